This is an optimization exercise on Yosys and OpenROAD, whose aim is small area, not a production implementation.
At most, simulation tests tie the RTL to the original design; equivalence was not proved.
Runs are listed by start time; runs that overlapped did not see each other's results, and the first one shown may already differ from the original design.
Not every run is shown, and edits may drop behaviour that the tests do not exercise.
For runs 9, 10, 13 to 15 and 17, only the layout was checked, not whether the RTL still works.
The clock port is modelled as an ideal driver; clocking choices that lean on that would not hold on a real chip.
No activity file was given, so power comes from the tool's default toggle rates.

--- config.mk ---
export PLATFORM = sky130hd
export DESIGN_NAME = uart_fifo
export DESIGN_NICKNAME = uart_fifo
export VERILOG_FILES = /design/flow/design.v
export SDC_FILE = /design/flow/constraint.sdc
export NUM_CORES = 4
export LEC_CHECK = 0
export CAP_MARGIN = 20
export CORE_MARGIN = 2
export CORE_UTILIZATION = 40
export SLEW_MARGIN = 20
--- design.v ---
`timescale 1ns / 1ps
module fifo #(parameter WIDTH=8, DEPTH=16)(   
    input clk,
    input reset,
    input wr_en,  
    input rd_en,   
    input [WIDTH-1:0] din, 
    output reg [WIDTH-1:0] dout,
    output empty,
    output full  
);
    reg [WIDTH-1:0] mem [0:DEPTH-1];  
    reg [3:0] wr_ptr;  
    reg [3:0] rd_ptr;  
    reg [4:0] count;  
    always @(posedge clk or posedge reset) begin
        if(reset) begin
            wr_ptr <= 0;
            rd_ptr <= 0;
            count <= 0;
            dout <= 0;
        end else begin
            if(wr_en && !full) begin
                mem[wr_ptr] <= din;  
                wr_ptr <= wr_ptr + 1;  
                count <= count + 1;  
            end
            if(rd_en && !empty) begin
                dout <= mem[rd_ptr];
                rd_ptr <= rd_ptr + 1;
                count <= count - 1;
            end
        end
    end
    assign empty = (count == 0);
    assign full = (count == DEPTH);
endmodule
module uart #(parameter CLK_FREQ=50000000, BAUD=115200)(
    input clk,
    input reset,
    input rx, 
    output reg tx,
    input [7:0] tx_data,
    input tx_start,
    output reg tx_busy,
    output reg [7:0] rx_data,
    output reg rx_ready
);
    localparam CLOCKS_PER_BIT = CLK_FREQ / BAUD;
    reg [15:0] tx_counter;
    reg [3:0] tx_bit_count;
    reg [9:0] tx_shift;
    reg [15:0] rx_counter;
    reg [3:0] rx_bit_count;
    reg [9:0] rx_shift;
    reg rx_active;
    always @(posedge clk or posedge reset) begin
        if(reset) begin
            tx <= 1;   
            tx_busy <= 0;
            tx_counter <= 0;
            tx_bit_count <= 0;
        end else begin
            if(tx_start && !tx_busy) begin
                tx_shift <= {1'b1, tx_data, 1'b0};  
                tx_busy <= 1;
                tx_bit_count <= 0;
                tx_counter <= 0;
            end
            if(tx_busy) begin
                if(tx_counter == CLOCKS_PER_BIT-1) begin   
                    tx_counter <= 0;   
                    tx <= tx_shift[0];  
                    tx_shift <= tx_shift >> 1;  
                    tx_bit_count <= tx_bit_count + 1;
                    if(tx_bit_count == 9) begin   
                        tx_busy <= 0;
                    end
                end else begin
                    tx_counter <= tx_counter + 1;
                end
            end
        end
    end
    always @(posedge clk or posedge reset) begin
        if(reset) begin
            rx_data <= 0;
            rx_ready <= 0;
            rx_active <= 0;
            rx_counter <= 0;
            rx_bit_count <= 0;
        end else begin
            rx_ready <= 0;
            if(!rx_active) begin   
                if(rx == 1'b0) begin
                    rx_active <= 1;
                    rx_counter <= 0;
                    rx_bit_count <= 0;
                end
            end else begin
                if(rx_counter == CLOCKS_PER_BIT-1) begin
                    rx_counter <= 0;
                    rx_shift <= {rx, rx_shift[9:1]};  
                    rx_bit_count <= rx_bit_count + 1;
                    if(rx_bit_count == 9) begin
                        rx_data <= rx_shift[8:1];
                        rx_ready <= 1;  
                        rx_active <= 0;
                    end
                end else begin
                    rx_counter <= rx_counter + 1;
                end
            end
        end
    end
endmodule
module uart_fifo(
    input clk,
    input reset,
    input uart_rx,
    output uart_tx,
    output [7:0] led
);
    wire [7:0] fifo_out;
    wire fifo_empty;
    wire fifo_full;
    wire fifo_rd;
    wire [7:0] uart_rx_data;
    wire uart_rx_ready;
    wire uart_tx_busy;
    reg fifo_wr;
    reg [7:0] uart_tx_data;
    reg uart_tx_start;
    fifo fifo_inst (
        .clk(clk),
        .reset(reset),
        .wr_en(fifo_wr),
        .rd_en(fifo_rd),
        .din(uart_rx_data),
        .dout(fifo_out),
        .empty(fifo_empty),
        .full(fifo_full)
    );
    uart #(.CLK_FREQ(50000000), .BAUD(3125000)) uart_inst (
        .clk(clk),
        .reset(reset),
        .rx(uart_rx),
        .tx(uart_tx),
        .tx_data(uart_tx_data),
        .tx_start(uart_tx_start),
        .tx_busy(uart_tx_busy),
        .rx_data(uart_rx_data),
        .rx_ready(uart_rx_ready)
    );
    assign led = fifo_out;
    assign fifo_rd = !fifo_empty && !uart_tx_busy;
    always @(posedge clk or posedge reset) begin
        if(reset) begin
            fifo_wr <= 0;
            uart_tx_start <= 0;
            uart_tx_data <= 0;
        end else begin
            fifo_wr <= uart_rx_ready;  
            if(uart_rx_ready) begin
                uart_tx_data <= uart_rx_data;
            end
            if(fifo_rd) begin
                uart_tx_start <= 1;
            end else begin
                uart_tx_start <= 0;
            end
        end
    end
endmodule
--- run.sh ---
#!/bin/bash
# synth_recipe.tcl (not shown) runs the flow's synth.tcl, then flattens the netlist and writes it again
# the make line also repeats each setting of config.mk as NAME=value (left out here)
make -C /OpenROAD-flow-scripts/flow DESIGN_CONFIG=/design/flow/config.mk WORK_HOME=/design/flow/orfs CLKGATE_MAP_FILE= SYNTH_SCRIPT=/design/flow/synth_recipe.tcl finish
--- constraint.sdc ---
create_clock -name core_clock -period 10.0 [get_ports {clk}]
set_input_delay 2.0000 -clock core_clock [delete_from_list [all_inputs] [get_ports {clk}]]
set_output_delay 2.0000 -clock core_clock [all_outputs]
set_load 0.01 [all_outputs]
==> flow_metrics.env, run 1 <==
export IMPL_status="timing/DRC/antenna clean"
export IMPL_leakagePower_nw=3.78
export IMPL_seq_power_share=0.425
export IMPL_crit_path_cell_trace="clkdlybuf4s50_1 -> inv_4 -> and2_1 -> nand2_1 -> nor3_1"
export IMPL_drt_iter0_drc=745
export IMPL_post_synth_num_cell_types=59
export IMPL_synth_seq_cells=230
export IMPL_synth_top_family_by_area="compound AO/OA/AOI/OAI gates"
export IMPL_grt_util_all_layers=0.174
export IMPL_synth_compound_area_share=0.122
export IMPL_total_power_divided_by_cell_area_nw_per_um2=251
export IMPL_postRouteWirelength_um=22300
export IMPL_cp_slowest_cell="sky130_fd_sc_hd__nor3_1"
export IMPL_clock_insertion_delay_worst_skew_ps=520
export IMPL_cts_buffer_count=24
export IMPL_cp_buffers_inverters=2
export IMPL_synth_area_in_adders=0.0204
export IMPL_final_layout_size_suffix_gt1_frac=0.108
export IMPL_pin_count_of_the_biggest_net_entering_global_routing=60
export IMPL_htreeDepth=1
export IMPL_worstRegToRegCells=7
export IMPL_clk_path_buf_depth=3
export IMPL_synthesis_area_per_instance_um2=12.9
export IMPL_synth_edff_count=147
export IMPL_yosysSeqAreaShare=0.662
export IMPL_min_path_cells=0
export IMPL_vias_after_detailed_routing=6217
export IMPL_timing_clock_skew_ps=15.5
export IMPL_ys_flop_type="sky130_fd_sc_hd__edfxtp_1"
export IMPL_synth_cells=761
export IMPL_cap_violations=0
export IMPL_number_of_search_and_repair_iterations_in_the_first_detailed_routing_pass=5
export IMPL_timing_critical_path_arrival_ps=4110
export IMPL_grt_first_pass_wirelength_um=35000
export IMPL_area_growth_pct=12.3
export IMPL_gpl_final_weighted_congestion=0.822
export IMPL_holdBufCountCts=0
export IMPL_synthTopCellsByArea="sky130_fd_sc_hd__edfxtp_1 45%, sky130_fd_sc_hd__dfrtp_1 21%, sky130_fd_sc_hd__o21ai_0 2.8%"
export IMPL_maxSlewHeadroom=0.287
export IMPL_max_vdd_ir_drop_mv=0.140
export IMPL_die_height_um=161
export IMPL_finish_utilization=0.456
export IMPL_mostFrequentLayoutCells="147 x sky130_fd_sc_hd__edfxtp_1, 82 x sky130_fd_sc_hd__dfrtp_1, 64 x sky130_fd_sc_hd__nand2_1, 55 x sky130_fd_sc_hd__o21ai_0, 43 x sky130_fd_sc_hd__nor2_1"
export IMPL_report_final_hold_viol_count=0
export IMPL_worst_path_maximum_fanout=36
export IMPL_cp_required_ps=10130
export IMPL_die_width_um=161
export IMPL_clk_root_buffer_cell="sky130_fd_sc_hd__clkbuf_16"
export IMPL_synth_top_area_cell="sky130_fd_sc_hd__edfxtp_1"
export IMPL_n_fill_cell=2156
export IMPL_post_cts_repair_setup_buffers=0
export IMPL_fin_setup_tns_ps=0
export IMPL_port_buffer_count=11
export IMPL_cts_sink_count=230
export IMPL_worstSetupPathType="primary input to flop"
export IMPL_rsz_0062_raised_after_global_routing="no"
export IMPL_min_period_over_period=0.398
export IMPL_number_of_failing_setup_endpoints_in_the_final_timing_report=0
export IMPL_share_clk_of_total_power=0.307
export IMPL_switching_share=0.322
export IMPL_layout_nets=789
export IMPL_final_common_cell="sky130_fd_sc_hd__edfxtp_1"
export IMPL_num_io_pins=12
export IMPL_core_region_area_um2=24200
export IMPL_post_route_min_period_ps=3980
export IMPL_cp_slowest_stage_delay_ps=850
export IMPL_cts_tree="built"
export IMPL_critical_path_top_delay_family="simple AND/OR/NAND/NOR gates"
export IMPL_clock_pin_transition_on_the_worst_setup_and_hold_timing_paths_ps=60
export IMPL_num_rows=57
export IMPL_hpwlAfterDp_um=13700
export IMPL_synth_fp_nets=780
export IMPL_synth_area_mux_share=0.0468
export IMPL_p_int_mw=1.87
export IMPL_synthXorXnorAreaFrac=0.0161
export IMPL_initial_core_util=0.406
export IMPL_worst_hold_path_type="flop to flop"
export IMPL_antenna_violations_before_repair=1
export IMPL_viasPerCell=5.59
export IMPL_max_freq_ghz=0.251
export IMPL_number_of_cells_upsized_or_downsized_after_cts=0
export IMPL_worst_setup_path_start_kind="primary input"
export IMPL_endpoint_kind="flop"
export IMPL_routed_wire_length_per_instance_um=20.0
export IMPL_power_switching_uw=891
export IMPL_ant_nets=0
export IMPL_fp_dieArea_um2=25800
export IMPL_netlist_area_leader_share=0.450
export IMPL_power_combinational_fraction=0.268
export IMPL_ys_warnings_count=4
export IMPL_ys_async_sr_fraction=0.361
export IMPL_drcViolationCount=0
export IMPL_yosys_area_share_simple=0.109
export IMPL_final_max_slew_violation_count=0
export IMPL_cp_num_cells=5
export IMPL_tightest_slew_ps=1060
export IMPL_synth_cell_area_um2=9810
export IMPL_overflow=0
export IMPL_vias_in_the_first_global_route=5927
-- metrics by stage --
| step | power, mW | area (um2) | cells | hold slack, ps | worst slack, ps |
|---|---|---|---|---|---|
| global route | 2.91 | 11000 | 1112 | 440 | 5870 |
| detailed placement | 1.93 | 10200 | 1066 | 412 | 5390 |
| global placement | 1.93 | 10200 | 1066 | 406 | 5430 |
| finish | 2.76 | 11000 | 1113 | 424 | 6020 |
| floorplan | 1.70 | 9810 | 761 | 352 | 4590 |
| CTS | 2.78 | 11000 | 1110 | 426 | 5910 |
-- cell type report --
| cell class | count | area, um2 | share of cell area |
|---|---|---|---|
| inverter | 18 | 70.1 | 0.00636 |
| clock buffer | 29 | 641 | 0.0582 |
| multi-input combinational | 471 | 3090 | 0.280 |
| timing repair buffer | 25 | 210 | 0.0191 |
| tap | 324 | 405 | 0.0368 |
| sequential | 230 | 6490 | 0.589 |
| clock inverter | 15 | 104 | 0.00943 |
| antenna | 1 | 2.50 | 0.000227 |
-- power by group through the flow --
| stage | registers, mW | clock network, mW | logic (mW) |
|---|---|---|---|
| floorplan | 1.18 | 0 | 0.521 |
| global placement | 1.19 | 0 | 0.734 |
| detailed placement | 1.19 | 0 | 0.739 |
| CTS | 1.18 | 0.866 | 0.740 |
| global route | 1.19 | 0.900 | 0.815 |
| finish | 1.18 | 0.847 | 0.741 |
-- routing by layer --
| layer | global-route usage | vias to the layer above | part of all wire |
|---|---|---|---|
| li1 | - | 2906 | - |
| met1 | 0.264 | 3074 | 0.47 |
| met2 | 0.259 | 197 | 0.44 |
| met3 | 0.0263 | 40 | 0.057 |
| met4 | 0.0541 | 0 | 0.026 |
| met5 | 0 | - | 0 |
-- registers in the layout (all words and copies together), names as in the netlist, 5 cells and up --
register              flops
fifo_inst.count           5
fifo_inst.dout            8
uart_inst.tx_shift       10
uart_inst.rx_counter     16
fifo_inst.mem           128
uart_inst.rx_shift        9
uart_inst.tx_counter     16
uart_inst.rx_data         8
uart_tx_data              8
-- cell families (layout without fill, tap and decap cells) --
logic type | Yosys count | after routing
adders and majority gates | 16 | 16
buffers and inverters | 60 | 87
xor gates and xnor gates | 18 | 18
and+or+nand+nor | 214 | 214
muxes | 40 | 40
other | 0 | 1
AOI/OAI and AO/OA | 183 | 183
DFF | 230 | 230
-- final timing paths --
kind / start / end / slack, ps
worst max-delay path: reset / fifo_inst.mem[3][1]$_DFFE_PP_ / 6020
worst min-delay path: uart_inst.rx_shift[9]$_DFFE_PP_ / uart_inst.rx_shift[8]$_DFFE_PP_ / 420
worst max register to register: fifo_inst.count[1]$_DFFE_PP0P_ / fifo_inst.count[4]$_DFFE_PP0P_ / 6910
worst min register to register: uart_inst.rx_shift[9]$_DFFE_PP_ / uart_inst.rx_shift[8]$_DFFE_PP_ / 420
max in group asynchronous: reset / fifo_inst.dout[2]$_DFFE_PP0P_ / 7010
min in group asynchronous: reset / uart_inst.rx_bit_count[1]$_DFFE_PP0P_ / 1870
-- cells in the mapped netlist (15+ instances only) --
| master | number |
|---|---|
| sky130_fd_sc_hd__a21oi_1 | 33 |
| sky130_fd_sc_hd__a22oi_1 | 18 |
| sky130_fd_sc_hd__inv_1 | 18 |
| sky130_fd_sc_hd__nand2_1 | 64 |
| sky130_fd_sc_hd__edfxtp_1 | 147 |
| sky130_fd_sc_hd__mux2i_1 | 17 |
| sky130_fd_sc_hd__mux2_2 | 15 |
| sky130_fd_sc_hd__ha_1 | 16 |
| sky130_fd_sc_hd__o21ai_0 | 55 |
| sky130_fd_sc_hd__clkbuf_1 | 35 |
| sky130_fd_sc_hd__nor2_1 | 44 |
| sky130_fd_sc_hd__nand3_1 | 30 |
| sky130_fd_sc_hd__dfrtp_1 | 82 |
==> run 2, diff against run 1 <==
==> design.v (replaced) <==
`timescale 1ns / 1ps
module uart_fifo(
    input clk,
    input reset,
    input uart_rx,
    output uart_tx,
    output [7:0] led
);
    reg [3:0] rph;
    reg [3:0] rb;
    reg [7:0] rsh;
    reg rrdy, fwr;
    wire ract = rb[3] | ~rb[1];
    wire rsmp = ract & (rph == 4'd15);
    always @(posedge clk or posedge reset) begin
        if (reset) begin
            rb <= 4'd2;
            rrdy <= 1'b0;
            fwr <= 1'b0;
        end else begin
            rrdy <= rsmp & (rb == 4'd1);
            fwr <= rrdy;
            if (!ract) begin
                if (!uart_rx) rb <= 4'd8;
            end else if (rsmp) begin
                rb <= rb + 4'd1;
            end
        end
    end
    always @(posedge clk) begin
        rph <= (!ract) ? 4'd0 : rph + 4'd1;
        if (rsmp & rb[3]) rsh <= {uart_rx, rsh[7:1]};
    end
    reg [7:0] mem [0:15];
    reg cnt;
    reg [3:0] s;
    reg [7:0] dout;
    reg [8:0] t;
    wire busy = t[8];
    wire rd = cnt & ~busy;
    integer i;
    always @(posedge clk) begin
        if (fwr) begin
            mem[0] <= rsh;
            for (i = 1; i < 16; i = i + 1) mem[i] <= mem[i-1];
        end
    end
    always @(posedge clk or posedge reset) begin
        if (reset) begin
            cnt <= 1'b0;
            s <= 4'd0;
            dout <= 8'd0;
        end else begin
            cnt <= ~rd & (cnt | fwr);
            if (rd & fwr) s <= s + 4'd1;
            if (rd) dout <= mem[s];
        end
    end
    reg flag;
    always @(posedge clk or posedge reset) begin
        if (reset) begin
            t <= 9'd0;
        end else begin
            if (rd) t <= 9'd351;
            else if (busy) t <= t + 9'd1;
        end
    end
    always @(posedge clk) begin
        if (t == 9'd351) flag <= 1'b0;
        else if (fwr) flag <= 1'b1;
    end
    wire [7:0] txb = flag ? mem[1] : mem[0];
    assign uart_tx = (busy & t[7]) ? txb[t[6:4]] : ~(busy & (t[7:4] == 4'd7));
    assign led = dout;
endmodule
--- a/config.mk
+++ b/config.mk
@@ -5,7 +5,8 @@
 export SDC_FILE = /design/flow/constraint.sdc
 export NUM_CORES = 4
 export LEC_CHECK = 0
+export ABC_AREA = 1
 export CAP_MARGIN = 20
 export CORE_MARGIN = 2
-export CORE_UTILIZATION = 40
+export CORE_UTILIZATION = 70
 export SLEW_MARGIN = 20
==> run 2 against run 1 <==
Against the previous run:
- still clean
- clock skew fell by 7.9 ps
- clock-buffer cell count is 2 lower
- synthesized cell count is 10% lower
- wire length fell by 31%
- worst setup slack worse by 330 ps
- core utilization rose by 35 points
- combinational power shrank 76%
- critical path type is now flop to primary output
- critical endpoint is now uart_tx
==> flow_metrics.env, run 2 <==
export IMPL_cp_slowest_stage_delay_ps=550
export IMPL_die_width_um=105
export IMPL_cts_buffer_count=17
export IMPL_drcViolationCount=0
export IMPL_grt_first_pass_wirelength_um=24500
export IMPL_synth_top_area_cell="sky130_fd_sc_hd__edfxtp_1"
export IMPL_min_period_over_period=0.431
export IMPL_vias_after_detailed_routing=4970
export IMPL_cpMostUsedCell="sky130_fd_sc_hd__nand2_1"
export IMPL_number_of_search_and_repair_iterations_in_the_first_detailed_routing_pass=6
export IMPL_antenna_cells=0
export IMPL_fin_setup_tns_ps=0
export IMPL_total_power_divided_by_cell_area_nw_per_um2=211
export IMPL_synth_cells=685
export IMPL_status="timing/DRC/antenna clean"
export IMPL_cp_buffers_inverters=1
export IMPL_cp_required_ps=8000
export IMPL_timing_critical_path_arrival_ps=2310
export IMPL_core_region_area_um2=9860
export IMPL_viasPerCell=5.92
export IMPL_clock_pin_transition_on_the_worst_setup_and_hold_timing_paths_ps=60
export IMPL_r2r_start="s[1]$_DFFE_PP0P_"
export IMPL_post_cts_repair_setup_buffers=0
export IMPL_critical_path_top_delay_family="simple AND/OR/NAND/NOR gates"
export IMPL_num_rows=36
export IMPL_postRouteWirelength_um=15400
export IMPL_pin_count_of_the_biggest_net_entering_global_routing=80
export IMPL_cp_num_cells=9
export IMPL_worst_hold_path_type="flop to flop"
export IMPL_max_vdd_ir_drop_mv=0.204
export IMPL_worst_setup_path_start_kind="flop"
export IMPL_ys_flop_type="sky130_fd_sc_hd__edfxtp_1"
export IMPL_number_of_cells_upsized_or_downsized_after_cts=0
export IMPL_timing_rr_end="dout[6]$_DFFE_PP0P_"
export IMPL_report_final_hold_viol_count=0
export IMPL_ys_async_sr_fraction=0.166
export IMPL_antenna_violations_before_repair=0
export IMPL_synth_fp_nets=696
export IMPL_final_max_slew_violation_count=0
export IMPL_port_buffer_count=11
export IMPL_synth_top_cells_by_count="143 x sky130_fd_sc_hd__nand2_1, 136 x sky130_fd_sc_hd__edfxtp_1, 109 x sky130_fd_sc_hd__nor2_1, 81 x sky130_fd_sc_hd__inv_1, 69 x sky130_fd_sc_hd__nand3_1"
export IMPL_grt_util_all_layers=0.296
export IMPL_number_of_flip_flops_in_the_largest_register=128
export IMPL_synthesis_area_per_instance_um2=10.5
export IMPL_yosysMostFrequentCell="sky130_fd_sc_hd__nand2_1"
export IMPL_crit_end="uart_tx"
export IMPL_tightest_slew_ps=991
export IMPL_final_layout_size_suffix_gt1_frac=0.0608
export IMPL_overflow=0
export IMPL_place_ws_ps=6290
export IMPL_htreeDepth=4
export IMPL_cap_violations=0
export IMPL_clk_root_buffer_cell="sky130_fd_sc_hd__clkbuf_8"
export IMPL_leakagePower_nw=3.33
export IMPL_area_growth_pct=11.1
export IMPL_num_io_pins=12
export IMPL_reg2reg_setup_slack_ps=7030
export IMPL_mostFrequentLayoutCells="143 x sky130_fd_sc_hd__nand2_1, 136 x sky130_fd_sc_hd__edfxtp_1, 109 x sky130_fd_sc_hd__nor2_1, 80 x sky130_fd_sc_hd__inv_1, 69 x sky130_fd_sc_hd__nand3_1"
export IMPL_worstSetupPathType="flop to primary output"
export IMPL_synth_edff_count=136
export IMPL_final_common_cell="sky130_fd_sc_hd__nand2_1"
export IMPL_clk_path_buf_depth=2
export IMPL_synth_cell_area_um2=7180
export IMPL_maxSlewHeadroom=0.340
export IMPL_layout_nets=705
export IMPL_post_route_min_period_ps=4310
export IMPL_setup_ws_ps=5690
export IMPL_vias_in_the_first_global_route=4767
export IMPL_hpwlAfterDp_um=9020
export IMPL_endpoint_kind="primary output"
export IMPL_registers_top_by_ff_count="mem"
export IMPL_post_synth_num_cell_types=28
export IMPL_clock_insertion_delay_worst_skew_ps=550
export IMPL_fp_dieArea_um2=11100
export IMPL_largestRegisters="mem (128), t (9)"
export IMPL_ys_warnings_count=2
export IMPL_number_of_failing_setup_endpoints_in_the_final_timing_report=0
export IMPL_crit_path_cell_trace="nor2_1 -> nor2_1 -> o21ai_0 -> nand3_1 -> nand3_1 -> nand2_1 -> nand2_1 -> nand2_1 -> clkdlybuf4s50_1"
export IMPL_rsz_0062_raised_after_global_routing="no"
export IMPL_drt_iter0_drc=525
export IMPL_holdBufCountCts=0
export IMPL_cp_slowest_cell="sky130_fd_sc_hd__dfxtp_1"
export IMPL_crit_start="flag$_SDFFE_PN0P_"
export IMPL_routed_wire_length_per_instance_um=18.3
export IMPL_max_freq_ghz=0.232
export IMPL_ant_nets=0
export IMPL_gpl_final_weighted_congestion=0.872
export IMPL_worst_path_maximum_fanout=13
export IMPL_synthTopCellsByArea="sky130_fd_sc_hd__edfxtp_1 57%, sky130_fd_sc_hd__dfrtp_1 9.4%, sky130_fd_sc_hd__nand2_1 7.5%"
export IMPL_cts_sink_count=169
export IMPL_netlist_area_leader_share=0.569
export IMPL_die_height_um=105
export IMPL_synth_seq_cells=169
export IMPL_post_layout_total_power_mw=1.68
export IMPL_cts_tree="built"
export IMPL_timing_clock_skew_ps=7.60
export IMPL_yosysSeqAreaShare=0.681
export IMPL_initial_core_util=0.728
export IMPL_worstRegToRegCells=9
-- run 2: cell types whose count changed after synthesis, moves of 16 or more --
| cell | delta |
|---|---|
| sky130_fd_sc_hd__nand2_1 | +79 |
| sky130_fd_sc_hd__nor2_1 | +65 |
| sky130_fd_sc_hd__inv_1 | +63 |
| sky130_fd_sc_hd__dfrtp_1 | -55 |
| sky130_fd_sc_hd__o21ai_0 | -44 |
| sky130_fd_sc_hd__nand3_1 | +39 |
| sky130_fd_sc_hd__clkbuf_1 | -25 |
| sky130_fd_sc_hd__nand4_1 | +23 |
| sky130_fd_sc_hd__a21oi_1 | -20 |
| sky130_fd_sc_hd__a22oi_1 | -18 |
| sky130_fd_sc_hd__mux2i_1 | -16 |
-- run 2: logic make-up (layout without fill, tap and decap cells) --
group	Yosys count	count (layout)	synth area share
adder cells (fa/ha/maj)	8	8	0.0139
buffers and inverters	111	133	0.0610
XOR/XNOR	5	5	0.00610
multiplexers	1	1	0.00139
AO/OA/AOI/OAI	29	29	0.0216
flip-flops	169	169	0.681
AND/OR/NAND/NOR	362	362	0.215
-- run 2: worst reg2reg max path, stage by stage, from the launching register on --
cell,delay [ps]
sky130_fd_sc_hd__dfrtp_1,410
sky130_fd_sc_hd__inv_1,140
sky130_fd_sc_hd__ha_1,760
sky130_fd_sc_hd__nand3_1,670
sky130_fd_sc_hd__nand2_1,290
sky130_fd_sc_hd__nor2_2,190
sky130_fd_sc_hd__nor2_1,130
sky130_fd_sc_hd__nand2_1,80
sky130_fd_sc_hd__nand2_1,100
sky130_fd_sc_hd__nand2_1,70
-- run 2: per-layer routing --
metal / up-vias / track usage / wire (um)
met3: 35 / 0.0742 / 1370
met2: 238 / 0.464 / 7440
li1: 2306 / - / -
met4: 0 / 0.114 / 352
met5: - / 0 / 0
met1: 2391 / 0.405 / 6220
-- run 2: per-stage QoR --
stage / utilization / std cells / cell area [um2] / hold WS, ps
4_1_cts: 0.809 / 840 / 7980 / 355
3_5_place_dp: 0.749 / 808 / 7380 / 340
2_1_floorplan: - / 685 / 7180 / 331
3_3_place_gp: 0.749 / 808 / 7380 / 336
5_1_grt: 0.809 / 840 / 7980 / 356
6_report: 0.809 / 840 / 7980 / 352
-- run 2: area by class of cell --
cell class	count	area (um2)
Clock buffer	27	567
Clock inverter	5	25.0
Fill cell	560	1890
Inverter	83	312
Multi-Input combinational cell	405	1850
Sequential cell	169	4890
Tap cell	133	166
Timing Repair Buffer	18	163
-- run 2: power by group --
part | switching (mW) | internal, mW
clock network | 0.259 | 0.384
logic | 0.0955 | 0.0795
registers | 0.0495 | 0.813
-- run 2: worst min-delay path by stage --
stage / startpoint / to / slack, ps / cells after the start
2_1_floorplan: rrdy$_DFF_PP0_ / fwr$_DFF_PP0_ / 330 / 0
3_3_place_gp: rrdy$_DFF_PP0_ / fwr$_DFF_PP0_ / 340 / 0
3_5_place_dp: rrdy$_DFF_PP0_ / fwr$_DFF_PP0_ / 340 / 0
4_1_cts: rrdy$_DFF_PP0_ / fwr$_DFF_PP0_ / 360 / 0
5_1_grt: rrdy$_DFF_PP0_ / fwr$_DFF_PP0_ / 360 / 0
6_report: rrdy$_DFF_PP0_ / fwr$_DFF_PP0_ / 350 / 0
==> run 3, diff against run 2 <==
--- a/config.mk
+++ b/config.mk
@@ -5,8 +5,7 @@
 export SDC_FILE = /design/flow/constraint.sdc
 export NUM_CORES = 4
 export LEC_CHECK = 0
-export ABC_AREA = 1
 export CAP_MARGIN = 20
 export CORE_MARGIN = 2
-export CORE_UTILIZATION = 70
+export CORE_UTILIZATION = 40
 export SLEW_MARGIN = 20
==> run 3 against run 2 <==
Against the previous run:
- sequential cell count is the same
- global-route usage shrank 14 points
- sequential share of layout area grew 3.6 points
- largest power group unchanged
- wire length shrank 12%
- via count shrank 22%
- synthesized cell count shrank 36%
- combinational power shrank 41%
- first-iteration DRC count shrank 19%
==> flow_metrics.env, run 3 <==
export IMPL_htreeDepth=4
export IMPL_num_io_pins=12
export IMPL_routed_wire_length_per_instance_um=19.8
export IMPL_ys_warnings_count=2
export IMPL_use_met3=0.0452
export IMPL_ant_nets=0
export IMPL_cts_buffer_count=17
export IMPL_synth_cells=435
export IMPL_final_common_cell="sky130_fd_sc_hd__edfxtp_1"
export IMPL_reg2reg_setup_slack_ps=7480
export IMPL_cap_violations=0
export IMPL_max_vdd_ir_drop_mv=0.126
export IMPL_mostFrequentLayoutCells="136 x sky130_fd_sc_hd__edfxtp_1, 26 x sky130_fd_sc_hd__nor2_1, 26 x sky130_fd_sc_hd__dfrtp_1, 22 x sky130_fd_sc_hd__a21oi_1, 21 x sky130_fd_sc_hd__nand2_1"
export IMPL_fin_setup_tns_ps=0
export IMPL_core_region_area_um2=16400
export IMPL_post_synth_num_cell_types=47
export IMPL_yosysMostFrequentCell="sky130_fd_sc_hd__edfxtp_1"
export IMPL_area_growth_pct=13.4
export IMPL_vias_after_detailed_routing=3864
export IMPL_synth_top_cells_by_count="136 x sky130_fd_sc_hd__edfxtp_1, 27 x sky130_fd_sc_hd__dfrtp_1, 26 x sky130_fd_sc_hd__nor2_1, 22 x sky130_fd_sc_hd__a21oi_1, 21 x sky130_fd_sc_hd__nand2_1"
export IMPL_yosysSeqAreaShare=0.735
export IMPL_pin_count_of_the_biggest_net_entering_global_routing=71
export IMPL_final_instance_count_excl_fill=685
export IMPL_clock_insertion_delay_worst_skew_ps=430
export IMPL_min_period_over_period=0.475
export IMPL_dpl_cell_count=653
export IMPL_clk_path_buf_depth=2
export IMPL_synth_fp_nets=446
export IMPL_ys_async_sr_fraction=0.166
export IMPL_post_route_min_period_ps=4750
export IMPL_num_rows=47
export IMPL_setup_ws_ps=5250
export IMPL_leakagePower_nw=2.51
export IMPL_post_layout_total_power_mw=1.54
export IMPL_post_route_design_area_um2=7540
export IMPL_number_of_search_and_repair_iterations_in_the_first_detailed_routing_pass=6
export IMPL_final_layout_size_suffix_gt1_frac=0.0989
export IMPL_endpoint_kind="primary output"
export IMPL_cts_sink_count=169
export IMPL_number_of_cells_upsized_or_downsized_after_cts=0
export IMPL_antenna_cells=0
export IMPL_placed_cell_area_um2=7010
export IMPL_status="timing/DRC/antenna clean"
export IMPL_registers_top_by_ff_count="mem"
export IMPL_vias_in_the_first_global_route=3791
export IMPL_fp_dieArea_um2=17700
export IMPL_hpwlAfterDp_um=7790
export IMPL_synth_top_area_cell="sky130_fd_sc_hd__edfxtp_1"
export IMPL_synth_edff_count=136
export IMPL_number_of_flip_flops_in_the_largest_register=128
export IMPL_cts_tree="built"
export IMPL_synth_seq_cells=169
export IMPL_holdBufCountCts=0
export IMPL_number_of_failing_setup_endpoints_in_the_final_timing_report=0
export IMPL_worst_setup_path_start_kind="flop"
export IMPL_timing_clock_skew_ps=13.0
export IMPL_drcViolationCount=0
export IMPL_grt_first_pass_wirelength_um=21500
export IMPL_worst_path_maximum_fanout=12
export IMPL_overflow=0
export IMPL_timing_critical_path_arrival_ps=2750
export IMPL_cp_required_ps=8000
export IMPL_worst_hold_path_type="flop to flop"
export IMPL_initial_core_util=0.405
export IMPL_synth_cell_area_um2=6650
export IMPL_clk_root_buffer_cell="sky130_fd_sc_hd__clkbuf_16"
export IMPL_largestRegisters="mem (128), t (9)"
export IMPL_post_cts_repair_setup_buffers=0
export IMPL_die_width_um=133
export IMPL_gpl_final_weighted_congestion=0.818
export IMPL_die_height_um=133
export IMPL_worstSetupPathType="flop to primary output"
export IMPL_layout_nets=463
export IMPL_max_freq_ghz=0.210
export IMPL_grt_util_all_layers=0.160
export IMPL_clock_pin_transition_on_the_worst_setup_and_hold_timing_paths_ps=60
export IMPL_viasPerCell=5.64
export IMPL_tightest_slew_ps=872
export IMPL_netlist_area_leader_share=0.614
export IMPL_antenna_violations_before_repair=0
export IMPL_hold_worst_slack_ps=348
export IMPL_gr_max_usage_layer="met2"
export IMPL_ys_flop_type="sky130_fd_sc_hd__edfxtp_1"
export IMPL_total_power_divided_by_cell_area_nw_per_um2=205
export IMPL_synthesis_area_per_instance_um2=15.3
export IMPL_synthTopCellsByArea="sky130_fd_sc_hd__edfxtp_1 61%, sky130_fd_sc_hd__dfrtp_1 10%, sky130_fd_sc_hd__mux2i_1 1.8%"
export IMPL_n_fill_cell=1421
export IMPL_final_max_slew_violation_count=0
export IMPL_use_met2=0.233
export IMPL_finish_utilization=0.459
export IMPL_drt_iter0_drc=425
export IMPL_port_buffer_count=11
export IMPL_postRouteWirelength_um=13600
export IMPL_report_final_hold_viol_count=0
export IMPL_place_ws_ps=5710
export IMPL_grt_util_met1=0.229
export IMPL_rsz_0062_raised_after_global_routing="no"
export IMPL_maxSlewHeadroom=0.419
[run 3: metal layers]
layer,vias to the layer above,wire length (um)
met5,-,0
met4,0,268
met3,21,812
met2,141,6250
met1,1950,6250
li1,1752,-
[run 3: cell families after synthesis]
| kind of cell | synth area share |
|---|---|
| adders and majority gates | 0.0151 |
| buffers and inverters | 0.0179 |
| xor gates and xnor gates | 0.00922 |
| muxes | 0.0412 |
| AOI/OAI and AO/OA | 0.113 |
| DFF | 0.735 |
| and+or+nand+nor | 0.0693 |
[run 3: final timing paths]
kind | cells past startpoint | start | to
worst max register to register | 3 | fwr$_DFF_PP0_ | s[1]$_DFFE_PP0P_
worst max-delay path | 5 | t[5]$_DFFE_PP0P_ | uart_tx
worst min register to register | 0 | rrdy$_DFF_PP0_ | fwr$_DFF_PP0_
max in group asynchronous | 3 | reset | fwr$_DFF_PP0_
min in group asynchronous | 3 | reset | dout[1]$_DFFE_PP0P_
worst min-delay path | 0 | rrdy$_DFF_PP0_ | fwr$_DFF_PP0_
[run 3: final cells by class]
type / count / area (um2) / area share
clock buffers: 25 / 485 / 0.0644
clock inverters: 7 / 46.3 / 0.00614
inverters: 5 / 18.8 / 0.00249
multi-input cells: 239 / 1640 / 0.218
flip-flops and latches: 169 / 4890 / 0.649
well taps: 220 / 275 / 0.0365
repair buffers: 20 / 178 / 0.0236
[run 3: power by group]
group	internal, mW	switching [mW]
registers	0.798	0.0458
logic	0.0556	0.0486
clock network	0.336	0.258
total	1.19	0.352
[run 3: critical path, stage by stage (launching register included)]
cell	delay, ps
sky130_fd_sc_hd__dfrtp_1	620
sky130_fd_sc_hd__mux4_1	620
sky130_fd_sc_hd__mux2_2	290
sky130_fd_sc_hd__a211oi_2	210
sky130_fd_sc_hd__a21oi_1	90
sky130_fd_sc_hd__clkdlybuf4s50_1	500
==> run 4, diff against run 3 <==
--- a/design.v
+++ b/design.v
@@ -31,32 +31,45 @@
         rph <= (!ract) ? 4'd0 : rph + 4'd1;
         if (rsmp & rb[3]) rsh <= {uart_rx, rsh[7:1]};
     end
-    reg [7:0] mem [0:15];
     reg cnt;
-    reg [3:0] s;
-    reg [7:0] dout;
-    reg [8:0] t;
+    reg [3:0] pw, pr;
+    reg [8:0] t;             
     wire busy = t[8];
     wire rd = cnt & ~busy;
+    reg [7:0] ring [0:15];
+    wire [7:0] tap = ring[15];
+    wire wphys = ract & (rb == 4'd0) & (pw == 4'd15);
     integer i;
     always @(posedge clk) begin
-        if (fwr) begin
-            mem[0] <= rsh;
-            for (i = 1; i < 16; i = i + 1) mem[i] <= mem[i-1];
-        end
+        ring[0] <= wphys ? rsh : tap;
+        for (i = 1; i < 16; i = i + 1) ring[i] <= ring[i-1];
     end
     always @(posedge clk or posedge reset) begin
         if (reset) begin
             cnt <= 1'b0;
-            s <= 4'd0;
-            dout <= 8'd0;
+            pw <= 4'd0;
+            pr <= 4'd0;
         end else begin
             cnt <= ~rd & (cnt | fwr);
-            if (rd & fwr) s <= s + 4'd1;
-            if (rd) dout <= mem[s];
+            pw <= pw + 4'd1 + {3'd0, fwr};
+            pr <= pr + 4'd1 + {3'd0, rd};
         end
     end
-    reg flag;
+    reg [7:0] nxt;
+    wire fix = fwr & ~rd & (pw == pr);
+    wire fetch = busy & (t[7:4] == 4'd6) & (pr == 4'd15);
+    always @(posedge clk) begin
+        if (fix) nxt <= rsh;
+        else if (fetch) nxt <= tap;
+    end
+    reg [7:0] dout;
+    always @(posedge clk or posedge reset) begin
+        if (reset) dout <= 8'd0;
+        else if (rd) dout <= nxt;
+    end
+    reg flag;                
+    reg pre;                 
+    reg tx;
     always @(posedge clk or posedge reset) begin
         if (reset) begin
             t <= 9'd0;
@@ -65,11 +78,18 @@
             else if (busy) t <= t + 9'd1;
         end
     end
+    wire [2:0] lane = t[6:4] + 3'd1;
+    wire nb = (pw == {3'd0, flag}) ? tap[lane] : pre;
     always @(posedge clk) begin
         if (t == 9'd351) flag <= 1'b0;
         else if (fwr) flag <= 1'b1;
+        pre <= nb;
     end
-    wire [7:0] txb = flag ? mem[1] : mem[0];
-    assign uart_tx = (busy & t[7]) ? txb[t[6:4]] : ~(busy & (t[7:4] == 4'd7));
+    always @(posedge clk or posedge reset) begin
+        if (reset) tx <= 1'b1;
+        else if (busy & (t[3:0] == 4'd15) & (t[7] | t[5]))
+            tx <= (t[7:4] == 4'd6) ? 1'b0 : (t[7:4] == 4'd15) ? 1'b1 : nb;
+    end
+    assign uart_tx = tx;
     assign led = dout;
 endmodule
==> run 4 against run 3 <==
Against the previous run:
- combinational power grew 62%
- total power grew 11%
- highest routed layer unchanged
- sequential power grew 5.3%
- non-clock buffer count shrank 8
- area after synthesis shrank 23%
- critical endpoint unchanged
==> flow_metrics.env, run 4 <==
export IMPL_status="timing/DRC/antenna clean"
export IMPL_number_of_flip_flops_in_the_largest_register=128
export IMPL_worst_hold_path_type="flop to flop"
export IMPL_place_ws_ps=6930
export IMPL_cts_sink_count=183
export IMPL_clk_root_buffer_cell="sky130_fd_sc_hd__clkbuf_16"
export IMPL_endpoint_kind="primary output"
export IMPL_post_cts_repair_setup_buffers=0
export IMPL_ant_nets=0
export IMPL_num_rows=41
export IMPL_post_route_min_period_ps=3500
export IMPL_final_instance_count_excl_fill=553
export IMPL_synthTopCellsByArea="sky130_fd_sc_hd__dfxtp_1 53%, sky130_fd_sc_hd__dfrtp_1 15%, sky130_fd_sc_hd__edfxtp_1 9.4%"
export IMPL_ys_async_sr_fraction=0.180
export IMPL_setup_ws_ps=6500
export IMPL_yosysMostFrequentCell="sky130_fd_sc_hd__dfxtp_1"
export IMPL_worst_setup_path_start_kind="flop"
export IMPL_worstSetupPathType="flop to primary output"
export IMPL_post_synth_num_cell_types=37
export IMPL_final_layout_size_suffix_gt1_frac=0.144
export IMPL_clock_insertion_delay_worst_skew_ps=420
export IMPL_antenna_cells=0
export IMPL_synth_cell_area_um2=5090
export IMPL_cap_violations=0
export IMPL_synth_fp_nets=357
export IMPL_switching_share=0.250
export IMPL_n_fill_cell=1099
export IMPL_timing_critical_path_arrival_ps=1500
export IMPL_final_max_slew_violation_count=0
export IMPL_cp_buffers_inverters=1
export IMPL_netlist_area_leader_share=0.527
export IMPL_ys_warnings_count=2
export IMPL_cts_tree="built"
export IMPL_htreeDepth=4
export IMPL_registers_top_by_ff_count="ring"
export IMPL_hpwlAfterDp_um=4220
export IMPL_worst_path_maximum_fanout=4
export IMPL_initial_core_util=0.407
export IMPL_timing_clock_skew_ps=10.5
export IMPL_tightest_slew_ps=884
export IMPL_seq_power_share=0.519
export IMPL_leakagePower_nw=2.52
export IMPL_min_period_over_period=0.350
export IMPL_vias_after_detailed_routing=2401
export IMPL_max_freq_ghz=0.286
export IMPL_cp_required_ps=8000
export IMPL_pin_count_of_the_biggest_net_entering_global_routing=34
export IMPL_total_power_divided_by_cell_area_nw_per_um2=285
export IMPL_placed_cell_area_um2=5410
export IMPL_critical_path_top_delay_family="flip-flops"
export IMPL_holdBufCountCts=0
export IMPL_grt_util_all_layers=0.111
export IMPL_layout_nets=383
export IMPL_dpl_cell_count=521
export IMPL_post_route_design_area_um2=6000
export IMPL_synth_seq_cells=183
export IMPL_cts_buffer_count=17
export IMPL_seq_area_um2=3990
export IMPL_port_buffer_count=11
export IMPL_vias_in_the_first_global_route=2326
export IMPL_p_int_mw=1.28
export IMPL_cp_slowest_stage_delay_ps=560
export IMPL_rsz_0062_raised_after_global_routing="no"
export IMPL_crit_end="uart_tx"
export IMPL_clk_path_buf_depth=2
export IMPL_overflow=0
export IMPL_r2r_start="t[8]$_DFF_PP0_"
export IMPL_synthesis_area_per_instance_um2=14.9
export IMPL_drt_iter0_drc=128
export IMPL_number_of_cells_upsized_or_downsized_after_cts=0
export IMPL_multi_input_comb_area_um2=1030
export IMPL_fp_dieArea_um2=13700
export IMPL_area_growth_pct=17.8
export IMPL_crit_path_cell_trace="clkdlybuf4s50_1"
export IMPL_die_height_um=117
export IMPL_postRouteWirelength_um=6750
export IMPL_final_common_cell="sky130_fd_sc_hd__dfxtp_1"
export IMPL_viasPerCell=4.34
export IMPL_num_io_pins=12
export IMPL_largestRegisters="ring (128), t (9)"
export IMPL_die_width_um=117
export IMPL_reg2reg_setup_slack_ps=7530
export IMPL_crit_start="tx$_DFFE_PP1P_"
export IMPL_power_combinational_fraction=0.098
export IMPL_grt_first_pass_wirelength_um=11200
export IMPL_synth_edff_count=16
export IMPL_share_clk_of_total_power=0.383
export IMPL_number_of_failing_setup_endpoints_in_the_final_timing_report=0
export IMPL_hold_worst_slack_ps=324
export IMPL_number_of_search_and_repair_iterations_in_the_first_detailed_routing_pass=7
export IMPL_ys_flop_type="sky130_fd_sc_hd__dfxtp_1"
export IMPL_synth_top_area_cell="sky130_fd_sc_hd__dfxtp_1"
export IMPL_routed_wire_length_per_instance_um=12.2
export IMPL_antenna_violations_before_repair=0
export IMPL_gpl_final_weighted_congestion=0.705
export IMPL_core_region_area_um2=12500
export IMPL_power_switching_uw=428
export IMPL_synth_cells=342
export IMPL_timing_rr_end="pr[3]$_DFF_PP0_"
export IMPL_drcViolationCount=0
export IMPL_fin_setup_tns_ps=0
export IMPL_synth_top_cells_by_count="134 x sky130_fd_sc_hd__dfxtp_1, 31 x sky130_fd_sc_hd__dfrtp_1, 30 x sky130_fd_sc_hd__nand2_1, 17 x sky130_fd_sc_hd__mux2_2, 16 x sky130_fd_sc_hd__edfxtp_1"
export IMPL_cp_num_cells=1
export IMPL_max_vdd_ir_drop_mv=0.147
export IMPL_worstRegToRegCells=6
export IMPL_clock_pin_transition_on_the_worst_setup_and_hold_timing_paths_ps=70
export IMPL_maxSlewHeadroom=0.410
export IMPL_yosysSeqAreaShare=0.783
export IMPL_cp_slowest_cell="sky130_fd_sc_hd__dfstp_2"
export IMPL_mostFrequentLayoutCells="134 x sky130_fd_sc_hd__dfxtp_1, 31 x sky130_fd_sc_hd__dfrtp_1, 30 x sky130_fd_sc_hd__nand2_1, 18 x sky130_fd_sc_hd__clkbuf_16, 17 x sky130_fd_sc_hd__mux2_2"
export IMPL_report_final_hold_viol_count=0
[run 4: cell count changes after synthesis, sizes merged, moves of 14 or more]
cell	change
a21oi	-18
dfxtp	+129
buf	-14
edfxtp	-120
nand3	-15
[run 4: cell type report]
cell class	count	area share
inverters	15	0.00938
multi-input cells	139	0.171
flip-flops and latches	183	0.665
well taps	172	0.0359
repair buffers	12	0.0196
clock inverters	12	0.0211
clock buffers	20	0.0780
[run 4: kinds of logic (layout without fill, tap and decap cells)]
kind of cell | after synthesis | in the layout | synth area share
adder cells (fa/ha/maj) | 12 | 12 | 0.0295
XOR/XNOR | 14 | 14 | 0.0241
multiplexers | 22 | 22 | 0.0540
AND/OR/NAND/NOR | 69 | 69 | 0.0661
flip-flops | 183 | 183 | 0.783
buffers and inverters | 20 | 59 | 0.0150
AO/OA/AOI/OAI | 22 | 22 | 0.0280
[run 4: worst min path at each step]
stage,startpoint,end,slack [ps],cells past startpoint
finish,ring[12][1]$_DFF_P_,ring[13][1]$_DFF_P_,320,0
global route,ring[6][4]$_DFF_P_,ring[7][4]$_DFF_P_,330,0
CTS,ring[12][1]$_DFF_P_,ring[13][1]$_DFF_P_,320,0
detailed placement,ring[7][7]$_DFF_P_,ring[8][7]$_DFF_P_,310,0
global placement,ring[14][4]$_DFF_P_,ring[15][4]$_DFF_P_,310,0
floorplan,ring[9][0]$_DFF_P_,ring[10][0]$_DFF_P_,310,0
[run 4: power groups by stage]
stage | clock [mW] | sequential [mW] | combinational (mW)
after floorplan | 0 | 0.888 | 0.122
after global placement | 0 | 0.901 | 0.163
after detailed placement | 0 | 0.905 | 0.170
after CTS | 0.670 | 0.890 | 0.172
after global routing | 0.703 | 0.901 | 0.191
final | 0.656 | 0.889 | 0.168
[run 4: layer usage]
layer  vias up  GRT usage  share of wire
met1      1164      0.142           0.51
met4         0     0.0682          0.018
met3         9     0.0433          0.037
met2        34      0.159           0.43
li1       1194          -              -
met5         -          0              0
[run 4: metrics by stage]
stage | util | power [mW]
detailed placement | 0.432 | 1.07
global route | 0.480 | 1.79
floorplan | - | 1.01
CTS | 0.480 | 1.73
global placement | 0.432 | 1.06
finish | 0.480 | 1.71
==> run 5, diff against run 4 <==
--- a/config.mk
+++ b/config.mk
@@ -7,5 +7,7 @@
 export LEC_CHECK = 0
 export CAP_MARGIN = 20
 export CORE_MARGIN = 2
-export CORE_UTILIZATION = 40
+export CORE_UTILIZATION = 60
+export CTS_BUF_LIST = sky130_fd_sc_hd__clkbuf_8
+export CTS_CLUSTER_SIZE = 30
 export SLEW_MARGIN = 20
==> run 5 against run 4 <==
Against the previous run:
- synthesized cell count stayed put
- first-iteration DRC count fell by 34%
- die area shrank 32%
- largest cell class unchanged
- core utilization increased by 22 points
- critical path type unchanged
- highest routed layer unchanged
- final area shrank 3.6%
==> flow_metrics.env, run 5 <==
export IMPL_synth_top_cells_by_count="134 x sky130_fd_sc_hd__dfxtp_1, 31 x sky130_fd_sc_hd__dfrtp_1, 30 x sky130_fd_sc_hd__nand2_1, 17 x sky130_fd_sc_hd__mux2_2, 16 x sky130_fd_sc_hd__edfxtp_1"
export IMPL_overflow=0
export IMPL_worst_setup_path_start_kind="flop"
export IMPL_synthTopCellsByArea="sky130_fd_sc_hd__dfxtp_1 53%, sky130_fd_sc_hd__dfrtp_1 15%, sky130_fd_sc_hd__edfxtp_1 9.4%"
export IMPL_drcViolationCount=0
export IMPL_synth_fp_nets=357
export IMPL_met2_wirelength_um=2830
export IMPL_drt_iter0_drc=85
export IMPL_n_fill_cell=548
export IMPL_hold_worst_slack_ps=326
export IMPL_num_io_pins=12
export IMPL_grt_util_all_layers=0.164
export IMPL_total_power_divided_by_cell_area_nw_per_um2=273
export IMPL_number_of_cells_upsized_or_downsized_after_cts=0
export IMPL_clock_pin_transition_on_the_worst_setup_and_hold_timing_paths_ps=110
export IMPL_number_of_flip_flops_in_the_largest_register=128
export IMPL_dpl_cell_count=455
export IMPL_antenna_violations_before_repair=0
export IMPL_endpoint_kind="primary output"
export IMPL_synth_cell_area_um2=5090
export IMPL_min_period_over_period=0.354
export IMPL_clock_insertion_delay_worst_skew_ps=450
export IMPL_die_width_um=96.2
export IMPL_cts_sink_count=183
export IMPL_vias_after_detailed_routing=2373
export IMPL_cp_slowest_stage_delay_ps=560
export IMPL_cts_tree="built"
export IMPL_final_layout_size_suffix_gt1_frac=0.149
export IMPL_post_route_design_area_um2=5790
export IMPL_fp_dieArea_um2=9240
export IMPL_synth_cells=342
export IMPL_initial_core_util=0.620
export IMPL_ys_flop_type="sky130_fd_sc_hd__dfxtp_1"
export IMPL_max_freq_ghz=0.282
export IMPL_yosysMostFrequentCell="sky130_fd_sc_hd__dfxtp_1"
export IMPL_reg2reg_setup_slack_ps=7660
export IMPL_placed_cell_area_um2=5330
export IMPL_grt_first_pass_wirelength_um=10900
export IMPL_netlist_area_leader_share=0.527
export IMPL_num_rows=33
export IMPL_cp_num_cells=1
export IMPL_ant_nets=0
export IMPL_core_region_area_um2=8220
export IMPL_seq_area_um2=3990
export IMPL_post_synth_num_cell_types=37
export IMPL_tightest_slew_ps=665
export IMPL_cts_buffer_count=17
export IMPL_postRouteWirelength_um=6560
export IMPL_max_vdd_ir_drop_mv=0.165
export IMPL_synthesis_area_per_instance_um2=14.9
export IMPL_critical_path_top_delay_family="flip-flops"
export IMPL_die_height_um=96.2
export IMPL_hold_path_startpoint="ring[5][4]$_DFF_P_"
export IMPL_cp_slowest_cell="sky130_fd_sc_hd__dfstp_2"
export IMPL_area_growth_pct=13.6
export IMPL_r2r_start="t[4]$_DFFE_PP0P_"
export IMPL_number_of_search_and_repair_iterations_in_the_first_detailed_routing_pass=4
export IMPL_clk_root_buffer_cell="sky130_fd_sc_hd__clkbuf_8"
export IMPL_cp_buffers_inverters=1
export IMPL_synth_top_area_cell="sky130_fd_sc_hd__dfxtp_1"
export IMPL_post_route_min_period_ps=3540
export IMPL_synth_edff_count=16
export IMPL_synth_seq_cells=183
export IMPL_hpwlAfterDp_um=4120
export IMPL_fin_setup_tns_ps=0
export IMPL_layout_nets=384
export IMPL_routed_wl_met3_um=208
export IMPL_worst_path_maximum_fanout=4
export IMPL_timing_critical_path_arrival_ps=1540
export IMPL_worstSetupPathType="flop to primary output"
export IMPL_final_max_slew_violation_count=0
export IMPL_routed_wire_length_per_instance_um=13.5
export IMPL_highest_signal_layer="met4"
export IMPL_largestRegisters="ring (128), t (9)"
export IMPL_setup_ws_ps=6460
export IMPL_viasPerCell=4.87
export IMPL_pin_count_of_the_biggest_net_entering_global_routing=34
export IMPL_maxSlewHeadroom=0.556
export IMPL_gpl_final_weighted_congestion=0.736
export IMPL_timing_clock_skew_ps=14.4
export IMPL_met1Wirelength_um=3410
export IMPL_worst_hold_path_type="flop to flop"
export IMPL_cap_violations=0
export IMPL_cp_required_ps=8000
export IMPL_final_common_cell="sky130_fd_sc_hd__dfxtp_1"
export IMPL_final_instance_count_excl_fill=487
export IMPL_vias_in_the_first_global_route=2274
export IMPL_multi_input_comb_area_um2=1030
export IMPL_crit_start="tx$_DFFE_PP1P_"
export IMPL_min_path_cells=0
export IMPL_yosysSeqAreaShare=0.783
export IMPL_holdBufCountCts=0
export IMPL_ys_warnings_count=2
export IMPL_htreeDepth=4
export IMPL_crit_path_cell_trace="clkdlybuf4s50_1"
export IMPL_post_layout_total_power_mw=1.58
export IMPL_port_buffer_count=11
export IMPL_rsz_0062_raised_after_global_routing="no"
export IMPL_report_final_hold_viol_count=0
export IMPL_finish_utilization=0.704
export IMPL_registers_top_by_ff_count="ring"
export IMPL_mostFrequentLayoutCells="134 x sky130_fd_sc_hd__dfxtp_1, 31 x sky130_fd_sc_hd__dfrtp_1, 30 x sky130_fd_sc_hd__nand2_1, 17 x sky130_fd_sc_hd__mux2_2, 17 x sky130_fd_sc_hd__clkbuf_8"
export IMPL_place_ws_ps=6940
export IMPL_antenna_cells=0
export IMPL_number_of_failing_setup_endpoints_in_the_final_timing_report=0
export IMPL_ys_async_sr_fraction=0.180
export IMPL_status="timing/DRC/antenna clean"
export IMPL_post_cts_repair_setup_buffers=0
export IMPL_leakagePower_nw=2.46
export IMPL_worstRegToRegCells=6
export IMPL_clk_path_buf_depth=2
[run 5: final cells by class]
class                   instances  area share
clock buffers                  17      0.0404
clock inverters                15      0.0385
inverters                      15     0.00973
multi-input cells             139       0.177
flip-flops and latches        183       0.690
well taps                     105      0.0227
repair buffers                 13      0.0216
[run 5: per-layer routing]
metal | track usage | vias to the layer above
li1 | - | 1204
met1 | 0.227 | 1124
met2 | 0.229 | 35
met3 | 0.0517 | 10
met4 | 0.0893 | 0
met5 | 0 | -
[run 5: kinds of logic after synthesis]
kind of cell               after synthesis  share of synthesized area
xor gates and xnor gates                14                     0.0241
muxes                                   22                     0.0540
and+or+nand+nor                         69                     0.0661
DFF                                    183                      0.783
adders and majority gates               12                     0.0295
buffers and inverters                   20                     0.0150
AOI/OAI and AO/OA                       22                     0.0280
[run 5: power by group]
group	internal, mW	switching [mW]
registers	0.822	0.0668
logic	0.0891	0.0792
clock network	0.224	0.297
[run 5: final timing paths]
check / end
max: uart_tx
min: ring[6][4]$_DFF_P_
max reg2reg: tx$_DFFE_PP1P_
min reg2reg: ring[6][4]$_DFF_P_
max in group asynchronous: rb[1]$_DFFE_PP1P_
min in group asynchronous: t[0]$_DFFE_PP0P_
==> run 6, diff against run 5 <==
--- a/config.mk
+++ b/config.mk
@@ -8,6 +8,7 @@
 export CAP_MARGIN = 20
 export CORE_MARGIN = 2
 export CORE_UTILIZATION = 60
-export CTS_BUF_LIST = sky130_fd_sc_hd__clkbuf_8
-export CTS_CLUSTER_SIZE = 30
+export CTS_BUF_LIST = sky130_fd_sc_hd__clkbuf_4 sky130_fd_sc_hd__clkbuf_8
+export CTS_CLUSTER_DIAMETER = 40
+export CTS_CLUSTER_SIZE = 12
 export SLEW_MARGIN = 20
==> run 6 against run 5 <==
Against the previous run:
- still clean
- worst setup slack unchanged
- critical path type unchanged
- total power unchanged
- core utilization unchanged
- highest routed layer unchanged
==> flow_metrics.env, run 6 <==
export IMPL_htreeDepth=4
export IMPL_worstSetupPathType="flop to primary output"
export IMPL_report_final_hold_viol_count=0
export IMPL_synth_edff_count=16
export IMPL_grt_util_all_layers=0.164
export IMPL_final_max_slew_violation_count=0
export IMPL_grt_first_pass_wirelength_um=10900
export IMPL_holdBufCountCts=0
export IMPL_netlist_area_leader_share=0.527
export IMPL_layout_nets=384
export IMPL_ant_nets=0
export IMPL_timing_clock_skew_ps=14.4
export IMPL_worstRegToRegCells=6
export IMPL_num_rows=33
export IMPL_worst_setup_path_start_kind="flop"
export IMPL_initial_core_util=0.620
export IMPL_clock_pin_transition_on_the_worst_setup_and_hold_timing_paths_ps=110
export IMPL_post_route_min_period_ps=3540
export IMPL_registers_top_by_ff_count="ring"
export IMPL_status="timing/DRC/antenna clean"
export IMPL_cp_slowest_stage_delay_ps=560
export IMPL_cts_buffer_count=17
export IMPL_antenna_cells=0
export IMPL_timing_critical_path_arrival_ps=1540
export IMPL_pin_count_of_the_biggest_net_entering_global_routing=34
export IMPL_worst_hold_path_type="flop to flop"
export IMPL_postRouteWirelength_um=6560
export IMPL_die_width_um=96.2
export IMPL_min_delay_worst_endpoint="ring[6][4]$_DFF_P_"
export IMPL_synth_cell_area_um2=5090
export IMPL_leakagePower_nw=2.46
export IMPL_synthTopCellsByArea="sky130_fd_sc_hd__dfxtp_1 53%, sky130_fd_sc_hd__dfrtp_1 15%, sky130_fd_sc_hd__edfxtp_1 9.4%"
export IMPL_synth_fp_nets=357
export IMPL_largestRegisters="ring (128), t (9)"
export IMPL_finish_utilization=0.704
export IMPL_cp_slowest_cell="sky130_fd_sc_hd__dfstp_2"
export IMPL_drt_iter0_drc=85
export IMPL_synth_top_cells_by_count="134 x sky130_fd_sc_hd__dfxtp_1, 31 x sky130_fd_sc_hd__dfrtp_1, 30 x sky130_fd_sc_hd__nand2_1, 17 x sky130_fd_sc_hd__mux2_2, 16 x sky130_fd_sc_hd__edfxtp_1"
export IMPL_routed_wire_length_per_instance_um=13.5
export IMPL_ys_warnings_count=2
export IMPL_ys_flop_type="sky130_fd_sc_hd__dfxtp_1"
export IMPL_tightest_slew_ps=665
export IMPL_clk_path_buf_depth=2
export IMPL_drcViolationCount=0
export IMPL_seq_area_um2=3990
export IMPL_dpl_cell_count=455
export IMPL_vias_in_the_first_global_route=2274
export IMPL_core_region_area_um2=8220
export IMPL_fin_setup_tns_ps=0
export IMPL_cp_buffers_inverters=1
export IMPL_total_power_divided_by_cell_area_nw_per_um2=273
export IMPL_viasPerCell=4.87
export IMPL_final_layout_size_suffix_gt1_frac=0.149
export IMPL_multi_input_comb_area_um2=1030
export IMPL_overflow=0
export IMPL_number_of_search_and_repair_iterations_in_the_first_detailed_routing_pass=4
export IMPL_yosysMostFrequentCell="sky130_fd_sc_hd__dfxtp_1"
export IMPL_num_io_pins=12
export IMPL_min_period_over_period=0.354
export IMPL_ys_async_sr_fraction=0.180
export IMPL_fp_dieArea_um2=9240
export IMPL_port_buffer_count=11
export IMPL_critical_path_top_delay_family="flip-flops"
export IMPL_post_cts_repair_setup_buffers=0
export IMPL_reg2reg_setup_slack_ps=7660
export IMPL_vias_after_detailed_routing=2373
export IMPL_synth_top_area_cell="sky130_fd_sc_hd__dfxtp_1"
export IMPL_cp_required_ps=8000
export IMPL_cts_tree="built"
export IMPL_setup_ws_ps=6460
export IMPL_endpoint_kind="primary output"
export IMPL_synthesis_area_per_instance_um2=14.9
export IMPL_timing_rr_end="tx$_DFFE_PP1P_"
export IMPL_n_fill_cell=548
export IMPL_clock_insertion_delay_worst_skew_ps=450
export IMPL_antenna_violations_before_repair=0
export IMPL_number_of_failing_setup_endpoints_in_the_final_timing_report=0
export IMPL_mostFrequentLayoutCells="134 x sky130_fd_sc_hd__dfxtp_1, 31 x sky130_fd_sc_hd__dfrtp_1, 30 x sky130_fd_sc_hd__nand2_1, 17 x sky130_fd_sc_hd__mux2_2, 17 x sky130_fd_sc_hd__clkbuf_8"
export IMPL_worst_path_maximum_fanout=4
export IMPL_maxSlewHeadroom=0.556
export IMPL_yosysSeqAreaShare=0.783
export IMPL_synth_cells=342
export IMPL_rsz_0062_raised_after_global_routing="no"
export IMPL_place_ws_ps=6940
export IMPL_post_synth_num_cell_types=37
export IMPL_clk_root_buffer_cell="sky130_fd_sc_hd__clkbuf_8"
export IMPL_cts_sink_count=183
export IMPL_die_height_um=96.2
export IMPL_hold_path_startpoint="ring[5][4]$_DFF_P_"
export IMPL_gpl_final_weighted_congestion=0.736
export IMPL_crit_path_cell_trace="clkdlybuf4s50_1"
export IMPL_number_of_flip_flops_in_the_largest_register=128
export IMPL_max_vdd_ir_drop_mv=0.165
export IMPL_r2r_start="t[4]$_DFFE_PP0P_"
export IMPL_final_common_cell="sky130_fd_sc_hd__dfxtp_1"
export IMPL_max_freq_ghz=0.282
export IMPL_min_path_cells=0
export IMPL_area_growth_pct=13.6
export IMPL_cap_violations=0
export IMPL_final_instance_count_excl_fill=487
export IMPL_hpwlAfterDp_um=4120
export IMPL_number_of_cells_upsized_or_downsized_after_cts=0
export IMPL_synth_seq_cells=183
==> run 6: cell counts in the layout (fill, tap and decap cells not counted) <==
No cell type changed its count.
==> run 6: layout make-up <==
cell class / count / area share
timing repair buffer: 13 / 0.0216
inverter: 15 / 0.00973
sequential: 183 / 0.690
multi-input combinational: 139 / 0.177
clock inverter: 15 / 0.0385
tap: 105 / 0.0227
clock buffer: 17 / 0.0404
==> run 6: worst max-delay path by stage <==
stage	startpoint	end	depth (start not counted)
2_1_floorplan	reset	cnt$_DFF_PP0_	1
6_report	tx$_DFFE_PP1P_	uart_tx	1
3_3_place_gp	tx$_DFFE_PP1P_	uart_tx	1
5_1_grt	tx$_DFFE_PP1P_	uart_tx	1
4_1_cts	tx$_DFFE_PP1P_	uart_tx	1
3_5_place_dp	tx$_DFFE_PP1P_	uart_tx	1
==> run 6: cells by family after synthesis <==
group | count (synthesis) | synth area share
flops | 183 | 0.783
simple gates | 69 | 0.0661
compound gates | 22 | 0.0280
mux | 22 | 0.0540
buf+inv | 20 | 0.0150
xor+xnor | 14 | 0.0241
fa+ha+maj | 12 | 0.0295
==> run 6: through the flow <==
stage / hold slack, ps / total power [mW] / instance area (um2)
floorplan: 310 / 1.01 / 5090
global placement: 310 / 1.06 / 5330
detailed placement: 312 / 1.07 / 5330
CTS: 330 / 1.59 / 5790
global route: 335 / 1.66 / 5790
finish: 326 / 1.58 / 5790
==> run 6: metal layers <==
metal  GRT usage  part of all wire  up-vias
met5           0                 0        -
met2       0.229              0.43       35
met1       0.227              0.52     1124
met3      0.0517             0.032       10
met4      0.0893             0.016        0
li1            -                 -     1204
==> run 6: power breakdown <==
part | leakage [nW] | internal, mW | switching (mW)
clock network | 0.223 | 0.224 | 0.297
registers | 1.65 | 0.822 | 0.0668
logic | 0.580 | 0.0891 | 0.0792
==> run 7, diff against run 6 <==
==> design.v (replaced) <==
`timescale 1ns / 1ps
module uart_fifo(
    input clk,
    input reset,
    input uart_rx,
    output uart_tx,
    output [7:0] led
);
    reg ract;
    reg [3:0] rph;
    reg [3:0] rb;
    reg sb;                  
    reg rrdy, fwr;
    wire rsmp = ract & (rph == 4'd15);
    always @(posedge clk or posedge reset) begin
        if (reset) begin
            ract <= 1'b0;
            rrdy <= 1'b0;
            fwr <= 1'b0;
        end else begin
            rrdy <= rsmp & (rb == 4'd0);
            fwr <= rrdy;
            if (!ract) ract <= ~uart_rx;
            else if (rsmp & (rb == 4'd0)) ract <= 1'b0;
        end
    end
    always @(posedge clk) begin
        rph <= (!ract) ? 4'd0 : rph + 4'd1;
        if (!ract) rb <= 4'd7;
        else if (rsmp) rb <= rb + 4'd1;
        if (rsmp) sb <= uart_rx;
    end
    reg cnt;
    reg [3:0] pw, pr;
    reg busy;                
    reg [7:0] tl;
    wire rd = cnt & ~busy;
    reg [7:0] ring [0:15];
    wire [7:0] tap = ring[15];
    wire wbit = ract & rb[3] & (pw == 4'd15);    
    wire [7:0] wl = wbit ? (8'd1 << rb[2:0]) : 8'd0;
    integer i;
    always @(posedge clk) begin
        ring[0] <= (tap & ~wl) | ({8{sb}} & wl);
        for (i = 1; i < 16; i = i + 1) ring[i] <= ring[i-1];
    end
    always @(posedge clk or posedge reset) begin
        if (reset) begin
            cnt <= 1'b0;
            pw <= 4'd0;
            pr <= 4'd0;
        end else begin
            cnt <= ~rd & (cnt | fwr);
            pw <= pw + 4'd1 + {3'd0, fwr};
            pr <= pr + 4'd1 + {3'd0, rd};
        end
    end
    reg [7:0] nxt;
    wire [7:0] cl = (~cnt & (pw == pr)) ? wl : 8'd0;
    wire fetch = busy & (tl[7:4] == 4'd6) & (pr == 4'd15);
    always @(posedge clk) begin
        if (fetch) nxt <= (tap & ~cl) | ({8{sb}} & cl);
        else nxt <= (nxt & ~cl) | ({8{sb}} & cl);
    end
    reg [7:0] dout;
    always @(posedge clk or posedge reset) begin
        if (reset) dout <= 8'd0;
        else if (rd) dout <= nxt;
    end
    reg flag;                
    reg pre;                 
    reg tx;
    always @(posedge clk or posedge reset) begin
        if (reset) busy <= 1'b0;
        else busy <= rd | (busy & ~(tl == 8'hff));
    end
    always @(posedge clk) tl <= rd ? 8'h5f : tl + 8'd1;
    wire [2:0] lane = tl[6:4] + 3'd1;
    wire nb = (pw == {3'd0, flag}) ? tap[lane] : pre;
    always @(posedge clk) begin
        if (busy & (tl == 8'h5f)) flag <= 1'b0;
        else if (fwr) flag <= 1'b1;
        pre <= nb;
    end
    always @(posedge clk or posedge reset) begin
        if (reset) tx <= 1'b1;
        else if (busy & (tl[3:0] == 4'd15) & (tl[7] | tl[5]))
            tx <= (tl[7:4] == 4'd6) ? 1'b0 : (tl[7:4] == 4'd15) ? 1'b1 : nb;
    end
    assign uart_tx = tx;
    assign led = dout;
endmodule
--- a/config.mk
+++ b/config.mk
@@ -8,7 +8,5 @@
 export CAP_MARGIN = 20
 export CORE_MARGIN = 2
 export CORE_UTILIZATION = 60
-export CTS_BUF_LIST = sky130_fd_sc_hd__clkbuf_4 sky130_fd_sc_hd__clkbuf_8
-export CTS_CLUSTER_DIAMETER = 40
-export CTS_CLUSTER_SIZE = 12
+export CTS_BUF_LIST = sky130_fd_sc_hd__clkbuf_8
 export SLEW_MARGIN = 20
==> run 7 against run 6 <==
Against the previous run:
- still clean
- core utilization decreased by 0.65 points
- first-iteration DRC count increased by 47%
- fmax increased by 1.2%
- critical path type unchanged
- highest routed layer unchanged
==> flow_metrics.env, run 7 <==
export IMPL_routed_wire_length_per_instance_um=13.8
export IMPL_max_freq_ghz=0.286
export IMPL_final_common_cell="sky130_fd_sc_hd__dfxtp_1"
export IMPL_hold_path_startpoint="ring[6][3]$_DFF_P_"
export IMPL_postRouteWirelength_um=7130
export IMPL_worst_path_maximum_fanout=2
export IMPL_leakagePower_nw=2.50
export IMPL_synthesis_area_per_instance_um2=13.5
export IMPL_critical_path_top_delay_family="flip-flops"
export IMPL_clock_pin_transition_on_the_worst_setup_and_hold_timing_paths_ps=100
export IMPL_timing_critical_path_arrival_ps=1500
export IMPL_netlist_area_leader_share=0.581
export IMPL_clock_insertion_delay_worst_skew_ps=430
export IMPL_overflow=0
export IMPL_fin_setup_tns_ps=0
export IMPL_synth_edff_count=9
export IMPL_number_of_search_and_repair_iterations_in_the_first_detailed_routing_pass=4
export IMPL_die_width_um=95.6
export IMPL_max_vdd_ir_drop_mv=0.157
export IMPL_vias_in_the_first_global_route=2485
export IMPL_cap_violations=0
export IMPL_rsz_0062_raised_after_global_routing="no"
export IMPL_number_of_failing_setup_endpoints_in_the_final_timing_report=0
export IMPL_timing_clock_skew_ps=11.2
export IMPL_yosysMostFrequentCell="sky130_fd_sc_hd__dfxtp_1"
export IMPL_post_synth_num_cell_types=39
export IMPL_n_fill_cell=596
export IMPL_worstRegToRegCells=6
export IMPL_initial_core_util=0.616
export IMPL_worstSetupPathType="flop to primary output"
export IMPL_min_delay_worst_endpoint="ring[7][3]$_DFF_P_"
export IMPL_pin_count_of_the_biggest_net_entering_global_routing=23
export IMPL_tightest_slew_ps=871
export IMPL_cts_buffer_count=17
export IMPL_drcViolationCount=0
export IMPL_clk_root_buffer_cell="sky130_fd_sc_hd__clkbuf_8"
export IMPL_gpl_final_weighted_congestion=0.765
export IMPL_post_route_design_area_um2=5710
export IMPL_synth_top_area_cell="sky130_fd_sc_hd__dfxtp_1"
export IMPL_endpoint_kind="primary output"
export IMPL_htreeDepth=4
export IMPL_synth_top_cells_by_count="146 x sky130_fd_sc_hd__dfxtp_1, 61 x sky130_fd_sc_hd__nand2_1, 21 x sky130_fd_sc_hd__dfrtp_1, 17 x sky130_fd_sc_hd__inv_1, 15 x sky130_fd_sc_hd__ha_1"
export IMPL_maxSlewHeadroom=0.418
export IMPL_synth_seq_cells=177
export IMPL_cts_tree="built"
export IMPL_r2r_start="busy$_DFF_PP0_"
export IMPL_clk_path_buf_depth=2
export IMPL_ys_async_sr_fraction=0.124
export IMPL_cp_required_ps=8000
export IMPL_vias_after_detailed_routing=2556
export IMPL_antenna_violations_before_repair=0
export IMPL_antenna_cells=0
export IMPL_port_buffer_count=11
export IMPL_core_region_area_um2=8180
export IMPL_post_cts_repair_setup_buffers=0
export IMPL_number_of_cells_upsized_or_downsized_after_cts=0
export IMPL_status="timing/DRC/antenna clean"
export IMPL_number_of_flip_flops_in_the_largest_register=128
export IMPL_synthTopCellsByArea="sky130_fd_sc_hd__dfxtp_1 58%, sky130_fd_sc_hd__dfrtp_1 10%, sky130_fd_sc_hd__edfxtp_1 5.4%"
export IMPL_grt_first_pass_wirelength_um=11900
export IMPL_synth_fp_nets=390
export IMPL_final_max_slew_violation_count=0
export IMPL_viasPerCell=4.95
export IMPL_timing_rr_end="pr[2]$_DFF_PP0_"
export IMPL_holdBufCountCts=0
export IMPL_post_route_min_period_ps=3500
export IMPL_report_final_hold_viol_count=0
export IMPL_synth_cells=372
export IMPL_worst_hold_path_type="flop to flop"
export IMPL_area_growth_pct=13.3
export IMPL_cp_buffers_inverters=1
export IMPL_cp_slowest_stage_delay_ps=540
export IMPL_min_path_cells=0
export IMPL_yosysSeqAreaShare=0.744
export IMPL_final_layout_size_suffix_gt1_frac=0.127
export IMPL_grt_util_all_layers=0.178
export IMPL_min_period_over_period=0.350
export IMPL_registers_top_by_ff_count="ring"
export IMPL_ant_nets=0
export IMPL_mostFrequentLayoutCells="146 x sky130_fd_sc_hd__dfxtp_1, 61 x sky130_fd_sc_hd__nand2_1, 21 x sky130_fd_sc_hd__dfrtp_1, 17 x sky130_fd_sc_hd__inv_1, 17 x sky130_fd_sc_hd__clkbuf_8"
export IMPL_num_rows=33
export IMPL_layout_nets=416
export IMPL_crit_path_cell_trace="clkdlybuf4s50_1"
export IMPL_cp_slowest_cell="sky130_fd_sc_hd__dfstp_2"
export IMPL_cts_sink_count=177
export IMPL_reg2reg_setup_slack_ps=7810
export IMPL_ys_warnings_count=2
export IMPL_ys_flop_type="sky130_fd_sc_hd__dfxtp_1"
export IMPL_largestRegisters="ring (128), dout (8), tl (8)"
export IMPL_die_height_um=95.6
export IMPL_total_power_divided_by_cell_area_nw_per_um2=247
export IMPL_synth_cell_area_um2=5030
export IMPL_drt_iter0_drc=125
export IMPL_fp_dieArea_um2=9140
export IMPL_num_io_pins=12
export IMPL_worst_setup_path_start_kind="flop"
export IMPL_placed_cell_area_um2=5260
export IMPL_hpwlAfterDp_um=4730
## run 7: changes by cell type after synthesis, sizes merged, moves of 4 or more
cell	before	now
dfrtp	31	21
dfxtp	134	146
edfxtp	16	9
mux2	18	9
mux2i	2	9
nand2	30	62
nand4	4	11
o21ai	7	2
xnor2	4	8
## run 7: worst register-to-register path: stages (launching register included)
cell                      delay (ps)
sky130_fd_sc_hd__dfrtp_1         460
sky130_fd_sc_hd__nor2b_1         580
sky130_fd_sc_hd__inv_1           440
sky130_fd_sc_hd__ha_1            330
sky130_fd_sc_hd__inv_1            60
sky130_fd_sc_hd__ha_1            140
sky130_fd_sc_hd__xor2_1          130
## run 7: per-layer routing
layer,vias up,GRT usage,routed length (um)
met5,-,0,0
met4,0,0.0786,139
met3,15,0.0617,199
met2,44,0.279,3300
met1,1218,0.225,3490
li1,1279,-,-
## run 7: area by class of cell
class,instances,area [um2],area share
repair buffers,11,110,0.0193
multi-input cells,174,1210,0.212
clock inverters,15,211,0.0371
inverters,17,63.8,0.0112
well taps,105,131,0.0230
clock buffers,17,234,0.0410
flip-flops and latches,177,3740,0.656
## run 7: power by group
group / total (mW) / internal, mW / switching, mW / leakage (nW)
Sequential: 0.779 / 0.742 / 0.0368 / 1.50
Clock: 0.520 / 0.242 / 0.279 / 0.222
Combinational: 0.112 / 0.0448 / 0.0674 / 0.773
## run 7: cells by family after synthesis
group / after synthesis / share of synthesized area
flip-flops: 177 / 0.744
AND/OR/NAND/NOR: 109 / 0.108
buffers and inverters: 21 / 0.0159
XOR/XNOR: 20 / 0.0348
multiplexers: 20 / 0.0470
adder cells (fa/ha/maj): 15 / 0.0373
AO/OA/AOI/OAI: 10 / 0.0134
## run 7: how the worst max path moves through the flow
stage / startpoint / depth (start not counted) / to / slack [ps]
after floorplan: tx$_DFFE_PP1P_ / 0 / uart_tx / 7470
after global placement: reset / 2 / dout[6]$_DFFE_PP0P_ / 6930
after detailed placement: reset / 2 / dout[6]$_DFFE_PP0P_ / 6900
after CTS: tx$_DFFE_PP1P_ / 1 / uart_tx / 6470
after global routing: tx$_DFFE_PP1P_ / 1 / uart_tx / 6440
final: tx$_DFFE_PP1P_ / 1 / uart_tx / 6500
## run 7: through the flow
step	hold WS (ps)	setup WS (ps)	power (mW)	cells	util
after floorplan	310	7470	0.873	372	-
after global placement	311	6930	0.902	484	0.643
after detailed placement	312	6900	0.906	484	0.643
after CTS	328	6470	1.42	516	0.698
after global routing	331	6440	1.47	516	0.698
final	326	6500	1.41	516	0.698
==> run 8, diff against run 7 <==
==> flow/run.sh (new file) <==
#!/bin/bash
# Standard layout, with the clock tree built without dummy loads and from
# clkbuf_8 cells, and ports buffered with buf_1.
set -o pipefail
export CTS_ARGS="-sink_clustering_enable -repair_clock_nets -dont_use_dummy_load -buf_list sky130_fd_sc_hd__clkbuf_8"
export BUFFER_PORTS_ARGS="-buffer_cell sky130_fd_sc_hd__buf_1"
bash standard.sh > standard.log 2>&1
==> standard.sh (new file) <==
#!/bin/bash
# synth_recipe.tcl (not shown) runs the flow's synth.tcl, then flattens the netlist and writes it again
# the make line also repeats each setting of config.mk as NAME=value (left out here)
make -C /OpenROAD-flow-scripts/flow DESIGN_CONFIG=/design/flow/config.mk WORK_HOME=/design/flow/orfs CLKGATE_MAP_FILE= SYNTH_SCRIPT=/design/flow/synth_recipe.tcl "${@:-finish}"
--- a/config.mk
+++ b/config.mk
@@ -8,5 +8,4 @@
 export CAP_MARGIN = 20
 export CORE_MARGIN = 2
 export CORE_UTILIZATION = 60
-export CTS_BUF_LIST = sky130_fd_sc_hd__clkbuf_8
 export SLEW_MARGIN = 20
removed: run.sh
==> run 8 against run 7 <==
Against the previous run:
- global-route usage is 0.25 points lower
- fmax up 13%
- cell count down 2.9%
- via count down 4.3%
- clock skew grew 41 ps
- highest routed layer unchanged
- final area shrank 4.9%
- first-iteration DRC count is 26% lower
- wire length is 1.8% lower
- die area unchanged
- still clean
==> flow_metrics.env, run 8 <==
export IMPL_routed_wire_length_per_instance_um=14.0
export IMPL_crit_path_cell_trace="buf_1"
export IMPL_cp_buffers_inverters=1
export IMPL_worst_setup_path_start_kind="flop"
export IMPL_ys_warnings_count=2
export IMPL_min_period_over_period=0.308
export IMPL_die_height_um=95.6
export IMPL_num_rows=33
export IMPL_drt_iter0_drc=93
export IMPL_layout_nets=416
export IMPL_met1Wirelength_um=3450
export IMPL_finish_utilization=0.664
export IMPL_post_cts_repair_setup_buffers=0
export IMPL_hold_worst_slack_ps=299
export IMPL_fp_dieArea_um2=9140
export IMPL_synth_area_mux_share=0.0470
export IMPL_htreeDepth=4
export IMPL_cap_violations=0
export IMPL_timing_rr_end="pr[2]$_DFF_PP0_"
export IMPL_initial_core_util=0.616
export IMPL_cp_required_ps=8000
export IMPL_met2_wirelength_um=3200
export IMPL_yosys_area_share_simple=0.108
export IMPL_antenna_violations_before_repair=0
export IMPL_ys_async_sr_fraction=0.124
export IMPL_endpoint_kind="primary output"
export IMPL_n_fill_cell=634
export IMPL_max_freq_ghz=0.325
export IMPL_synth_seq_cells=177
export IMPL_synth_area_in_adders=0.0373
export IMPL_grt_util_all_layers=0.176
export IMPL_gpl_final_weighted_congestion=0.786
export IMPL_synthXorXnorAreaFrac=0.0348
export IMPL_timing_critical_path_arrival_ps=1080
export IMPL_drcViolationCount=0
export IMPL_worstSetupPathType="flop to primary output"
export IMPL_status="timing/DRC/antenna clean"
export IMPL_worstRegToRegCells=6
export IMPL_number_of_search_and_repair_iterations_in_the_first_detailed_routing_pass=4
export IMPL_yosysMostFrequentCell="sky130_fd_sc_hd__dfxtp_1"
export IMPL_final_layout_size_suffix_gt1_frac=0.0934
export IMPL_min_path_cells=0
export IMPL_holdBufCountCts=0
export IMPL_grt_first_pass_wirelength_um=11800
export IMPL_hold_path_startpoint="ring[5][1]$_DFF_P_"
export IMPL_antenna_cells=0
export IMPL_hpwlAfterDp_um=4680
export IMPL_timing_clock_skew_ps=52.5
export IMPL_total_power_divided_by_cell_area_nw_per_um2=229
export IMPL_vias_after_detailed_routing=2447
export IMPL_worst_hold_path_type="flop to flop"
export IMPL_highest_signal_layer="met4"
export IMPL_min_delay_worst_endpoint="ring[6][1]$_DFF_P_"
export IMPL_synth_top_cells_by_count="146 x sky130_fd_sc_hd__dfxtp_1, 61 x sky130_fd_sc_hd__nand2_1, 21 x sky130_fd_sc_hd__dfrtp_1, 17 x sky130_fd_sc_hd__inv_1, 15 x sky130_fd_sc_hd__ha_1"
export IMPL_cts_sink_count=177
export IMPL_cts_tree="built"
export IMPL_area_growth_pct=7.75
export IMPL_registers_top_by_ff_count="ring"
export IMPL_final_instance_count_excl_fill=501
export IMPL_clock_pin_transition_on_the_worst_setup_and_hold_timing_paths_ps=90
export IMPL_report_final_hold_viol_count=0
export IMPL_dpl_cell_count=484
export IMPL_synth_top_area_cell="sky130_fd_sc_hd__dfxtp_1"
export IMPL_worst_path_maximum_fanout=2
export IMPL_number_of_cells_upsized_or_downsized_after_cts=0
export IMPL_ant_nets=0
export IMPL_number_of_failing_setup_endpoints_in_the_final_timing_report=0
export IMPL_r2r_start="busy$_DFF_PP0_"
export IMPL_final_common_cell="sky130_fd_sc_hd__dfxtp_1"
export IMPL_postRouteWirelength_um=7000
export IMPL_ys_flop_type="sky130_fd_sc_hd__dfxtp_1"
export IMPL_critical_path_top_delay_family="flip-flops"
export IMPL_leakagePower_nw=2.37
export IMPL_final_max_slew_violation_count=0
export IMPL_rsz_0062_raised_after_global_routing="no"
export IMPL_fin_setup_tns_ps=0
export IMPL_synth_top_family_by_area="simple AND/OR/NAND/NOR gates"
export IMPL_post_route_min_period_ps=3080
export IMPL_synth_edff_count=9
export IMPL_reg2reg_setup_slack_ps=7860
export IMPL_netlist_area_leader_share=0.581
export IMPL_number_of_flip_flops_in_the_largest_register=128
export IMPL_cp_slowest_cell="sky130_fd_sc_hd__dfstp_2"
export IMPL_clk_path_buf_depth=2
export IMPL_routed_wl_met3_um=256
export IMPL_clk_root_buffer_cell="sky130_fd_sc_hd__clkbuf_8"
export IMPL_overflow=0
export IMPL_max_vdd_ir_drop_mv=0.198
export IMPL_synth_compound_area_share=0.0134
export IMPL_synth_fp_nets=390
export IMPL_synth_cells=372
export IMPL_tightest_slew_ps=861
export IMPL_clock_insertion_delay_worst_skew_ps=450
export IMPL_mostFrequentLayoutCells="146 x sky130_fd_sc_hd__dfxtp_1, 61 x sky130_fd_sc_hd__nand2_1, 21 x sky130_fd_sc_hd__dfrtp_1, 17 x sky130_fd_sc_hd__inv_1, 17 x sky130_fd_sc_hd__clkbuf_8"
export IMPL_synth_cell_area_um2=5030
export IMPL_synthTopCellsByArea="sky130_fd_sc_hd__dfxtp_1 58%, sky130_fd_sc_hd__dfrtp_1 10%, sky130_fd_sc_hd__edfxtp_1 5.4%"
export IMPL_yosysSeqAreaShare=0.744
export IMPL_core_region_area_um2=8180
export IMPL_cts_buffer_count=17
export IMPL_num_io_pins=12
export IMPL_die_width_um=95.6
export IMPL_vias_in_the_first_global_route=2444
export IMPL_cp_slowest_stage_delay_ps=530
export IMPL_port_buffer_count=11
export IMPL_largestRegisters="ring (128), dout (8), tl (8)"
export IMPL_synthesis_area_per_instance_um2=13.5
export IMPL_pin_count_of_the_biggest_net_entering_global_routing=23
export IMPL_post_synth_num_cell_types=39
export IMPL_maxSlewHeadroom=0.426
export IMPL_viasPerCell=4.88
[run 8: changes by cell type in the layout (fill, tap and decap cells not counted)]
| cell | delta |
|---|---|
| sky130_fd_sc_hd__inv_6 | -1 |
| sky130_fd_sc_hd__clkinv_8 | -2 |
| sky130_fd_sc_hd__bufinv_16 | -2 |
| sky130_fd_sc_hd__inv_8 | -5 |
| sky130_fd_sc_hd__inv_12 | -2 |
| sky130_fd_sc_hd__clkinv_4 | -1 |
| sky130_fd_sc_hd__clkdlybuf4s50_1 | -11 |
| sky130_fd_sc_hd__buf_1 | +11 |
| sky130_fd_sc_hd__clkinvlp_4 | -1 |
| sky130_fd_sc_hd__clkinv_2 | -1 |
[run 8: worst max-delay path by stage]
stage / depth (start not counted) / endpoint / slack (ps) / startpoint
floorplan: 0 / uart_tx / 7470 / tx$_DFFE_PP1P_
global placement: 2 / dout[6]$_DFFE_PP0P_ / 7270 / reset
detailed placement: 2 / dout[5]$_DFFE_PP0P_ / 7230 / reset
CTS: 1 / uart_tx / 6900 / tx$_DFFE_PP1P_
global route: 1 / uart_tx / 6880 / tx$_DFFE_PP1P_
finish: 1 / uart_tx / 6920 / tx$_DFFE_PP1P_
[run 8: layer usage]
| layer | GRT usage | vias up |
|---|---|---|
| met2 | 0.273 | 43 |
| met3 | 0.0474 | 9 |
| li1 | - | 1255 |
| met4 | 0.0786 | 0 |
| met1 | 0.232 | 1140 |
| met5 | 0 | - |
[run 8: logic make-up after synthesis]
logic type,Yosys count
buf+inv,21
mux,20
fa+ha+maj,15
xor+xnor,20
compound gates,10
simple gates,109
flops,177
[run 8: through the flow]
| stage | setup WS (ps) | power [mW] | instance area, um2 |
|---|---|---|---|
| 6_report | 6920 | 1.24 | 5430 |
| 5_1_grt | 6880 | 1.29 | 5430 |
| 4_1_cts | 6900 | 1.25 | 5430 |
| 3_5_place_dp | 7230 | 0.907 | 5190 |
| 3_3_place_gp | 7270 | 0.901 | 5190 |
| 2_1_floorplan | 7470 | 0.873 | 5030 |
[run 8: report_power, final]
part	internal (mW)	switching, mW
logic	0.0444	0.0668
clock network	0.150	0.200
registers	0.742	0.0375
[run 8: area by class of cell]
type | count | area [um2] | area share
Clock buffer | 17 | 234 | 0.0431
Inverter | 17 | 63.8 | 0.0118
Multi-Input combinational cell | 174 | 1210 | 0.223
Sequential cell | 177 | 3740 | 0.690
Tap cell | 105 | 131 | 0.0242
Timing Repair Buffer | 11 | 41.3 | 0.00761
==> run 9, diff against run 8 <==
--- a/design.v
+++ b/design.v
@@ -37,11 +37,11 @@
     wire rd = cnt & ~busy;
     reg [7:0] ring [0:15];
     wire [7:0] tap = ring[15];
-    wire wbit = ract & rb[3] & (pw == 4'd15);    
-    wire [7:0] wl = wbit ? (8'd1 << rb[2:0]) : 8'd0;
+    wire wbit = ract & rb[3] & (pw == 4'd15);
+    wire [7:0] rin = wbit ? {sb, tap[7:1]} : tap;
     integer i;
     always @(posedge clk) begin
-        ring[0] <= (tap & ~wl) | ({8{sb}} & wl);
+        ring[0] <= rin;
         for (i = 1; i < 16; i = i + 1) ring[i] <= ring[i-1];
     end
     always @(posedge clk or posedge reset) begin
@@ -56,11 +56,11 @@
         end
     end
     reg [7:0] nxt;
-    wire [7:0] cl = (~cnt & (pw == pr)) ? wl : 8'd0;
-    wire fetch = busy & (tl[7:4] == 4'd6) & (pr == 4'd15);
+    wire fwin = busy & ~tl[7] & ~(tl[5] & tl[4]) & ~(tl[5] & (tl[3:0] == 4'd15));
+    wire fetch = fwin & (pr == 4'd15);
+    wire cap = wbit & ~cnt & (pw == pr);
     always @(posedge clk) begin
-        if (fetch) nxt <= (tap & ~cl) | ({8{sb}} & cl);
-        else nxt <= (nxt & ~cl) | ({8{sb}} & cl);
+        if (fetch | cap) nxt <= rin;
     end
     reg [7:0] dout;
     always @(posedge clk or posedge reset) begin
@@ -70,22 +70,23 @@
     reg flag;                
     reg pre;                 
     reg tx;
+    wire [8:0] tl1 = {1'b0, tl} + 9'd1;
     always @(posedge clk or posedge reset) begin
         if (reset) busy <= 1'b0;
-        else busy <= rd | (busy & ~(tl == 8'hff));
+        else busy <= rd | (busy & ~tl1[8]);
     end
-    always @(posedge clk) tl <= rd ? 8'h5f : tl + 8'd1;
+    always @(posedge clk) tl <= rd ? 8'h5f : tl1[7:0];
     wire [2:0] lane = tl[6:4] + 3'd1;
     wire nb = (pw == {3'd0, flag}) ? tap[lane] : pre;
     always @(posedge clk) begin
-        if (busy & (tl == 8'h5f)) flag <= 1'b0;
+        if (busy & ~tl[7] & ~tl[5]) flag <= 1'b0;
         else if (fwr) flag <= 1'b1;
         pre <= nb;
     end
     always @(posedge clk or posedge reset) begin
         if (reset) tx <= 1'b1;
         else if (busy & (tl[3:0] == 4'd15) & (tl[7] | tl[5]))
-            tx <= (tl[7:4] == 4'd6) ? 1'b0 : (tl[7:4] == 4'd15) ? 1'b1 : nb;
+            tx <= (~tl[7] & ~tl[4]) ? 1'b0 : (tl[7:4] == 4'd15) ? 1'b1 : nb;
     end
     assign uart_tx = tx;
     assign led = dout;
==> flow/run.sh (replaced) <==
#!/bin/bash
# Standard layout, except:
# - the clock tree is built by flow/clock_tree.tcl before CTS (a root buffer
#   and one clkbuf_16 per region of registers); CTS then skips its nets;
# - ports are buffered with buf_1.
set -o pipefail
export PRE_CTS_TCL="$PWD/flow/clock_tree.tcl"
export BUFFER_PORTS_ARGS="-buffer_cell sky130_fd_sc_hd__buf_1"
bash standard.sh > standard.log 2>&1
==> flow/clock_tree.tcl (new file) <==
# A two-level clock tree, built before CTS: the clock port drives one root
# buffer, which drives NLEAF leaf buffers, each driving the registers of one
# region of the placement (found by recursive bisection at the median, along
# the longer side). CTS is then told to skip these nets.
set nleaf 5
set leafcell sky130_fd_sc_hd__clkbuf_16
set rootcell sky130_fd_sc_hd__clkbuf_4
set block [ord::get_db_block]
set db [ord::get_db]
set clknet [$block findNet clk]
set sinks {}
foreach it [$clknet getITerms] {
  set loc [[$it getInst] getLocation]
  lappend sinks [list $it [lindex $loc 0] [lindex $loc 1]]
}
proc bisect {items n} {
  if {$n <= 1 || [llength $items] <= 1} { return [list $items] }
  set xs [lsort -integer [lmap i $items {lindex $i 1}]]
  set ys [lsort -integer [lmap i $items {lindex $i 2}]]
  set dx [expr {[lindex $xs end] - [lindex $xs 0]}]
  set dy [expr {[lindex $ys end] - [lindex $ys 0]}]
  set key [expr {$dx >= $dy ? 1 : 2}]
  set s [lsort -integer -index $key $items]
  set n1 [expr {$n / 2}]
  set k [expr {([llength $s] * $n1) / $n}]
  return [concat [bisect [lrange $s 0 [expr {$k-1}]] $n1] [bisect [lrange $s $k end] [expr {$n - $n1}]]]
}
set groups [bisect $sinks $nleaf]
set rootnet [odb::dbNet_create $block "clkroot_net"]
$rootnet setSigType CLOCK
set skip [list clk clkroot_net]
set gi 0; set rx 0; set ry 0
foreach g $groups {
  set sx 0; set sy 0
  foreach i $g { incr sx [lindex $i 1]; incr sy [lindex $i 2] }
  set cx [expr {$sx / [llength $g]}]; set cy [expr {$sy / [llength $g]}]
  set buf [odb::dbInst_create $block [$db findMaster $leafcell] "clkleaf_$gi"]
  set net [odb::dbNet_create $block "clkleaf_net_$gi"]
  $net setSigType CLOCK
  foreach i $g {
    set it [lindex $i 0]
    $it disconnect
    $it connect $net
  }
  [$buf findITerm A] connect $rootnet
  [$buf findITerm X] connect $net
  $buf setLocation $cx $cy
  $buf setPlacementStatus PLACED
  lappend skip "clkleaf_net_$gi"
  puts "clkleaf_$gi: [llength $g] sinks at $cx $cy"
  incr rx $cx; incr ry $cy
  incr gi
}
set root [odb::dbInst_create $block [$db findMaster $rootcell] "clkroot"]
[$root findITerm A] connect $clknet
[$root findITerm X] connect $rootnet
$root setLocation [expr {$rx / $gi}] [expr {$ry / $gi}]
$root setPlacementStatus PLACED
set_cts_config -skip_nets $skip
==> run 9 against run 8 <==
Against the previous run:
- first-iteration DRC count shrank 24%
- final area shrank 8.7%
- sequential share of layout area grew 6.6 points
- fmax shrank 2.5%
- total power shrank 12%
- register-to-register slack gained 220 ps
- combinational power shrank 52%
- via count shrank 17%
==> flow_metrics.env, run 9 <==
export IMPL_leakagePower_nw=2.07
export IMPL_synthesis_area_per_instance_um2=14.7
export IMPL_setup_ws_ps=6840
export IMPL_place_ws_ps=7180
export IMPL_drt_iter0_drc=71
export IMPL_postRouteWirelength_um=5800
export IMPL_number_of_cells_upsized_or_downsized_after_cts=0
export IMPL_die_width_um=92.1
export IMPL_synth_cells=316
export IMPL_crit_path_cell_trace="buf_1"
export IMPL_number_of_failing_setup_endpoints_in_the_final_timing_report=0
export IMPL_grt_first_pass_wirelength_um=9770
export IMPL_fp_dieArea_um2=8470
export IMPL_worstSetupPathType="flop to primary output"
export IMPL_cp_buffers_inverters=1
export IMPL_die_height_um=92.1
export IMPL_number_of_search_and_repair_iterations_in_the_first_detailed_routing_pass=4
export IMPL_num_rows=32
export IMPL_min_period_over_period=0.316
export IMPL_timing_clock_skew_ps=14.6
export IMPL_cp_slowest_stage_delay_ps=550
export IMPL_final_max_slew_violation_count=0
export IMPL_timing_critical_path_arrival_ps=1160
export IMPL_status="timing/DRC/antenna clean"
export IMPL_synth_fp_nets=328
export IMPL_tightest_slew_ps=881
export IMPL_ys_warnings_count=2
export IMPL_total_power_divided_by_cell_area_nw_per_um2=220
export IMPL_worst_path_maximum_fanout=2
export IMPL_synth_cell_area_um2=4650
export IMPL_cp_slowest_cell="sky130_fd_sc_hd__dfstp_2"
export IMPL_post_cts_repair_setup_buffers=0
export IMPL_vias_after_detailed_routing=2043
export IMPL_ys_async_sr_fraction=0.124
export IMPL_critical_path_top_delay_family="flip-flops"
export IMPL_synth_seq_cells=177
export IMPL_mostFrequentLayoutCells="146 x sky130_fd_sc_hd__dfxtp_1, 39 x sky130_fd_sc_hd__nand2_1, 21 x sky130_fd_sc_hd__dfrtp_1, 12 x sky130_fd_sc_hd__inv_1, 11 x sky130_fd_sc_hd__buf_1"
export IMPL_max_freq_ghz=0.316
export IMPL_final_common_cell="sky130_fd_sc_hd__dfxtp_1"
export IMPL_post_synth_num_cell_types=34
export IMPL_fin_setup_tns_ps=0
export IMPL_number_of_flip_flops_in_the_largest_register=128
export IMPL_synthTopCellsByArea="sky130_fd_sc_hd__dfxtp_1 63%, sky130_fd_sc_hd__dfrtp_1 11%, sky130_fd_sc_hd__edfxtp_1 5.8%"
export IMPL_antenna_violations_before_repair=0
export IMPL_holdBufCountCts=0
export IMPL_routed_wire_length_per_instance_um=13.4
export IMPL_clock_pin_transition_on_the_worst_setup_and_hold_timing_paths_ps=120
export IMPL_final_instance_count_excl_fill=433
export IMPL_viasPerCell=4.72
export IMPL_antenna_cells=0
export IMPL_grt_util_all_layers=0.142
export IMPL_vias_in_the_first_global_route=2010
export IMPL_clock_insertion_delay_worst_skew_ps=470
export IMPL_pin_count_of_the_biggest_net_entering_global_routing=37
export IMPL_layout_nets=345
export IMPL_post_route_min_period_ps=3160
export IMPL_ys_flop_type="sky130_fd_sc_hd__dfxtp_1"
export IMPL_worst_setup_path_start_kind="flop"
export IMPL_dpl_cell_count=427
export IMPL_hpwlAfterDp_um=3660
export IMPL_maxSlewHeadroom=0.412
export IMPL_yosysSeqAreaShare=0.805
export IMPL_endpoint_kind="primary output"
export IMPL_report_final_hold_viol_count=0
export IMPL_area_growth_pct=6.48
export IMPL_max_vdd_ir_drop_mv=0.241
export IMPL_port_buffer_count=11
export IMPL_synth_top_area_cell="sky130_fd_sc_hd__dfxtp_1"
export IMPL_yosysMostFrequentCell="sky130_fd_sc_hd__dfxtp_1"
export IMPL_core_region_area_um2=7610
export IMPL_drcViolationCount=0
export IMPL_rsz_0062_raised_after_global_routing="no"
export IMPL_gpl_final_weighted_congestion=0.770
export IMPL_netlist_area_leader_share=0.628
export IMPL_overflow=0
export IMPL_synth_edff_count=9
export IMPL_worst_hold_path_type="flop to flop"
export IMPL_registers_top_by_ff_count="ring"
export IMPL_num_io_pins=12
export IMPL_final_layout_size_suffix_gt1_frac=0.0634
export IMPL_synth_top_cells_by_count="146 x sky130_fd_sc_hd__dfxtp_1, 39 x sky130_fd_sc_hd__nand2_1, 21 x sky130_fd_sc_hd__dfrtp_1, 12 x sky130_fd_sc_hd__inv_1, 10 x sky130_fd_sc_hd__xor2_1"
export IMPL_ant_nets=0
export IMPL_initial_core_util=0.612
export IMPL_cap_violations=0
export IMPL_cp_required_ps=8000
run 9: changes by cell type in the layout (fill, tap and decap cells not counted), moves of 3 or more:
cell                        before  now
sky130_fd_sc_hd__clkbuf_8       17    0
sky130_fd_sc_hd__clkbuf_16       0    5
sky130_fd_sc_hd__nand2_1        61   39
sky130_fd_sc_hd__inv_1          17   12
sky130_fd_sc_hd__nand4_1        10    5
sky130_fd_sc_hd__mux2i_1         9    1
sky130_fd_sc_hd__ha_1           15    9
sky130_fd_sc_hd__nor2_1         14    7
sky130_fd_sc_hd__nor3_4          3    0
run 9: worst paths after layout:
kind                       slack [ps]  cells after the start                 from             endpoint
max                              6840                      1       tx$_DFFE_PP1P_              uart_tx
min                               330                      0  ring[11][7]$_DFF_P_  ring[12][7]$_DFF_P_
max reg2reg                      8080                      5       ract$_DFF_PP0_     nxt[4]$_DFFE_PP_
min reg2reg                       330                      0  ring[11][7]$_DFF_P_  ring[12][7]$_DFF_P_
max in group asynchronous        7790                      2                reset  dout[6]$_DFFE_PP0P_
min in group asynchronous        1660                      2                reset       rrdy$_DFF_PP0_
run 9: cell type report:
cell class	instances	area, um2
Sequential cell	177	3740
Fill cell	577	2650
Multi-Input combinational cell	123	847
Buffer	6	133
Tap cell	102	128
Timing Repair Buffer	13	56.3
Inverter	12	45.0
run 9: power by group:
group          switching (mW)  internal, mW  leakage [nW]
logic                  0.0256        0.0277         0.512
clock network           0.179        0.0954        0.0662
registers              0.0250         0.738          1.49
total                   0.229         0.861          2.07
run 9: cell families (layout without fill, tap and decap cells):
group	count (synthesis)	in the layout	share of synthesized area
AO/OA/AOI/OAI	13	13	0.0183
XOR/XNOR	19	19	0.0358
adder cells (fa/ha/maj)	9	9	0.0242
buffers and inverters	16	31	0.0129
flip-flops	177	177	0.805
multiplexers	12	12	0.0352
AND/OR/NAND/NOR	70	70	0.0686
run 9: per-layer routing:
layer  global-route usage  routed length (um)  vias to the layer above
li1                     -                   -                     1049
met1                0.216                3070                      975
met2                0.232                2520                       14
met3               0.0148                 151                        5
met4               0.0162                  63                        0
met5                    0                   0                        -
run 9: metrics by stage:
| stage | hold WS, ps | util | instance area [um2] | power (mW) |
|---|---|---|---|---|
| after floorplan | 310 | - | 4650 | 0.818 |
| after CTS | 312 | 0.651 | 4950 | 1.05 |
| after global routing | 339 | 0.651 | 4950 | 1.14 |
| after global placement | 310 | 0.634 | 4820 | 0.830 |
| after detailed placement | 312 | 0.634 | 4820 | 0.833 |
| final | 332 | 0.651 | 4950 | 1.09 |
==> run 10, diff against run 9 <==
--- a/flow/clock_tree.tcl
+++ b/flow/clock_tree.tcl
@@ -2,7 +2,7 @@
 # buffer, which drives NLEAF leaf buffers, each driving the registers of one
 # region of the placement (found by recursive bisection at the median, along
 # the longer side). CTS is then told to skip these nets.
-set nleaf 5
+set nleaf 6
 set leafcell sky130_fd_sc_hd__clkbuf_16
 set rootcell sky130_fd_sc_hd__clkbuf_4
 set block [ord::get_db_block]
==> run 10 against run 9 <==
Against the previous run:
- still clean on timing, DRC and antenna
- wire length is 3.0% higher
- area after synthesis is the same
- final area is 0.51% higher
- clock skew grew 5.6 ps
- worst setup slack got worse by 12 ps
- total power up 1.7%
- die area is the same
- sequential share of layout area decreased by 0.38 points
- combinational power barely moved
- register-to-register slack is essentially flat
==> flow_metrics.env, run 10 <==
export IMPL_synth_fp_nets=328
export IMPL_hpwlAfterDp_um=3660
export IMPL_max_vdd_ir_drop_mv=0.205
export IMPL_netlist_area_leader_share=0.628
export IMPL_synth_edff_count=9
export IMPL_total_power_divided_by_cell_area_nw_per_um2=223
export IMPL_min_period_over_period=0.317
export IMPL_drt_iter0_drc=83
export IMPL_synth_cell_area_um2=4650
export IMPL_cp_required_ps=8000
export IMPL_tightest_slew_ps=882
export IMPL_synth_top_area_cell="sky130_fd_sc_hd__dfxtp_1"
export IMPL_use_met2=0.247
export IMPL_grt_util_met1=0.220
export IMPL_max_freq_ghz=0.315
export IMPL_synth_top_cells_by_count="146 x sky130_fd_sc_hd__dfxtp_1, 39 x sky130_fd_sc_hd__nand2_1, 21 x sky130_fd_sc_hd__dfrtp_1, 12 x sky130_fd_sc_hd__inv_1, 10 x sky130_fd_sc_hd__xor2_1"
export IMPL_synth_seq_cells=177
export IMPL_report_final_hold_viol_count=0
export IMPL_critical_path_top_delay_family="flip-flops"
export IMPL_num_io_pins=12
export IMPL_drcViolationCount=0
export IMPL_ys_warnings_count=2
export IMPL_post_cts_repair_setup_buffers=0
export IMPL_status="timing/DRC/antenna clean"
export IMPL_post_synth_num_cell_types=34
export IMPL_postRouteWirelength_um=5980
export IMPL_vias_in_the_first_global_route=2081
export IMPL_cp_buffers_inverters=1
export IMPL_grt_util_all_layers=0.148
export IMPL_holdBufCountCts=0
export IMPL_routed_wire_length_per_instance_um=13.8
export IMPL_gpl_final_weighted_congestion=0.770
export IMPL_area_growth_pct=7.02
export IMPL_port_buffer_count=11
export IMPL_synthTopCellsByArea="sky130_fd_sc_hd__dfxtp_1 63%, sky130_fd_sc_hd__dfrtp_1 11%, sky130_fd_sc_hd__edfxtp_1 5.8%"
export IMPL_cp_slowest_stage_delay_ps=550
export IMPL_initial_core_util=0.612
export IMPL_synth_cells=316
export IMPL_final_max_slew_violation_count=0
export IMPL_synthesis_area_per_instance_um2=14.7
export IMPL_yosysSeqAreaShare=0.805
export IMPL_antenna_cells=0
export IMPL_grt_first_pass_wirelength_um=10100
export IMPL_core_region_area_um2=7610
export IMPL_pin_count_of_the_biggest_net_entering_global_routing=31
export IMPL_crit_path_cell_trace="buf_1"
export IMPL_registers_top_by_ff_count="ring"
export IMPL_worst_hold_path_type="flop to flop"
export IMPL_number_of_flip_flops_in_the_largest_register=128
export IMPL_timing_critical_path_arrival_ps=1170
export IMPL_worst_setup_path_start_kind="flop"
export IMPL_num_rows=32
export IMPL_use_met3=0.0140
export IMPL_overflow=0
export IMPL_worst_path_maximum_fanout=2
export IMPL_worstSetupPathType="flop to primary output"
export IMPL_ant_nets=0
export IMPL_ys_async_sr_fraction=0.124
export IMPL_fin_setup_tns_ps=0
export IMPL_number_of_failing_setup_endpoints_in_the_final_timing_report=0
export IMPL_ys_flop_type="sky130_fd_sc_hd__dfxtp_1"
export IMPL_clock_pin_transition_on_the_worst_setup_and_hold_timing_paths_ps=110
export IMPL_rsz_0062_raised_after_global_routing="no"
export IMPL_vias_after_detailed_routing=2088
export IMPL_number_of_cells_upsized_or_downsized_after_cts=0
export IMPL_post_route_min_period_ps=3170
export IMPL_gr_max_usage_layer="met2"
export IMPL_maxSlewHeadroom=0.411
export IMPL_final_common_cell="sky130_fd_sc_hd__dfxtp_1"
export IMPL_antenna_violations_before_repair=0
export IMPL_endpoint_kind="primary output"
export IMPL_cap_violations=0
export IMPL_final_layout_size_suffix_gt1_frac=0.0663
export IMPL_fp_dieArea_um2=8470
export IMPL_layout_nets=346
export IMPL_clock_insertion_delay_worst_skew_ps=480
export IMPL_yosysMostFrequentCell="sky130_fd_sc_hd__dfxtp_1"
export IMPL_cp_slowest_cell="sky130_fd_sc_hd__dfstp_2"
export IMPL_mostFrequentLayoutCells="146 x sky130_fd_sc_hd__dfxtp_1, 39 x sky130_fd_sc_hd__nand2_1, 21 x sky130_fd_sc_hd__dfrtp_1, 12 x sky130_fd_sc_hd__inv_1, 11 x sky130_fd_sc_hd__buf_1"
export IMPL_viasPerCell=4.81
export IMPL_die_width_um=92.1
export IMPL_post_layout_total_power_mw=1.11
export IMPL_number_of_search_and_repair_iterations_in_the_first_detailed_routing_pass=4
export IMPL_leakagePower_nw=2.08
export IMPL_n_fill_cell=573
export IMPL_timing_clock_skew_ps=20.3
export IMPL_die_height_um=92.1
==> run 10: through the flow <==
stage | setup slack, ps | area [um2] | hold slack, ps | instances | util
floorplan | 7470 | 4650 | 310 | 316 | -
global placement | 7260 | 4820 | 310 | 427 | 0.634
detailed placement | 7180 | 4820 | 312 | 427 | 0.634
CTS | 7170 | 4980 | 312 | 434 | 0.654
global route | 6780 | 4980 | 331 | 434 | 0.654
finish | 6830 | 4980 | 321 | 434 | 0.654
==> run 10: area by class of cell <==
class,instances,area [um2],area share
inverter,12,45.0,0.00905
multi-input combinational,123,847,0.170
sequential,177,3740,0.752
buffer,7,158,0.0317
tap,102,128,0.0256
timing repair buffer,13,56.3,0.0113
==> run 10: path summary, 6_finish.rpt <==
kind                       slack [ps]  cells past startpoint                 from             endpoint
max                              6830                      1       tx$_DFFE_PP1P_              uart_tx
min                               320                      0  ring[13][5]$_DFF_P_  ring[14][5]$_DFF_P_
max reg2reg                      8080                      7        cnt$_DFF_PP0_      pr[2]$_DFF_PP0_
min reg2reg                       320                      0  ring[13][5]$_DFF_P_  ring[14][5]$_DFF_P_
max in group asynchronous        7780                      2                reset  dout[6]$_DFFE_PP0P_
min in group asynchronous        1650                      2                reset       rrdy$_DFF_PP0_
==> run 10: cells by family after synthesis <==
logic type / share of synthesized area
adders and majority gates: 0.0242
DFF: 0.805
AOI/OAI and AO/OA: 0.0183
xor gates and xnor gates: 0.0358
muxes: 0.0352
and+or+nand+nor: 0.0686
buffers and inverters: 0.0129
==> run 10: routing by layer <==
layer | up-vias | share of wire | wire (um)
met1 | 1008 | 0.51 | 3030
met3 | 4 | 0.030 | 180
met5 | - | 0 | 0
met2 | 22 | 0.45 | 2710
li1 | 1054 | - | -
met4 | 0 | 0.0094 | 56
==> run 10: report_power, final <==
part / switching (mW) / internal, mW / leakage [nW] / total, mW
Combinational: 0.0253 / 0.0276 / 0.512 / 0.0530
Sequential: 0.0250 / 0.738 / 1.49 / 0.763
Clock: 0.181 / 0.112 / 0.0785 / 0.293
==> run 11, diff against run 10 <==
--- a/design.v
+++ b/design.v
@@ -7,27 +7,25 @@
     output [7:0] led
 );
     reg ract;
-    reg [3:0] rph;
-    reg [3:0] rb;
+    reg [7:0] u;
     reg sb;                  
     reg rrdy, fwr;
-    wire rsmp = ract & (rph == 4'd15);
+    wire rsmp = ract & (u[3:0] == 4'd15);
+    wire rend = ract & (u == 8'h0f);
     always @(posedge clk or posedge reset) begin
         if (reset) begin
             ract <= 1'b0;
             rrdy <= 1'b0;
             fwr <= 1'b0;
         end else begin
-            rrdy <= rsmp & (rb == 4'd0);
+            rrdy <= rend;
             fwr <= rrdy;
             if (!ract) ract <= ~uart_rx;
-            else if (rsmp & (rb == 4'd0)) ract <= 1'b0;
+            else if (rend) ract <= 1'b0;
         end
     end
     always @(posedge clk) begin
-        rph <= (!ract) ? 4'd0 : rph + 4'd1;
-        if (!ract) rb <= 4'd7;
-        else if (rsmp) rb <= rb + 4'd1;
+        u <= ract ? u + 8'd1 : 8'h70;
         if (rsmp) sb <= uart_rx;
     end
     reg cnt;
@@ -37,8 +35,9 @@
     wire rd = cnt & ~busy;
     reg [7:0] ring [0:15];
     wire [7:0] tap = ring[15];
-    wire wbit = ract & rb[3] & (pw == 4'd15);
-    wire [7:0] rin = wbit ? {sb, tap[7:1]} : tap;
+    wire wbit = ract & u[7] & (pw == 4'd15);
+    wire trot;
+    wire [7:0] rin = (wbit | trot) ? {wbit ? sb : tap[0], tap[7:1]} : tap;
     integer i;
     always @(posedge clk) begin
         ring[0] <= rin;
@@ -76,8 +75,9 @@
         else busy <= rd | (busy & ~tl1[8]);
     end
     always @(posedge clk) tl <= rd ? 8'h5f : tl1[7:0];
-    wire [2:0] lane = tl[6:4] + 3'd1;
-    wire nb = (pw == {3'd0, flag}) ? tap[lane] : pre;
+    wire tslot = (pw == {3'd0, flag});
+    assign trot = tslot & busy & ((tl[7] & ~(tl[6] & tl[5] & tl[4])) | (tl[7:4] == 4'd7));
+    wire nb = tslot ? tap[0] : pre;
     always @(posedge clk) begin
         if (busy & ~tl[7] & ~tl[5]) flag <= 1'b0;
         else if (fwr) flag <= 1'b1;
==> flow/run.sh (replaced) <==
#!/bin/bash
# Standard layout, except:
# - the clock tree is built by flow/clock_tree.tcl before CTS (a root buffer
#   and one clkbuf_16 per region of registers); CTS then skips its nets;
# - ports are buffered with buf_1;
# - after global routing, gates off the critical paths are downsized
#   (ORFS's power recovery, on all paths).
set -o pipefail
export PRE_CTS_TCL="$PWD/flow/clock_tree.tcl"
export BUFFER_PORTS_ARGS="-buffer_cell sky130_fd_sc_hd__buf_1"
export RECOVER_POWER=100
bash standard.sh > standard.log 2>&1
--- a/flow/clock_tree.tcl
+++ b/flow/clock_tree.tcl
@@ -2,7 +2,7 @@
 # buffer, which drives NLEAF leaf buffers, each driving the registers of one
 # region of the placement (found by recursive bisection at the median, along
 # the longer side). CTS is then told to skip these nets.
-set nleaf 6
+set nleaf 5
 set leafcell sky130_fd_sc_hd__clkbuf_16
 set rootcell sky130_fd_sc_hd__clkbuf_4
 set block [ord::get_db_block]
--- a/config.mk
+++ b/config.mk
@@ -7,5 +7,5 @@
 export LEC_CHECK = 0
 export CAP_MARGIN = 20
 export CORE_MARGIN = 2
-export CORE_UTILIZATION = 60
+export CORE_UTILIZATION = 75
 export SLEW_MARGIN = 20
==> run 11 against run 10 <==
Against the previous run:
- still clean on timing, DRC and antenna
- total power grew 0.64%
- sequential power hardly changed
- fmax grew 0.30%
- clock power down 5%
- via count grew 4.1%
- critical path depth unchanged
- clock skew fell by 11 ps
- cell count is 5.8% lower
- sequential cell count is the same
- global-route usage rose by 7.5 points
- area after synthesis decreased by 0.24%
- core utilization increased by 16 points
- critical path type unchanged
- largest cell class unchanged
==> flow_metrics.env, run 11 <==
export IMPL_status="timing/DRC/antenna clean"
export IMPL_cp_slowest_cell="sky130_fd_sc_hd__dfstp_1"
export IMPL_post_route_design_area_um2=4850
export IMPL_worstRegToRegCells=6
export IMPL_initial_core_util=0.779
export IMPL_cp_required_ps=8000
export IMPL_die_width_um=82.7
export IMPL_worstSetupPathType="flop to primary output"
export IMPL_synth_fp_nets=332
export IMPL_synth_cells=323
export IMPL_final_common_cell="sky130_fd_sc_hd__dfxtp_1"
export IMPL_ys_warnings_count=2
export IMPL_worst_path_maximum_fanout=2
export IMPL_synth_top_area_cell="sky130_fd_sc_hd__dfxtp_1"
export IMPL_gpl_final_weighted_congestion=0.767
export IMPL_hpwlAfterDp_um=4610
export IMPL_drcViolationCount=0
export IMPL_maxSlewHeadroom=0.457
export IMPL_cp_slowest_stage_delay_ps=550
export IMPL_grt_first_pass_wirelength_um=11300
export IMPL_report_final_hold_viol_count=0
export IMPL_ys_async_sr_fraction=0.124
export IMPL_holdBufCountCts=0
export IMPL_viasPerCell=5.32
export IMPL_synth_top_cells_by_count="146 x sky130_fd_sc_hd__dfxtp_1, 43 x sky130_fd_sc_hd__nand2_1, 21 x sky130_fd_sc_hd__dfrtp_1, 11 x sky130_fd_sc_hd__inv_1, 11 x sky130_fd_sc_hd__nor2_1"
export IMPL_layout_nets=345
export IMPL_overflow=0
export IMPL_synth_cell_area_um2=4640
export IMPL_crit_path_cell_trace="buf_1"
export IMPL_met2_wirelength_um=3740
export IMPL_met1Wirelength_um=3110
export IMPL_cap_violations=0
export IMPL_cp_buffers_inverters=1
export IMPL_number_of_cells_upsized_or_downsized_after_cts=0
export IMPL_rsz_0062_raised_after_global_routing="no"
export IMPL_num_rows=28
export IMPL_vias_in_the_first_global_route=2186
export IMPL_final_layout_size_suffix_gt1_frac=0.0240
export IMPL_synthesis_area_per_instance_um2=14.4
export IMPL_final_instance_count_excl_fill=409
export IMPL_dpl_cell_count=403
export IMPL_area_growth_pct=4.42
export IMPL_num_io_pins=12
export IMPL_worst_setup_path_start_kind="flop"
export IMPL_max_vdd_ir_drop_mv=0.218
export IMPL_ys_flop_type="sky130_fd_sc_hd__dfxtp_1"
export IMPL_fin_setup_tns_ps=0
export IMPL_timing_clock_skew_ps=9.50
export IMPL_core_region_area_um2=5960
export IMPL_antenna_cells=0
export IMPL_post_cts_repair_setup_buffers=0
export IMPL_post_route_min_period_ps=3160
export IMPL_placed_cell_area_um2=4740
export IMPL_vias_after_detailed_routing=2174
export IMPL_postRouteWirelength_um=7200
export IMPL_timing_critical_path_arrival_ps=1160
export IMPL_r2r_start="busy$_DFF_PP0_"
export IMPL_endpoint_kind="primary output"
export IMPL_netlist_area_leader_share=0.630
export IMPL_number_of_flip_flops_in_the_largest_register=128
export IMPL_hold_path_startpoint="ring[11][7]$_DFF_P_"
export IMPL_leakagePower_nw=2.02
export IMPL_clock_insertion_delay_worst_skew_ps=470
export IMPL_pin_count_of_the_biggest_net_entering_global_routing=37
export IMPL_registers_top_by_ff_count="ring"
export IMPL_setup_ws_ps=6840
export IMPL_reg2reg_setup_slack_ps=7790
export IMPL_total_power_divided_by_cell_area_nw_per_um2=230
export IMPL_fp_dieArea_um2=6830
export IMPL_yosysSeqAreaShare=0.807
export IMPL_grt_util_all_layers=0.223
export IMPL_min_path_cells=0
export IMPL_critical_path_top_delay_family="flip-flops"
export IMPL_timing_rr_end="pr[2]$_DFF_PP0_"
export IMPL_number_of_search_and_repair_iterations_in_the_first_detailed_routing_pass=4
export IMPL_tightest_slew_ps=814
export IMPL_routed_wire_length_per_instance_um=17.6
export IMPL_clock_pin_transition_on_the_worst_setup_and_hold_timing_paths_ps=120
export IMPL_final_max_slew_violation_count=0
export IMPL_worst_hold_path_type="flop to flop"
export IMPL_mostFrequentLayoutCells="146 x sky130_fd_sc_hd__dfxtp_1, 43 x sky130_fd_sc_hd__nand2_1, 21 x sky130_fd_sc_hd__dfrtp_1"
export IMPL_ant_nets=0
export IMPL_finish_utilization=0.814
export IMPL_number_of_failing_setup_endpoints_in_the_final_timing_report=0
export IMPL_post_synth_num_cell_types=32
export IMPL_synthTopCellsByArea="sky130_fd_sc_hd__dfxtp_1 63%, sky130_fd_sc_hd__dfrtp_1 11%, sky130_fd_sc_hd__edfxtp_1 5.8%"
export IMPL_min_period_over_period=0.316
export IMPL_highest_signal_layer="met4"
export IMPL_die_height_um=82.7
export IMPL_min_delay_worst_endpoint="ring[12][7]$_DFF_P_"
export IMPL_synth_edff_count=9
export IMPL_max_freq_ghz=0.316
export IMPL_place_ws_ps=7290
export IMPL_synth_seq_cells=177
export IMPL_port_buffer_count=11
export IMPL_antenna_violations_before_repair=0
export IMPL_routed_wl_met3_um=203
export IMPL_drt_iter0_drc=178
export IMPL_yosysMostFrequentCell="sky130_fd_sc_hd__dfxtp_1"
==> run 11: cell types whose count changed after synthesis, moves of 3 or more <==
cell | before | now
sky130_fd_sc_hd__nand2_1 | 39 | 43
sky130_fd_sc_hd__nand3_1 | 2 | 7
sky130_fd_sc_hd__mux2_4 | 0 | 8
sky130_fd_sc_hd__ha_1 | 9 | 6
sky130_fd_sc_hd__o21ai_0 | 3 | 7
sky130_fd_sc_hd__mux2_2 | 9 | 1
sky130_fd_sc_hd__nor2_1 | 7 | 11
==> run 11: through the flow <==
stage	hold WS (ps)	total power [mW]
final	335	1.12
after detailed placement	313	0.851
after CTS	312	1.07
after global routing	339	1.15
after global placement	312	0.836
after floorplan	310	0.829
==> run 11: cell families (layout without fill, tap and decap cells) <==
logic type,after synthesis,count (layout),synth area share
AND/OR/NAND/NOR,80,80,0.0763
adder cells (fa/ha/maj),6,6,0.0162
XOR/XNOR,20,20,0.0377
AO/OA/AOI/OAI,14,14,0.0186
multiplexers,9,9,0.0283
buffers and inverters,17,28,0.0159
flip-flops,177,177,0.807
==> run 11: area by class of cell <==
type / count / area, um2
sequential: 177 / 3740
multi-input combinational: 129 / 792
inverter: 11 / 41.3
buffer: 6 / 133
fill: 316 / 1110
tap: 75 / 93.8
timing repair buffer: 11 / 41.3
==> run 11: worst max path at each step <==
stage / cells past startpoint / start / slack, ps / end
finish: 1 / tx$_DFFE_PP1P_ / 6840 / uart_tx
detailed placement: 2 / reset / 7290 / dout[1]$_DFFE_PP0P_
global placement: 2 / reset / 7340 / dout[0]$_DFFE_PP0P_
floorplan: 0 / tx$_DFFE_PP1P_ / 7470 / uart_tx
global route: 1 / tx$_DFFE_PP1P_ / 6740 / uart_tx
CTS: 2 / reset / 7310 / dout[1]$_DFFE_PP0P_
==> run 11: power by group <==
group / switching, mW / internal, mW / leakage (nW) / total [mW]
sequential: 0.0281 / 0.737 / 1.49 / 0.765
combinational: 0.0410 / 0.0308 / 0.456 / 0.0718
clock: 0.184 / 0.0957 / 0.0662 / 0.279
==> run 11: metal layers <==
layer / track usage / up-vias
li1: - / 1053
met1: 0.292 / 1066
met2: 0.413 / 45
met3: 0.0141 / 10
met4: 0.0410 / 0
met5: 0 / -
==> run 12, diff against run 11 <==
--- a/config.mk
+++ b/config.mk
@@ -7,5 +7,5 @@
 export LEC_CHECK = 0
 export CAP_MARGIN = 20
 export CORE_MARGIN = 2
-export CORE_UTILIZATION = 75
+export CORE_UTILIZATION = 60
 export SLEW_MARGIN = 20
==> run 12 against run 11 <==
Against the previous run:
- still clean
- worst hold slack got worse by 3.1 ps
- wire length shrank 22%
- fmax increased by 0.36%
- critical path depth unchanged
- first-iteration DRC count is 61% lower
- combinational power decreased by 17%
- sequential cell count is the same
- total power down 2.1%
- cell count up 6.6%
- sequential share of layout area decreased by 0.53 points
- core utilization shrank 17 points
==> flow_metrics.env, run 12 <==
export IMPL_max_vdd_ir_drop_mv=0.209
export IMPL_die_width_um=91.9
export IMPL_grt_first_pass_wirelength_um=9210
export IMPL_number_of_flip_flops_in_the_largest_register=128
export IMPL_multi_input_comb_area_um2=792
export IMPL_hold_worst_slack_ps=332
export IMPL_cp_slowest_cell="sky130_fd_sc_hd__dfstp_2"
export IMPL_report_final_hold_viol_count=0
export IMPL_final_layout_size_suffix_gt1_frac=0.0269
export IMPL_number_of_search_and_repair_iterations_in_the_first_detailed_routing_pass=5
export IMPL_rsz_0062_raised_after_global_routing="no"
export IMPL_synth_top_area_cell="sky130_fd_sc_hd__dfxtp_1"
export IMPL_fin_setup_tns_ps=0
export IMPL_n_fill_cell=595
export IMPL_netlist_area_leader_share=0.630
export IMPL_hpwlAfterDp_um=3780
export IMPL_routed_wl_met3_um=173
export IMPL_vias_in_the_first_global_route=1969
export IMPL_leakagePower_nw=2.02
export IMPL_cap_violations=0
export IMPL_clock_pin_transition_on_the_worst_setup_and_hold_timing_paths_ps=120
export IMPL_number_of_cells_upsized_or_downsized_after_cts=0
export IMPL_registers_top_by_ff_count="ring"
export IMPL_final_common_cell="sky130_fd_sc_hd__dfxtp_1"
export IMPL_synth_cells=323
export IMPL_min_period_over_period=0.315
export IMPL_met1Wirelength_um=2870
export IMPL_total_power_divided_by_cell_area_nw_per_um2=224
export IMPL_drt_iter0_drc=69
export IMPL_die_height_um=91.9
export IMPL_cp_slowest_stage_delay_ps=540
export IMPL_post_cts_repair_setup_buffers=0
export IMPL_grt_util_all_layers=0.134
export IMPL_worst_hold_path_type="flop to flop"
export IMPL_post_route_min_period_ps=3150
export IMPL_synth_edff_count=9
export IMPL_layout_nets=345
export IMPL_ant_nets=0
export IMPL_drcViolationCount=0
export IMPL_port_buffer_count=11
export IMPL_mostFrequentLayoutCells="146 x sky130_fd_sc_hd__dfxtp_1, 43 x sky130_fd_sc_hd__nand2_1, 21 x sky130_fd_sc_hd__dfrtp_1"
export IMPL_vias_after_detailed_routing=2056
export IMPL_fp_dieArea_um2=8450
export IMPL_post_synth_num_cell_types=32
export IMPL_synth_cell_area_um2=4640
export IMPL_max_freq_ghz=0.317
export IMPL_yosysMostFrequentCell="sky130_fd_sc_hd__dfxtp_1"
export IMPL_reg2reg_setup_slack_ps=7770
export IMPL_routed_wire_length_per_instance_um=12.9
export IMPL_postRouteWirelength_um=5610
export IMPL_clock_insertion_delay_worst_skew_ps=470
export IMPL_synthTopCellsByArea="sky130_fd_sc_hd__dfxtp_1 63%, sky130_fd_sc_hd__dfrtp_1 11%, sky130_fd_sc_hd__edfxtp_1 5.8%"
export IMPL_post_route_design_area_um2=4880
export IMPL_synth_seq_cells=177
export IMPL_ys_flop_type="sky130_fd_sc_hd__dfxtp_1"
export IMPL_synth_top_cells_by_count="146 x sky130_fd_sc_hd__dfxtp_1, 43 x sky130_fd_sc_hd__nand2_1, 21 x sky130_fd_sc_hd__dfrtp_1, 11 x sky130_fd_sc_hd__inv_1, 11 x sky130_fd_sc_hd__nor2_1"
export IMPL_timing_clock_skew_ps=13.3
export IMPL_area_growth_pct=5.15
export IMPL_num_rows=32
export IMPL_seq_area_um2=3740
export IMPL_cp_required_ps=8000
export IMPL_crit_path_cell_trace="buf_1"
export IMPL_dpl_cell_count=430
export IMPL_critical_path_top_delay_family="flip-flops"
export IMPL_placed_cell_area_um2=4780
export IMPL_pin_count_of_the_biggest_net_entering_global_routing=37
export IMPL_gpl_final_weighted_congestion=0.798
export IMPL_worst_setup_path_start_kind="flop"
export IMPL_maxSlewHeadroom=0.436
export IMPL_holdBufCountCts=0
export IMPL_antenna_violations_before_repair=0
export IMPL_final_max_slew_violation_count=0
export IMPL_highest_signal_layer="met4"
export IMPL_timing_critical_path_arrival_ps=1150
export IMPL_core_region_area_um2=7610
export IMPL_ys_warnings_count=2
export IMPL_cp_buffers_inverters=1
export IMPL_worstSetupPathType="flop to primary output"
export IMPL_viasPerCell=4.72
export IMPL_yosysSeqAreaShare=0.807
export IMPL_synthesis_area_per_instance_um2=14.4
export IMPL_ys_async_sr_fraction=0.124
export IMPL_final_instance_count_excl_fill=436
export IMPL_met2_wirelength_um=2430
export IMPL_antenna_cells=0
export IMPL_initial_core_util=0.610
export IMPL_overflow=0
export IMPL_tightest_slew_ps=845
export IMPL_worst_path_maximum_fanout=2
export IMPL_synth_fp_nets=332
export IMPL_endpoint_kind="primary output"
export IMPL_finish_utilization=0.641
export IMPL_status="timing/DRC/antenna clean"
export IMPL_num_io_pins=12
export IMPL_number_of_failing_setup_endpoints_in_the_final_timing_report=0
## run 12: stage by stage
| stage | total power, mW | setup slack [ps] |
|---|---|---|
| after floorplan | 0.829 | 7470 |
| after global placement | 0.839 | 7260 |
| after detailed placement | 0.841 | 7220 |
| after CTS | 1.06 | 7230 |
| after global routing | 1.14 | 6780 |
| final | 1.09 | 6850 |
## run 12: area by class of cell
| cell class | instances | area share |
|---|---|---|
| well taps | 102 | 0.0262 |
| flip-flops and latches | 177 | 0.767 |
| multi-input cells | 129 | 0.162 |
| plain buffers | 6 | 0.0272 |
| repair buffers | 11 | 0.00846 |
| inverters | 11 | 0.00846 |
## run 12: power breakdown
part	internal (mW)	switching, mW
Clock	0.0953	0.177
Sequential	0.737	0.0244
Combinational	0.0302	0.0292
## run 12: kinds of logic after synthesis
kind of cell / synth area share
AND/OR/NAND/NOR: 0.0763
XOR/XNOR: 0.0377
adder cells (fa/ha/maj): 0.0162
multiplexers: 0.0283
buffers and inverters: 0.0159
AO/OA/AOI/OAI: 0.0186
flip-flops: 0.807
## run 12: path summary, 6_finish.rpt
path / startpoint / end / cells past startpoint
worst max-delay path: tx$_DFFE_PP1P_ / uart_tx / 1
worst min-delay path: ring[7][4]$_DFF_P_ / ring[8][4]$_DFF_P_ / 0
worst max register to register: busy$_DFF_PP0_ / pr[2]$_DFF_PP0_ / 6
worst min register to register: ring[7][4]$_DFF_P_ / ring[8][4]$_DFF_P_ / 0
max in group asynchronous: reset / dout[6]$_DFFE_PP0P_ / 2
min in group asynchronous: reset / rrdy$_DFF_PP0_ / 2
## run 12: per-layer routing
layer / track usage / up-vias
li1: - / 1051
met1: 0.198 / 962
met2: 0.219 / 30
met3: 0.0123 / 13
met4: 0.0286 / 0
met5: 0 / -
==> run 13, diff against run 12 <==
--- a/design.v
+++ b/design.v
@@ -6,12 +6,16 @@
     output uart_tx,
     output [7:0] led
 );
+    function [3:0] db;
+        input [3:0] q;
+        db = {q[2:0], q[3] ^ q[2] ^ (q[2:0] == 3'd0)};
+    endfunction
     reg ract;
-    reg [7:0] u;
+    reg [3:0] ul, uh;
     reg sb;                  
     reg rrdy, fwr;
-    wire rsmp = ract & (u[3:0] == 4'd15);
-    wire rend = ract & (u == 8'h0f);
+    wire rsmp = ract & (ul == 4'd8);
+    wire rend = rsmp & (uh == 4'd0);
     always @(posedge clk or posedge reset) begin
         if (reset) begin
             ract <= 1'b0;
@@ -25,17 +29,18 @@
         end
     end
     always @(posedge clk) begin
-        u <= ract ? u + 8'd1 : 8'h70;
+        ul <= ract ? db(ul) : 4'd0;
+        uh <= ract ? uh + {3'd0, ul == 4'd8} : 4'd7;
         if (rsmp) sb <= uart_rx;
     end
     reg cnt;
     reg [3:0] pw, pr;
     reg busy;                
-    reg [7:0] tl;
+    reg [3:0] tlo, th;       
     wire rd = cnt & ~busy;
     reg [7:0] ring [0:15];
     wire [7:0] tap = ring[15];
-    wire wbit = ract & u[7] & (pw == 4'd15);
+    wire wbit = ract & uh[3] & (pw == 4'd15);
     wire trot;
     wire [7:0] rin = (wbit | trot) ? {wbit ? sb : tap[0], tap[7:1]} : tap;
     integer i;
@@ -55,7 +60,7 @@
         end
     end
     reg [7:0] nxt;
-    wire fwin = busy & ~tl[7] & ~(tl[5] & tl[4]) & ~(tl[5] & (tl[3:0] == 4'd15));
+    wire fwin = busy & ~th[3] & ~(th[1] & th[0]) & ~(th[1] & (tlo == 4'd8));
     wire fetch = fwin & (pr == 4'd15);
     wire cap = wbit & ~cnt & (pw == pr);
     always @(posedge clk) begin
@@ -69,24 +74,26 @@
     reg flag;                
     reg pre;                 
     reg tx;
-    wire [8:0] tl1 = {1'b0, tl} + 9'd1;
     always @(posedge clk or posedge reset) begin
         if (reset) busy <= 1'b0;
-        else busy <= rd | (busy & ~tl1[8]);
+        else busy <= rd | (busy & ~((th == 4'd15) & (tlo == 4'd8)));
     end
-    always @(posedge clk) tl <= rd ? 8'h5f : tl1[7:0];
+    always @(posedge clk) begin
+        tlo <= rd ? 4'd8 : db(tlo);
+        th <= rd ? 4'd5 : th + {3'd0, tlo == 4'd8};
+    end
     wire tslot = (pw == {3'd0, flag});
-    assign trot = tslot & busy & ((tl[7] & ~(tl[6] & tl[5] & tl[4])) | (tl[7:4] == 4'd7));
+    assign trot = tslot & busy & ((th[3] & ~(th[2] & th[1] & th[0])) | (th == 4'd7));
     wire nb = tslot ? tap[0] : pre;
     always @(posedge clk) begin
-        if (busy & ~tl[7] & ~tl[5]) flag <= 1'b0;
+        if (busy & ~th[3] & ~th[1]) flag <= 1'b0;
         else if (fwr) flag <= 1'b1;
         pre <= nb;
     end
     always @(posedge clk or posedge reset) begin
         if (reset) tx <= 1'b1;
-        else if (busy & (tl[3:0] == 4'd15) & (tl[7] | tl[5]))
-            tx <= (~tl[7] & ~tl[4]) ? 1'b0 : (tl[7:4] == 4'd15) ? 1'b1 : nb;
+        else if (busy & (tlo == 4'd8) & (th[3] | th[1]))
+            tx <= (~th[3] & ~th[0]) ? 1'b0 : (th == 4'd15) ? 1'b1 : nb;
     end
     assign uart_tx = tx;
     assign led = dout;
--- a/flow/clock_tree.tcl
+++ b/flow/clock_tree.tcl
@@ -4,7 +4,7 @@
 # the longer side). CTS is then told to skip these nets.
 set nleaf 5
 set leafcell sky130_fd_sc_hd__clkbuf_16
-set rootcell sky130_fd_sc_hd__clkbuf_4
+set rootcell sky130_fd_sc_hd__clkbuf_1
 set block [ord::get_db_block]
 set db [ord::get_db]
 set clknet [$block findNet clk]
==> run 13 against run 12 <==
Against the previous run:
- die area is essentially flat
- critical path depth is the same
- synthesized cell count shrank 4.0%
- highest routed layer unchanged
- still clean on timing, DRC and antenna
- final area grew 0.15%
- critical endpoint unchanged
- wire length grew 0.68%
- sequential cell count is the same
==> flow_metrics.env, run 13 <==
export IMPL_die_height_um=91.9
export IMPL_vias_after_detailed_routing=2030
export IMPL_port_buffer_count=11
export IMPL_post_route_min_period_ps=3560
export IMPL_finish_utilization=0.642
export IMPL_holdBufCountCts=0
export IMPL_num_rows=32
export IMPL_synth_cells=310
export IMPL_mostFrequentLayoutCells="146 x sky130_fd_sc_hd__dfxtp_1, 30 x sky130_fd_sc_hd__nand2_1, 21 x sky130_fd_sc_hd__dfrtp_1, 13 x sky130_fd_sc_hd__inv_1"
export IMPL_cp_required_ps=8000
export IMPL_report_final_hold_viol_count=0
export IMPL_post_cts_repair_setup_buffers=0
export IMPL_tightest_slew_ps=827
export IMPL_clock_insertion_delay_worst_skew_ps=870
export IMPL_ys_flop_type="sky130_fd_sc_hd__dfxtp_1"
export IMPL_cp_buffers_inverters=1
export IMPL_endpoint_kind="primary output"
export IMPL_postRouteWirelength_um=5650
export IMPL_num_io_pins=12
export IMPL_ys_async_sr_fraction=0.124
export IMPL_die_width_um=91.9
export IMPL_gpl_final_weighted_congestion=0.776
export IMPL_synth_edff_count=9
export IMPL_grt_util_all_layers=0.140
export IMPL_drcViolationCount=0
export IMPL_yosysMostFrequentCell="sky130_fd_sc_hd__dfxtp_1"
export IMPL_largestRegisters="ring (128), dout (8), nxt (8)"
export IMPL_dpl_cell_count=421
export IMPL_antenna_cells=0
export IMPL_vias_in_the_first_global_route=1959
export IMPL_netlist_area_leader_share=0.630
export IMPL_maxSlewHeadroom=0.448
export IMPL_min_period_over_period=0.356
export IMPL_number_of_failing_setup_endpoints_in_the_final_timing_report=0
export IMPL_area_growth_pct=5.34
export IMPL_synthTopCellsByArea="sky130_fd_sc_hd__dfxtp_1 63%, sky130_fd_sc_hd__dfrtp_1 11%, sky130_fd_sc_hd__edfxtp_1 5.8%"
export IMPL_clock_pin_transition_on_the_worst_setup_and_hold_timing_paths_ps=130
export IMPL_number_of_cells_upsized_or_downsized_after_cts=0
export IMPL_cp_slowest_cell="sky130_fd_sc_hd__dfstp_2"
export IMPL_worst_hold_path_type="flop to flop"
export IMPL_worstSetupPathType="flop to primary output"
export IMPL_post_route_design_area_um2=4890
export IMPL_final_max_slew_violation_count=0
export IMPL_overflow=0
export IMPL_core_region_area_um2=7610
export IMPL_number_of_flip_flops_in_the_largest_register=128
export IMPL_timing_critical_path_arrival_ps=1560
export IMPL_synthesis_area_per_instance_um2=15.0
export IMPL_synth_top_cells_by_count="146 x sky130_fd_sc_hd__dfxtp_1, 30 x sky130_fd_sc_hd__nand2_1, 21 x sky130_fd_sc_hd__dfrtp_1, 13 x sky130_fd_sc_hd__inv_1, 11 x sky130_fd_sc_hd__nor2_1"
export IMPL_synth_seq_cells=177
export IMPL_synth_top_area_cell="sky130_fd_sc_hd__dfxtp_1"
export IMPL_fin_setup_tns_ps=0
export IMPL_final_instance_count_excl_fill=427
export IMPL_fp_dieArea_um2=8450
export IMPL_synth_cell_area_um2=4640
export IMPL_routed_wire_length_per_instance_um=13.2
export IMPL_rsz_0062_raised_after_global_routing="no"
export IMPL_grt_first_pass_wirelength_um=9650
export IMPL_yosysSeqAreaShare=0.807
export IMPL_viasPerCell=4.75
export IMPL_registers_top_by_ff_count="ring"
export IMPL_final_common_cell="sky130_fd_sc_hd__dfxtp_1"
export IMPL_reg2reg_setup_slack_ps=7670
export IMPL_hpwlAfterDp_um=3710
export IMPL_cap_violations=0
export IMPL_post_synth_num_cell_types=36
export IMPL_layout_nets=340
export IMPL_drt_iter0_drc=61
export IMPL_initial_core_util=0.610
export IMPL_pin_count_of_the_biggest_net_entering_global_routing=37
export IMPL_worst_setup_path_start_kind="flop"
export IMPL_worst_path_maximum_fanout=2
export IMPL_ys_warnings_count=2
export IMPL_max_freq_ghz=0.281
export IMPL_placed_cell_area_um2=4800
export IMPL_synth_fp_nets=323
export IMPL_status="timing/DRC/antenna clean"
export IMPL_cp_slowest_stage_delay_ps=550
export IMPL_ant_nets=0
export IMPL_timing_clock_skew_ps=16.0
export IMPL_number_of_search_and_repair_iterations_in_the_first_detailed_routing_pass=4
export IMPL_final_layout_size_suffix_gt1_frac=0.0338
export IMPL_antenna_violations_before_repair=0
export IMPL_crit_path_cell_trace="buf_1"
export IMPL_critical_path_top_delay_family="flip-flops"
[run 13: path summary, 6_finish.rpt]
kind / startpoint / endpoint / cells past startpoint
hold reg to reg: ring[10][3]$_DFF_P_ / ring[11][3]$_DFF_P_ / 0
max in group asynchronous: reset / dout[3]$_DFFE_PP0P_ / 2
min in group asynchronous: reset / dout[7]$_DFFE_PP0P_ / 2
setup / recovery: tx$_DFFE_PP1P_ / uart_tx / 1
hold / removal: ring[10][3]$_DFF_P_ / ring[11][3]$_DFF_P_ / 0
setup reg to reg: busy$_DFF_PP0_ / pr[2]$_DFF_PP0_ / 6
[run 13: kinds of logic (layout without fill, tap and decap cells)]
| family | Yosys count | after routing | share of synthesized area |
|---|---|---|---|
| AO/OA/AOI/OAI | 12 | 12 | 0.0186 |
| XOR/XNOR | 16 | 16 | 0.0302 |
| multiplexers | 9 | 9 | 0.0283 |
| adder cells (fa/ha/maj) | 10 | 10 | 0.0270 |
| AND/OR/NAND/NOR | 70 | 70 | 0.0742 |
| flip-flops | 177 | 177 | 0.807 |
| buffers and inverters | 16 | 31 | 0.0146 |
[run 13: final cells by class]
type                    instances  area (um2)
flip-flops and latches        177        3740
fillers                       578        2720
multi-input cells             117         792
plain buffers                   6         129
well taps                     102         128
inverters                      13        48.8
repair buffers                 12        45.0
[run 13: through the flow]
step	setup WS, ps	hold WS, ps
after global routing	6320	332
after detailed placement	7240	312
final	6440	328
after floorplan	7470	310
after CTS	7240	312
after global placement	7240	310
[run 13: metal layers]
metal,up-vias,share of wire,track usage
met5,-,0,0
met4,0,0.019,0.0224
met3,9,0.024,0.0123
met2,15,0.43,0.222
met1,981,0.53,0.216
li1,1025,-,-
Power of run 13 is not shown: the default activity estimate is doubtful for this run.
==> run 14, diff against run 13 <==
--- a/flow/clock_tree.tcl
+++ b/flow/clock_tree.tcl
@@ -4,7 +4,7 @@
 # the longer side). CTS is then told to skip these nets.
 set nleaf 5
 set leafcell sky130_fd_sc_hd__clkbuf_16
-set rootcell sky130_fd_sc_hd__clkbuf_1
+set rootcell sky130_fd_sc_hd__clkbuf_4
 set block [ord::get_db_block]
 set db [ord::get_db]
 set clknet [$block findNet clk]
==> run 14 against run 13 <==
Against the previous run:
- wire length barely moved
- clock skew down 0.67 ps
- first-iteration DRC count is 1.6% higher
- still clean on timing, DRC and antenna
- sequential cell count did not move
- worst setup slack better by 410 ps
- final area hardly changed
- die area unchanged
- area after synthesis is the same
- fmax increased by 13%
- critical path type unchanged
- register-to-register slack is essentially flat
==> flow_metrics.env, run 14 <==
export IMPL_n_fill_cell=578
export IMPL_cp_slowest_stage_delay_ps=550
export IMPL_gpl_final_weighted_congestion=0.776
export IMPL_endpoint_kind="primary output"
export IMPL_critical_path_top_delay_family="flip-flops"
export IMPL_vias_after_detailed_routing=2031
export IMPL_mostFrequentLayoutCells="146 x sky130_fd_sc_hd__dfxtp_1, 30 x sky130_fd_sc_hd__nand2_1, 21 x sky130_fd_sc_hd__dfrtp_1, 13 x sky130_fd_sc_hd__inv_1"
export IMPL_post_cts_repair_setup_buffers=0
export IMPL_reg2reg_setup_slack_ps=7670
export IMPL_die_height_um=91.9
export IMPL_overflow=0
export IMPL_port_buffer_count=11
export IMPL_worstRegToRegCells=6
export IMPL_report_final_hold_viol_count=0
export IMPL_synth_edff_count=9
export IMPL_num_io_pins=12
export IMPL_crit_start="tx$_DFFE_PP1P_"
export IMPL_clock_insertion_delay_worst_skew_ps=460
export IMPL_core_region_area_um2=7610
export IMPL_largestRegisters="ring (128), dout (8), nxt (8)"
export IMPL_die_width_um=91.9
export IMPL_pin_count_of_the_biggest_net_entering_global_routing=37
export IMPL_cp_num_cells=1
export IMPL_number_of_cells_upsized_or_downsized_after_cts=0
export IMPL_holdBufCountCts=0
export IMPL_synth_cell_area_um2=4640
export IMPL_max_freq_ghz=0.317
export IMPL_worst_path_maximum_fanout=2
export IMPL_num_rows=32
export IMPL_viasPerCell=4.76
export IMPL_synthesis_area_per_instance_um2=15.0
export IMPL_r2r_start="busy$_DFF_PP0_"
export IMPL_synth_fp_nets=323
export IMPL_synth_seq_cells=177
export IMPL_number_of_flip_flops_in_the_largest_register=128
export IMPL_grt_first_pass_wirelength_um=9650
export IMPL_hpwlAfterDp_um=3710
export IMPL_postRouteWirelength_um=5650
export IMPL_synthTopCellsByArea="sky130_fd_sc_hd__dfxtp_1 63%, sky130_fd_sc_hd__dfrtp_1 11%, sky130_fd_sc_hd__edfxtp_1 5.8%"
export IMPL_post_synth_num_cell_types=36
export IMPL_status="timing/DRC/antenna clean"
export IMPL_ys_async_sr_fraction=0.124
export IMPL_worstSetupPathType="flop to primary output"
export IMPL_maxSlewHeadroom=0.448
export IMPL_netlist_area_leader_share=0.630
export IMPL_worst_setup_path_start_kind="flop"
export IMPL_ant_nets=0
export IMPL_antenna_cells=0
export IMPL_registers_top_by_ff_count="ring"
export IMPL_rsz_0062_raised_after_global_routing="no"
export IMPL_min_period_over_period=0.315
export IMPL_final_layout_size_suffix_gt1_frac=0.0369
export IMPL_synth_top_area_cell="sky130_fd_sc_hd__dfxtp_1"
export IMPL_cp_slowest_cell="sky130_fd_sc_hd__dfstp_2"
export IMPL_final_max_slew_violation_count=0
export IMPL_grt_util_all_layers=0.140
export IMPL_initial_core_util=0.610
export IMPL_crit_path_cell_trace="buf_1"
export IMPL_fin_setup_tns_ps=0
export IMPL_post_route_min_period_ps=3150
export IMPL_yosysSeqAreaShare=0.807
export IMPL_synth_cells=310
export IMPL_layout_nets=340
export IMPL_cp_required_ps=8000
export IMPL_drcViolationCount=0
export IMPL_fp_dieArea_um2=8450
export IMPL_tightest_slew_ps=827
export IMPL_yosysMostFrequentCell="sky130_fd_sc_hd__dfxtp_1"
export IMPL_timing_rr_end="pr[2]$_DFF_PP0_"
export IMPL_ys_warnings_count=2
export IMPL_synth_top_cells_by_count="146 x sky130_fd_sc_hd__dfxtp_1, 30 x sky130_fd_sc_hd__nand2_1, 21 x sky130_fd_sc_hd__dfrtp_1, 13 x sky130_fd_sc_hd__inv_1, 11 x sky130_fd_sc_hd__nor2_1"
export IMPL_timing_clock_skew_ps=15.3
export IMPL_final_common_cell="sky130_fd_sc_hd__dfxtp_1"
export IMPL_timing_critical_path_arrival_ps=1150
export IMPL_worst_hold_path_type="flop to flop"
export IMPL_area_growth_pct=5.42
export IMPL_crit_end="uart_tx"
export IMPL_cap_violations=0
export IMPL_routed_wire_length_per_instance_um=13.2
export IMPL_drt_iter0_drc=62
export IMPL_ys_flop_type="sky130_fd_sc_hd__dfxtp_1"
export IMPL_antenna_violations_before_repair=0
export IMPL_cp_buffers_inverters=1
export IMPL_clock_pin_transition_on_the_worst_setup_and_hold_timing_paths_ps=120
export IMPL_vias_in_the_first_global_route=1964
export IMPL_number_of_failing_setup_endpoints_in_the_final_timing_report=0
export IMPL_number_of_search_and_repair_iterations_in_the_first_detailed_routing_pass=4
-- run 14: how the worst min path moves through the flow --
stage	cells after the start	slack, ps	startpoint	end
2_1_floorplan	0	310	ring[9][0]$_DFF_P_	ring[10][0]$_DFF_P_
3_3_place_gp	0	310	ring[6][1]$_DFF_P_	ring[7][1]$_DFF_P_
3_5_place_dp	0	310	ring[3][1]$_DFF_P_	ring[4][1]$_DFF_P_
4_1_cts	0	310	ring[9][6]$_DFF_P_	ring[10][6]$_DFF_P_
5_1_grt	0	330	ring[14][1]$_DFF_P_	ring[15][1]$_DFF_P_
6_report	0	330	ring[10][3]$_DFF_P_	ring[11][3]$_DFF_P_
-- run 14: cells by family after synthesis --
group,count (synthesis),share of synthesized area
AOI/OAI and AO/OA,12,0.0186
xor gates and xnor gates,16,0.0302
adders and majority gates,10,0.0270
buffers and inverters,16,0.0146
DFF,177,0.807
muxes,9,0.0283
and+or+nand+nor,70,0.0742
-- run 14: layer usage --
layer | track usage | part of all wire | up-vias | wire length (um)
met3 | 0.0123 | 0.024 | 9 | 133
li1 | - | - | 1025 | -
met4 | 0.0224 | 0.018 | 0 | 104
met1 | 0.216 | 0.53 | 981 | 2990
met5 | 0 | 0 | - | 0
met2 | 0.222 | 0.43 | 16 | 2420
-- run 14: layout make-up --
cell class                      count  area, um2  share of cell area
Multi-Input combinational cell    117        792               0.162
Sequential cell                   177       3740               0.766
Timing Repair Buffer               12       45.0             0.00921
Inverter                           13       48.8             0.00998
Buffer                              6        133              0.0271
Tap cell                          102        128              0.0261
-- run 14: metrics by stage --
step,util,std cells,setup WS (ps),hold slack (ps),area [um2]
final,0.643,427,6850,327,4890
after detailed placement,0.631,421,7240,312,4800
after global routing,0.643,427,6780,331,4890
after global placement,0.631,421,7240,310,4800
after CTS,0.648,427,7240,312,4930
after floorplan,-,310,7470,310,4640
Power of run 14 is not shown: the default activity estimate is doubtful for this run.
==> run 15, diff against run 14 <==
==> design.v (replaced) <==
`timescale 1ns / 1ps
module uart_fifo(
    input clk,
    input reset,
    input uart_rx,
    output uart_tx,
    output [7:0] led
);
    reg ract;
    reg [7:0] u;
    reg sb;
    reg fwr;
    wire rsmp = ract & (u[3:0] == 4'd15);
    wire rend = ract & (u == 8'h0f);
    wire rrdy = sb & ~ract;
    always @(posedge clk or posedge reset) begin
        if (reset) begin
            ract <= 1'b0;
            sb <= 1'b0;
            fwr <= 1'b0;
        end else begin
            fwr <= rrdy;
            if (!ract) ract <= ~uart_rx;
            else if (rend) ract <= 1'b0;
            if (rsmp) sb <= uart_rx | rend;
            else if (!ract) sb <= 1'b0;
        end
    end
    always @(posedge clk) begin
        u <= ract ? u + 8'd1 : 8'h70;
    end
    reg cnt;
    reg [3:0] pw, pr;
    reg busy;                
    reg [7:0] tl;
    wire rd = cnt & ~busy;
    reg [7:0] ring [0:15];
    wire [7:0] tap = ring[15];
    wire wbit = ract & u[7] & (pw == 4'd15);
    wire trot;
    wire [7:0] rin = (wbit | trot) ? {wbit ? sb : tap[0], tap[7:1]} : tap;
    integer i;
    always @(posedge clk) begin
        ring[0] <= rin;
        for (i = 1; i < 16; i = i + 1) ring[i] <= ring[i-1];
    end
    always @(posedge clk or posedge reset) begin
        if (reset) begin
            cnt <= 1'b0;
            pw <= 4'd0;
            pr <= 4'd0;
        end else begin
            cnt <= ~rd & (cnt | fwr);
            pw <= pw + 4'd1 + {3'd0, fwr};
            pr <= pr + 4'd1 + {3'd0, rd};
        end
    end
    reg [7:0] nxt;
    wire fwin = busy & ~tl[7] & ~(tl[5] & tl[4]) & ~(tl[5] & (tl[3:0] == 4'd15));
    wire fetch = fwin & (pr == 4'd15);
    wire cap = wbit & ~cnt & (pw == pr);
    always @(posedge clk) begin
        if (fetch | cap) nxt <= rin;
    end
    reg [7:0] dout;
    always @(posedge clk or posedge reset) begin
        if (reset) dout <= 8'd0;
        else if (rd) dout <= nxt;
    end
    reg flag;                
    reg pre;                 
    reg tx;
    wire [8:0] tl1 = {1'b0, tl} + 9'd1;
    always @(posedge clk or posedge reset) begin
        if (reset) busy <= 1'b0;
        else busy <= rd | (busy & ~tl1[8]);
    end
    always @(posedge clk) tl <= rd ? 8'h5f : tl1[7:0];
    wire tslot = (pw == {3'd0, flag});
    assign trot = tslot & busy & ((tl[7] & ~(tl[6] & tl[5] & tl[4])) | (tl[7:4] == 4'd7));
    wire nb = tslot ? tap[0] : pre;
    always @(posedge clk) begin
        if (busy & ~tl[7] & ~tl[5]) flag <= 1'b0;
        else if (fwr) flag <= 1'b1;
        pre <= nb;
    end
    always @(posedge clk or posedge reset) begin
        if (reset) tx <= 1'b1;
        else if (busy & (tl[3:0] == 4'd15) & (tl[7] | tl[5]))
            tx <= (~tl[7] & ~tl[4]) ? 1'b0 : (tl[7:4] == 4'd15) ? 1'b1 : nb;
    end
    assign uart_tx = tx;
    assign led = dout;
endmodule
==> run 15 against run 14 <==
Against the previous run:
- still clean on timing, DRC and antenna
- register-to-register slack improved by 90 ps
- worst setup slack worse by 3.8 ps
- worst hold slack worse by 2.7 ps
- core utilization fell by 0.12 points
- cell count increased by 0.94%
- via count increased by 0.15%
- critical path type unchanged
- wire length up 0.53%
==> flow_metrics.env, run 15 <==
export IMPL_r2r_start="busy$_DFF_PP0_"
export IMPL_cp_slowest_cell="sky130_fd_sc_hd__dfstp_1"
export IMPL_yosysSeqAreaShare=0.801
export IMPL_share_clk_of_total_power=0.216
export IMPL_power_switching_uw=314
export IMPL_number_of_search_and_repair_iterations_in_the_first_detailed_routing_pass=4
export IMPL_multi_input_comb_area_um2=825
export IMPL_drt_iter0_drc=28
export IMPL_endpoint_kind="primary output"
export IMPL_post_synth_num_cell_types=37
export IMPL_synth_edff_count=8
export IMPL_power_combinational_fraction=0.122
export IMPL_clock_insertion_delay_worst_skew_ps=460
export IMPL_reg2reg_setup_slack_ps=7760
export IMPL_total_power_divided_by_cell_area_nw_per_um2=258
export IMPL_post_route_min_period_ps=3160
export IMPL_port_buffer_count=11
export IMPL_seq_power_share=0.662
export IMPL_cp_buffers_inverters=1
export IMPL_finish_utilization=0.642
export IMPL_synth_seq_cells=176
export IMPL_die_width_um=91.9
export IMPL_ys_async_sr_fraction=0.125
export IMPL_tightest_slew_ps=842
export IMPL_antenna_violations_before_repair=0
export IMPL_pin_count_of_the_biggest_net_entering_global_routing=37
export IMPL_clock_pin_transition_on_the_worst_setup_and_hold_timing_paths_ps=120
export IMPL_final_layout_size_suffix_gt1_frac=0.0304
export IMPL_hold_worst_slack_ps=324
export IMPL_switching_share=0.249
export IMPL_worst_setup_path_start_kind="flop"
export IMPL_synth_cell_area_um2=4640
export IMPL_number_of_flip_flops_in_the_largest_register=128
export IMPL_layout_nets=340
export IMPL_post_cts_repair_setup_buffers=0
export IMPL_min_period_over_period=0.316
export IMPL_number_of_failing_setup_endpoints_in_the_final_timing_report=0
export IMPL_setup_ws_ps=6840
export IMPL_holdBufCountCts=0
export IMPL_leakagePower_nw=2.03
export IMPL_mostFrequentLayoutCells="146 x sky130_fd_sc_hd__dfxtp_1, 36 x sky130_fd_sc_hd__nand2_1, 21 x sky130_fd_sc_hd__dfrtp_1, 11 x sky130_fd_sc_hd__xor2_1, 11 x sky130_fd_sc_hd__buf_1"
export IMPL_cap_violations=0
export IMPL_ys_warnings_count=2
export IMPL_synthTopCellsByArea="sky130_fd_sc_hd__dfxtp_1 63%, sky130_fd_sc_hd__dfrtp_1 11%, sky130_fd_sc_hd__edfxtp_1 5.2%"
export IMPL_max_vdd_ir_drop_mv=0.265
export IMPL_num_io_pins=12
export IMPL_initial_core_util=0.610
export IMPL_grt_util_all_layers=0.136
export IMPL_final_max_slew_violation_count=0
export IMPL_ys_flop_type="sky130_fd_sc_hd__dfxtp_1"
export IMPL_yosysMostFrequentCell="sky130_fd_sc_hd__dfxtp_1"
export IMPL_viasPerCell=4.72
export IMPL_synth_top_cells_by_count="146 x sky130_fd_sc_hd__dfxtp_1, 36 x sky130_fd_sc_hd__nand2_1, 21 x sky130_fd_sc_hd__dfrtp_1, 11 x sky130_fd_sc_hd__xor2_1"
export IMPL_grt_first_pass_wirelength_um=9440
export IMPL_worstSetupPathType="flop to primary output"
export IMPL_crit_path_cell_trace="buf_1"
export IMPL_routed_wire_length_per_instance_um=13.2
export IMPL_status="timing/DRC/antenna clean"
export IMPL_p_int_uw=946
export IMPL_critical_path_top_delay_family="flip-flops"
export IMPL_final_instance_count_excl_fill=431
export IMPL_netlist_area_leader_share=0.630
export IMPL_synth_fp_nets=326
export IMPL_crit_start="tx$_DFFE_PP1P_"
export IMPL_vias_after_detailed_routing=2034
export IMPL_vias_in_the_first_global_route=1937
export IMPL_registers_top_by_ff_count="ring"
export IMPL_area_growth_pct=5.26
export IMPL_cp_slowest_stage_delay_ps=550
export IMPL_max_freq_ghz=0.317
export IMPL_num_rows=32
export IMPL_rsz_0062_raised_after_global_routing="no"
export IMPL_core_region_area_um2=7610
export IMPL_final_common_cell="sky130_fd_sc_hd__dfxtp_1"
export IMPL_cp_required_ps=8000
export IMPL_place_ws_ps=7240
export IMPL_timing_clock_skew_ps=15.1
export IMPL_ant_nets=0
export IMPL_maxSlewHeadroom=0.438
export IMPL_antenna_cells=0
export IMPL_overflow=0
export IMPL_synth_top_area_cell="sky130_fd_sc_hd__dfxtp_1"
export IMPL_synth_cells=317
export IMPL_hpwlAfterDp_um=3800
export IMPL_worst_path_maximum_fanout=2
export IMPL_synthesis_area_per_instance_um2=14.6
export IMPL_postRouteWirelength_um=5680
export IMPL_report_final_hold_viol_count=0
export IMPL_worst_hold_path_type="flop to flop"
export IMPL_hold_path_startpoint="ring[10][1]$_DFF_P_"
export IMPL_fp_dieArea_um2=8450
export IMPL_seq_area_um2=3710
export IMPL_dpl_cell_count=425
export IMPL_die_height_um=91.9
export IMPL_number_of_cells_upsized_or_downsized_after_cts=0
export IMPL_n_fill_cell=592
export IMPL_gpl_final_weighted_congestion=0.781
export IMPL_drcViolationCount=0
export IMPL_fin_setup_tns_ps=0
export IMPL_timing_critical_path_arrival_ps=1160
[run 15: cell types whose count changed after synthesis, sizes merged, moves of 2 or more]
cell   previous run  this run
nand2            30        36
and2              6         2
ha               10         6
inv              13        10
nand3             2         5
nor2b             2         5
nor3              3         0
xnor2             7        10
and3              3         5
buf               1         3
xor2              9        11
[run 15: final timing paths]
kind                                        to  depth (start not counted)
min reg2reg                ring[11][1]$_DFF_P_                          0
max                                    uart_tx                          1
max in group asynchronous  dout[3]$_DFFE_PP0P_                          2
min                        ring[11][1]$_DFF_P_                          0
min in group asynchronous       ract$_DFF_PP0_                          2
max reg2reg                    pr[2]$_DFF_PP0_                          6
[run 15: cells by family (layout without fill, tap and decap cells)]
group / count (synthesis) / in the layout / synth area share
flip-flops: 176 / 176 / 0.801
adder cells (fa/ha/maj): 6 / 6 / 0.0162
multiplexers: 10 / 10 / 0.0305
XOR/XNOR: 21 / 21 / 0.0397
AO/OA/AOI/OAI: 16 / 16 / 0.0248
buffers and inverters: 16 / 28 / 0.0148
AND/OR/NAND/NOR: 72 / 72 / 0.0731
[run 15: layer usage]
metal  track usage  routed length (um)  up-vias
li1              -                   -     1040
met5             0                   0        -
met2         0.214                2470       17
met3        0.0140                 153        5
met1         0.213                3000      972
met4        0.0149                  63        0
[run 15: power by group through the flow]
stage	Sequential [mW]	Combinational [mW]	Clock, mW
global placement	0.848	0.152	0
detailed placement	0.850	0.158	0
finish	0.834	0.153	0.273
global route	0.843	0.176	0.305
floorplan	0.834	0.132	0
CTS	0.850	0.159	0.216
[run 15: area by class of cell]
| class | instances | area share |
|---|---|---|
| buffer | 6 | 0.0272 |
| inverter | 10 | 0.00769 |
| multi-input combinational | 125 | 0.169 |
| sequential | 176 | 0.761 |
| tap | 102 | 0.0261 |
| timing repair buffer | 12 | 0.00923 |
[run 15: worst reg2reg max path, stage by stage (launching register included)]
cell	delay (ps)
sky130_fd_sc_hd__dfrtp_1	470
sky130_fd_sc_hd__nor2b_1	590
sky130_fd_sc_hd__inv_1	440
sky130_fd_sc_hd__ha_1	330
sky130_fd_sc_hd__inv_1	60
sky130_fd_sc_hd__ha_1	150
sky130_fd_sc_hd__xor2_1	140
[run 15: metrics by stage]
step                      instance area, um2  power (mW)
final                                   4880        1.26
after floorplan                         4640       0.966
after global routing                    4880        1.32
after global placement                  4780       0.999
after CTS                               4920        1.22
after detailed placement                4780        1.01
==> run 16, diff against run 15 <==
--- a/design.v
+++ b/design.v
@@ -6,12 +6,16 @@
     output uart_tx,
     output [7:0] led
 );
+    function [3:0] db;
+        input [3:0] q;
+        db = {q[2:0], q[3] ^ q[2] ^ (q[2:0] == 3'd0)};
+    endfunction
     reg ract;
-    reg [7:0] u;
+    reg [3:0] ul, uh;
     reg sb;
     reg fwr;
-    wire rsmp = ract & (u[3:0] == 4'd15);
-    wire rend = ract & (u == 8'h0f);
+    wire rsmp = ract & (ul == 4'd8);
+    wire rend = rsmp & (uh == 4'd0);
     wire rrdy = sb & ~ract;
     always @(posedge clk or posedge reset) begin
         if (reset) begin
@@ -27,16 +31,17 @@
         end
     end
     always @(posedge clk) begin
-        u <= ract ? u + 8'd1 : 8'h70;
+        ul <= ract ? db(ul) : 4'd0;
+        uh <= ract ? uh + {3'd0, ul == 4'd8} : 4'd7;
     end
     reg cnt;
     reg [3:0] pw, pr;
     reg busy;                
-    reg [7:0] tl;
+    reg [3:0] tlo, th;       
     wire rd = cnt & ~busy;
     reg [7:0] ring [0:15];
     wire [7:0] tap = ring[15];
-    wire wbit = ract & u[7] & (pw == 4'd15);
+    wire wbit = ract & uh[3] & (pw == 4'd15);
     wire trot;
     wire [7:0] rin = (wbit | trot) ? {wbit ? sb : tap[0], tap[7:1]} : tap;
     integer i;
@@ -56,7 +61,7 @@
         end
     end
     reg [7:0] nxt;
-    wire fwin = busy & ~tl[7] & ~(tl[5] & tl[4]) & ~(tl[5] & (tl[3:0] == 4'd15));
+    wire fwin = busy & ~th[3] & ~(th[1] & th[0]) & ~(th[1] & (tlo == 4'd8));
     wire fetch = fwin & (pr == 4'd15);
     wire cap = wbit & ~cnt & (pw == pr);
     always @(posedge clk) begin
@@ -70,24 +75,26 @@
     reg flag;                
     reg pre;                 
     reg tx;
-    wire [8:0] tl1 = {1'b0, tl} + 9'd1;
     always @(posedge clk or posedge reset) begin
         if (reset) busy <= 1'b0;
-        else busy <= rd | (busy & ~tl1[8]);
+        else busy <= rd | (busy & ~((th == 4'd15) & (tlo == 4'd8)));
     end
-    always @(posedge clk) tl <= rd ? 8'h5f : tl1[7:0];
+    always @(posedge clk) begin
+        tlo <= rd ? 4'd8 : db(tlo);
+        th <= rd ? 4'd5 : th + {3'd0, tlo == 4'd8};
+    end
     wire tslot = (pw == {3'd0, flag});
-    assign trot = tslot & busy & ((tl[7] & ~(tl[6] & tl[5] & tl[4])) | (tl[7:4] == 4'd7));
+    assign trot = tslot & busy & ((th[3] & ~(th[2] & th[1] & th[0])) | (th == 4'd7));
     wire nb = tslot ? tap[0] : pre;
     always @(posedge clk) begin
-        if (busy & ~tl[7] & ~tl[5]) flag <= 1'b0;
+        if (busy & ~th[3] & ~th[1]) flag <= 1'b0;
         else if (fwr) flag <= 1'b1;
         pre <= nb;
     end
     always @(posedge clk or posedge reset) begin
         if (reset) tx <= 1'b1;
-        else if (busy & (tl[3:0] == 4'd15) & (tl[7] | tl[5]))
-            tx <= (~tl[7] & ~tl[4]) ? 1'b0 : (tl[7:4] == 4'd15) ? 1'b1 : nb;
+        else if (busy & (tlo == 4'd8) & (th[3] | th[1]))
+            tx <= (~th[3] & ~th[0]) ? 1'b0 : (th == 4'd15) ? 1'b1 : nb;
     end
     assign uart_tx = tx;
     assign led = dout;
==> run 16 against run 15 <==
Against the previous run:
- sequential share of layout area increased by 0.16 points
- highest routed layer unchanged
- sequential cell count unchanged
- core utilization increased by 1.9 points
- worst hold slack improved by 1.8 ps
- global-route usage increased by 0.53 points
- fmax decreased by 0.48%
- worst setup slack got worse by 15 ps
==> flow_metrics.env, run 16 <==
export IMPL_viasPerCell=4.73
export IMPL_num_rows=31
export IMPL_clock_insertion_delay_worst_skew_ps=470
export IMPL_worstSetupPathType="flop to primary output"
export IMPL_synth_seq_cells=176
export IMPL_initial_core_util=0.627
export IMPL_cp_buffers_inverters=1
export IMPL_layout_nets=341
export IMPL_post_cts_repair_setup_buffers=0
export IMPL_min_period_over_period=0.317
export IMPL_number_of_cells_upsized_or_downsized_after_cts=0
export IMPL_drt_iter0_drc=73
export IMPL_synth_cells=311
export IMPL_yosysMostFrequentCell="sky130_fd_sc_hd__dfxtp_1"
export IMPL_port_buffer_count=11
export IMPL_max_freq_ghz=0.315
export IMPL_antenna_violations_before_repair=0
export IMPL_holdBufCountCts=0
export IMPL_report_final_hold_viol_count=0
export IMPL_yosysSeqAreaShare=0.804
export IMPL_gpl_final_weighted_congestion=0.849
export IMPL_worst_setup_path_start_kind="flop"
export IMPL_endpoint_kind="primary output"
export IMPL_vias_in_the_first_global_route=1976
export IMPL_final_layout_size_suffix_gt1_frac=0.0307
export IMPL_post_route_min_period_ps=3170
export IMPL_registers_top_by_ff_count="ring"
export IMPL_synth_top_cells_by_count="146 x sky130_fd_sc_hd__dfxtp_1, 30 x sky130_fd_sc_hd__nand2_1, 21 x sky130_fd_sc_hd__dfrtp_1, 13 x sky130_fd_sc_hd__inv_1, 13 x sky130_fd_sc_hd__nor2_1"
export IMPL_crit_path_cell_trace="buf_1"
export IMPL_status="timing/DRC/antenna clean"
export IMPL_ys_warnings_count=2
export IMPL_mostFrequentLayoutCells="146 x sky130_fd_sc_hd__dfxtp_1, 30 x sky130_fd_sc_hd__nand2_1, 21 x sky130_fd_sc_hd__dfrtp_1, 13 x sky130_fd_sc_hd__inv_1, 13 x sky130_fd_sc_hd__nor2_1"
export IMPL_number_of_failing_setup_endpoints_in_the_final_timing_report=0
export IMPL_post_synth_num_cell_types=36
export IMPL_number_of_flip_flops_in_the_largest_register=128
export IMPL_maxSlewHeadroom=0.435
export IMPL_grt_first_pass_wirelength_um=9700
export IMPL_critical_path_top_delay_family="flip-flops"
export IMPL_area_growth_pct=5.47
export IMPL_die_width_um=91.7
export IMPL_ant_nets=0
export IMPL_ys_async_sr_fraction=0.125
export IMPL_timing_clock_skew_ps=13.1
export IMPL_hold_worst_slack_ps=326
export IMPL_synth_edff_count=8
export IMPL_synthTopCellsByArea="sky130_fd_sc_hd__dfxtp_1 63%, sky130_fd_sc_hd__dfrtp_1 11%, sky130_fd_sc_hd__edfxtp_1 5.2%"
export IMPL_clock_pin_transition_on_the_worst_setup_and_hold_timing_paths_ps=120
export IMPL_cap_violations=0
export IMPL_postRouteWirelength_um=5740
export IMPL_vias_after_detailed_routing=2012
export IMPL_final_max_slew_violation_count=0
export IMPL_pin_count_of_the_biggest_net_entering_global_routing=37
export IMPL_worst_hold_path_type="flop to flop"
export IMPL_ys_flop_type="sky130_fd_sc_hd__dfxtp_1"
export IMPL_synth_fp_nets=324
export IMPL_fin_setup_tns_ps=0
export IMPL_overflow=0
export IMPL_routed_wire_length_per_instance_um=13.5
export IMPL_cp_slowest_cell="sky130_fd_sc_hd__dfstp_1"
export IMPL_synth_cell_area_um2=4620
export IMPL_antenna_cells=0
export IMPL_fp_dieArea_um2=8420
export IMPL_final_common_cell="sky130_fd_sc_hd__dfxtp_1"
export IMPL_synth_top_area_cell="sky130_fd_sc_hd__dfxtp_1"
export IMPL_largestRegisters="ring (128), dout (8), nxt (8)"
export IMPL_rsz_0062_raised_after_global_routing="no"
export IMPL_synthesis_area_per_instance_um2=14.9
export IMPL_core_region_area_um2=7370
export IMPL_netlist_area_leader_share=0.633
export IMPL_die_height_um=91.7
export IMPL_drcViolationCount=0
export IMPL_grt_util_all_layers=0.141
export IMPL_cp_slowest_stage_delay_ps=550
export IMPL_tightest_slew_ps=847
export IMPL_worst_path_maximum_fanout=2
export IMPL_hpwlAfterDp_um=3740
export IMPL_number_of_search_and_repair_iterations_in_the_first_detailed_routing_pass=4
export IMPL_num_io_pins=12
export IMPL_cp_required_ps=8000
export IMPL_timing_critical_path_arrival_ps=1170
[run 16: changes by cell type after synthesis, moves of 3 or more]
| cell | before | now |
|---|---|---|
| sky130_fd_sc_hd__xnor2_1 | 10 | 7 |
| sky130_fd_sc_hd__inv_1 | 10 | 13 |
| sky130_fd_sc_hd__nand2_1 | 36 | 30 |
| sky130_fd_sc_hd__nor2_1 | 10 | 13 |
| sky130_fd_sc_hd__nor3_1 | 0 | 3 |
| sky130_fd_sc_hd__and3_1 | 5 | 0 |
| sky130_fd_sc_hd__and2_1 | 2 | 5 |
| sky130_fd_sc_hd__ha_1 | 6 | 10 |
[run 16: logic make-up (layout without fill, tap and decap cells)]
kind of cell,after synthesis,count (layout),share of synthesized area
AOI/OAI and AO/OA,14,14,0.0228
xor gates and xnor gates,16,16,0.0303
adders and majority gates,10,10,0.0271
buffers and inverters,16,31,0.0146
DFF,176,176,0.804
muxes,10,10,0.0306
and+or+nand+nor,69,69,0.0704
[run 16: layout make-up]
class                      count  area (um2)
multi-input combinational    119         807
fill                         546        2500
buffer                         6         133
timing repair buffer          12        45.0
sequential                   176        3710
inverter                      13        48.8
tap                           99         124
[run 16: routing by layer]
metal / wire, um / GRT usage / part of all wire
met4: 89 / 0.0174 / 0.016
met2: 2540 / 0.238 / 0.44
met3: 154 / 0.0140 / 0.027
met5: 0 / 0 / 0
met1: 2960 / 0.207 / 0.52
[run 16: worst paths after layout]
path                                startpoint             endpoint  slack, ps  cells past startpoint
min                        ring[13][6]$_DFF_P_  ring[14][6]$_DFF_P_        330                      0
max                             tx$_DFFE_PP1P_              uart_tx       6830                      1
min reg2reg                ring[13][6]$_DFF_P_  ring[14][6]$_DFF_P_        330                      0
min in group asynchronous                reset  dout[7]$_DFFE_PP0P_       1660                      2
max in group asynchronous                reset       ract$_DFF_PP0_       7820                      2
max reg2reg                     busy$_DFF_PP0_      pr[2]$_DFF_PP0_       7750                      6
[run 16: metrics by stage]
step | cells | utilization | cell area [um2] | worst slack [ps]
after floorplan | 311 | - | 4620 | 7470
after global placement | 419 | 0.648 | 4770 | 7280
after detailed placement | 419 | 0.648 | 4770 | 7190
after CTS | 425 | 0.666 | 4910 | 7190
after global routing | 425 | 0.661 | 4870 | 6750
final | 425 | 0.661 | 4870 | 6830
Power of run 16 is not shown: the default activity estimate is doubtful for this run.
==> run 17, diff against run 16 <==
--- a/design.v
+++ b/design.v
@@ -63,7 +63,7 @@
     reg [7:0] nxt;
     wire fwin = busy & ~th[3] & ~(th[1] & th[0]) & ~(th[1] & (tlo == 4'd8));
     wire fetch = fwin & (pr == 4'd15);
-    wire cap = wbit & ~cnt & (pw == pr);
+    wire cap = wbit & ~cnt & (pr == 4'd15);    
     always @(posedge clk) begin
         if (fetch | cap) nxt <= rin;
     end
==> run 17 against run 16 <==
Against the previous run:
- still clean on timing, DRC and antenna
- via count is 1.8% lower
- die area is 0.75% lower
- register-to-register slack worse by 130 ps
- cell count is 0.94% lower
- worst setup slack better by 13 ps
- synthesized cell count is 0.96% lower
- core utilization is 0.20 points lower
- clock skew is 1.3 ps lower
- sequential share of layout area is 0.63 points higher
- area after synthesis is 0.79% lower
- global-route usage is 1.3 points lower
- critical path depth stayed put
- critical endpoint unchanged
- largest cell class unchanged
- highest routed layer unchanged
==> flow_metrics.env, run 17 <==
export IMPL_post_route_min_period_ps=3160
export IMPL_min_period_over_period=0.316
export IMPL_antenna_cells=0
export IMPL_maxSlewHeadroom=0.249
export IMPL_worst_setup_path_start_kind="flop"
export IMPL_synth_cells=308
export IMPL_r2r_start="tlo[2]$_SDFF_PP0_"
export IMPL_hold_path_startpoint="ring[13][3]$_DFF_P_"
export IMPL_cp_slowest_stage_delay_ps=550
export IMPL_timing_critical_path_arrival_ps=1160
export IMPL_routed_wire_length_per_instance_um=12.5
export IMPL_grt_util_all_layers=0.128
export IMPL_ys_async_sr_fraction=0.125
export IMPL_synth_fp_nets=321
export IMPL_synth_top_area_cell="sky130_fd_sc_hd__dfxtp_1"
export IMPL_critical_path_top_delay_family="flip-flops"
export IMPL_clock_insertion_delay_worst_skew_ps=470
export IMPL_cp_required_ps=8000
export IMPL_endpoint_kind="primary output"
export IMPL_synth_seq_cells=176
export IMPL_antenna_violations_before_repair=0
export IMPL_ant_nets=0
export IMPL_post_synth_num_cell_types=35
export IMPL_fin_setup_tns_ps=0
export IMPL_drt_iter0_drc=42
export IMPL_num_io_pins=12
export IMPL_overflow=0
export IMPL_status="timing/DRC/antenna clean"
export IMPL_vias_in_the_first_global_route=1851
export IMPL_holdBufCountCts=0
export IMPL_area_growth_pct=5.43
export IMPL_worst_path_maximum_fanout=2
export IMPL_fp_dieArea_um2=8350
export IMPL_pin_count_of_the_biggest_net_entering_global_routing=37
export IMPL_hpwlAfterDp_um=3430
export IMPL_crit_start="tx$_DFFE_PP1P_"
export IMPL_worst_hold_path_type="flop to flop"
export IMPL_n_fill_cell=550
export IMPL_die_height_um=91.4
export IMPL_die_width_um=91.4
export IMPL_viasPerCell=4.69
export IMPL_cap_violations=0
export IMPL_postRouteWirelength_um=5270
export IMPL_netlist_area_leader_share=0.638
export IMPL_synthesis_area_per_instance_um2=14.9
export IMPL_number_of_flip_flops_in_the_largest_register=128
export IMPL_synth_top_cells_by_count="146 x sky130_fd_sc_hd__dfxtp_1, 31 x sky130_fd_sc_hd__nand2_1, 21 x sky130_fd_sc_hd__dfrtp_1, 14 x sky130_fd_sc_hd__inv_1, 12 x sky130_fd_sc_hd__nor2_1"
export IMPL_max_freq_ghz=0.317
export IMPL_ys_warnings_count=2
export IMPL_registers_top_by_ff_count="ring"
export IMPL_worstSetupPathType="flop to primary output"
export IMPL_grt_first_pass_wirelength_um=8830
export IMPL_ys_flop_type="sky130_fd_sc_hd__dfxtp_1"
export IMPL_layout_nets=337
export IMPL_reg2reg_setup_slack_ps=7620
export IMPL_yosysSeqAreaShare=0.811
export IMPL_cp_buffers_inverters=1
export IMPL_synthTopCellsByArea="sky130_fd_sc_hd__dfxtp_1 64%, sky130_fd_sc_hd__dfrtp_1 11%, sky130_fd_sc_hd__edfxtp_1 5.2%"
export IMPL_number_of_failing_setup_endpoints_in_the_final_timing_report=0
export IMPL_yosysMostFrequentCell="sky130_fd_sc_hd__dfxtp_1"
export IMPL_crit_path_cell_trace="buf_1"
export IMPL_number_of_search_and_repair_iterations_in_the_first_detailed_routing_pass=4
export IMPL_post_cts_repair_setup_buffers=0
export IMPL_final_max_slew_violation_count=0
export IMPL_tightest_slew_ps=1120
export IMPL_number_of_cells_upsized_or_downsized_after_cts=0
export IMPL_report_final_hold_viol_count=0
export IMPL_synth_cell_area_um2=4580
export IMPL_mostFrequentLayoutCells="146 x sky130_fd_sc_hd__dfxtp_1, 31 x sky130_fd_sc_hd__nand2_1, 21 x sky130_fd_sc_hd__dfrtp_1, 14 x sky130_fd_sc_hd__inv_1, 12 x sky130_fd_sc_hd__nor2_1"
export IMPL_core_region_area_um2=7330
export IMPL_largestRegisters="ring (128), dout (8), nxt (8)"
export IMPL_final_layout_size_suffix_gt1_frac=0.0373
export IMPL_cp_slowest_cell="sky130_fd_sc_hd__dfstp_2"
export IMPL_num_rows=31
export IMPL_gpl_final_weighted_congestion=0.801
export IMPL_clock_pin_transition_on_the_worst_setup_and_hold_timing_paths_ps=120
export IMPL_vias_after_detailed_routing=1976
export IMPL_initial_core_util=0.625
export IMPL_rsz_0062_raised_after_global_routing="no"
export IMPL_synth_edff_count=8
export IMPL_port_buffer_count=11
export IMPL_timing_clock_skew_ps=11.8
export IMPL_final_common_cell="sky130_fd_sc_hd__dfxtp_1"
export IMPL_drcViolationCount=0
==> run 17: changes by cell type after synthesis, sizes merged, moves of 2 or more <==
cell	previous run	this run
nor2b	3	6
nor3	3	5
and2	5	2
xnor2	7	4
nand4	3	1
nand2b	4	2
==> run 17: layer usage <==
metal	up-vias	GRT usage	wire, um	part of all wire
met3	9	0.0116	143	0.027
met2	23	0.201	2190	0.42
li1	1017	-	-	-
met5	-	0	0	0
met1	927	0.199	2840	0.54
met4	0	0.0227	98	0.019
==> run 17: per-stage QoR <==
stage	instances	hold WS (ps)	worst slack, ps	utilization	area [um2]
floorplan	308	310	7470	-	4580
global placement	415	310	7290	0.646	4730
detailed placement	415	312	7260	0.646	4730
CTS	421	312	7250	0.664	4870
global route	421	332	6770	0.659	4830
finish	421	327	6840	0.659	4830
==> run 17: final timing paths <==
kind | to | depth (start not counted)
setup / recovery | uart_tx | 1
hold / removal | ring[14][3]$_DFF_P_ | 0
setup reg to reg | nxt[7]$_DFFE_PP_ | 6
hold reg to reg | ring[14][3]$_DFF_P_ | 0
max in group asynchronous | busy$_DFF_PP0_ | 2
min in group asynchronous | fwr$_DFF_PP0_ | 2
==> run 17: logic make-up (layout without fill, tap and decap cells) <==
logic type	after synthesis	count (layout)	share of synthesized area
simple gates	68	68	0.0691
flops	176	176	0.811
compound gates	14	14	0.0229
fa+ha+maj	10	10	0.0273
buf+inv	18	32	0.0164
mux	10	10	0.0308
xor+xnor	12	12	0.0229
==> run 17: cell type report <==
type                    instances  area [um2]  share of cell area
flip-flops and latches        176        3710               0.769
well taps                      99         124              0.0256
multi-input cells             114         763               0.158
plain buffers                   6         133              0.0274
repair buffers                 12        45.0             0.00932
inverters                      14        52.6              0.0109
Power of run 17 is not shown: the default activity estimate is doubtful for this run.
==> run 18, diff against run 17 <==
--- a/design.v
+++ b/design.v
@@ -15,7 +15,7 @@
     reg sb;
     reg fwr;
     wire rsmp = ract & (ul == 4'd8);
-    wire rend = rsmp & (uh == 4'd0);
+    wire rend = rsmp & ~uh[3] & ~uh[0];     
     wire rrdy = sb & ~ract;
     always @(posedge clk or posedge reset) begin
         if (reset) begin
@@ -61,7 +61,7 @@
         end
     end
     reg [7:0] nxt;
-    wire fwin = busy & ~th[3] & ~(th[1] & th[0]) & ~(th[1] & (tlo == 4'd8));
+    wire fwin = busy & ~th[3] & th[1] & ~(th[0] & (tlo == 4'd8));
     wire fetch = fwin & (pr == 4'd15);
     wire cap = wbit & ~cnt & (pr == 4'd15);    
     always @(posedge clk) begin
@@ -77,24 +77,24 @@
     reg tx;
     always @(posedge clk or posedge reset) begin
         if (reset) busy <= 1'b0;
-        else busy <= rd | (busy & ~((th == 4'd15) & (tlo == 4'd8)));
+        else busy <= rd | (busy & ~(~th[3] & ~th[1] & (tlo == 4'd8)));
     end
     always @(posedge clk) begin
         tlo <= rd ? 4'd8 : db(tlo);
-        th <= rd ? 4'd5 : th + {3'd0, tlo == 4'd8};
+        th <= rd ? 4'd6 : th + {3'd0, tlo == 4'd8};
     end
     wire tslot = (pw == {3'd0, flag});
-    assign trot = tslot & busy & ((th[3] & ~(th[2] & th[1] & th[0])) | (th == 4'd7));
+    assign trot = tslot & busy & th[3];
     wire nb = tslot ? tap[0] : pre;
     always @(posedge clk) begin
-        if (busy & ~th[3] & ~th[1]) flag <= 1'b0;
+        if (busy & ~th[3] & th[1] & ~th[0]) flag <= 1'b0;
         else if (fwr) flag <= 1'b1;
         pre <= nb;
     end
     always @(posedge clk or posedge reset) begin
         if (reset) tx <= 1'b1;
-        else if (busy & (tlo == 4'd8) & (th[3] | th[1]))
-            tx <= (~th[3] & ~th[0]) ? 1'b0 : (th == 4'd15) ? 1'b1 : nb;
+        else if (busy & (tlo == 4'd8) & (th[3] | ~th[1] | th[0]))
+            tx <= (~th[3] & th[0]) ? 1'b0 : (~th[3] & ~th[1]) ? 1'b1 : nb;
     end
     assign uart_tx = tx;
     assign led = dout;
--- a/flow/clock_tree.tcl
+++ b/flow/clock_tree.tcl
@@ -1,10 +1,10 @@
-# A two-level clock tree, built before CTS: the clock port drives one root
-# buffer, which drives NLEAF leaf buffers, each driving the registers of one
-# region of the placement (found by recursive bisection at the median, along
-# the longer side). CTS is then told to skip these nets.
-set nleaf 5
+# A clock tree built before CTS: the clock port drives NLEAF leaf buffers
+# (through one root buffer if rootcell is set), each driving the registers of
+# one region of the placement (found by recursive bisection at the median,
+# along the longer side). CTS is then told to skip these nets.
+set nleaf 4
 set leafcell sky130_fd_sc_hd__clkbuf_16
-set rootcell sky130_fd_sc_hd__clkbuf_4
+set rootcell ""
 set block [ord::get_db_block]
 set db [ord::get_db]
 set clknet [$block findNet clk]
@@ -26,9 +26,14 @@
   return [concat [bisect [lrange $s 0 [expr {$k-1}]] $n1] [bisect [lrange $s $k end] [expr {$n - $n1}]]]
 }
 set groups [bisect $sinks $nleaf]
-set rootnet [odb::dbNet_create $block "clkroot_net"]
-$rootnet setSigType CLOCK
-set skip [list clk clkroot_net]
+if {$rootcell ne ""} {
+  set rootnet [odb::dbNet_create $block "clkroot_net"]
+  $rootnet setSigType CLOCK
+  set skip [list clk clkroot_net]
+} else {
+  set rootnet $clknet
+  set skip [list clk]
+}
 set gi 0; set rx 0; set ry 0
 foreach g $groups {
   set sx 0; set sy 0
@@ -51,9 +56,11 @@
   incr rx $cx; incr ry $cy
   incr gi
 }
-set root [odb::dbInst_create $block [$db findMaster $rootcell] "clkroot"]
-[$root findITerm A] connect $clknet
-[$root findITerm X] connect $rootnet
-$root setLocation [expr {$rx / $gi}] [expr {$ry / $gi}]
-$root setPlacementStatus PLACED
+if {$rootcell ne ""} {
+  set root [odb::dbInst_create $block [$db findMaster $rootcell] "clkroot"]
+  [$root findITerm A] connect $clknet
+  [$root findITerm X] connect $rootnet
+  $root setLocation [expr {$rx / $gi}] [expr {$ry / $gi}]
+  $root setPlacementStatus PLACED
+}
 set_cts_config -skip_nets $skip
--- a/config.mk
+++ b/config.mk
@@ -7,5 +7,5 @@
 export LEC_CHECK = 0
 export CAP_MARGIN = 20
 export CORE_MARGIN = 2
-export CORE_UTILIZATION = 60
+export CORE_UTILIZATION = 85
 export SLEW_MARGIN = 20
==> run 18 against run 17 <==
Against the previous run:
- the flow now stops in detailed placement
- synthesized cell count is 2.6% lower
- area after synthesis is 1.2% lower
==> flow_metrics.env, run 18 <==
export IMPL_status="stopped before the end"
export IMPL_outcome_stop_stage="detailed placement"
export IMPL_toolErrorMsg="Error: detail_place.tcl, 38 bad optional access"
export IMPL_num_rows=26
export IMPL_post_synth_num_cell_types=34
export IMPL_gpl_final_weighted_congestion=0.813
export IMPL_synth_cells=300
export IMPL_ys_warnings_count=2
export IMPL_initial_core_util=0.881
export IMPL_synth_cell_area_um2=4530
export IMPL_synthTopCellsByArea="sky130_fd_sc_hd__dfxtp_1 65%, sky130_fd_sc_hd__dfrtp_1 12%, sky130_fd_sc_hd__edfxtp_1 5.3%"
export IMPL_yosysSeqAreaShare=0.820
export IMPL_netlist_area_leader_share=0.645
export IMPL_synth_top_area_cell="sky130_fd_sc_hd__dfxtp_1"
export IMPL_die_width_um=77.0
export IMPL_port_buffer_count=11
export IMPL_synth_fp_nets=313
export IMPL_ys_flop_type="sky130_fd_sc_hd__dfxtp_1"
export IMPL_die_height_um=77.0
export IMPL_synth_top_cells_by_count="146 x sky130_fd_sc_hd__dfxtp_1, 33 x sky130_fd_sc_hd__nand2_1, 21 x sky130_fd_sc_hd__dfrtp_1, 12 x sky130_fd_sc_hd__inv_1, 10 x sky130_fd_sc_hd__ha_1"
export IMPL_yosysMostFrequentCell="sky130_fd_sc_hd__dfxtp_1"
export IMPL_num_io_pins=12
export IMPL_synth_seq_cells=176
export IMPL_synthesis_area_per_instance_um2=15.1
export IMPL_ys_async_sr_fraction=0.125
export IMPL_synth_edff_count=8
## run 18: cell types whose count changed after synthesis, sizes merged, moves of 2 or more
cell,change
nor2b,-3
nor3,-2
and2,+7
nand2,+2
nand2b,+2
inv,-2
nor2,-4
or2,-2
o21ai,-2
## run 18: power by group through the flow
stage	combinational [mW]	clock, mW	sequential (mW)
floorplan	0.141	0	0.845
global placement	0.169	0	0.852
## run 18: logic make-up after synthesis
family / share of synthesized area
buf+inv: 0.0133
mux: 0.0246
xor+xnor: 0.0213
compound gates: 0.0182
flops: 0.820
fa+ha+maj: 0.0276
simple gates: 0.0746
## run 18: worst max-delay path by stage
stage	start	endpoint	cells after the start
after floorplan	tx$_DFFE_PP1P_	uart_tx	0
after global placement	reset	ract$_DFF_PP0_	2
==> run 19, diff against run 18 <==
--- a/flow/clock_tree.tcl
+++ b/flow/clock_tree.tcl
@@ -1,10 +1,10 @@
-# A clock tree built before CTS: the clock port drives NLEAF leaf buffers
-# (through one root buffer if rootcell is set), each driving the registers of
-# one region of the placement (found by recursive bisection at the median,
-# along the longer side). CTS is then told to skip these nets.
-set nleaf 4
+# A two-level clock tree, built before CTS: the clock port drives one root
+# buffer, which drives NLEAF leaf buffers, each driving the registers of one
+# region of the placement (found by recursive bisection at the median, along
+# the longer side). CTS is then told to skip these nets.
+set nleaf 5
 set leafcell sky130_fd_sc_hd__clkbuf_16
-set rootcell ""
+set rootcell sky130_fd_sc_hd__clkbuf_4
 set block [ord::get_db_block]
 set db [ord::get_db]
 set clknet [$block findNet clk]
@@ -26,14 +26,9 @@
   return [concat [bisect [lrange $s 0 [expr {$k-1}]] $n1] [bisect [lrange $s $k end] [expr {$n - $n1}]]]
 }
 set groups [bisect $sinks $nleaf]
-if {$rootcell ne ""} {
-  set rootnet [odb::dbNet_create $block "clkroot_net"]
-  $rootnet setSigType CLOCK
-  set skip [list clk clkroot_net]
-} else {
-  set rootnet $clknet
-  set skip [list clk]
-}
+set rootnet [odb::dbNet_create $block "clkroot_net"]
+$rootnet setSigType CLOCK
+set skip [list clk clkroot_net]
 set gi 0; set rx 0; set ry 0
 foreach g $groups {
   set sx 0; set sy 0
@@ -56,11 +51,9 @@
   incr rx $cx; incr ry $cy
   incr gi
 }
-if {$rootcell ne ""} {
-  set root [odb::dbInst_create $block [$db findMaster $rootcell] "clkroot"]
-  [$root findITerm A] connect $clknet
-  [$root findITerm X] connect $rootnet
-  $root setLocation [expr {$rx / $gi}] [expr {$ry / $gi}]
-  $root setPlacementStatus PLACED
-}
+set root [odb::dbInst_create $block [$db findMaster $rootcell] "clkroot"]
+[$root findITerm A] connect $clknet
+[$root findITerm X] connect $rootnet
+$root setLocation [expr {$rx / $gi}] [expr {$ry / $gi}]
+$root setPlacementStatus PLACED
 set_cts_config -skip_nets $skip
--- a/config.mk
+++ b/config.mk
@@ -7,5 +7,5 @@
 export LEC_CHECK = 0
 export CAP_MARGIN = 20
 export CORE_MARGIN = 2
-export CORE_UTILIZATION = 85
+export CORE_UTILIZATION = 60
 export SLEW_MARGIN = 20
==> run 19 against run 18 <==
Against the previous run:
- the run now finishes clean
- synthesized cell count unchanged
- area after synthesis unchanged
==> flow_metrics.env, run 19 <==
export IMPL_netlist_area_leader_share=0.645
export IMPL_drcViolationCount=0
export IMPL_synth_top_cells_by_count="146 x sky130_fd_sc_hd__dfxtp_1, 33 x sky130_fd_sc_hd__nand2_1, 21 x sky130_fd_sc_hd__dfrtp_1, 12 x sky130_fd_sc_hd__inv_1, 10 x sky130_fd_sc_hd__ha_1"
export IMPL_seq_power_share=0.654
export IMPL_leakagePower_nw=2.04
export IMPL_vias_after_detailed_routing=1920
export IMPL_clock_insertion_delay_worst_skew_ps=470
export IMPL_synthTopCellsByArea="sky130_fd_sc_hd__dfxtp_1 65%, sky130_fd_sc_hd__dfrtp_1 12%, sky130_fd_sc_hd__edfxtp_1 5.3%"
export IMPL_timing_critical_path_arrival_ps=1190
export IMPL_synth_top_area_cell="sky130_fd_sc_hd__dfxtp_1"
export IMPL_p_int_uw=962
export IMPL_post_route_min_period_ps=3190
export IMPL_power_combinational_fraction=0.133
export IMPL_cp_slowest_stage_delay_ps=560
export IMPL_cp_required_ps=8000
export IMPL_number_of_cells_upsized_or_downsized_after_cts=0
export IMPL_synth_edff_count=8
export IMPL_ys_warnings_count=2
export IMPL_report_final_hold_viol_count=0
export IMPL_fin_setup_tns_ps=0
export IMPL_number_of_flip_flops_in_the_largest_register=128
export IMPL_final_max_slew_violation_count=0
export IMPL_grt_util_all_layers=0.141
export IMPL_die_width_um=90.9
export IMPL_max_vdd_ir_drop_mv=0.220
export IMPL_clock_pin_transition_on_the_worst_setup_and_hold_timing_paths_ps=120
export IMPL_max_freq_ghz=0.314
export IMPL_holdBufCountCts=0
export IMPL_reg2reg_setup_slack_ps=7500
export IMPL_share_clk_of_total_power=0.213
export IMPL_total_power_divided_by_cell_area_nw_per_um2=267
export IMPL_area_growth_pct=5.75
export IMPL_final_layout_size_suffix_gt1_frac=0.0255
export IMPL_timing_clock_skew_ps=16.2
export IMPL_post_route_design_area_um2=4790
export IMPL_viasPerCell=4.65
export IMPL_largestRegisters="ring (128), dout (8), nxt (8)"
export IMPL_synthesis_area_per_instance_um2=15.1
export IMPL_worst_path_maximum_fanout=2
export IMPL_overflow=0
export IMPL_die_height_um=90.9
export IMPL_worst_hold_path_type="flop to flop"
export IMPL_vias_in_the_first_global_route=1901
export IMPL_cp_slowest_cell="sky130_fd_sc_hd__dfstp_1"
export IMPL_rsz_0062_raised_after_global_routing="no"
export IMPL_placed_cell_area_um2=4690
export IMPL_post_synth_num_cell_types=34
export IMPL_tightest_slew_ps=1170
export IMPL_cap_violations=0
export IMPL_worst_setup_path_start_kind="flop"
export IMPL_fp_dieArea_um2=8260
export IMPL_number_of_failing_setup_endpoints_in_the_final_timing_report=0
export IMPL_crit_path_cell_trace="buf_1"
export IMPL_status="timing/DRC/antenna clean"
export IMPL_initial_core_util=0.621
export IMPL_port_buffer_count=11
export IMPL_final_common_cell="sky130_fd_sc_hd__dfxtp_1"
export IMPL_routed_wire_length_per_instance_um=13.6
export IMPL_drt_iter0_drc=71
export IMPL_ys_flop_type="sky130_fd_sc_hd__dfxtp_1"
export IMPL_critical_path_top_delay_family="flip-flops"
export IMPL_ys_async_sr_fraction=0.125
export IMPL_mostFrequentLayoutCells="146 x sky130_fd_sc_hd__dfxtp_1, 33 x sky130_fd_sc_hd__nand2_1, 21 x sky130_fd_sc_hd__dfrtp_1, 12 x sky130_fd_sc_hd__inv_1, 11 x sky130_fd_sc_hd__buf_1"
export IMPL_switching_share=0.248
export IMPL_worstSetupPathType="flop to primary output"
export IMPL_endpoint_kind="primary output"
export IMPL_antenna_violations_before_repair=0
export IMPL_hpwlAfterDp_um=3640
export IMPL_synth_cell_area_um2=4530
export IMPL_registers_top_by_ff_count="ring"
export IMPL_min_period_over_period=0.319
export IMPL_num_io_pins=12
export IMPL_grt_first_pass_wirelength_um=9550
export IMPL_postRouteWirelength_um=5600
export IMPL_synth_fp_nets=313
export IMPL_layout_nets=329
export IMPL_ant_nets=0
export IMPL_maxSlewHeadroom=0.215
export IMPL_yosysSeqAreaShare=0.820
export IMPL_antenna_cells=0
export IMPL_yosysMostFrequentCell="sky130_fd_sc_hd__dfxtp_1"
export IMPL_post_cts_repair_setup_buffers=0
export IMPL_synth_cells=300
export IMPL_number_of_search_and_repair_iterations_in_the_first_detailed_routing_pass=4
export IMPL_cp_buffers_inverters=1
export IMPL_gpl_final_weighted_congestion=0.752
export IMPL_synth_seq_cells=176
export IMPL_core_region_area_um2=7290
export IMPL_pin_count_of_the_biggest_net_entering_global_routing=37
export IMPL_power_switching_uw=318
export IMPL_num_rows=31
==> run 19: area by class of cell <==
| type | count | area, um2 |
|---|---|---|
| inverter | 12 | 45.0 |
| timing repair buffer | 12 | 48.8 |
| buffer | 6 | 133 |
| fill | 565 | 2500 |
| sequential | 176 | 3710 |
| multi-input combinational | 108 | 723 |
| tap | 99 | 124 |
==> run 19: metrics by stage <==
| step | cells | hold slack, ps | utilization | power, mW | setup WS, ps |
|---|---|---|---|---|---|
| global placement | 407 | 310 | 0.643 | 1.03 | 7200 |
| detailed placement | 407 | 312 | 0.643 | 1.04 | 7190 |
| CTS | 413 | 312 | 0.661 | 1.26 | 7180 |
| global route | 413 | 335 | 0.657 | 1.35 | 6740 |
| floorplan | 300 | 310 | - | 0.987 | 7470 |
| finish | 413 | 328 | 0.657 | 1.28 | 6810 |
==> run 19: worst paths after layout <==
path,startpoint,endpoint,cells after the start
setup / recovery,tx$_DFFE_PP1P_,uart_tx,1
hold / removal,ring[12][0]$_DFF_P_,ring[13][0]$_DFF_P_,0
setup reg to reg,tlo[2]$_SDFF_PP0_,nxt[1]$_DFFE_PP_,6
hold reg to reg,ring[12][0]$_DFF_P_,ring[13][0]$_DFF_P_,0
max in group asynchronous,reset,pr[0]$_DFF_PP0_,2
min in group asynchronous,reset,cnt$_DFF_PP0_,2
==> run 19: power groups by stage <==
stage | combinational, mW | sequential [mW] | clock [mW]
after floorplan | 0.141 | 0.845 | 0
after global placement | 0.173 | 0.855 | 0
after detailed placement | 0.179 | 0.859 | 0
after CTS | 0.181 | 0.860 | 0.216
after global routing | 0.199 | 0.848 | 0.306
final | 0.170 | 0.837 | 0.272
==> run 19: kinds of logic after synthesis <==
| group | after synthesis | synth area share |
|---|---|---|
| multiplexers | 10 | 0.0246 |
| AO/OA/AOI/OAI | 9 | 0.0182 |
| buffers and inverters | 16 | 0.0133 |
| flip-flops | 176 | 0.820 |
| adder cells (fa/ha/maj) | 10 | 0.0276 |
| AND/OR/NAND/NOR | 68 | 0.0746 |
| XOR/XNOR | 11 | 0.0213 |
==> run 19: metal layers <==
layer | up-vias | part of all wire | GRT usage
li1 | 981 | - | -
met1 | 915 | 0.51 | 0.209
met2 | 17 | 0.45 | 0.234
met3 | 7 | 0.027 | 0.0142
met4 | 0 | 0.016 | 0.0227
met5 | - | 0 | 0
==> run 20, diff against run 19 <==
--- a/design.v
+++ b/design.v
@@ -35,13 +35,13 @@
         uh <= ract ? uh + {3'd0, ul == 4'd8} : 4'd7;
     end
     reg cnt;
-    reg [3:0] pw, pr;
+    reg [3:0] pl, pr;
     reg busy;                
     reg [3:0] tlo, th;       
     wire rd = cnt & ~busy;
     reg [7:0] ring [0:15];
     wire [7:0] tap = ring[15];
-    wire wbit = ract & uh[3] & (pw == 4'd15);
+    wire wbit = ract & uh[3] & (pl == 4'd0);
     wire trot;
     wire [7:0] rin = (wbit | trot) ? {wbit ? sb : tap[0], tap[7:1]} : tap;
     integer i;
@@ -52,12 +52,12 @@
     always @(posedge clk or posedge reset) begin
         if (reset) begin
             cnt <= 1'b0;
-            pw <= 4'd0;
+            pl <= 4'd1;
             pr <= 4'd0;
         end else begin
             cnt <= ~rd & (cnt | fwr);
-            pw <= pw + 4'd1 + {3'd0, fwr};
-            pr <= pr + 4'd1 + {3'd0, rd};
+            pl <= pl + {3'd0, ~fwr};
+            pr <= pr + {3'd0, ~rd};
         end
     end
     reg [7:0] nxt;
@@ -83,7 +83,7 @@
         tlo <= rd ? 4'd8 : db(tlo);
         th <= rd ? 4'd6 : th + {3'd0, tlo == 4'd8};
     end
-    wire tslot = (pw == {3'd0, flag});
+    wire tslot = (pl[3:1] == 3'd7) & (pl[0] ^ flag);    
     assign trot = tslot & busy & th[3];
     wire nb = tslot ? tap[0] : pre;
     always @(posedge clk) begin
--- a/flow/clock_tree.tcl
+++ b/flow/clock_tree.tcl
@@ -1,10 +1,10 @@
-# A two-level clock tree, built before CTS: the clock port drives one root
-# buffer, which drives NLEAF leaf buffers, each driving the registers of one
-# region of the placement (found by recursive bisection at the median, along
-# the longer side). CTS is then told to skip these nets.
+# A clock tree built before CTS: the clock port drives NLEAF leaf buffers
+# (through one root buffer if rootcell is set), each driving the registers of
+# one region of the placement (found by recursive bisection at the median,
+# along the longer side). CTS is then told to skip these nets.
 set nleaf 5
 set leafcell sky130_fd_sc_hd__clkbuf_16
-set rootcell sky130_fd_sc_hd__clkbuf_4
+set rootcell "sky130_fd_sc_hd__clkbuf_4"
 set block [ord::get_db_block]
 set db [ord::get_db]
 set clknet [$block findNet clk]
@@ -26,9 +26,14 @@
   return [concat [bisect [lrange $s 0 [expr {$k-1}]] $n1] [bisect [lrange $s $k end] [expr {$n - $n1}]]]
 }
 set groups [bisect $sinks $nleaf]
-set rootnet [odb::dbNet_create $block "clkroot_net"]
-$rootnet setSigType CLOCK
-set skip [list clk clkroot_net]
+if {$rootcell ne ""} {
+  set rootnet [odb::dbNet_create $block "clkroot_net"]
+  $rootnet setSigType CLOCK
+  set skip [list clk clkroot_net]
+} else {
+  set rootnet $clknet
+  set skip [list clk]
+}
 set gi 0; set rx 0; set ry 0
 foreach g $groups {
   set sx 0; set sy 0
@@ -51,9 +56,11 @@
   incr rx $cx; incr ry $cy
   incr gi
 }
-set root [odb::dbInst_create $block [$db findMaster $rootcell] "clkroot"]
-[$root findITerm A] connect $clknet
-[$root findITerm X] connect $rootnet
-$root setLocation [expr {$rx / $gi}] [expr {$ry / $gi}]
-$root setPlacementStatus PLACED
+if {$rootcell ne ""} {
+  set root [odb::dbInst_create $block [$db findMaster $rootcell] "clkroot"]
+  [$root findITerm A] connect $clknet
+  [$root findITerm X] connect $rootnet
+  $root setLocation [expr {$rx / $gi}] [expr {$ry / $gi}]
+  $root setPlacementStatus PLACED
+}
 set_cts_config -skip_nets $skip
==> run 20 against run 19 <==
Against the previous run:
- sequential power up 0.6%
- via count decreased by 1.1%
- worst hold slack lost 2.4 ps
- sequential share of layout area up 0.39 points
- area after synthesis down 0.50%
- cell count fell by 1.5%
- first-iteration DRC count grew 11%
- global-route usage decreased by 1.2 points
- die area decreased by 0.47%
- combinational power shrank 2%
- largest cell class unchanged
- highest routed layer unchanged
==> flow_metrics.env, run 20 <==
export IMPL_tightest_slew_ps=932
export IMPL_final_common_cell="sky130_fd_sc_hd__dfxtp_1"
export IMPL_synthTopCellsByArea="sky130_fd_sc_hd__dfxtp_1 65%, sky130_fd_sc_hd__dfrtp_1 11%, sky130_fd_sc_hd__edfxtp_1 5.3%"
export IMPL_synth_top_family_by_area="simple AND/OR/NAND/NOR gates"
export IMPL_seq_area_um2=3720
export IMPL_synth_compound_area_share=0.0150
export IMPL_antenna_violations_before_repair=0
export IMPL_vias_after_detailed_routing=1899
export IMPL_ys_warnings_count=2
export IMPL_leakagePower_nw=1.96
export IMPL_synth_cell_area_um2=4510
export IMPL_synth_seq_cells=176
export IMPL_number_of_flip_flops_in_the_largest_register=128
export IMPL_num_io_pins=12
export IMPL_max_vdd_ir_drop_mv=0.214
export IMPL_yosysMostFrequentCell="sky130_fd_sc_hd__dfxtp_1"
export IMPL_final_instance_count_excl_fill=407
export IMPL_grt_first_pass_wirelength_um=8840
export IMPL_timing_clock_skew_ps=14.8
export IMPL_gpl_final_weighted_congestion=0.677
export IMPL_number_of_failing_setup_endpoints_in_the_final_timing_report=0
export IMPL_maxSlewHeadroom=0.375
export IMPL_min_period_over_period=0.315
export IMPL_overflow=0
export IMPL_synth_edff_count=8
export IMPL_synth_top_cells_by_count="146 x sky130_fd_sc_hd__dfxtp_1, 32 x sky130_fd_sc_hd__nand2_1, 20 x sky130_fd_sc_hd__dfrtp_1, 10 x sky130_fd_sc_hd__ha_1, 10 x sky130_fd_sc_hd__mux2_2"
export IMPL_viasPerCell=4.67
export IMPL_max_freq_ghz=0.318
export IMPL_status="timing/DRC/antenna clean"
export IMPL_post_layout_total_power_mw=1.28
export IMPL_die_width_um=90.7
export IMPL_worst_path_maximum_fanout=2
export IMPL_n_fill_cell=550
export IMPL_ys_flop_type="sky130_fd_sc_hd__dfxtp_1"
export IMPL_vias_in_the_first_global_route=1817
export IMPL_port_buffer_count=11
export IMPL_layout_nets=323
export IMPL_postRouteWirelength_um=5200
export IMPL_cp_slowest_cell="sky130_fd_sc_hd__dfstp_2"
export IMPL_report_final_hold_viol_count=0
export IMPL_finish_utilization=0.657
export IMPL_drt_iter0_drc=79
export IMPL_number_of_search_and_repair_iterations_in_the_first_detailed_routing_pass=3
export IMPL_crit_path_cell_trace="buf_1"
export IMPL_met1Wirelength_um=2740
export IMPL_final_layout_size_suffix_gt1_frac=0.0357
export IMPL_dpl_cell_count=401
export IMPL_fp_dieArea_um2=8220
export IMPL_clock_insertion_delay_worst_skew_ps=460
export IMPL_registers_top_by_ff_count="ring"
export IMPL_timing_critical_path_arrival_ps=1150
export IMPL_multi_input_comb_area_um2=729
export IMPL_highest_signal_layer="met4"
export IMPL_cp_buffers_inverters=1
export IMPL_synth_area_in_adders=0.0278
export IMPL_mostFrequentLayoutCells="146 x sky130_fd_sc_hd__dfxtp_1, 32 x sky130_fd_sc_hd__nand2_1, 20 x sky130_fd_sc_hd__dfrtp_1, 11 x sky130_fd_sc_hd__buf_1, 10 x sky130_fd_sc_hd__ha_1"
export IMPL_cp_required_ps=8000
export IMPL_met2_wirelength_um=2260
export IMPL_worstSetupPathType="flop to primary output"
export IMPL_synthesis_area_per_instance_um2=15.2
export IMPL_num_rows=31
export IMPL_post_route_min_period_ps=3150
export IMPL_holdBufCountCts=0
export IMPL_largestRegisters="ring (128), dout (8), nxt (8)"
export IMPL_routed_wl_met3_um=148
export IMPL_routed_wire_length_per_instance_um=12.8
export IMPL_die_height_um=90.7
export IMPL_yosys_area_share_simple=0.0761
export IMPL_total_power_divided_by_cell_area_nw_per_um2=268
export IMPL_worst_setup_path_start_kind="flop"
export IMPL_yosysSeqAreaShare=0.825
export IMPL_endpoint_kind="primary output"
export IMPL_antenna_cells=0
export IMPL_ant_nets=0
export IMPL_hpwlAfterDp_um=3330
export IMPL_cap_violations=0
export IMPL_placed_cell_area_um2=4650
export IMPL_synth_cells=296
export IMPL_cp_slowest_stage_delay_ps=550
export IMPL_post_cts_repair_setup_buffers=0
export IMPL_post_synth_num_cell_types=34
export IMPL_ys_async_sr_fraction=0.125
export IMPL_synth_top_area_cell="sky130_fd_sc_hd__dfxtp_1"
export IMPL_worst_hold_path_type="flop to flop"
export IMPL_netlist_area_leader_share=0.649
export IMPL_rsz_0062_raised_after_global_routing="no"
export IMPL_drcViolationCount=0
export IMPL_grt_util_all_layers=0.130
export IMPL_critical_path_top_delay_family="flip-flops"
export IMPL_synthXorXnorAreaFrac=0.0214
export IMPL_post_route_design_area_um2=4770
export IMPL_core_region_area_um2=7250
export IMPL_clock_pin_transition_on_the_worst_setup_and_hold_timing_paths_ps=120
export IMPL_synth_area_mux_share=0.0250
export IMPL_initial_core_util=0.621
export IMPL_final_max_slew_violation_count=0
export IMPL_fin_setup_tns_ps=0
export IMPL_number_of_cells_upsized_or_downsized_after_cts=0
export IMPL_synth_fp_nets=309
export IMPL_area_growth_pct=5.78
export IMPL_pin_count_of_the_biggest_net_entering_global_routing=37
run 20: changes by cell type after synthesis, moves of 2 or more:
cell,delta
sky130_fd_sc_hd__buf_2,+2
sky130_fd_sc_hd__clkbuf_1,-2
sky130_fd_sc_hd__inv_1,-6
sky130_fd_sc_hd__mux2_1,-2
sky130_fd_sc_hd__mux2_2,+3
sky130_fd_sc_hd__nand3_1,+4
sky130_fd_sc_hd__xnor2_1,+3
sky130_fd_sc_hd__xor2_1,-3
run 20: final timing paths:
path,depth (start not counted),slack (ps),from,to
worst max-delay path,1,6850,tx$_DFFE_PP1P_,uart_tx
worst min-delay path,0,330,ring[13][1]$_DFF_P_,ring[14][1]$_DFF_P_
min in group asynchronous,2,1660,reset,sb$_DFFE_PP0P_
worst min register to register,0,330,ring[13][1]$_DFF_P_,ring[14][1]$_DFF_P_
worst max register to register,5,7660,busy$_DFF_PP0_,pr[2]$_DFF_PP0_
max in group asynchronous,2,7820,reset,dout[4]$_DFFE_PP0P_
run 20: stage by stage:
stage	setup WS, ps	hold WS [ps]
floorplan	7470	310
global placement	7290	311
detailed placement	7260	312
CTS	7250	312
global route	6790	328
finish	6850	326
run 20: where the power goes:
group          leakage, nW  total, mW  internal (mW)  switching, mW
Combinational        0.385      0.166         0.0862         0.0796
Clock               0.0662      0.270         0.0954          0.175
Sequential            1.51      0.842          0.785         0.0570
Total                 1.96       1.28          0.967          0.311
run 20: logic make-up (layout without fill, tap and decap cells):
family,Yosys count,count (layout)
flip-flops,176,176
adder cells (fa/ha/maj),10,10
multiplexers,10,10
AO/OA/AOI/OAI,7,7
XOR/XNOR,11,11
AND/OR/NAND/NOR,71,71
buffers and inverters,11,23
run 20: area by class of cell:
type	count	share of cell area
multi-input cells	109	0.153
inverters	6	0.00473
plain buffers	6	0.0278
well taps	99	0.0260
flip-flops and latches	176	0.780
repair buffers	11	0.00866
run 20: per-layer routing:
layer / track usage / vias up
li1: - / 971
met1: 0.202 / 908
met2: 0.203 / 15
met3: 0.0150 / 5
met4: 0.0154 / 0
met5: 0 / -

## afterwards: timing with drivers on the ports
How much do the figures lean on ideal ports? The routed layouts below were timed once more, with nothing changed but the port constraints. Step 1 (the two cells are an assumption about what drives the block):
set clk [get_ports {clk}]
set_driving_cell -lib_cell sky130_fd_sc_hd__clkbuf_16 $clk
set_driving_cell -lib_cell sky130_fd_sc_hd__buf_2 [delete_from_list [all_inputs] $clk]
Step 2, shift: input delay + t, output delay - t, t = (earliest + latest rising clock arrival at the registers) / 2. This alone moves slack from input paths to output paths. Slacks: ideal / step 1 / step 2; pairs: ideal / step 1.
| run | shift t [ns] | setup slack, ns | latest minus earliest clock arrival (ns) | worst slew at a driven data input, ns | pins driven straight from the clock port |
|---|---|---|---|---|---|
| run 1 | 0.559 | 6.023 / 6.049 / 5.489 | 0.016 / 0.017 | 0.03 | 1 |
| run 2 | 0.587 | 5.688 / 5.651 / 6.237 | 0.008 / 0.009 | 0.03 | 1 |
| run 3 | 0.459 | 5.248 / 5.210 / 5.669 | 0.013 / 0.014 | 0.03 | 1 |
| run 4 | 0.451 | 6.501 / 6.461 / 6.911 | 0.011 / 0.011 | 0.03 | 1 |
| run 5 | 0.474 | 6.460 / 6.429 / 6.903 | 0.016 / 0.016 | 0.03 | 1 |
| run 6 | 0.474 | 6.460 / 6.429 / 6.903 | 0.016 / 0.016 | 0.03 | 1 |
| run 7 | 0.457 | 6.504 / 6.472 / 6.929 | 0.013 / 0.013 | 0.03 | 1 |
| run 8 | 0.454 | 6.919 / 6.888 / 7.277 | 0.053 / 0.053 | 0.03 | 1 |
| run 9 | 0.489 | 6.840 / 6.814 / 7.302 | 0.015 / 0.015 | 0.03 | 1 |
| run 10 | 0.498 | 6.828 / 6.801 / 7.291 | 0.021 / 0.021 | 0.03 | 1 |
| run 11 | 0.485 | 6.837 / 6.814 / 7.300 | 0.013 / 0.013 | 0.03 | 1 |
| run 12 | 0.488 | 6.849 / 6.823 / 7.311 | 0.018 / 0.018 | 0.03 | 1 |
| run 13 | 0.890 | 6.436 / 6.409 / 7.299 | 0.017 / 0.018 | 0.03 | 1 |
| run 14 | 0.477 | 6.848 / 6.824 / 7.301 | 0.017 / 0.017 | 0.03 | 1 |
| run 15 | 0.478 | 6.844 / 6.819 / 7.297 | 0.015 / 0.015 | 0.03 | 1 |
| run 16 | 0.488 | 6.829 / 6.803 / 7.291 | 0.016 / 0.016 | 0.03 | 1 |
| run 17 | 0.495 | 6.842 / 6.814 / 7.309 | 0.014 / 0.014 | 0.03 | 1 |
| run 19 | 0.491 | 6.814 / 6.785 / 7.277 | 0.017 / 0.017 | 0.03 | 1 |
| run 20 | 0.477 | 6.855 / 6.831 / 7.308 | 0.017 / 0.017 | 0.03 | 1 |
After both steps every run listed still meets setup and hold. For run 1, which loses most, drivers alone change the setup slack by +0.026 ns; drivers and shift together by -0.534 ns. The worst setup slack also covers recovery checks on asynchronous resets.
